Background: an optimization exercise with open tools, aiming at small area. Do not read the settings as production practice. The RTL was checked by simulation tests, not by an equivalence proof against the original design. Order is by start time. A run may have started before the one above it ended, and the first run may already hold edits. Some runs may be left out. An edit can pass the tests and still lose a function that they never use. Power is estimated from default activity; no workload was simulated.

[flow/run.sh]
#!/bin/bash
# synth_recipe.tcl (not shown) runs the flow's synth.tcl, then flattens the netlist and writes it again
# the make line also repeats each setting of config.mk as NAME=value (left out here)
make -C /OpenROAD-flow-scripts/flow DESIGN_CONFIG=/design/flow/config.mk WORK_HOME=/design/flow/orfs CLKGATE_MAP_FILE= SYNTH_SCRIPT=/design/flow/synth_recipe.tcl finish
[flow/config.mk]
export PLATFORM = sky130hd
export DESIGN_NAME = Gelu_Top
export DESIGN_NICKNAME = Gelu_Top
export VERILOG_FILES = /design/flow/design.v
export SDC_FILE = /design/flow/constraint.sdc
export NUM_CORES = 8
export LEC_CHECK = 0
export ABC_AREA = 1
export CAP_MARGIN = 20
export CORE_MARGIN = 2
export CORE_UTILIZATION = 40
export SLEW_MARGIN = 20
[flow/constraint.sdc]
create_clock -name core_clock -period 6.0 [get_ports {clk}]
set_input_delay 1.2000 -clock core_clock [delete_from_list [all_inputs] [get_ports {clk}]]
set_output_delay 1.2000 -clock core_clock [all_outputs]
set_load 0.01 [all_outputs]
[flow/design.v]
module gelu_corr (x00, x01, x02, x03, x04, x05, x06, x07, x08, x09, x10, z0, z1, z2, z3, z4);
  input  x00, x01, x02, x03, x04, x05, x06, x07, x08, x09, x10;
  output z0, z1, z2, z3, z4;
  wire new_n17, new_n18, new_n19, new_n20, new_n21, new_n22, new_n23,
    new_n24, new_n25, new_n27, new_n28, new_n29, new_n30, new_n31, new_n32,
    new_n33, new_n34, new_n35, new_n36, new_n37, new_n38, new_n39, new_n40,
    new_n41, new_n42, new_n43, new_n44, new_n45, new_n46, new_n47, new_n48,
    new_n49, new_n50, new_n51, new_n52, new_n53, new_n54, new_n55, new_n56,
    new_n57, new_n58, new_n59, new_n60, new_n61, new_n62, new_n63, new_n64,
    new_n65, new_n66, new_n67, new_n68, new_n69, new_n70, new_n71, new_n72,
    new_n73, new_n74, new_n75, new_n76, new_n77, new_n78, new_n79, new_n80,
    new_n82, new_n83, new_n84, new_n85, new_n86, new_n87, new_n88, new_n89,
    new_n90, new_n91, new_n92, new_n93, new_n94, new_n95, new_n96, new_n97,
    new_n98, new_n99, new_n100, new_n101, new_n102, new_n103, new_n104,
    new_n105, new_n106, new_n107, new_n108, new_n109, new_n110, new_n111,
    new_n112, new_n113, new_n114, new_n115, new_n116, new_n117, new_n118,
    new_n119, new_n120, new_n121, new_n122, new_n123, new_n124, new_n125,
    new_n126, new_n127, new_n128, new_n129, new_n130, new_n131, new_n132,
    new_n133, new_n134, new_n135, new_n136, new_n137, new_n138, new_n139,
    new_n140, new_n141, new_n142, new_n143, new_n144, new_n145, new_n146,
    new_n147, new_n149, new_n150, new_n151, new_n152, new_n153, new_n154,
    new_n155, new_n156, new_n157, new_n158, new_n159, new_n160, new_n161,
    new_n162, new_n163, new_n164, new_n165, new_n166, new_n167, new_n168,
    new_n169, new_n170, new_n171, new_n172, new_n173, new_n174, new_n175,
    new_n176, new_n177, new_n178, new_n179, new_n180, new_n181, new_n182,
    new_n183, new_n184, new_n185, new_n186, new_n187, new_n188, new_n189,
    new_n190, new_n191, new_n192, new_n193, new_n194, new_n195, new_n196,
    new_n197, new_n198, new_n199, new_n200, new_n201, new_n202, new_n203,
    new_n204, new_n205, new_n206, new_n207, new_n208, new_n209, new_n210,
    new_n211, new_n212, new_n213, new_n214, new_n216, new_n217, new_n218,
    new_n219, new_n220, new_n221, new_n222, new_n223, new_n224, new_n225,
    new_n226, new_n227, new_n228, new_n229, new_n230, new_n231, new_n232,
    new_n233, new_n234, new_n235, new_n236, new_n237, new_n238, new_n239,
    new_n240, new_n241, new_n242, new_n243, new_n244, new_n245, new_n246,
    new_n247, new_n248, new_n249, new_n250, new_n251, new_n252, new_n253,
    new_n254, new_n255, new_n256, new_n257, new_n258, new_n259, new_n260,
    new_n261, new_n262, new_n263, new_n264, new_n265, new_n266, new_n267,
    new_n268, new_n269, new_n270, new_n271, new_n272, new_n273, new_n274,
    new_n275, new_n276, new_n277, new_n278, new_n279, new_n280, new_n281,
    new_n282, new_n283, new_n284, new_n285, new_n286, new_n287, new_n288,
    new_n289, new_n290, new_n291, new_n292, new_n293, new_n294, new_n295,
    new_n296, new_n297, new_n298, new_n299, new_n300, new_n301, new_n302,
    new_n303, new_n304, new_n305, new_n306, new_n307, new_n308, new_n309,
    new_n310, new_n311, new_n312, new_n313, new_n314, new_n315, new_n316,
    new_n317, new_n318, new_n319, new_n320, new_n321, new_n322, new_n323,
    new_n324, new_n325, new_n326, new_n327, new_n328, new_n329, new_n330,
    new_n331, new_n332, new_n333, new_n334, new_n335, new_n336, new_n337,
    new_n338, new_n339, new_n340, new_n341, new_n342, new_n343, new_n344,
    new_n345, new_n346, new_n347, new_n348, new_n349, new_n350, new_n351,
    new_n352, new_n353, new_n354, new_n355, new_n356, new_n357, new_n358,
    new_n359, new_n360, new_n361, new_n362, new_n363, new_n364, new_n365,
    new_n366, new_n367, new_n368, new_n369, new_n370, new_n371, new_n372,
    new_n373, new_n374, new_n375, new_n376, new_n377, new_n378, new_n379,
    new_n380, new_n381, new_n382;
  assign new_n17 = ~x07 & ~x09;
  assign new_n18 = ~x08 & ~x10;
  assign new_n19 = new_n17 & new_n18;
  assign new_n20 = x06 & ~new_n19;
  assign new_n21 = ~x04 & ~new_n20;
  assign new_n22 = x01 & x02;
  assign new_n23 = ~x04 & ~x05;
  assign new_n24 = x00 & ~new_n23;
  assign new_n25 = new_n22 & new_n24;
  assign z0 = ~new_n21 & new_n25;
  assign new_n27 = ~x10 & new_n17;
  assign new_n28 = x02 & x05;
  assign new_n29 = ~new_n27 & ~new_n28;
  assign new_n30 = ~x09 & x10;
  assign new_n31 = x09 & ~x10;
  assign new_n32 = x07 & ~new_n31;
  assign new_n33 = ~new_n30 & new_n32;
  assign new_n34 = ~x03 & ~new_n33;
  assign new_n35 = x08 & ~new_n34;
  assign new_n36 = ~new_n29 & new_n35;
  assign new_n37 = x02 & new_n18;
  assign new_n38 = ~x02 & ~x05;
  assign new_n39 = x09 & x10;
  assign new_n40 = ~x08 & ~new_n39;
  assign new_n41 = new_n38 & ~new_n40;
  assign new_n42 = ~new_n37 & ~new_n41;
  assign new_n43 = x03 & ~x07;
  assign new_n44 = ~new_n42 & new_n43;
  assign new_n45 = x08 & x10;
  assign new_n46 = x09 & new_n45;
  assign new_n47 = ~x02 & ~x08;
  assign new_n48 = x05 & ~new_n47;
  assign new_n49 = ~new_n46 & ~new_n48;
  assign new_n50 = ~x02 & ~x07;
  assign new_n51 = ~x03 & new_n50;
  assign new_n52 = ~new_n49 & new_n51;
  assign new_n53 = ~new_n44 & ~new_n52;
  assign new_n54 = ~new_n36 & new_n53;
  assign new_n55 = x07 & new_n38;
  assign new_n56 = x03 & x05;
  assign new_n57 = x07 & new_n56;
  assign new_n58 = ~x08 & new_n57;
  assign new_n59 = ~new_n55 & ~new_n58;
  assign new_n60 = new_n54 & new_n59;
  assign new_n61 = x04 & ~new_n60;
  assign new_n62 = x03 & x10;
  assign new_n63 = ~x09 & ~new_n62;
  assign new_n64 = x08 & ~new_n63;
  assign new_n65 = ~x04 & ~x07;
  assign new_n66 = ~new_n64 & new_n65;
  assign new_n67 = ~new_n61 & ~new_n66;
  assign new_n68 = x06 & new_n38;
  assign new_n69 = ~new_n67 & new_n68;
  assign new_n70 = ~x08 & ~x09;
  assign new_n71 = ~x07 & new_n70;
  assign new_n72 = x02 & ~x05;
  assign new_n73 = new_n71 & new_n72;
  assign new_n74 = ~x06 & new_n23;
  assign new_n75 = x00 & x01;
  assign new_n76 = x04 & x05;
  assign new_n77 = new_n75 & ~new_n76;
  assign new_n78 = ~new_n74 & new_n77;
  assign new_n79 = ~new_n73 & new_n78;
  assign new_n80 = ~z0 & new_n79;
  assign z1 = ~new_n69 & new_n80;
  assign new_n82 = ~x07 & ~new_n46;
  assign new_n83 = ~x03 & ~x07;
  assign new_n84 = ~x05 & ~new_n83;
  assign new_n85 = ~new_n82 & new_n84;
  assign new_n86 = ~new_n28 & ~new_n85;
  assign new_n87 = new_n21 & ~new_n86;
  assign new_n88 = ~x08 & new_n83;
  assign new_n89 = x06 & ~new_n88;
  assign new_n90 = ~x02 & x05;
  assign new_n91 = x04 & new_n90;
  assign new_n92 = ~new_n89 & new_n91;
  assign new_n93 = ~new_n87 & ~new_n92;
  assign new_n94 = ~new_n69 & new_n93;
  assign new_n95 = x01 & ~new_n94;
  assign new_n96 = ~x03 & ~x09;
  assign new_n97 = x07 & new_n28;
  assign new_n98 = new_n35 & new_n97;
  assign new_n99 = ~new_n96 & new_n98;
  assign new_n100 = x06 & new_n28;
  assign new_n101 = ~new_n99 & ~new_n100;
  assign new_n102 = ~x10 & new_n96;
  assign new_n103 = ~x08 & new_n102;
  assign new_n104 = ~x06 & ~new_n103;
  assign new_n105 = ~new_n46 & ~new_n104;
  assign new_n106 = x07 & ~new_n105;
  assign new_n107 = x01 & ~new_n71;
  assign new_n108 = x06 & ~new_n107;
  assign new_n109 = ~x05 & ~new_n108;
  assign new_n110 = ~new_n106 & new_n109;
  assign new_n111 = x02 & ~x04;
  assign new_n112 = ~new_n110 & new_n111;
  assign new_n113 = new_n101 & new_n112;
  assign new_n114 = x03 & x07;
  assign new_n115 = ~new_n83 & ~new_n114;
  assign new_n116 = ~x05 & ~new_n115;
  assign new_n117 = ~new_n30 & ~new_n116;
  assign new_n118 = x08 & new_n72;
  assign new_n119 = ~x07 & ~new_n56;
  assign new_n120 = x04 & ~x05;
  assign new_n121 = ~x08 & new_n120;
  assign new_n122 = ~new_n90 & ~new_n121;
  assign new_n123 = new_n119 & ~new_n122;
  assign new_n124 = ~new_n118 & ~new_n123;
  assign new_n125 = ~new_n98 & new_n124;
  assign new_n126 = ~new_n117 & ~new_n125;
  assign new_n127 = ~new_n51 & ~new_n72;
  assign new_n128 = ~x03 & x09;
  assign new_n129 = x08 & new_n128;
  assign new_n130 = x04 & ~new_n129;
  assign new_n131 = ~new_n127 & new_n130;
  assign new_n132 = ~x08 & new_n30;
  assign new_n133 = x03 & new_n72;
  assign new_n134 = new_n132 & new_n133;
  assign new_n135 = x06 & ~new_n134;
  assign new_n136 = ~new_n131 & ~new_n135;
  assign new_n137 = ~new_n126 & new_n136;
  assign new_n138 = new_n46 & new_n97;
  assign new_n139 = new_n90 & new_n115;
  assign new_n140 = ~new_n138 & ~new_n139;
  assign new_n141 = new_n135 & new_n140;
  assign new_n142 = ~new_n61 & new_n141;
  assign new_n143 = ~new_n137 & ~new_n142;
  assign new_n144 = x04 & new_n22;
  assign new_n145 = ~new_n143 & new_n144;
  assign new_n146 = ~new_n113 & ~new_n145;
  assign new_n147 = ~new_n95 & new_n146;
  assign z2 = x00 & ~new_n147;
  assign new_n149 = x03 & x09;
  assign new_n150 = x10 & new_n149;
  assign new_n151 = ~x08 & ~new_n150;
  assign new_n152 = ~x07 & ~new_n151;
  assign new_n153 = x07 & ~x08;
  assign new_n154 = new_n63 & new_n153;
  assign new_n155 = ~new_n152 & ~new_n154;
  assign new_n156 = new_n22 & new_n74;
  assign new_n157 = ~new_n155 & new_n156;
  assign new_n158 = ~x00 & ~new_n157;
  assign new_n159 = new_n40 & ~new_n149;
  assign new_n160 = new_n74 & ~new_n159;
  assign new_n161 = new_n147 & new_n160;
  assign new_n162 = x07 & new_n103;
  assign new_n163 = ~new_n46 & ~new_n162;
  assign new_n164 = x02 & x07;
  assign new_n165 = new_n163 & new_n164;
  assign new_n166 = new_n107 & ~new_n165;
  assign new_n167 = ~x01 & ~new_n50;
  assign new_n168 = x06 & ~new_n167;
  assign new_n169 = ~new_n166 & new_n168;
  assign new_n170 = ~x02 & x07;
  assign new_n171 = ~x01 & ~new_n63;
  assign new_n172 = ~x06 & ~new_n171;
  assign new_n173 = ~new_n50 & ~new_n172;
  assign new_n174 = x01 & new_n63;
  assign new_n175 = x08 & ~new_n174;
  assign new_n176 = ~new_n173 & new_n175;
  assign new_n177 = new_n170 & new_n176;
  assign new_n178 = ~x01 & x07;
  assign new_n179 = ~x02 & new_n178;
  assign new_n180 = new_n159 & new_n179;
  assign new_n181 = ~new_n177 & ~new_n180;
  assign new_n182 = ~new_n169 & new_n181;
  assign new_n183 = ~new_n69 & new_n182;
  assign new_n184 = new_n23 & ~new_n183;
  assign new_n185 = x07 & new_n39;
  assign new_n186 = new_n75 & ~new_n185;
  assign new_n187 = ~x08 & ~new_n149;
  assign new_n188 = x06 & x07;
  assign new_n189 = ~new_n102 & new_n188;
  assign new_n190 = ~new_n187 & new_n189;
  assign new_n191 = ~x04 & ~new_n190;
  assign new_n192 = ~new_n101 & new_n191;
  assign new_n193 = new_n74 & new_n162;
  assign new_n194 = x00 & ~new_n193;
  assign new_n195 = ~new_n192 & new_n194;
  assign new_n196 = ~new_n186 & ~new_n195;
  assign new_n197 = x07 & x08;
  assign new_n198 = x09 & new_n197;
  assign new_n199 = x05 & ~new_n82;
  assign new_n200 = ~new_n198 & ~new_n199;
  assign new_n201 = ~x06 & ~new_n200;
  assign new_n202 = ~x03 & x05;
  assign new_n203 = new_n197 & new_n202;
  assign new_n204 = ~new_n19 & ~new_n90;
  assign new_n205 = ~x06 & new_n70;
  assign new_n206 = ~new_n204 & ~new_n205;
  assign new_n207 = ~new_n203 & ~new_n206;
  assign new_n208 = ~new_n201 & new_n207;
  assign new_n209 = ~x04 & ~new_n208;
  assign new_n210 = ~new_n143 & ~new_n209;
  assign new_n211 = x01 & ~new_n210;
  assign new_n212 = ~new_n196 & ~new_n211;
  assign new_n213 = ~new_n184 & new_n212;
  assign new_n214 = ~new_n161 & new_n213;
  assign z3 = ~new_n158 & ~new_n214;
  assign new_n216 = new_n47 & ~new_n114;
  assign new_n217 = ~new_n119 & new_n216;
  assign new_n218 = ~new_n128 & new_n217;
  assign new_n219 = new_n56 & new_n197;
  assign new_n220 = new_n18 & new_n55;
  assign new_n221 = ~new_n219 & ~new_n220;
  assign new_n222 = new_n135 & new_n221;
  assign new_n223 = ~new_n218 & new_n222;
  assign new_n224 = new_n54 & new_n223;
  assign new_n225 = x03 & new_n118;
  assign new_n226 = ~x03 & x10;
  assign new_n227 = new_n38 & new_n226;
  assign new_n228 = ~new_n50 & ~new_n227;
  assign new_n229 = ~new_n225 & new_n228;
  assign new_n230 = ~x03 & ~new_n129;
  assign new_n231 = x02 & new_n27;
  assign new_n232 = ~new_n132 & ~new_n231;
  assign new_n233 = ~new_n230 & new_n232;
  assign new_n234 = ~new_n229 & new_n233;
  assign new_n235 = ~x06 & ~new_n217;
  assign new_n236 = ~new_n234 & new_n235;
  assign new_n237 = x04 & ~new_n236;
  assign new_n238 = ~new_n224 & new_n237;
  assign new_n239 = x07 & ~x09;
  assign new_n240 = x06 & ~x08;
  assign new_n241 = ~new_n239 & ~new_n240;
  assign new_n242 = new_n41 & new_n115;
  assign new_n243 = ~x06 & ~new_n45;
  assign new_n244 = x02 & new_n57;
  assign new_n245 = ~new_n243 & new_n244;
  assign new_n246 = ~new_n242 & ~new_n245;
  assign new_n247 = ~new_n241 & ~new_n246;
  assign new_n248 = ~x04 & ~x09;
  assign new_n249 = ~x06 & new_n43;
  assign new_n250 = new_n248 & new_n249;
  assign new_n251 = ~new_n48 & new_n250;
  assign new_n252 = ~new_n247 & ~new_n251;
  assign new_n253 = ~new_n238 & new_n252;
  assign new_n254 = x01 & ~new_n253;
  assign new_n255 = x02 & new_n103;
  assign new_n256 = ~x01 & ~x07;
  assign new_n257 = new_n70 & ~new_n256;
  assign new_n258 = ~new_n255 & new_n257;
  assign new_n259 = new_n50 & ~new_n62;
  assign new_n260 = x03 & new_n178;
  assign new_n261 = x09 & ~new_n260;
  assign new_n262 = ~new_n259 & new_n261;
  assign new_n263 = x06 & ~new_n262;
  assign new_n264 = ~new_n258 & new_n263;
  assign new_n265 = ~new_n40 & new_n170;
  assign new_n266 = ~x07 & new_n45;
  assign new_n267 = ~new_n64 & ~new_n266;
  assign new_n268 = ~new_n265 & new_n267;
  assign new_n269 = ~new_n264 & new_n268;
  assign new_n270 = x02 & new_n39;
  assign new_n271 = ~new_n231 & ~new_n270;
  assign new_n272 = ~new_n176 & new_n271;
  assign new_n273 = ~new_n269 & new_n272;
  assign new_n274 = new_n62 & new_n71;
  assign new_n275 = ~x01 & ~new_n163;
  assign new_n276 = ~new_n17 & ~new_n128;
  assign new_n277 = ~new_n114 & new_n276;
  assign new_n278 = x08 & ~x10;
  assign new_n279 = ~new_n178 & new_n278;
  assign new_n280 = new_n277 & new_n279;
  assign new_n281 = ~new_n179 & ~new_n280;
  assign new_n282 = ~new_n275 & new_n281;
  assign new_n283 = ~x06 & ~new_n282;
  assign new_n284 = ~new_n274 & ~new_n283;
  assign new_n285 = ~new_n273 & new_n284;
  assign new_n286 = new_n23 & ~new_n285;
  assign new_n287 = x01 & ~new_n31;
  assign new_n288 = ~x02 & ~new_n287;
  assign new_n289 = x01 & new_n28;
  assign new_n290 = new_n30 & new_n289;
  assign new_n291 = ~new_n118 & ~new_n290;
  assign new_n292 = x01 & x09;
  assign new_n293 = x07 & new_n292;
  assign new_n294 = ~x03 & ~new_n248;
  assign new_n295 = ~new_n293 & new_n294;
  assign new_n296 = ~new_n291 & new_n295;
  assign new_n297 = ~new_n128 & ~new_n256;
  assign new_n298 = x02 & ~new_n297;
  assign new_n299 = x07 & ~new_n260;
  assign new_n300 = ~new_n298 & ~new_n299;
  assign new_n301 = new_n121 & ~new_n152;
  assign new_n302 = ~new_n300 & new_n301;
  assign new_n303 = ~new_n296 & ~new_n302;
  assign new_n304 = ~new_n288 & ~new_n303;
  assign new_n305 = new_n27 & new_n47;
  assign new_n306 = ~new_n270 & ~new_n305;
  assign new_n307 = x05 & ~x07;
  assign new_n308 = ~x08 & new_n307;
  assign new_n309 = x01 & x07;
  assign new_n310 = ~new_n197 & ~new_n309;
  assign new_n311 = ~new_n308 & new_n310;
  assign new_n312 = ~new_n306 & new_n311;
  assign new_n313 = new_n202 & new_n256;
  assign new_n314 = new_n306 & ~new_n313;
  assign new_n315 = ~x04 & ~new_n314;
  assign new_n316 = ~new_n312 & new_n315;
  assign new_n317 = ~new_n304 & ~new_n316;
  assign new_n318 = ~x06 & ~new_n317;
  assign new_n319 = ~new_n190 & ~new_n308;
  assign new_n320 = x01 & x05;
  assign new_n321 = new_n40 & new_n320;
  assign new_n322 = new_n319 & new_n321;
  assign new_n323 = ~new_n96 & ~new_n292;
  assign new_n324 = new_n266 & ~new_n323;
  assign new_n325 = new_n150 & new_n153;
  assign new_n326 = ~new_n19 & ~new_n325;
  assign new_n327 = ~new_n324 & new_n326;
  assign new_n328 = ~new_n322 & new_n327;
  assign new_n329 = x06 & ~new_n328;
  assign new_n330 = ~x06 & ~x09;
  assign new_n331 = new_n56 & new_n330;
  assign new_n332 = new_n119 & new_n292;
  assign new_n333 = ~x06 & new_n320;
  assign new_n334 = ~new_n57 & ~new_n333;
  assign new_n335 = ~new_n332 & new_n334;
  assign new_n336 = ~new_n39 & ~new_n335;
  assign new_n337 = ~new_n331 & ~new_n336;
  assign new_n338 = x08 & ~new_n337;
  assign new_n339 = ~x07 & new_n96;
  assign new_n340 = x05 & ~new_n339;
  assign new_n341 = x06 & ~new_n340;
  assign new_n342 = new_n319 & ~new_n341;
  assign new_n343 = ~x01 & ~new_n342;
  assign new_n344 = ~new_n338 & ~new_n343;
  assign new_n345 = ~new_n329 & new_n344;
  assign new_n346 = new_n111 & ~new_n345;
  assign new_n347 = ~new_n318 & ~new_n346;
  assign new_n348 = ~new_n286 & new_n347;
  assign new_n349 = ~new_n254 & new_n348;
  assign new_n350 = x00 & ~new_n349;
  assign new_n351 = x02 & ~new_n63;
  assign new_n352 = ~x02 & new_n96;
  assign new_n353 = ~new_n149 & ~new_n352;
  assign new_n354 = ~new_n351 & new_n353;
  assign new_n355 = x01 & ~new_n354;
  assign new_n356 = x07 & ~new_n355;
  assign new_n357 = ~x02 & ~new_n159;
  assign new_n358 = ~x00 & ~new_n357;
  assign new_n359 = x00 & ~new_n277;
  assign new_n360 = ~new_n358 & ~new_n359;
  assign new_n361 = ~x03 & new_n19;
  assign new_n362 = new_n74 & ~new_n361;
  assign new_n363 = ~x00 & ~x01;
  assign new_n364 = ~new_n40 & ~new_n363;
  assign new_n365 = x08 & ~new_n102;
  assign new_n366 = ~new_n364 & ~new_n365;
  assign new_n367 = new_n362 & new_n366;
  assign new_n368 = ~new_n360 & new_n367;
  assign new_n369 = ~new_n356 & new_n368;
  assign new_n370 = new_n22 & new_n23;
  assign new_n371 = x00 & x09;
  assign new_n372 = ~new_n330 & ~new_n371;
  assign new_n373 = new_n370 & new_n372;
  assign new_n374 = new_n88 & new_n373;
  assign new_n375 = x00 & ~new_n129;
  assign new_n376 = new_n50 & ~new_n375;
  assign new_n377 = ~x00 & new_n164;
  assign new_n378 = ~new_n376 & ~new_n377;
  assign new_n379 = x01 & new_n160;
  assign new_n380 = ~new_n378 & new_n379;
  assign new_n381 = ~new_n374 & ~new_n380;
  assign new_n382 = ~new_n369 & new_n381;
  assign z4 = new_n350 | ~new_n382;
endmodule
module Gelu (
    input  [2:0] in_scale,
    input        g,
    input  [7:0] x,
    output [7:0] y
);
wire       sign = x[7];
wire [6:0] m    = x[6:0] ^ {7{sign}};
wire [4:0] c;
gelu_corr u_c (
    .x00(in_scale[2]), .x01(in_scale[1]), .x02(in_scale[0]), .x03(sign),
    .x04(m[6]), .x05(m[5]), .x06(m[4]), .x07(m[3]), .x08(m[2]), .x09(m[1]), .x10(m[0]),
    .z0(c[4]), .z1(c[3]), .z2(c[2]), .z3(c[1]), .z4(c[0])
);
wire [7:0] xp = x & {8{~sign & g}};
wire [4:0] cg = c & {5{g}};
assign y = xp - {3'b000, cg};
endmodule
module Gelu_Top
(
    input clk,
    input rst_n,
    input gelu,
    input [2:0]    in_scale,
    input [8 *32-1:0]    dat_in,
    output[8 *32-1:0]    dat_out,
    input  in_vld,
    output out_vld
);
wire [8 *32-1:0] y;
genvar i;
generate
    for (i = 0; i < 32; i = i + 1) begin : act
        Gelu u_Gelu (
            .in_scale (in_scale),
            .g        (gelu),
            .x        (dat_in[i*8 +: 8]),
            .y        (y[i*8 +: 8])
        );
    end
endgenerate
reg [8 *32-1:0] y_reg;
reg vld_reg;
always @(posedge clk) y_reg <= y;
always @(posedge clk or negedge rst_n)
    if (!rst_n) vld_reg <= 1'b0;
    else        vld_reg <= in_vld;
assign dat_out = y_reg;
assign out_vld = vld_reg;
endmodule
==> results.sh, run 1 <==
export IMPL_drt_total_wl_um=296000
export IMPL_ant_nets=0
export IMPL_clockBufferDepth=3
export IMPL_gp_congestion=1.04
export IMPL_grt_pass1_wl_um=451000
export IMPL_max_stage_delay_ps=610
export IMPL_synth_nets=12100
export IMPL_synth_xor_area_share_pct=2.60
export IMPL_initial_utilization_pct=40.4
export IMPL_syn_inst=11300
export IMPL_crit_required_ps=6570
export IMPL_h_tree_depth=2
export IMPL_final_layout_size_suffix_gt1_share_pct=4.24
export IMPL_cp_end_kind="flip-flop"
export IMPL_yosys_area_top_type_share_pct=21.6
export IMPL_grt_total_usage_pct=36.6
export IMPL_synthesis_area_mm2=0.0599
export IMPL_cts_hold_buffers=0
export IMPL_nFillCells=16100
export IMPL_cap_violations=0
export IMPL_grt_overflow=0
export IMPL_fp_dieW_um=391
export IMPL_slew_headroom_pct=47.0
export IMPL_synth_simple_gate_area_share_pct=42.1
export IMPL_synthTopCellsByCount="3442 x nand2_1, 1408 x nor2_1, 1223 x inv_1, 819 x o21ai_0, 716 x nand3_1"
export IMPL_syn_to_final_growth_pct=15.0
export IMPL_postCtsSetupBuffers=0
export IMPL_synth_cell_types=56
export IMPL_power_w=0.0126
export IMPL_fmax_mhz=197
export IMPL_critPathLaunch="dat_in[247]"
export IMPL_synth_yosys_seq_area_share_pct=8.60
export IMPL_critPathMaxFanout=10
export IMPL_dp_cells=13500
export IMPL_setup_viol=0
export IMPL_syn_avg_cell_area_um2=5.30
export IMPL_core_area_mm2=0.148
export IMPL_cts_root_buf="clkbuf_16"
export IMPL_crit_arrival_ps=5640
export IMPL_p_leak_nw=34.3
export IMPL_yosys_top_cells_area="nand2_1 22%, ha_1 10%, nor2_1 8.8%, dfxtp_1 8.6%, inv_1 7.7%"
export IMPL_worst_pin_slew_ps=795
export IMPL_synth_edf_count=0
export IMPL_die_area_mm2=0.153
export IMPL_die_h_um=391
export IMPL_yosys_mux_area_fraction_pct=0
export IMPL_dpl_hpwl_um=218000
export IMPL_io_pins=520
export IMPL_via_per_inst=6.17
export IMPL_cts_clk_slew_worst_paths_ps=60
export IMPL_row_count=141
export IMPL_clkSinkCount=257
export IMPL_yosysWarningCount=1
export IMPL_synth_flop_cell="dfxtp_1"
export IMPL_drtIter0Drc=13300
export IMPL_cpMostUsedCell="nand2_1"
export IMPL_synth_most_common_cell="nand2_1"
export IMPL_synth_top_family_by_area="simple AND/OR/NAND/NOR gates"
export IMPL_rsz0062_at_grt="no"
export IMPL_crit_slowest_cell="clkdlybuf4s50_1"
export IMPL_fin_ws_ps=933
export IMPL_min_path_type="input port to asynchronous set/reset pin"
export IMPL_drc_errors=0
export IMPL_hold_viol=0
export IMPL_drt_pass1_iter_count=19
export IMPL_wl_per_cell_um=21.7
export IMPL_final_cells=13600
export IMPL_pwr_density_cell_mw_per_mm2=183
export IMPL_slew_viol_final=0
export IMPL_synth_compound_area_share_pct=23.0
export IMPL_portBuffers=519
export IMPL_nets=12400
export IMPL_vias=83900
export IMPL_pre_cts_ws_ps=441
export IMPL_ir_drop_mv=0.216
export IMPL_path_class="input port to flip-flop"
export IMPL_largest_reg_flops=256
export IMPL_min_period_ps=5070
export IMPL_tns_ps=0
export IMPL_finalCritPeriodShare_pct=84.5
export IMPL_ys_ff_latch=257
export IMPL_grt_max_degree=108
export IMPL_ctsResizeCount=0
export IMPL_ys_async_sr_fraction_pct=0.389
export IMPL_regArea_mm2=0.00515
export IMPL_grt_pass1_vias=78000
export IMPL_multiInputGateArea_mm2=0.0472
export IMPL_antenna_found_initial=29
export IMPL_cp_start_kind="input port"
export IMPL_synth_fa_ha_area_share_pct=11.1
export IMPL_synth_top_area_cell="nand2_1"
export IMPL_postLayoutCoreUtil_pct=46.5
export IMPL_cts_buffers=39
export IMPL_status="complete, no violations"
export IMPL_cts_tree="done"
==> power breakdown <==
| part | total [W] | internal, W | switching [W] |
|---|---|---|---|
| registers | 0.00234 | 0.00212 | 0.000222 |
| clock network | 0.00251 | 0.00143 | 0.00108 |
| logic | 0.00778 | 0.00275 | 0.00503 |
| total | 0.0126 | 0.00630 | 0.00633 |
==> stage by stage <==
| step | area (µm²) | hold slack [ps] |
|---|---|---|
| 2_1_floorplan | 59900 | 904 |
| 3_3_place_gp | 67500 | 1350 |
| 3_5_place_dp | 67500 | 1350 |
| 4_1_cts | 68800 | 682 |
| 5_1_grt | 68900 | 700 |
| 6_report | 68900 | 720 |
==> metal layers <==
| layer | vias up | track usage, % | share of wire [%] |
|---|---|---|---|
| met5 | - | 0 | 0.039 |
| met4 | 18 | 19.1 | 6.1 |
| met3 | 1401 | 9.00 | 13 |
| met2 | 6724 | 55.6 | 42 |
| met1 | 37600 | 47.6 | 39 |
| li1 | 38200 | - | - |
==> worst max-delay path by stage <==
stage	end	slack, ps	cells past startpoint
global placement	y_reg[246]	410	22
detailed placement	y_reg[71]	440	26
floorplan	y_reg[117]	1570	29
CTS	y_reg[71]	1100	26
finish	y_reg[247]	930	25
global route	y_reg[71]	510	28
==> critical path, delay by kind of cell <==
family	cells	cell delay, ps
fa+ha+maj	2	920
compound gates	3	700
simple gates	17	1750
buf+inv	3	1040
==> cells by family (layout without fill, tap and decap cells) <==
family | after synthesis | count (layout)
and+or+nand+nor | 6156 | 6156
adders and majority gates | 512 | 512
buffers and inverters | 1866 | 2210
DFF | 257 | 257
other | 0 | 16
AOI/OAI and AO/OA | 2342 | 2342
xor gates and xnor gates | 172 | 172
==> layout by cell type (no fill, tap or decap), drive strengths merged, types with 52 or more instances in the layout <==
master         netlist  routed
nand2             3467    3467
nor2              1419    1419
inv               1262    1266
o21ai              847     847
nand3              716     716
a21oi              701     701
clkdlybuf4s50        0     515
ha                 480     480
buf                371     322
nor3               265     265
dfxtp              256     256
nand4              189     189
o211ai             152     152
xor2               114     114
o22ai              113     113
a211oi             101     101
o31ai               76      76
o2111ai             73      73
xnor2               58      58
a22oi               52      52
==> cell type report <==
class / count / share of cell area [%]
repair buffers: 837 / 11.4
inverters: 1303 / 7.14
flip-flops and latches: 257 / 7.48
well taps: 1930 / 3.51
clock inverters: 20 / 0.323
diodes: 16 / 0.0581
multi-input cells: 9182 / 68.5
clock buffers: 50 / 1.60
==> run 2, diff against run 1 <==
==> flow/design.v (replaced) <==
module gelu_corr (x00, x01, x02, x03, x04, x05, x06, x07, x08, x09, x10, x11, z0, z1, z2, z3, z4);
  input  x00, x01, x02, x03, x04, x05, x06, x07, x08, x09, x10, x11;
  output z0, z1, z2, z3, z4;
  wire new_n18, new_n19, new_n20, new_n21, new_n22, new_n23, new_n24,
    new_n25, new_n26, new_n27, new_n28, new_n29, new_n30, new_n31, new_n32,
    new_n33, new_n34, new_n35, new_n37, new_n38, new_n39, new_n40, new_n41,
    new_n42, new_n43, new_n44, new_n45, new_n46, new_n47, new_n48, new_n49,
    new_n50, new_n51, new_n52, new_n53, new_n54, new_n55, new_n56, new_n57,
    new_n58, new_n59, new_n60, new_n61, new_n62, new_n63, new_n64, new_n66,
    new_n67, new_n68, new_n69, new_n70, new_n71, new_n72, new_n73, new_n74,
    new_n75, new_n76, new_n77, new_n78, new_n79, new_n80, new_n81, new_n82,
    new_n83, new_n84, new_n85, new_n86, new_n87, new_n88, new_n89, new_n90,
    new_n91, new_n92, new_n93, new_n94, new_n95, new_n96, new_n97, new_n98,
    new_n99, new_n100, new_n101, new_n102, new_n103, new_n104, new_n105,
    new_n106, new_n107, new_n108, new_n109, new_n110, new_n111, new_n112,
    new_n113, new_n114, new_n115, new_n116, new_n117, new_n118, new_n119,
    new_n120, new_n121, new_n122, new_n123, new_n124, new_n125, new_n126,
    new_n127, new_n128, new_n129, new_n130, new_n131, new_n132, new_n133,
    new_n134, new_n135, new_n136, new_n137, new_n138, new_n139, new_n140,
    new_n141, new_n142, new_n143, new_n144, new_n145, new_n146, new_n147,
    new_n148, new_n149, new_n150, new_n151, new_n152, new_n153, new_n154,
    new_n155, new_n156, new_n157, new_n158, new_n159, new_n160, new_n161,
    new_n162, new_n163, new_n164, new_n165, new_n166, new_n167, new_n168,
    new_n169, new_n170, new_n171, new_n172, new_n173, new_n174, new_n175,
    new_n176, new_n177, new_n178, new_n179, new_n180, new_n181, new_n182,
    new_n183, new_n184, new_n185, new_n186, new_n187, new_n188, new_n189,
    new_n190, new_n191, new_n192, new_n194, new_n195, new_n196, new_n197,
    new_n198, new_n199, new_n200, new_n201, new_n202, new_n203, new_n204,
    new_n206, new_n207, new_n208, new_n209, new_n210, new_n211, new_n212,
    new_n213, new_n214, new_n215, new_n216, new_n217, new_n218, new_n219,
    new_n220, new_n221, new_n222, new_n223, new_n224, new_n225, new_n226,
    new_n227, new_n228, new_n229, new_n230, new_n231, new_n232, new_n233,
    new_n234, new_n235, new_n236, new_n237, new_n238, new_n239, new_n240,
    new_n241, new_n242, new_n243, new_n244, new_n245, new_n246, new_n247,
    new_n248, new_n249, new_n250, new_n251, new_n252, new_n253, new_n254,
    new_n255, new_n256, new_n257, new_n258, new_n259, new_n260, new_n261,
    new_n262, new_n263, new_n264, new_n265, new_n266, new_n267, new_n268,
    new_n269, new_n270, new_n271, new_n272, new_n273, new_n274, new_n275,
    new_n276, new_n277, new_n278, new_n279, new_n280, new_n281, new_n282,
    new_n283, new_n284, new_n285, new_n286, new_n287, new_n288, new_n289,
    new_n290, new_n291, new_n292, new_n293, new_n294, new_n295, new_n296,
    new_n297, new_n298, new_n299, new_n300, new_n301, new_n302, new_n303,
    new_n304, new_n305, new_n306, new_n307, new_n308, new_n309, new_n310,
    new_n311, new_n312, new_n313;
  assign new_n18 = ~x03 & ~x06;
  assign new_n19 = x05 & ~new_n18;
  assign new_n20 = ~x09 & ~x10;
  assign new_n21 = x09 & x10;
  assign new_n22 = ~x08 & ~new_n21;
  assign new_n23 = ~x11 & new_n22;
  assign new_n24 = ~x06 & ~x09;
  assign new_n25 = ~x10 & x11;
  assign new_n26 = new_n24 & new_n25;
  assign new_n27 = ~new_n23 & ~new_n26;
  assign new_n28 = new_n20 & ~new_n27;
  assign new_n29 = x03 & ~new_n28;
  assign new_n30 = x06 & x07;
  assign new_n31 = new_n29 & new_n30;
  assign new_n32 = ~new_n19 & ~new_n31;
  assign new_n33 = x00 & x01;
  assign new_n34 = x02 & new_n33;
  assign new_n35 = x03 & new_n34;
  assign z0 = ~new_n32 & new_n35;
  assign new_n37 = ~x03 & x05;
  assign new_n38 = x06 & ~x07;
  assign new_n39 = new_n37 & new_n38;
  assign new_n40 = ~x05 & ~x08;
  assign new_n41 = x04 & x11;
  assign new_n42 = ~x10 & ~new_n41;
  assign new_n43 = x09 & ~new_n42;
  assign new_n44 = new_n40 & ~new_n43;
  assign new_n45 = ~x04 & ~new_n21;
  assign new_n46 = ~x04 & ~x11;
  assign new_n47 = x09 & ~new_n46;
  assign new_n48 = ~new_n45 & new_n47;
  assign new_n49 = x10 & x11;
  assign new_n50 = x04 & new_n49;
  assign new_n51 = ~x08 & ~new_n50;
  assign new_n52 = ~new_n48 & new_n51;
  assign new_n53 = x05 & ~new_n52;
  assign new_n54 = ~new_n44 & ~new_n53;
  assign new_n55 = x07 & new_n18;
  assign new_n56 = ~new_n54 & new_n55;
  assign new_n57 = ~new_n39 & ~new_n56;
  assign new_n58 = ~x08 & new_n20;
  assign new_n59 = x07 & ~new_n58;
  assign new_n60 = x00 & ~x06;
  assign new_n61 = ~x05 & new_n60;
  assign new_n62 = ~new_n59 & new_n61;
  assign new_n63 = new_n34 & ~new_n62;
  assign new_n64 = new_n32 & new_n63;
  assign z1 = new_n57 & new_n64;
  assign new_n66 = x08 & new_n30;
  assign new_n67 = ~x10 & new_n46;
  assign new_n68 = x10 & ~new_n46;
  assign new_n69 = ~new_n67 & ~new_n68;
  assign new_n70 = x09 & ~new_n69;
  assign new_n71 = ~x04 & ~new_n70;
  assign new_n72 = new_n66 & ~new_n71;
  assign new_n73 = x06 & x09;
  assign new_n74 = x07 & ~new_n73;
  assign new_n75 = new_n27 & new_n74;
  assign new_n76 = ~x04 & x08;
  assign new_n77 = new_n21 & new_n76;
  assign new_n78 = ~x04 & x07;
  assign new_n79 = ~new_n38 & ~new_n78;
  assign new_n80 = ~new_n77 & new_n79;
  assign new_n81 = ~new_n75 & new_n80;
  assign new_n82 = ~new_n72 & ~new_n81;
  assign new_n83 = ~x07 & ~new_n41;
  assign new_n84 = new_n47 & new_n83;
  assign new_n85 = ~x05 & ~new_n84;
  assign new_n86 = ~new_n82 & ~new_n85;
  assign new_n87 = ~x07 & ~x10;
  assign new_n88 = x08 & ~new_n42;
  assign new_n89 = x09 & new_n88;
  assign new_n90 = new_n87 & new_n89;
  assign new_n91 = ~new_n86 & ~new_n90;
  assign new_n92 = x03 & ~new_n91;
  assign new_n93 = ~x03 & x06;
  assign new_n94 = x11 & new_n93;
  assign new_n95 = ~new_n37 & ~new_n94;
  assign new_n96 = ~x07 & ~x08;
  assign new_n97 = ~new_n26 & ~new_n45;
  assign new_n98 = new_n96 & ~new_n97;
  assign new_n99 = ~x04 & ~x08;
  assign new_n100 = ~x09 & new_n99;
  assign new_n101 = x04 & x08;
  assign new_n102 = x09 & new_n101;
  assign new_n103 = new_n30 & ~new_n102;
  assign new_n104 = ~new_n100 & new_n103;
  assign new_n105 = ~new_n98 & ~new_n104;
  assign new_n106 = ~new_n95 & ~new_n105;
  assign new_n107 = ~new_n92 & ~new_n106;
  assign new_n108 = new_n19 & ~new_n72;
  assign new_n109 = new_n107 & new_n108;
  assign new_n110 = new_n57 & ~new_n109;
  assign new_n111 = new_n34 & ~new_n110;
  assign new_n112 = ~x02 & ~new_n48;
  assign new_n113 = x03 & ~new_n112;
  assign new_n114 = x06 & x08;
  assign new_n115 = new_n113 & new_n114;
  assign new_n116 = x03 & x07;
  assign new_n117 = ~x06 & ~new_n21;
  assign new_n118 = ~new_n20 & ~new_n117;
  assign new_n119 = ~x07 & new_n118;
  assign new_n120 = ~new_n116 & ~new_n119;
  assign new_n121 = ~x11 & new_n20;
  assign new_n122 = new_n76 & new_n121;
  assign new_n123 = x02 & ~new_n122;
  assign new_n124 = ~new_n120 & new_n123;
  assign new_n125 = ~new_n115 & ~new_n124;
  assign new_n126 = x08 & ~new_n30;
  assign new_n127 = x09 & new_n49;
  assign new_n128 = ~new_n30 & new_n127;
  assign new_n129 = ~new_n126 & ~new_n128;
  assign new_n130 = new_n29 & new_n129;
  assign new_n131 = ~x06 & new_n96;
  assign new_n132 = x07 & new_n127;
  assign new_n133 = ~new_n131 & ~new_n132;
  assign new_n134 = ~new_n130 & new_n133;
  assign new_n135 = ~new_n125 & new_n134;
  assign new_n136 = ~x02 & x06;
  assign new_n137 = ~x10 & ~new_n47;
  assign new_n138 = ~x04 & ~x09;
  assign new_n139 = x08 & ~new_n138;
  assign new_n140 = ~new_n137 & new_n139;
  assign new_n141 = new_n136 & ~new_n140;
  assign new_n142 = new_n116 & new_n141;
  assign new_n143 = x06 & ~new_n127;
  assign new_n144 = ~x08 & ~new_n143;
  assign new_n145 = new_n73 & ~new_n78;
  assign new_n146 = ~new_n49 & ~new_n145;
  assign new_n147 = ~new_n132 & ~new_n146;
  assign new_n148 = ~new_n144 & new_n147;
  assign new_n149 = new_n113 & new_n148;
  assign new_n150 = ~x08 & x09;
  assign new_n151 = ~x03 & new_n150;
  assign new_n152 = x07 & ~new_n101;
  assign new_n153 = ~new_n151 & new_n152;
  assign new_n154 = new_n149 & ~new_n153;
  assign new_n155 = ~x10 & ~x11;
  assign new_n156 = ~x08 & new_n155;
  assign new_n157 = ~new_n114 & ~new_n156;
  assign new_n158 = ~x09 & ~new_n157;
  assign new_n159 = new_n150 & ~new_n155;
  assign new_n160 = x02 & ~new_n159;
  assign new_n161 = ~new_n158 & new_n160;
  assign new_n162 = new_n116 & ~new_n161;
  assign new_n163 = ~new_n149 & new_n162;
  assign new_n164 = ~new_n154 & ~new_n163;
  assign new_n165 = x04 & new_n127;
  assign new_n166 = new_n131 & ~new_n165;
  assign new_n167 = ~new_n66 & ~new_n93;
  assign new_n168 = ~new_n166 & new_n167;
  assign new_n169 = x02 & ~new_n89;
  assign new_n170 = x03 & new_n69;
  assign new_n171 = ~new_n169 & ~new_n170;
  assign new_n172 = new_n168 & ~new_n171;
  assign new_n173 = ~x09 & ~new_n68;
  assign new_n174 = ~x03 & ~x07;
  assign new_n175 = new_n126 & ~new_n174;
  assign new_n176 = ~new_n173 & new_n175;
  assign new_n177 = new_n96 & new_n173;
  assign new_n178 = ~new_n136 & ~new_n177;
  assign new_n179 = ~new_n176 & new_n178;
  assign new_n180 = ~new_n172 & new_n179;
  assign new_n181 = new_n164 & new_n180;
  assign new_n182 = ~new_n142 & ~new_n181;
  assign new_n183 = ~new_n135 & new_n182;
  assign new_n184 = ~x08 & ~new_n183;
  assign new_n185 = x07 & ~new_n184;
  assign new_n186 = x02 & ~new_n185;
  assign new_n187 = x03 & ~new_n169;
  assign new_n188 = new_n183 & new_n187;
  assign new_n189 = ~new_n186 & ~new_n188;
  assign new_n190 = ~x05 & new_n33;
  assign new_n191 = new_n168 & new_n190;
  assign new_n192 = ~new_n189 & new_n191;
  assign z2 = new_n111 | new_n192;
  assign new_n194 = ~new_n56 & new_n107;
  assign new_n195 = new_n34 & ~new_n194;
  assign new_n196 = ~new_n183 & new_n190;
  assign new_n197 = ~x09 & ~new_n51;
  assign new_n198 = ~new_n150 & ~new_n197;
  assign new_n199 = ~new_n88 & ~new_n198;
  assign new_n200 = ~x01 & x02;
  assign new_n201 = x03 & new_n200;
  assign new_n202 = new_n62 & new_n201;
  assign new_n203 = new_n199 & new_n202;
  assign new_n204 = ~new_n196 & ~new_n203;
  assign z3 = new_n195 | ~new_n204;
  assign new_n206 = ~x03 & x04;
  assign new_n207 = x10 & ~x11;
  assign new_n208 = new_n206 & ~new_n207;
  assign new_n209 = x05 & ~new_n208;
  assign new_n210 = x03 & x11;
  assign new_n211 = ~x05 & ~x10;
  assign new_n212 = ~new_n210 & new_n211;
  assign new_n213 = x04 & new_n212;
  assign new_n214 = x09 & ~new_n212;
  assign new_n215 = ~new_n96 & ~new_n214;
  assign new_n216 = ~new_n213 & new_n215;
  assign new_n217 = ~x02 & ~x03;
  assign new_n218 = ~x01 & ~new_n20;
  assign new_n219 = ~new_n217 & new_n218;
  assign new_n220 = ~new_n216 & ~new_n219;
  assign new_n221 = ~new_n209 & ~new_n220;
  assign new_n222 = new_n40 & new_n69;
  assign new_n223 = ~new_n221 & ~new_n222;
  assign new_n224 = ~x01 & new_n199;
  assign new_n225 = ~x03 & ~new_n224;
  assign new_n226 = x03 & new_n199;
  assign new_n227 = ~new_n206 & ~new_n226;
  assign new_n228 = ~new_n225 & new_n227;
  assign new_n229 = new_n40 & ~new_n201;
  assign new_n230 = x01 & x02;
  assign new_n231 = x04 & new_n230;
  assign new_n232 = ~new_n229 & ~new_n231;
  assign new_n233 = ~new_n228 & new_n232;
  assign new_n234 = ~new_n223 & ~new_n233;
  assign new_n235 = ~z2 & ~new_n234;
  assign new_n236 = ~new_n47 & ~new_n54;
  assign new_n237 = ~x02 & ~new_n236;
  assign new_n238 = ~new_n235 & new_n237;
  assign new_n239 = ~x04 & x05;
  assign new_n240 = ~new_n54 & ~new_n239;
  assign new_n241 = ~x02 & ~new_n240;
  assign new_n242 = ~new_n20 & new_n239;
  assign new_n243 = new_n54 & new_n242;
  assign new_n244 = ~new_n241 & ~new_n243;
  assign new_n245 = x01 & ~new_n37;
  assign new_n246 = ~new_n244 & new_n245;
  assign new_n247 = ~new_n234 & ~new_n246;
  assign new_n248 = new_n99 & new_n201;
  assign new_n249 = x07 & ~new_n248;
  assign new_n250 = new_n60 & ~new_n249;
  assign new_n251 = ~new_n247 & new_n250;
  assign new_n252 = ~new_n238 & new_n251;
  assign new_n253 = x08 & new_n118;
  assign new_n254 = ~new_n194 & ~new_n253;
  assign new_n255 = x07 & ~x11;
  assign new_n256 = new_n24 & new_n255;
  assign new_n257 = ~new_n153 & ~new_n256;
  assign new_n258 = new_n254 & ~new_n257;
  assign new_n259 = x09 & new_n93;
  assign new_n260 = ~x07 & ~new_n101;
  assign new_n261 = ~new_n259 & new_n260;
  assign new_n262 = ~new_n254 & new_n261;
  assign new_n263 = ~new_n258 & ~new_n262;
  assign new_n264 = ~x11 & new_n21;
  assign new_n265 = new_n87 & new_n206;
  assign new_n266 = new_n25 & new_n239;
  assign new_n267 = ~new_n37 & ~new_n266;
  assign new_n268 = ~new_n265 & new_n267;
  assign new_n269 = ~new_n264 & ~new_n268;
  assign new_n270 = ~new_n263 & new_n269;
  assign new_n271 = ~new_n91 & ~new_n155;
  assign new_n272 = ~new_n37 & ~new_n271;
  assign new_n273 = new_n104 & new_n271;
  assign new_n274 = new_n48 & ~new_n126;
  assign new_n275 = ~new_n87 & new_n150;
  assign new_n276 = ~new_n74 & new_n275;
  assign new_n277 = ~new_n274 & ~new_n276;
  assign new_n278 = ~new_n273 & ~new_n277;
  assign new_n279 = ~new_n272 & new_n278;
  assign new_n280 = x05 & ~new_n96;
  assign new_n281 = new_n92 & new_n280;
  assign new_n282 = ~new_n279 & ~new_n281;
  assign new_n283 = ~new_n270 & new_n282;
  assign new_n284 = new_n34 & ~new_n283;
  assign new_n285 = x02 & new_n207;
  assign new_n286 = new_n18 & ~new_n20;
  assign new_n287 = ~new_n285 & new_n286;
  assign new_n288 = ~new_n43 & new_n287;
  assign new_n289 = new_n183 & new_n288;
  assign new_n290 = ~new_n22 & new_n141;
  assign new_n291 = ~new_n164 & ~new_n290;
  assign new_n292 = ~new_n43 & ~new_n122;
  assign new_n293 = x02 & ~new_n255;
  assign new_n294 = x03 & ~new_n293;
  assign new_n295 = ~new_n292 & new_n294;
  assign new_n296 = x02 & ~x03;
  assign new_n297 = new_n42 & new_n296;
  assign new_n298 = x03 & x10;
  assign new_n299 = x07 & ~new_n298;
  assign new_n300 = ~new_n297 & new_n299;
  assign new_n301 = new_n198 & new_n300;
  assign new_n302 = ~new_n295 & ~new_n301;
  assign new_n303 = ~x06 & ~new_n302;
  assign new_n304 = ~x02 & ~new_n206;
  assign new_n305 = ~new_n121 & ~new_n304;
  assign new_n306 = x06 & new_n96;
  assign new_n307 = ~new_n305 & new_n306;
  assign new_n308 = ~new_n113 & new_n307;
  assign new_n309 = ~new_n303 & ~new_n308;
  assign new_n310 = ~new_n291 & new_n309;
  assign new_n311 = ~new_n289 & new_n310;
  assign new_n312 = new_n190 & ~new_n311;
  assign new_n313 = ~new_n284 & ~new_n312;
  assign z4 = new_n252 | ~new_n313;
endmodule
module Gelu (
    input  [2:0] in_scale,
    input        g,
    input  [7:0] x,
    output [7:0] y
);
wire       sign = x[7];
wire [6:0] m    = x[6:0] ^ {7{sign}};
wire [4:0] c;
gelu_corr u_c (
    .x00(g), .x01(in_scale[2]), .x02(in_scale[1]), .x03(in_scale[0]), .x04(sign),
    .x05(m[6]), .x06(m[5]), .x07(m[4]), .x08(m[3]), .x09(m[2]), .x10(m[1]), .x11(m[0]),
    .z0(c[4]), .z1(c[3]), .z2(c[2]), .z3(c[1]), .z4(c[0])
);
wire [6:0] a = x[6:0] & {7{~sign & g}};
wire [6:0] cc = {2'b00, c};
wire [7:0] b;                        
assign b[0] = 1'b0;
genvar i;
generate
    for (i = 0; i < 7; i = i + 1) begin : sub
        wire p = a[i] ^ cc[i];
        assign y[i]   = p ^ b[i];
        assign b[i+1] = (~a[i] & cc[i]) | (~p & b[i]);
    end
endgenerate
assign y[7] = b[7];
endmodule
module Gelu_Top
(
    input clk,
    input rst_n,
    input gelu,
    input [2:0]    in_scale,
    input [8 *32-1:0]    dat_in,
    output[8 *32-1:0]    dat_out,
    input  in_vld,
    output out_vld
);
wire [8 *32-1:0] y;
genvar i;
generate
    for (i = 0; i < 32; i = i + 1) begin : act
        Gelu u_Gelu (
            .in_scale (in_scale),
            .g        (gelu),
            .x        (dat_in[i*8 +: 8]),
            .y        (y[i*8 +: 8])
        );
    end
endgenerate
reg [8 *32-1:0] y_reg;
reg vld_reg;
always @(posedge clk) y_reg <= y;
always @(posedge clk or negedge rst_n)
    if (!rst_n) vld_reg <= 1'b0;
    else        vld_reg <= in_vld;
assign dat_out = y_reg;
assign out_vld = vld_reg;
endmodule
==> flow/flow/run.sh (new file) <==
#!/bin/bash
# Own layout flow: the standard ORFS flow (standard.sh) with three changes:
#  - synthesis maps the logic with an area-only ABC script (flow/abc_area.script:
#    no buffering/upsizing inside ABC; OpenROAD repairs timing later) and without
#    Yosys's full/half-adder extraction;
#  - ports are buffered with sky130_fd_sc_hd__buf_1;
#  - CTS does not add dummy loads.
# Each tool's output goes to a log file in this folder.
set -euo pipefail
W=$(pwd)
rm -rf "$W/scripts"
cp -r "$FLOW_HOME/scripts" "$W/scripts"
cp "$W/flow/abc_area.script" "$W/scripts/abc_area.script"
export SCRIPTS_DIR="$W/scripts"
bash standard.sh ADDER_MAP_FILE= \
  "BUFFER_PORTS_ARGS=-buffer_cell sky130_fd_sc_hd__buf_1" \
  "CTS_ARGS=-sink_clustering_enable -repair_clock_nets -dont_use_dummy_load" \
  finish > "$W/flow_make.log" 2>&1
==> flow/flow/abc_area.script (new file) <==
strash
dch
map -a
topo
stime -c
==> flow/standard.sh (new file) <==
#!/bin/bash
# synth_recipe.tcl (not shown) runs the flow's synth.tcl, then flattens the netlist and writes it again
# the make line also repeats each setting of config.mk as NAME=value (left out here)
make -C /OpenROAD-flow-scripts/flow DESIGN_CONFIG=/design/flow/config.mk WORK_HOME=/design/flow/orfs CLKGATE_MAP_FILE= SYNTH_SCRIPT=/design/flow/synth_recipe.tcl "${@:-finish}"
--- a/flow/config.mk
+++ b/flow/config.mk
@@ -10,3 +10,3 @@
 export CORE_MARGIN = 2
-export CORE_UTILIZATION = 40
+export CORE_UTILIZATION = 30
 export SLEW_MARGIN = 20
removed: flow/run.sh
==> results.sh, run 2 <==
export IMPL_synth_cell_types=39
export IMPL_via_per_inst=5.96
export IMPL_final_common_cell="nand2_1"
export IMPL_grt_max_degree=117
export IMPL_final_layout_size_suffix_gt1_share_pct=12.1
export IMPL_hold_viol=0
export IMPL_critPathMaxFanout=10
export IMPL_drt_total_wl_um=246000
export IMPL_regArea_mm2=0.00515
export IMPL_synthTopCellsByCount="1587 x nand2_1, 1564 x nor2_1, 1086 x clkinv_1, 707 x a21oi_1, 603 x o21ai_0"
export IMPL_min_period_ps=5340
export IMPL_ant_nets=0
export IMPL_crit_required_ps=6470
export IMPL_io_pins=520
export IMPL_rsz0062_at_grt="no"
export IMPL_cp_end_kind="flip-flop"
export IMPL_cts_hold_buffers=0
export IMPL_fmax_mhz=187
export IMPL_status="complete, no violations"
export IMPL_synth_most_common_cell="nand2_1"
export IMPL_busiest_layer="met2"
export IMPL_crit_arrival_ps=5800
export IMPL_dpl_hpwl_um=186000
export IMPL_largest_reg_flops=256
export IMPL_wl_per_cell_um=21.5
export IMPL_setup_viol=0
export IMPL_synth_yosys_seq_area_share_pct=11.9
export IMPL_pwr_density_cell_mw_per_mm2=185
export IMPL_syn_inst=7991
export IMPL_cts_root_buf="clkbuf_16"
export IMPL_cap_violations=0
export IMPL_synth_edf_count=0
export IMPL_worst_pin_slew_ps=1050
export IMPL_path_class="input port to flip-flop"
export IMPL_use_met2_pct=48.9
export IMPL_drt_pass1_iter_count=10
export IMPL_met3_usage_pct=7.64
export IMPL_grt_met1_usage_pct=39.6
export IMPL_core_area_mm2=0.143
export IMPL_row_count=139
export IMPL_syn_avg_cell_area_um2=5.40
export IMPL_grt_overflow=0
export IMPL_cts_clk_slew_worst_paths_ps=50
export IMPL_vias=68200
export IMPL_ir_drop_mv=0.197
export IMPL_nFillCells=15900
export IMPL_p_leak_nw=22.1
export IMPL_whs_ps=339
export IMPL_grt_total_usage_pct=31.6
export IMPL_portBuffers=519
export IMPL_finalCritPeriodShare_pct=88.9
export IMPL_die_area_mm2=0.147
export IMPL_initial_utilization_pct=30.2
export IMPL_grt_pass1_vias=63900
export IMPL_cts_tree="done"
export IMPL_grt_pass1_wl_um=370000
export IMPL_synth_nets=8254
export IMPL_cts_buffers=37
export IMPL_gp_congestion=1.03
export IMPL_slew_headroom_pct=29.7
export IMPL_cp_start_kind="input port"
export IMPL_min_path_type="input port to asynchronous set/reset pin"
export IMPL_fp_dieW_um=383
export IMPL_synthesis_area_mm2=0.0432
export IMPL_nets=9788
export IMPL_yosysWarningCount=1
export IMPL_synth_flop_cell="dfxtp_1"
export IMPL_yosys_area_top_type_share_pct=13.8
export IMPL_yosys_top_cells_area="nand2_1 14%, nor2_1 14%, dfxtp_1 12%, clkinv_1 9.4%, a21oi_1 8.2%"
export IMPL_synth_top_area_cell="nand2_1"
export IMPL_antenna_found_initial=39
export IMPL_layout_common_cells="1587 x nand2_1, 1558 x nor2_1, 1078 x clkinv_1"
export IMPL_tns_ps=0
export IMPL_drc_errors=0
export IMPL_clockBufferDepth=3
export IMPL_slew_viol_final=0
export IMPL_ys_ff_latch=257
export IMPL_h_tree_depth=2
export IMPL_ys_async_sr_fraction_pct=0.389
export IMPL_clkSinkCount=257
export IMPL_multiInputGateArea_mm2=0.0340
export IMPL_power_w=0.0104
export IMPL_syn_to_final_growth_pct=30.0
export IMPL_die_h_um=383
export IMPL_drtIter0Drc=9426
export IMPL_ctsResizeCount=0
export IMPL_postCtsSetupBuffers=0
==> run 2: cell types whose count changed in the layout (fill, tap and decap cells not counted), moves of 145 or more <==
cell / change
nor2_1: +153
nand2_1: -1853
nand3_1: -489
clkinv_1: +1038
inv_1: -1218
clkdlybuf4s50_1: -515
a31oi_1: +145
o21ai_0: -216
buf_1: +516
ha_1: -480
buf_4: +659
==> run 2: area by class of cell <==
| class | instances | share of cell area [%] |
|---|---|---|
| Antenna cell | 16 | 0.0714 |
| Clock buffer | 37 | 1.65 |
| Inverter | 1086 | 7.33 |
| Multi-Input combinational cell | 6648 | 60.6 |
| Sequential cell | 257 | 9.18 |
| Tap cell | 1903 | 4.24 |
| Timing Repair Buffer | 1495 | 16.9 |
==> run 2: worst max-delay path, stage by stage <==
cell	delay (ps)
buf_1	180
clkinv_1	180
buf_4	170
nor2_1	40
nor2_1	770
nor2_1	140
a2111oi_0	520
buf_4	200
nor4_1	40
a21oi_1	240
o2111ai_1	140
nand3_1	140
o32ai_1	90
nand3b_1	190
a31oi_1	100
o221ai_1	280
nand2_1	120
nor2_1	100
a21oi_1	50
o21ai_0	230
a21boi_0	160
o21bai_1	230
nand2_1	120
xor2_1	150
==> run 2: cells by family after synthesis <==
family,share of synthesized area (%)
compound gates,36.1
xor+xnor,5.84
buf+inv,9.45
flops,11.9
mux,0.0232
simple gates,36.7
==> run 2: per-layer routing <==
metal | share of wire, % | wire length [µm] | vias to the layer above
met5 | 0.095 | 234 | -
met4 | 6.5 | 16100 | 40
met3 | 12 | 29700 | 1188
met2 | 43 | 105000 | 5024
met1 | 39 | 95200 | 30700
li1 | - | - | 31300
==> run 2: stage by stage <==
stage | instance area [µm²] | instances | worst slack (ps) | utilization [%]
2_1_floorplan | 43200 | 7991 | 300 | -
6_report | 56100 | 11400 | 665 | 39.2
3_3_place_gp | 55100 | 11400 | 95.1 | 38.5
4_1_cts | 56100 | 11400 | 817 | 39.2
5_1_grt | 56100 | 11400 | 118 | 39.2
3_5_place_dp | 55100 | 11400 | 222 | 38.5
==> run 2: final timing paths <==
check / cells past startpoint / to / start / slack [ps]
setup / recovery: 24 / y_reg[142] / dat_in[143] / 660
max in group asynchronous: 1 / vld_reg / rst_n / 5560
min in group core_clock: 1 / vld_reg / in_vld / 690
hold / removal: 1 / vld_reg / rst_n / 340
==> run 2: where the power goes <==
part,switching [W],total (W),internal [W],leakage [nW]
Clock,0.000851,0.00192,0.00107,0.456
Combinational,0.00398,0.00616,0.00218,19.5
Sequential,0.000193,0.00229,0.00210,2.15
==> run 3, diff against run 2 <==
==> flow/design.v (replaced) <==
module gelu_corr (x00, x01, x02, x03, x04, x05, x06, x07, x08, x09, x10, z0, z1, z2, z3, z4);
  input  x00, x01, x02, x03, x04, x05, x06, x07, x08, x09, x10;
  output z0, z1, z2, z3, z4;
  wire new_n17, new_n18, new_n19, new_n20, new_n21, new_n22, new_n23,
    new_n24, new_n25, new_n26, new_n28, new_n29, new_n30, new_n31, new_n32,
    new_n33, new_n34, new_n35, new_n36, new_n37, new_n38, new_n39, new_n40,
    new_n41, new_n42, new_n43, new_n44, new_n45, new_n46, new_n47, new_n48,
    new_n49, new_n50, new_n51, new_n52, new_n53, new_n54, new_n55, new_n56,
    new_n57, new_n58, new_n59, new_n60, new_n61, new_n62, new_n63, new_n64,
    new_n65, new_n66, new_n67, new_n68, new_n69, new_n70, new_n71, new_n72,
    new_n73, new_n74, new_n75, new_n76, new_n77, new_n79, new_n80, new_n81,
    new_n82, new_n83, new_n84, new_n85, new_n86, new_n87, new_n88, new_n89,
    new_n90, new_n91, new_n92, new_n93, new_n94, new_n95, new_n96, new_n97,
    new_n98, new_n99, new_n100, new_n101, new_n102, new_n103, new_n104,
    new_n105, new_n106, new_n107, new_n108, new_n109, new_n110, new_n111,
    new_n112, new_n113, new_n114, new_n115, new_n116, new_n117, new_n118,
    new_n119, new_n120, new_n121, new_n122, new_n123, new_n124, new_n125,
    new_n126, new_n127, new_n128, new_n129, new_n130, new_n131, new_n132,
    new_n133, new_n134, new_n135, new_n136, new_n137, new_n138, new_n139,
    new_n140, new_n141, new_n142, new_n143, new_n144, new_n145, new_n146,
    new_n147, new_n148, new_n149, new_n150, new_n151, new_n152, new_n153,
    new_n154, new_n155, new_n156, new_n157, new_n158, new_n159, new_n160,
    new_n161, new_n162, new_n163, new_n164, new_n165, new_n166, new_n167,
    new_n168, new_n169, new_n170, new_n171, new_n172, new_n173, new_n174,
    new_n175, new_n176, new_n177, new_n178, new_n179, new_n180, new_n181,
    new_n182, new_n183, new_n184, new_n185, new_n186, new_n187, new_n188,
    new_n189, new_n190, new_n191, new_n192, new_n193, new_n194, new_n195,
    new_n197, new_n198, new_n199, new_n200, new_n201, new_n202, new_n203,
    new_n204, new_n205, new_n206, new_n207, new_n208, new_n209, new_n210,
    new_n211, new_n212, new_n213, new_n214, new_n215, new_n216, new_n217,
    new_n218, new_n219, new_n220, new_n221, new_n222, new_n223, new_n224,
    new_n225, new_n226, new_n227, new_n228, new_n229, new_n231, new_n232,
    new_n233, new_n234, new_n235, new_n236, new_n237, new_n238, new_n239,
    new_n240, new_n241, new_n242, new_n243, new_n244, new_n245, new_n246,
    new_n247, new_n248, new_n249, new_n250, new_n251, new_n252, new_n253,
    new_n254, new_n255, new_n256, new_n257, new_n258, new_n259, new_n260,
    new_n261, new_n262, new_n263, new_n264, new_n265, new_n266, new_n267,
    new_n268, new_n269, new_n270, new_n271, new_n272;
  assign new_n17 = x00 & ~x04;
  assign new_n18 = ~x07 & ~x08;
  assign new_n19 = ~x09 & ~x10;
  assign new_n20 = new_n18 & new_n19;
  assign new_n21 = x02 & ~x05;
  assign new_n22 = x06 & ~new_n21;
  assign new_n23 = ~new_n20 & new_n22;
  assign new_n24 = new_n17 & ~new_n23;
  assign new_n25 = x02 & ~new_n24;
  assign new_n26 = x00 & x01;
  assign z0 = new_n25 & new_n26;
  assign new_n28 = ~x03 & x04;
  assign new_n29 = x09 & x10;
  assign new_n30 = x08 & new_n29;
  assign new_n31 = x03 & x05;
  assign new_n32 = x08 & new_n31;
  assign new_n33 = ~new_n30 & ~new_n32;
  assign new_n34 = ~x02 & ~x07;
  assign new_n35 = x02 & x07;
  assign new_n36 = ~new_n34 & ~new_n35;
  assign new_n37 = ~new_n33 & ~new_n36;
  assign new_n38 = ~x02 & x07;
  assign new_n39 = ~x08 & ~x09;
  assign new_n40 = ~x03 & ~x10;
  assign new_n41 = new_n39 & new_n40;
  assign new_n42 = ~new_n38 & ~new_n41;
  assign new_n43 = ~x05 & ~new_n42;
  assign new_n44 = ~new_n37 & ~new_n43;
  assign new_n45 = ~x02 & ~new_n44;
  assign new_n46 = new_n28 & ~new_n45;
  assign new_n47 = x10 & new_n39;
  assign new_n48 = new_n21 & ~new_n47;
  assign new_n49 = x04 & ~new_n48;
  assign new_n50 = ~x03 & ~x09;
  assign new_n51 = ~new_n19 & ~new_n50;
  assign new_n52 = x08 & new_n51;
  assign new_n53 = ~x07 & ~new_n52;
  assign new_n54 = ~new_n49 & ~new_n53;
  assign new_n55 = ~x04 & ~new_n39;
  assign new_n56 = ~x05 & ~x09;
  assign new_n57 = x10 & new_n18;
  assign new_n58 = ~new_n56 & new_n57;
  assign new_n59 = ~new_n55 & ~new_n58;
  assign new_n60 = x02 & ~new_n59;
  assign new_n61 = x03 & x09;
  assign new_n62 = x10 & new_n61;
  assign new_n63 = new_n18 & ~new_n62;
  assign new_n64 = ~x02 & ~x05;
  assign new_n65 = x04 & new_n64;
  assign new_n66 = new_n63 & new_n65;
  assign new_n67 = ~new_n60 & ~new_n66;
  assign new_n68 = ~new_n54 & new_n67;
  assign new_n69 = ~new_n46 & new_n68;
  assign new_n70 = ~x05 & x06;
  assign new_n71 = new_n69 & new_n70;
  assign new_n72 = x04 & ~new_n64;
  assign new_n73 = ~new_n71 & ~new_n72;
  assign new_n74 = ~x04 & ~x05;
  assign new_n75 = ~x06 & new_n74;
  assign new_n76 = new_n26 & ~new_n75;
  assign new_n77 = ~new_n25 & new_n76;
  assign z1 = new_n73 & new_n77;
  assign new_n79 = new_n26 & ~new_n73;
  assign new_n80 = x07 & ~new_n44;
  assign new_n81 = ~x05 & new_n52;
  assign new_n82 = ~new_n80 & ~new_n81;
  assign new_n83 = ~x02 & ~new_n61;
  assign new_n84 = new_n44 & new_n83;
  assign new_n85 = ~x01 & ~new_n84;
  assign new_n86 = ~new_n82 & new_n85;
  assign new_n87 = ~x01 & ~x07;
  assign new_n88 = ~x05 & x07;
  assign new_n89 = ~new_n87 & ~new_n88;
  assign new_n90 = x03 & new_n34;
  assign new_n91 = x08 & new_n61;
  assign new_n92 = ~new_n90 & ~new_n91;
  assign new_n93 = ~new_n89 & new_n92;
  assign new_n94 = x01 & x02;
  assign new_n95 = new_n20 & ~new_n94;
  assign new_n96 = ~x08 & ~new_n29;
  assign new_n97 = new_n94 & ~new_n96;
  assign new_n98 = ~new_n95 & ~new_n97;
  assign new_n99 = ~new_n93 & new_n98;
  assign new_n100 = x02 & new_n30;
  assign new_n101 = ~new_n74 & ~new_n100;
  assign new_n102 = ~new_n99 & new_n101;
  assign new_n103 = ~x09 & new_n40;
  assign new_n104 = x01 & ~x05;
  assign new_n105 = ~new_n62 & new_n104;
  assign new_n106 = ~new_n103 & new_n105;
  assign new_n107 = ~x08 & ~new_n40;
  assign new_n108 = ~x07 & ~new_n107;
  assign new_n109 = new_n106 & new_n108;
  assign new_n110 = ~new_n102 & ~new_n109;
  assign new_n111 = ~new_n86 & new_n110;
  assign new_n112 = ~x06 & ~new_n111;
  assign new_n113 = new_n32 & ~new_n111;
  assign new_n114 = ~new_n22 & ~new_n37;
  assign new_n115 = x01 & ~new_n19;
  assign new_n116 = new_n18 & ~new_n115;
  assign new_n117 = x08 & new_n115;
  assign new_n118 = ~x09 & new_n87;
  assign new_n119 = ~new_n117 & ~new_n118;
  assign new_n120 = ~new_n116 & new_n119;
  assign new_n121 = x02 & ~new_n120;
  assign new_n122 = ~new_n114 & new_n121;
  assign new_n123 = ~new_n113 & new_n122;
  assign new_n124 = ~new_n112 & ~new_n123;
  assign new_n125 = x08 & ~new_n103;
  assign new_n126 = ~new_n70 & ~new_n125;
  assign new_n127 = x07 & x08;
  assign new_n128 = new_n126 & new_n127;
  assign new_n129 = ~x02 & x05;
  assign new_n130 = x06 & ~new_n129;
  assign new_n131 = x06 & new_n18;
  assign new_n132 = ~new_n130 & ~new_n131;
  assign new_n133 = ~new_n128 & ~new_n132;
  assign new_n134 = x05 & x07;
  assign new_n135 = new_n30 & new_n134;
  assign new_n136 = new_n133 & ~new_n135;
  assign new_n137 = ~new_n69 & new_n136;
  assign new_n138 = x01 & new_n137;
  assign new_n139 = new_n124 & new_n138;
  assign new_n140 = ~new_n86 & ~new_n130;
  assign new_n141 = ~x03 & ~new_n96;
  assign new_n142 = ~new_n52 & new_n141;
  assign new_n143 = x09 & new_n134;
  assign new_n144 = new_n142 & new_n143;
  assign new_n145 = ~new_n61 & new_n96;
  assign new_n146 = x07 & ~new_n145;
  assign new_n147 = ~x01 & ~new_n21;
  assign new_n148 = ~new_n146 & new_n147;
  assign new_n149 = ~new_n144 & ~new_n148;
  assign new_n150 = new_n133 & new_n149;
  assign new_n151 = x08 & new_n21;
  assign new_n152 = ~new_n150 & ~new_n151;
  assign new_n153 = ~new_n140 & new_n152;
  assign new_n154 = new_n62 & new_n117;
  assign new_n155 = ~x05 & ~x07;
  assign new_n156 = ~x06 & new_n155;
  assign new_n157 = ~new_n154 & new_n156;
  assign new_n158 = new_n24 & ~new_n129;
  assign new_n159 = ~new_n157 & new_n158;
  assign new_n160 = ~new_n153 & new_n159;
  assign new_n161 = ~new_n139 & new_n160;
  assign new_n162 = ~new_n79 & ~new_n161;
  assign new_n163 = x02 & ~x09;
  assign new_n164 = x10 & new_n163;
  assign new_n165 = ~new_n142 & ~new_n164;
  assign new_n166 = ~new_n44 & ~new_n165;
  assign new_n167 = ~x08 & ~new_n51;
  assign new_n168 = x07 & ~new_n167;
  assign new_n169 = ~new_n63 & ~new_n168;
  assign new_n170 = ~x03 & new_n169;
  assign new_n171 = ~new_n42 & ~new_n170;
  assign new_n172 = ~x05 & ~x08;
  assign new_n173 = ~x10 & new_n172;
  assign new_n174 = ~new_n32 & ~new_n173;
  assign new_n175 = new_n171 & new_n174;
  assign new_n176 = x02 & new_n88;
  assign new_n177 = ~x06 & ~new_n176;
  assign new_n178 = x06 & ~new_n34;
  assign new_n179 = new_n52 & ~new_n178;
  assign new_n180 = ~new_n177 & ~new_n179;
  assign new_n181 = x02 & ~x03;
  assign new_n182 = ~new_n31 & ~new_n181;
  assign new_n183 = new_n52 & new_n182;
  assign new_n184 = ~new_n180 & ~new_n183;
  assign new_n185 = x04 & ~new_n184;
  assign new_n186 = ~new_n175 & new_n185;
  assign new_n187 = ~new_n137 & new_n186;
  assign new_n188 = ~new_n166 & ~new_n187;
  assign new_n189 = ~new_n155 & new_n188;
  assign new_n190 = ~x02 & ~new_n47;
  assign new_n191 = x04 & ~new_n190;
  assign new_n192 = ~new_n189 & new_n191;
  assign new_n193 = ~x06 & ~new_n192;
  assign new_n194 = new_n72 & ~new_n137;
  assign new_n195 = ~new_n193 & new_n194;
  assign z2 = ~new_n162 & ~new_n195;
  assign new_n197 = ~new_n145 & new_n157;
  assign new_n198 = x01 & x07;
  assign new_n199 = ~new_n126 & new_n198;
  assign new_n200 = new_n44 & new_n199;
  assign new_n201 = ~new_n197 & ~new_n200;
  assign new_n202 = ~new_n153 & new_n201;
  assign new_n203 = new_n17 & ~new_n202;
  assign new_n204 = ~new_n55 & new_n90;
  assign new_n205 = ~x08 & new_n38;
  assign new_n206 = ~new_n164 & ~new_n205;
  assign new_n207 = new_n28 & ~new_n206;
  assign new_n208 = ~new_n204 & ~new_n207;
  assign new_n209 = new_n193 & ~new_n208;
  assign new_n210 = new_n188 & ~new_n209;
  assign new_n211 = ~new_n59 & new_n129;
  assign new_n212 = x04 & new_n34;
  assign new_n213 = ~new_n211 & ~new_n212;
  assign new_n214 = new_n210 & ~new_n213;
  assign new_n215 = ~new_n52 & ~new_n134;
  assign new_n216 = ~x07 & ~new_n29;
  assign new_n217 = ~x04 & ~new_n155;
  assign new_n218 = ~new_n216 & new_n217;
  assign new_n219 = ~new_n215 & new_n218;
  assign new_n220 = x00 & ~new_n219;
  assign new_n221 = new_n193 & new_n220;
  assign new_n222 = ~new_n214 & new_n221;
  assign new_n223 = new_n32 & new_n38;
  assign new_n224 = new_n26 & ~new_n223;
  assign new_n225 = new_n74 & new_n94;
  assign new_n226 = new_n169 & new_n225;
  assign new_n227 = ~new_n224 & ~new_n226;
  assign new_n228 = ~new_n137 & ~new_n227;
  assign new_n229 = ~new_n222 & new_n228;
  assign z3 = new_n203 | new_n229;
  assign new_n231 = x00 & ~new_n145;
  assign new_n232 = new_n171 & ~new_n231;
  assign new_n233 = x00 & new_n169;
  assign new_n234 = ~x02 & ~new_n145;
  assign new_n235 = ~x07 & ~new_n125;
  assign new_n236 = ~new_n234 & new_n235;
  assign new_n237 = ~x01 & ~new_n236;
  assign new_n238 = new_n75 & ~new_n237;
  assign new_n239 = ~new_n233 & new_n238;
  assign new_n240 = ~new_n232 & new_n239;
  assign new_n241 = ~z3 & new_n240;
  assign new_n242 = z1 & ~new_n121;
  assign new_n243 = ~x05 & ~new_n242;
  assign new_n244 = ~x07 & ~new_n243;
  assign new_n245 = ~x08 & new_n106;
  assign new_n246 = new_n150 & ~new_n245;
  assign new_n247 = x06 & new_n63;
  assign new_n248 = ~new_n246 & ~new_n247;
  assign new_n249 = ~x04 & ~new_n248;
  assign new_n250 = ~new_n244 & new_n249;
  assign new_n251 = x01 & ~x02;
  assign new_n252 = new_n167 & new_n251;
  assign new_n253 = new_n250 & ~new_n252;
  assign new_n254 = new_n124 & ~new_n253;
  assign new_n255 = x03 & ~new_n63;
  assign new_n256 = x00 & new_n21;
  assign new_n257 = ~new_n198 & new_n256;
  assign new_n258 = ~new_n255 & new_n257;
  assign new_n259 = ~new_n29 & ~new_n39;
  assign new_n260 = new_n26 & new_n38;
  assign new_n261 = ~new_n259 & new_n260;
  assign new_n262 = ~new_n17 & ~new_n261;
  assign new_n263 = ~new_n258 & new_n262;
  assign new_n264 = ~new_n124 & new_n253;
  assign new_n265 = ~new_n263 & ~new_n264;
  assign new_n266 = ~new_n254 & new_n265;
  assign new_n267 = new_n26 & ~new_n210;
  assign new_n268 = x01 & new_n18;
  assign new_n269 = new_n181 & new_n268;
  assign new_n270 = new_n250 & new_n269;
  assign new_n271 = ~new_n267 & ~new_n270;
  assign new_n272 = ~new_n266 & new_n271;
  assign z4 = new_n241 | ~new_n272;
endmodule
module Gelu (
    input  [2:0] in_scale,
    input        g,
    input  [7:0] x,
    output [7:0] y
);
wire       sign = x[7];
wire [6:0] m    = x[6:0] ^ {7{sign}};
wire [4:0] ct;
gelu_corr u_c (
    .x00(in_scale[2]), .x01(in_scale[1]), .x02(in_scale[0]), .x03(sign),
    .x04(m[6]), .x05(m[5]), .x06(m[4]), .x07(m[3]), .x08(m[2]), .x09(m[1]), .x10(m[0]),
    .z0(ct[4]), .z1(ct[3]), .z2(ct[2]), .z3(ct[1]), .z4(ct[0])
);
wire [6:0] a = x[6:0] & {7{~sign & g}};
wire [6:0] c = {2'b00, ct & {5{g}}};
wire [7:0] b;                        
assign b[0] = 1'b0;
genvar i;
generate
    for (i = 0; i < 7; i = i + 1) begin : sub
        wire p = a[i] ^ c[i];
        assign y[i]   = p ^ b[i];
        assign b[i+1] = (~a[i] & c[i]) | (~p & b[i]);
    end
endgenerate
assign y[7] = b[7];
endmodule
module Gelu_Top
(
    input clk,
    input rst_n,
    input gelu,
    input [2:0]    in_scale,
    input [8 *32-1:0]    dat_in,
    output[8 *32-1:0]    dat_out,
    input  in_vld,
    output out_vld
);
wire [8 *32-1:0] y;
genvar i;
generate
    for (i = 0; i < 32; i = i + 1) begin : act
        Gelu u_Gelu (
            .in_scale (in_scale),
            .g        (gelu),
            .x        (dat_in[i*8 +: 8]),
            .y        (y[i*8 +: 8])
        );
    end
endgenerate
reg [8 *32-1:0] y_reg;
reg vld_reg;
always @(posedge clk) y_reg <= y;
always @(posedge clk or negedge rst_n)
    if (!rst_n) vld_reg <= 1'b0;
    else        vld_reg <= in_vld;
assign dat_out = y_reg;
assign out_vld = vld_reg;
endmodule
--- a/flow/flow/run.sh
+++ b/flow/flow/run.sh
@@ -1,3 +1,3 @@
 #!/bin/bash
-# Own layout flow: the standard ORFS flow (standard.sh) with three changes:
+# Own layout flow: the standard ORFS flow (standard.sh) with these changes:
 #  - synthesis maps the logic with an area-only ABC script (flow/abc_area.script:
@@ -6,4 +6,4 @@
 #  - ports are buffered with sky130_fd_sc_hd__buf_1;
-#  - CTS does not add dummy loads.
-# Each tool's output goes to a log file in this folder.
+#  - CTS adds no dummy loads.
+# make's output goes to flow_make.log here; ORFS keeps each step's log under orfs/logs.
 set -euo pipefail
--- a/flow/config.mk
+++ b/flow/config.mk
@@ -11,2 +11,4 @@
 export CORE_UTILIZATION = 30
+export GPL_TIMING_DRIVEN = 0
+export SETUP_SLACK_MARGIN = 0.2
 export SLEW_MARGIN = 20
==> results.sh, run 3 <==
export IMPL_grt_pass1_vias=55900
export IMPL_cts_buffers=37
export IMPL_syn_avg_cell_area_um2=5.36
export IMPL_core_area_mm2=0.133
export IMPL_cp_start_kind="input port"
export IMPL_cts_tree="done"
export IMPL_p_leak_nw=18.2
export IMPL_yosys_area_top_type_share_pct=16.5
export IMPL_critPathMaxFanout=34
export IMPL_ant_nets=0
export IMPL_pre_cts_ws_ps=-1850
export IMPL_yosys_top_cells_area="nor2_1 17%, dfxtp_1 13%, nand2_1 11%, clkinv_1 9.7%, o21ai_0 8.0%"
export IMPL_synth_yosys_seq_area_share_pct=12.8
export IMPL_synth_nets=7746
export IMPL_slew_viol_final=0
export IMPL_vias=62300
export IMPL_cts_clk_slew_worst_paths_ps=50
export IMPL_portBuffers=519
export IMPL_synth_edf_count=0
export IMPL_wl_per_cell_um=21.7
export IMPL_grt_max_degree=129
export IMPL_ys_ff_latch=257
export IMPL_ys_async_sr_fraction_pct=0.389
export IMPL_status="complete, no violations"
export IMPL_cpMostUsedCell="nand2_1"
export IMPL_syn_to_final_growth_pct=24.0
export IMPL_path_class="input port to flip-flop"
export IMPL_grt_pass1_wl_um=312000
export IMPL_fin_ws_ps=406
export IMPL_setup_viol=0
export IMPL_cts_hold_buffers=0
export IMPL_min_path_type="input port to asynchronous set/reset pin"
export IMPL_via_per_inst=6.22
export IMPL_io_pins=520
export IMPL_final_common_cell="nor2_1"
export IMPL_synthesis_area_mm2=0.0401
export IMPL_min_period_ps=5590
export IMPL_finalCritPeriodShare_pct=93.2
export IMPL_synth_flop_cell="dfxtp_1"
export IMPL_clockBufferDepth=3
export IMPL_drt_total_wl_um=217000
export IMPL_synth_most_common_cell="nor2_1"
export IMPL_drc_errors=0
export IMPL_drt_pass1_iter_count=9
export IMPL_yosysWarningCount=1
export IMPL_gp_congestion=1.03
export IMPL_initial_utilization_pct=30.2
export IMPL_cts_root_buf="clkbuf_16"
export IMPL_crit_required_ps=6470
export IMPL_ir_drop_mv=0.196
export IMPL_cap_violations=0
export IMPL_synthTopCellsByCount="1768 x nor2_1, 1174 x nand2_1, 1037 x clkinv_1, 638 x o21ai_0, 534 x a21oi_1"
export IMPL_max_stage_delay_ps=270
export IMPL_largest_reg_flops=256
export IMPL_drtIter0Drc=9243
export IMPL_fmax_mhz=179
export IMPL_crit_slowest_cell="o21ai_2"
export IMPL_grt_overflow=0
export IMPL_postLayoutCoreUtil_pct=37.4
export IMPL_die_area_mm2=0.137
export IMPL_final_layout_size_suffix_gt1_share_pct=11.4
export IMPL_dpl_hpwl_um=142000
export IMPL_pwr_density_cell_mw_per_mm2=192
export IMPL_hold_viol=0
export IMPL_crit_arrival_ps=6060
export IMPL_nets=8496
export IMPL_syn_inst=7483
export IMPL_clkSinkCount=257
export IMPL_cp_end_kind="flip-flop"
export IMPL_slew_headroom_pct=33.2
export IMPL_grt_total_usage_pct=28.0
export IMPL_power_w=0.00955
export IMPL_antenna_found_initial=29
export IMPL_h_tree_depth=2
export IMPL_worst_pin_slew_ps=995
export IMPL_fp_dieW_um=370
export IMPL_row_count=134
export IMPL_synth_cell_types=38
export IMPL_rsz0062_at_grt="yes"
export IMPL_synth_top_area_cell="nor2_1"
export IMPL_layout_common_cells="1498 x nor2_1, 1158 x nand2_1, 890 x clkinv_1"
export IMPL_die_h_um=370
[run 3: path summary, 6_finish.rpt]
check                       startpoint   endpoint  slack (ps)  depth (start not counted)
min                              rst_n    vld_reg         360                          1
min in group core_clock         in_vld    vld_reg         700                          1
max in group asynchronous        rst_n    vld_reg        5550                          1
max                        in_scale[0]  y_reg[38]         410                         30
[run 3: power by group]
| part | switching [W] | internal [W] |
|---|---|---|
| clock network | 0.000874 | 0.00107 |
| registers | 0.000140 | 0.00207 |
| logic | 0.00377 | 0.00162 |
| total | 0.00478 | 0.00477 |
[run 3: per-layer routing]
layer  GRT usage [%]  routed length (µm)  up-vias
li1                -                   -    28000
met3            8.35               31200     1386
met2            41.9               88000     5276
met5               0                 283        -
met1            36.0               81800    27600
met4            15.2               15700       38
[run 3: critical path, delay by kind of cell]
kind                      cells  cell delay [ps]
xor gates and xnor gates      1              210
buffers and inverters         7             1230
and+or+nand+nor               9             1020
AOI/OAI and AO/OA            13             2240
[run 3: repair_timing]
item                       CTS  global route
setup endpoints to repair  223           149
cloned                       8            11
hold endpoints to repair     0             0
setup buffers                7           127
resized for setup          297           563
pin swaps                    3            46
[run 3: stage by stage]
stage	cell area [µm²]	hold slack, ps	instances	setup TNS, ps
after CTS	47100	327	9861	0
final	49800	357	10000	0
after floorplan	40200	904	7483	0
after global routing	49800	336	10000	0
after global placement	44400	962	9770	-8088360
after detailed placement	45300	964	9809	-258470
[run 3: layout make-up]
class	count	area, µm²
multi-input cells	6190	32800
repair inverters	14	238
well taps	1768	2210
fillers	14700	83300
repair buffers	696	4120
diodes	7	17.5
flip-flops and latches	257	5150
clock buffers	37	926
inverters	1037	4290
[run 3: cells by family after synthesis]
| family | after synthesis | synth area share, % |
|---|---|---|
| AND/OR/NAND/NOR | 3828 | 39.1 |
| buffers and inverters | 1037 | 9.70 |
| AO/OA/AOI/OAI | 2163 | 34.0 |
| flip-flops | 257 | 12.8 |
| XOR/XNOR | 198 | 4.32 |
==> run 4, diff against run 3 <==
==> flow/run.sh (new file) <==
#!/bin/bash
# synth_recipe.tcl (not shown) runs the flow's synth.tcl, then flattens the netlist and writes it again
# the make line also repeats each setting of config.mk as NAME=value (left out here)
make -C /OpenROAD-flow-scripts/flow DESIGN_CONFIG=/design/flow/config.mk WORK_HOME=/design/flow/orfs CLKGATE_MAP_FILE= SYNTH_SCRIPT=/design/flow/synth_recipe.tcl finish
removed: flow/flow/run.sh
removed: flow/flow/abc_area.script
removed: flow/standard.sh
==> results.sh, run 4 <==
export IMPL_status="complete, no violations"
export IMPL_critPathMaxFanout=10
export IMPL_crit_arrival_ps=6300
export IMPL_p_leak_nw=31.1
export IMPL_path_class="input port to flip-flop"
export IMPL_cts_clk_slew_worst_paths_ps=50
export IMPL_synth_cell_types=55
export IMPL_cp_start_kind="input port"
export IMPL_hold_viol=0
export IMPL_portBuffers=517
export IMPL_antenna_found_initial=39
export IMPL_clockPowerShare_pct=17.9
export IMPL_synth_simple_gate_area_share_pct=47.1
export IMPL_grt_pass1_wl_um=443000
export IMPL_drtIter0Drc=9699
export IMPL_cts_buffers=35
export IMPL_clockBufferDepth=3
export IMPL_stdcell_area_mm2=0.0622
export IMPL_synth_flop_cell="dfxtp_1"
export IMPL_synth_compound_area_share_pct=15.5
export IMPL_die_h_um=407
export IMPL_synth_top_family_by_area="simple AND/OR/NAND/NOR gates"
export IMPL_die_area_mm2=0.166
export IMPL_row_count=148
export IMPL_power_w=0.0119
export IMPL_gp_congestion=1.08
export IMPL_cp_end_kind="flip-flop"
export IMPL_synth_edf_count=0
export IMPL_clkSinkCount=257
export IMPL_drt_total_wl_um=320000
export IMPL_nets=10200
export IMPL_cap_violations=0
export IMPL_synthTopCellsByCount="2962 x nand2_1, 1132 x inv_1, 805 x nor2_1, 746 x nand3_1, 334 x o21ai_0"
export IMPL_finalCritPeriodShare_pct=96.3
export IMPL_whs_ps=705
export IMPL_grt_max_degree=13
export IMPL_drt_pass1_iter_count=10
export IMPL_power_share_combinational_pct=63.5
export IMPL_ant_nets=0
export IMPL_cts_tree="done"
export IMPL_synth_xor_area_share_pct=0
export IMPL_synth_top_area_cell="nand2_1"
export IMPL_ys_async_sr_fraction_pct=0.389
export IMPL_layout_common_cells="2820 x nand2_1, 1103 x inv_1, 764 x nor2_1"
export IMPL_synthesis_area_mm2=0.0488
export IMPL_core_area_mm2=0.162
export IMPL_grt_pass1_vias=62500
export IMPL_synth_fa_ha_area_share_pct=12.6
export IMPL_initial_utilization_pct=30.1
export IMPL_min_period_ps=5780
export IMPL_syn_inst=8804
export IMPL_dpl_hpwl_um=237000
export IMPL_h_tree_depth=2
export IMPL_worst_pin_slew_ps=1350
export IMPL_p_sw_share_pct=49.2
export IMPL_ir_drop_mv=0.184
export IMPL_p_switching_w=0.00588
export IMPL_yosys_area_top_type_share_pct=22.8
export IMPL_yosys_mux_area_fraction_pct=0
export IMPL_final_layout_size_suffix_gt1_share_pct=16.2
export IMPL_min_path_type="input port to asynchronous set/reset pin"
export IMPL_internal_power_w=0.00606
export IMPL_synth_most_common_cell="nand2_1"
export IMPL_nFillCells=18100
export IMPL_grt_overflow=0
export IMPL_cts_root_buf="clkbuf_16"
export IMPL_yosysWarningCount=1
export IMPL_fp_dieW_um=407
export IMPL_syn_avg_cell_area_um2=5.54
export IMPL_fmax_mhz=173
export IMPL_slew_viol_final=0
export IMPL_io_pins=520
export IMPL_rsz0062_at_grt="yes"
export IMPL_vias=68500
export IMPL_largest_reg_flops=256
export IMPL_multiInputGateArea_mm2=0.0382
export IMPL_crit_required_ps=6530
export IMPL_placed_cell_area_mm2=0.0576
export IMPL_syn_to_final_growth_pct=27.4
export IMPL_grt_total_usage_pct=36.4
export IMPL_seq_power_share_pct=18.5
export IMPL_synth_yosys_seq_area_share_pct=10.5
export IMPL_via_per_inst=5.83
export IMPL_ys_ff_latch=257
export IMPL_wl_per_cell_um=27.2
export IMPL_synth_nets=9483
export IMPL_drc_errors=0
export IMPL_regArea_mm2=0.00515
export IMPL_yosys_top_cells_area="nand2_1 23%, dfxtp_1 10%, inv_1 8.7%, nand3_1 7.6%, ha_1 7.4%"
export IMPL_slew_headroom_pct=10.0
export IMPL_pwr_density_cell_mw_per_mm2=192
export IMPL_setup_viol=0
export IMPL_final_common_cell="nand2_1"
## run 4: per-stage QoR
step	TNS, ps	std cells	setup WS (ps)	utilization, %
2_1_floorplan	0	8804	237	-
3_3_place_gp	-397710	11500	-2560	35.0
3_5_place_dp	-219330	11500	-1840	35.5
4_1_cts	0	11600	163	36.8
5_1_grt	0	11700	131	38.3
6_report	0	11800	223	38.3
## run 4: per-layer routing
| metal | track usage (%) | wire length, µm | up-vias |
|---|---|---|---|
| met5 | 0.259 | 264 | - |
| met4 | 28.9 | 31600 | 28 |
| met3 | 12.0 | 42100 | 1437 |
| met2 | 52.8 | 128000 | 5328 |
| met1 | 43.9 | 118000 | 31500 |
| li1 | - | - | 30200 |
## run 4: kinds of logic (layout without fill, tap and decap cells)
kind of cell,after synthesis,after routing
and+or+nand+nor,5315,5315
buffers and inverters,1599,2365
AOI/OAI and AO/OA,1217,1217
adders and majority gates,416,416
DFF,257,257
other,0,18
## run 4: final cells by class
cell class,instances,area share [%]
diodes,18,0.0724
plain buffers,339,4.30
clock buffers,48,1.62
clock inverters,13,0.217
inverters,1260,7.92
multi-input cells,6948,61.5
flip-flops and latches,257,8.28
well taps,2175,4.38
repair buffers,705,11.7
## run 4: power by group through the flow
| stage | registers (W) | clock network [W] | logic (W) |
|---|---|---|---|
| detailed placement | 0.00225 | 0 | 0.00687 |
| floorplan | 0.00245 | 0 | 0.00368 |
| global placement | 0.00225 | 0 | 0.00687 |
| global route | 0.00225 | 0.00227 | 0.00805 |
| CTS | 0.00222 | 0.00223 | 0.00701 |
| finish | 0.00221 | 0.00214 | 0.00758 |
## run 4: worst paths after layout
path                        startpoint         to  depth (start not counted)
max in group asynchronous        rst_n    vld_reg                          1
worst min-delay path             rst_n    vld_reg                          1
worst max-delay path       in_scale[0]  y_reg[30]                         20
min in group core_clock         in_vld    vld_reg                          1
## run 4: repair_timing
action,in CTS,in global routing
setup endpoints to repair,168,111
pin swaps,18,92
hold buffers,0,0
resized for setup,223,578
gates cloned,6,1
buffers inserted,35,113
## run 4: worst max-delay path: stages
cell and delay (ps):
buf_12 130, inv_8 80, buf_2 460, buf_2 860, nor3_1 170, o21ai_0 350
a21boi_1 260, nand3_1 100, nand2_1 80, nand2_1 110, nand3_1 100, a21oi_1 120
ha_1 220, fa_1 390, fa_1 390, fa_1 390, fa_2 370, ha_1 200
ha_1 280, inv_1 40
==> run 5, diff against run 4 <==
==> flow/flow/run.sh (new file) <==
#!/bin/bash
# Own layout flow: the standard ORFS flow (standard.sh) with these changes:
#  - synthesis maps the logic with an area-only ABC script (flow/abc_area.script:
#    no buffering/upsizing inside ABC; OpenROAD repairs timing later) and without
#    Yosys's full/half-adder extraction;
#  - ports are buffered with sky130_fd_sc_hd__buf_1;
#  - CTS adds no dummy loads.
# make's output goes to flow_make.log here; ORFS keeps each step's log under orfs/logs.
set -euo pipefail
W=$(pwd)
rm -rf "$W/scripts"
cp -r "$FLOW_HOME/scripts" "$W/scripts"
cp "$W/flow/abc_area.script" "$W/scripts/abc_area.script"
export SCRIPTS_DIR="$W/scripts"
bash standard.sh ADDER_MAP_FILE= \
  "BUFFER_PORTS_ARGS=-buffer_cell sky130_fd_sc_hd__buf_1" \
  "CTS_ARGS=-sink_clustering_enable -repair_clock_nets -dont_use_dummy_load" \
  finish > "$W/flow_make.log" 2>&1
==> flow/flow/abc_area.script (new file) <==
strash
dch
map -a
topo
stime -c
==> flow/standard.sh (new file) <==
#!/bin/bash
# synth_recipe.tcl (not shown) runs the flow's synth.tcl, then flattens the netlist and writes it again
# the make line also repeats each setting of config.mk as NAME=value (left out here)
make -C /OpenROAD-flow-scripts/flow DESIGN_CONFIG=/design/flow/config.mk WORK_HOME=/design/flow/orfs CLKGATE_MAP_FILE= SYNTH_SCRIPT=/design/flow/synth_recipe.tcl "${@:-finish}"
--- a/flow/config.mk
+++ b/flow/config.mk
@@ -10,5 +10,5 @@
 export CORE_MARGIN = 2
-export CORE_UTILIZATION = 30
+export CORE_UTILIZATION = 40
 export GPL_TIMING_DRIVEN = 0
-export SETUP_SLACK_MARGIN = 0.2
+export SETUP_SLACK_MARGIN = 0.1
 export SLEW_MARGIN = 20
removed: flow/run.sh
==> results.sh, run 5 <==
export IMPL_setup_viol=0
export IMPL_synth_most_common_cell="nor2_1"
export IMPL_gp_congestion=1.01
export IMPL_cts_clk_slew_worst_paths_ps=50
export IMPL_via_per_inst=6.43
export IMPL_synth_nets=7746
export IMPL_min_period_ps=5730
export IMPL_stdcell_area_mm2=0.0484
export IMPL_synth_edf_count=0
export IMPL_path_class="input port to flip-flop"
export IMPL_hold_viol=0
export IMPL_p_switching_w=0.00473
export IMPL_crit_arrival_ps=6180
export IMPL_grt_overflow=0
export IMPL_ir_drop_mv=0.195
export IMPL_fmax_mhz=174
export IMPL_wl_per_cell_um=21.8
export IMPL_syn_to_final_growth_pct=20.5
export IMPL_cts_tree="done"
export IMPL_grt_max_degree=197
export IMPL_status="complete, no violations"
export IMPL_seq_power_share_pct=23.5
export IMPL_layout_common_cells="1523 x nor2_1, 1161 x nand2_1, 890 x clkinv_1"
export IMPL_yosysWarningCount=1
export IMPL_cp_end_kind="flip-flop"
export IMPL_ys_ff_latch=257
export IMPL_synth_top_area_cell="nor2_1"
export IMPL_final_common_cell="nor2_1"
export IMPL_cp_start_kind="input port"
export IMPL_clockPowerShare_pct=20.5
export IMPL_io_pins=520
export IMPL_synthTopCellsByCount="1768 x nor2_1, 1174 x nand2_1, 1037 x clkinv_1, 638 x o21ai_0, 534 x a21oi_1"
export IMPL_drt_pass1_iter_count=10
export IMPL_regArea_mm2=0.00515
export IMPL_final_cells=9495
export IMPL_antenna_found_initial=18
export IMPL_yosys_top_cells_area="nor2_1 17%, dfxtp_1 13%, nand2_1 11%, clkinv_1 9.7%, o21ai_0 8.0%"
export IMPL_p_leak_nw=17.8
export IMPL_internal_power_w=0.00472
export IMPL_power_share_combinational_pct=56.0
export IMPL_synth_cell_types=38
export IMPL_drtIter0Drc=8382
export IMPL_row_count=116
export IMPL_drc_errors=0
export IMPL_placed_cell_area_mm2=0.0447
export IMPL_initial_utilization_pct=40.3
export IMPL_finalCritPeriodShare_pct=95.5
export IMPL_slew_viol_final=0
export IMPL_largest_reg_flops=256
export IMPL_max_stage_delay_ps=410
export IMPL_syn_avg_cell_area_um2=5.36
export IMPL_critPathMaxFanout=128
export IMPL_ant_nets=0
export IMPL_min_path_type="input port to asynchronous set/reset pin"
export IMPL_drt_total_wl_um=207000
export IMPL_synthesis_area_mm2=0.0401
export IMPL_fp_dieW_um=321
export IMPL_cts_root_buf="clkbuf_16"
export IMPL_nets=8450
export IMPL_grt_pass1_wl_um=307000
export IMPL_synth_yosys_seq_area_share_pct=12.8
export IMPL_die_area_mm2=0.103
export IMPL_rsz0062_at_grt="yes"
export IMPL_worst_pin_slew_ps=1040
export IMPL_dp_cells=9339
export IMPL_cts_buffers=37
export IMPL_yosys_area_top_type_share_pct=16.5
export IMPL_slew_headroom_pct=30.5
export IMPL_syn_inst=7483
export IMPL_dpl_hpwl_um=145000
export IMPL_portBuffers=519
export IMPL_ys_async_sr_fraction_pct=0.389
export IMPL_final_layout_size_suffix_gt1_share_pct=10.2
export IMPL_h_tree_depth=2
export IMPL_nFillCells=10800
export IMPL_crit_slowest_cell="clkinv_16"
export IMPL_core_area_mm2=0.0997
export IMPL_grt_pass1_vias=55100
export IMPL_die_h_um=321
export IMPL_synth_flop_cell="dfxtp_1"
export IMPL_clockBufferDepth=3
export IMPL_vias=61000
export IMPL_clkSinkCount=257
export IMPL_pwr_density_cell_mw_per_mm2=195
export IMPL_multiInputGateArea_mm2=0.0325
export IMPL_cap_violations=0
export IMPL_crit_required_ps=6450
export IMPL_grt_total_usage_pct=36.7
export IMPL_cpMostUsedCell="nand2_1"
export IMPL_p_sw_share_pct=50.0
-- run 5: power by group through the flow --
| stage | sequential [W] | combinational (W) | clock, W |
|---|---|---|---|
| 2_1_floorplan | 0.00239 | 0.00290 | 0 |
| 3_3_place_gp | 0.00225 | 0.00481 | 0 |
| 3_5_place_dp | 0.00225 | 0.00473 | 0 |
| 4_1_cts | 0.00222 | 0.00482 | 0.00198 |
| 5_1_grt | 0.00224 | 0.00568 | 0.00204 |
| 6_report | 0.00222 | 0.00529 | 0.00194 |
-- run 5: what timing repair did --
| action | CTS | global route |
|---|---|---|
| gates resized for setup | 244 | 519 |
| hold buffers | 0 | 0 |
| gates cloned | 1 | 4 |
| pin swaps | 2 | 24 |
| setup buffers | 4 | 98 |
| endpoints found under the setup margin | 232 | 153 |
-- run 5: area by class of cell --
class	instances	share of cell area, %
tap	1298	3.36
timing repair inverter	3	0.0802
timing repair buffer	661	7.81
clock buffer	37	1.91
antenna	12	0.0621
multi-input combinational	6190	67.3
inverter	1037	8.84
sequential	257	10.6
-- run 5: routing by layer --
layer	global-route usage [%]	routed length (µm)	up-vias
met3	8.99	27200	1170
li1	-	-	27800
met5	0	129	-
met2	57.6	89100	4866
met4	19.3	13000	12
met1	46.4	77400	27100
-- run 5: worst paths after layout --
| kind | cells past startpoint | from | endpoint |
|---|---|---|---|
| min in group core_clock | 1 | in_vld | vld_reg |
| worst max-delay path | 30 | in_scale[0] | y_reg[6] |
| worst min-delay path | 1 | rst_n | vld_reg |
| max in group asynchronous | 1 | rst_n | vld_reg |
-- run 5: logic make-up after synthesis --
kind of cell           Yosys count  share of synthesized area, %
AO/OA/AOI/OAI                 2163                          34.0
XOR/XNOR                       198                          4.32
flip-flops                     257                          12.8
AND/OR/NAND/NOR               3828                          39.1
buffers and inverters         1037                          9.70
-- run 5: worst max-delay path, delay by kind of cell --
kind            cells  cell delay, ps
xor+xnor            1             180
simple gates       14            1690
compound gates     10            1790
buf+inv             5            1170
-- run 5: stage by stage --
stage / power [W] / hold WS (ps) / worst slack, ps / setup TNS, ps / utilization, %
detailed placement: 0.00698 / 965 / -2090 / -299780 / 44.9
floorplan: 0.00529 / 904 / 119 / 0 / -
finish: 0.00945 / 325 / 269 / 0 / 48.5
global placement: 0.00705 / 963 / -32930 / -8056040 / 43.9
CTS: 0.00901 / 300 / 31.2 / 0 / 46.3
global route: 0.00995 / 308 / 3.43 / 0 / 48.5
==> run 6, diff against run 5 <==
--- a/flow/config.mk
+++ b/flow/config.mk
@@ -10,3 +10,3 @@
 export CORE_MARGIN = 2
-export CORE_UTILIZATION = 40
+export CORE_UTILIZATION = 35
 export GPL_TIMING_DRIVEN = 0
==> results.sh, run 6 <==
export IMPL_status="complete, no violations"
export IMPL_synth_top_area_cell="nor2_1"
export IMPL_clockBufferDepth=3
export IMPL_crit_arrival_ps=6210
export IMPL_path_class="input port to flip-flop"
export IMPL_stdcell_area_mm2=0.0488
export IMPL_drtIter0Drc=9934
export IMPL_finalCritPeriodShare_pct=95.8
export IMPL_grt_total_usage_pct=32.0
export IMPL_yosys_top_cells_area="nor2_1 17%, dfxtp_1 13%, nand2_1 11%, clkinv_1 9.7%, o21ai_0 8.0%"
export IMPL_cpMostUsedCell="nand2_1"
export IMPL_min_period_ps=5750
export IMPL_fp_dieW_um=343
export IMPL_ant_nets=0
export IMPL_grt_pass1_wl_um=306000
export IMPL_cts_clk_slew_worst_paths_ps=50
export IMPL_yosys_area_top_type_share_pct=16.5
export IMPL_critPathMaxFanout=12
export IMPL_drc_errors=0
export IMPL_vias=61300
export IMPL_grt_max_degree=99
export IMPL_core_area_mm2=0.114
export IMPL_layout_common_cells="1525 x nor2_1, 1166 x nand2_1, 896 x clkinv_1"
export IMPL_synthesis_area_mm2=0.0401
export IMPL_seq_power_share_pct=23.4
export IMPL_drt_pass1_iter_count=9
export IMPL_pre_cts_ws_ps=-2150
export IMPL_power_share_combinational_pct=55.8
export IMPL_crit_slowest_cell="o2111ai_1"
export IMPL_dpl_hpwl_um=142000
export IMPL_syn_to_final_growth_pct=21.6
export IMPL_syn_inst=7483
export IMPL_slew_headroom_pct=29.4
export IMPL_final_layout_size_suffix_gt1_share_pct=10.2
export IMPL_cts_root_buf="clkbuf_16"
export IMPL_cp_start_kind="input port"
export IMPL_ys_async_sr_fraction_pct=0.389
export IMPL_synth_edf_count=0
export IMPL_worst_pin_slew_ps=1050
export IMPL_p_switching_w=0.00467
export IMPL_power_w=0.00943
export IMPL_cap_violations=0
export IMPL_placed_cell_area_mm2=0.0450
export IMPL_wl_per_cell_um=21.2
export IMPL_crit_required_ps=6460
export IMPL_synth_most_common_cell="nor2_1"
export IMPL_synth_yosys_seq_area_share_pct=12.8
export IMPL_row_count=124
export IMPL_gp_congestion=1.02
export IMPL_synth_cell_types=38
export IMPL_nets=8463
export IMPL_synth_flop_cell="dfxtp_1"
export IMPL_final_common_cell="nor2_1"
export IMPL_hold_viol=0
export IMPL_min_path_type="input port to asynchronous set/reset pin"
export IMPL_h_tree_depth=2
export IMPL_grt_pass1_vias=55100
export IMPL_p_sw_share_pct=49.5
export IMPL_synth_nets=7746
export IMPL_cp_end_kind="flip-flop"
export IMPL_internal_power_w=0.00476
export IMPL_antenna_found_initial=27
export IMPL_portBuffers=519
export IMPL_ir_drop_mv=0.225
export IMPL_drt_total_wl_um=207000
export IMPL_postLayoutCoreUtil_pct=42.8
export IMPL_rsz0062_at_grt="yes"
export IMPL_tns_ps=0
export IMPL_cts_tree="done"
export IMPL_synthTopCellsByCount="1768 x nor2_1, 1174 x nand2_1, 1037 x clkinv_1, 638 x o21ai_0, 534 x a21oi_1"
export IMPL_io_pins=520
export IMPL_die_area_mm2=0.117
export IMPL_max_stage_delay_ps=280
export IMPL_pwr_density_cell_mw_per_mm2=193
export IMPL_clkSinkCount=257
export IMPL_via_per_inst=6.30
export IMPL_cts_buffers=38
export IMPL_initial_utilization_pct=35.2
export IMPL_syn_avg_cell_area_um2=5.36
export IMPL_largest_reg_flops=256
export IMPL_setup_viol=0
export IMPL_slew_viol_final=0
export IMPL_die_h_um=343
export IMPL_clockPowerShare_pct=20.8
export IMPL_fin_ws_ps=253
export IMPL_grt_overflow=0
export IMPL_ys_ff_latch=257
export IMPL_yosysWarningCount=1
export IMPL_fmax_mhz=174
export IMPL_p_leak_nw=17.9
-- run 6: critical path, delay by kind of cell --
family,cells,cell delay [ps]
AOI/OAI and AO/OA,13,2250
xor gates and xnor gates,1,120
buffers and inverters,6,870
and+or+nand+nor,13,1760
-- run 6: final cells by class --
class	count	area, µm²
fill	12500	65200
multi-input combinational	6189	32500
sequential	257	5150
inverter	1037	4260
timing repair buffer	671	3940
tap	1512	1890
clock buffer	38	951
timing repair inverter	6	76.3
antenna	17	42.5
-- run 6: cell families (layout without fill, tap and decap cells) --
family,count (synthesis),in the layout,share of synthesized area (%)
compound gates,2163,2163,34.0
xor+xnor,198,198,4.32
buf+inv,1037,1752,9.70
flops,257,257,12.8
other cells,0,17,0
simple gates,3828,3828,39.1
-- run 6: path summary, 6_finish.rpt --
kind                             from  cells after the start        end
worst max-delay path       dat_in[55]                     33  y_reg[54]
worst min-delay path            rst_n                      1    vld_reg
max in group asynchronous       rst_n                      1    vld_reg
min in group core_clock        in_vld                      1    vld_reg
-- run 6: power groups by stage --
stage / Combinational (W) / Clock [W] / Sequential [W]
2_1_floorplan: 0.00290 / 0 / 0.00239
3_3_place_gp: 0.00477 / 0 / 0.00224
3_5_place_dp: 0.00469 / 0 / 0.00224
4_1_cts: 0.00479 / 0.00203 / 0.00221
5_1_grt: 0.00568 / 0.00208 / 0.00223
6_report: 0.00527 / 0.00196 / 0.00221
-- run 6: metrics by stage --
step           instances  hold WS [ps]
6_report            9727           347
5_1_grt             9722           322
4_1_cts             9599           316
3_5_place_dp        9555           966
3_3_place_gp        9514           966
2_1_floorplan       7483           904
-- run 6: layer usage --
metal | routed length (µm) | up-vias | track usage, %
li1 | - | 27800 | -
met4 | 14400 | 22 | 18.3
met2 | 87200 | 5008 | 49.2
met3 | 27500 | 1297 | 8.55
met1 | 77500 | 27100 | 40.3
met5 | 143 | - | 0
-- run 6: timing repair --
action,in CTS,in global routing
gates resized for setup,241,505
setup endpoints to repair,225,149
pin swaps,2,25
cloned,5,7
hold buffers,0,0
buffers inserted,2,104
==> run 7, diff against run 6 <==
--- a/flow/flow/run.sh
+++ b/flow/flow/run.sh
@@ -2,4 +2,5 @@
 # Own layout flow: the standard ORFS flow (standard.sh) with these changes:
-#  - synthesis maps the logic with an area-only ABC script (flow/abc_area.script:
-#    no buffering/upsizing inside ABC; OpenROAD repairs timing later) and without
+#  - synthesis maps the logic with its own ABC script (flow/abc_area.script: a
+#    balanced AIG mapped for area under a 2.5 ns delay target, with no buffering or
+#    upsizing inside ABC, as OpenROAD repairs timing later) and without
 #    Yosys's full/half-adder extraction;
==> flow/flow/abc_area.script (replaced) <==
strash
&get -n
&b
&put
dch
map -D 2500
topo
--- a/flow/config.mk
+++ b/flow/config.mk
@@ -10,3 +10,3 @@
 export CORE_MARGIN = 2
-export CORE_UTILIZATION = 35
+export CORE_UTILIZATION = 40
 export GPL_TIMING_DRIVEN = 0
==> results.sh, run 7 <==
export IMPL_fp_dieW_um=323
export IMPL_drc_errors=0
export IMPL_rsz0062_at_grt="yes"
export IMPL_synthTopCellsByCount="1864 x nand2_1, 1240 x nor2_1, 870 x clkinv_1, 669 x o21ai_0, 582 x a21oi_1"
export IMPL_final_common_cell="nand2_1"
export IMPL_slew_viol_final=0
export IMPL_grt_overflow=0
export IMPL_cts_root_buf="clkbuf_16"
export IMPL_finalCritPeriodShare_pct=96.1
export IMPL_synth_most_common_cell="nand2_1"
export IMPL_layout_common_cells="1860 x nand2_1, 1160 x nor2_1, 831 x clkinv_1"
export IMPL_cp_start_kind="input port"
export IMPL_synth_edf_count=0
export IMPL_worst_pin_slew_ps=1140
export IMPL_ys_ff_latch=257
export IMPL_syn_inst=7543
export IMPL_synth_cell_types=41
export IMPL_cts_clk_slew_worst_paths_ps=50
export IMPL_min_period_ps=5770
export IMPL_hold_viol=0
export IMPL_gp_congestion=1.04
export IMPL_cts_hold_buffers=0
export IMPL_synth_top_area_cell="nand2_1"
export IMPL_final_layout_size_suffix_gt1_share_pct=5.43
export IMPL_yosysWarningCount=1
export IMPL_slew_headroom_pct=24.0
export IMPL_initial_utilization_pct=40.5
export IMPL_antenna_found_initial=38
export IMPL_nets=8426
export IMPL_crit_slowest_cell="or2_2"
export IMPL_vias=61100
export IMPL_crit_arrival_ps=6330
export IMPL_p_leak_nw=17.8
export IMPL_largest_reg_flops=256
export IMPL_min_path_type="input port to asynchronous set/reset pin"
export IMPL_yosys_top_cells_area="nand2_1 17%, dfxtp_1 13%, nor2_1 11%, o21ai_0 8.2%, clkinv_1 8.0%"
export IMPL_postLayoutCoreUtil_pct=46.9
export IMPL_die_h_um=323
export IMPL_path_class="input port to flip-flop"
export IMPL_grt_pass1_vias=54800
export IMPL_clockBufferDepth=3
export IMPL_io_pins=520
export IMPL_stdcell_area_mm2=0.0470
export IMPL_syn_to_final_growth_pct=15.9
export IMPL_ant_nets=0
export IMPL_yosys_area_top_type_share_pct=17.2
export IMPL_drtIter0Drc=8467
export IMPL_pwr_density_cell_mw_per_mm2=197
export IMPL_core_area_mm2=0.100
export IMPL_syn_avg_cell_area_um2=5.38
export IMPL_dpl_hpwl_um=143000
export IMPL_crit_required_ps=6570
export IMPL_cts_buffers=36
export IMPL_grt_max_degree=206
export IMPL_setup_viol=0
export IMPL_placed_cell_area_mm2=0.0451
export IMPL_h_tree_depth=2
export IMPL_cts_tree="done"
export IMPL_nFillCells=11000
export IMPL_cap_violations=0
export IMPL_cp_end_kind="flip-flop"
export IMPL_synth_flop_cell="dfxtp_1"
export IMPL_ir_drop_mv=0.200
export IMPL_tns_ps=0
export IMPL_synthesis_area_mm2=0.0406
export IMPL_portBuffers=519
export IMPL_grt_pass1_wl_um=306000
export IMPL_max_stage_delay_ps=300
export IMPL_wl_per_cell_um=21.3
export IMPL_grt_total_usage_pct=36.3
export IMPL_cp_cell_sequence="buf_8 -> buf_12 -> buf_12 -> buf_16 -> inv_8 -> nor2_4 -> a21boi_0 -> o22ai_1 -> nand3_1 -> a21oi_1 -> nor2_2 -> o21ai_0 -> or2_2 -> a21oi_1 -> o311ai_0 -> nand2_1 -> nand2_1 -> o221ai_1 -> a31oi_1 -> o21ai_0 -> a21oi_1 -> o21ai_1 -> o211ai_1 -> nand2_1"
export IMPL_drt_total_wl_um=203000
export IMPL_clkSinkCount=257
export IMPL_row_count=116
export IMPL_via_per_inst=6.41
export IMPL_drt_pass1_iter_count=10
export IMPL_status="complete, no violations"
export IMPL_ys_async_sr_fraction_pct=0.389
export IMPL_critPathMaxFanout=30
export IMPL_synth_nets=7806
export IMPL_die_area_mm2=0.104
export IMPL_fmax_mhz=173
export IMPL_synth_yosys_seq_area_share_pct=12.7
[run 7: report_power, final]
group          total, W  internal [W]  switching [W]
registers       0.00221       0.00207       0.000140
clock network   0.00189       0.00105       0.000844
logic           0.00515       0.00151        0.00365
total           0.00925       0.00462        0.00463
[run 7: area by class of cell]
cell class | count | area [µm²] | area share (%)
inverter | 870 | 3420 | 7.26
timing repair buffer | 577 | 2890 | 6.14
tap | 1357 | 1700 | 3.61
antenna | 21 | 52.6 | 0.112
clock buffer | 36 | 901 | 1.91
sequential | 257 | 5150 | 10.9
multi-input combinational | 6416 | 32800 | 69.8
timing repair inverter | 5 | 88.8 | 0.189
[run 7: per-layer routing]
layer | GRT usage [%] | part of all wire (%) | up-vias
met5 | 0 | 0.082 | -
met4 | 20.4 | 6.8 | 28
met3 | 10.1 | 14 | 1186
met2 | 55.6 | 42 | 5118
met1 | 45.8 | 37 | 26900
li1 | - | - | 27900
[run 7: kinds of logic (layout without fill, tap and decap cells)]
group / Yosys count / in the layout / share of synthesized area, %
flops: 257 / 257 / 12.7
buf+inv: 870 / 1488 / 8.04
simple gates: 3920 / 3920 / 39.4
xor+xnor: 228 / 228 / 4.92
other cells: 0 / 21 / 0
compound gates: 2268 / 2268 / 34.9
[run 7: stage by stage]
step / power, W / hold WS (ps) / setup WS [ps] / instances
6_report: 0.00925 / 325 / 231 / 9539
5_1_grt: 0.00980 / 305 / 9.79 / 9537
4_1_cts: 0.00901 / 296 / 13.1 / 9501
3_5_place_dp: 0.00702 / 969 / -2030 / 9456
3_3_place_gp: 0.00711 / 973 / -25610 / 9419
2_1_floorplan: 0.00534 / 904 / 176 / 7543
[run 7: what timing repair did]
action,CTS,global route
cloned,3,3
buffers inserted,6,14
endpoints found under the hold margin,0,0
pin swaps,4,4
setup endpoints to repair,253,120
resized for setup,106,204
[run 7: critical path: cells and delay by family]
kind,cells,cell delay (ps)
AO/OA/AOI/OAI,12,2550
buffers and inverters,5,1210
AND/OR/NAND/NOR,7,1280
[run 7: worst max path at each step]
| stage | slack [ps] | cells past startpoint | endpoint | from |
|---|---|---|---|---|
| floorplan | 180 | 11 | y_reg[103] | in_scale[1] |
| global placement | -25610 | 12 | y_reg[95] | in_scale[0] |
| detailed placement | -2030 | 23 | y_reg[254] | in_scale[0] |
| CTS | 10 | 21 | y_reg[254] | dat_in[255] |
| global route | 10 | 25 | y_reg[110] | in_scale[0] |
| finish | 230 | 24 | y_reg[126] | in_scale[0] |
==> run 8, diff against run 7 <==
--- a/flow/flow/run.sh
+++ b/flow/flow/run.sh
@@ -7,3 +7,3 @@
 #  - ports are buffered with sky130_fd_sc_hd__buf_1;
-#  - CTS adds no dummy loads.
+#  - CTS clusters up to 20 sinks within 80 um per leaf buffer and adds no dummy loads.
 # make's output goes to flow_make.log here; ORFS keeps each step's log under orfs/logs.
@@ -17,3 +17,3 @@
   "BUFFER_PORTS_ARGS=-buffer_cell sky130_fd_sc_hd__buf_1" \
-  "CTS_ARGS=-sink_clustering_enable -repair_clock_nets -dont_use_dummy_load" \
+  "CTS_ARGS=-sink_clustering_enable -repair_clock_nets -dont_use_dummy_load -sink_clustering_size 20 -sink_clustering_max_diameter 80" \
   finish > "$W/flow_make.log" 2>&1
--- a/flow/config.mk
+++ b/flow/config.mk
@@ -12,3 +12,3 @@
 export GPL_TIMING_DRIVEN = 0
-export SETUP_SLACK_MARGIN = 0.1
+export SETUP_SLACK_MARGIN = 0.15
 export SLEW_MARGIN = 20
==> results.sh, run 8 <==
export IMPL_status="complete, no violations"
export IMPL_ys_async_sr_fraction_pct=0.389
export IMPL_synth_flop_cell="dfxtp_1"
export IMPL_grt_max_degree=206
export IMPL_grt_overflow=0
export IMPL_final_layout_size_suffix_gt1_share_pct=5.31
export IMPL_tns_ps=0
export IMPL_drt_pass1_iter_count=12
export IMPL_grt_pass1_vias=54800
export IMPL_yosys_top_cells_area="nand2_1 17%, dfxtp_1 13%, nor2_1 11%, o21ai_0 8.2%, clkinv_1 8.0%"
export IMPL_slew_headroom_pct=24.1
export IMPL_grt_total_usage_pct=36.1
export IMPL_layout_common_cells="1859 x nand2_1, 1162 x nor2_1, 830 x clkinv_1"
export IMPL_setup_viol=0
export IMPL_crit_required_ps=6570
export IMPL_p_leak_nw=17.7
export IMPL_hold_viol=0
export IMPL_synth_yosys_seq_area_share_pct=12.7
export IMPL_initial_utilization_pct=40.5
export IMPL_largest_reg_flops=256
export IMPL_wl_per_cell_um=21.1
export IMPL_rsz0062_at_grt="yes"
export IMPL_clockBufferDepth=3
export IMPL_ant_nets=0
export IMPL_yosysWarningCount=1
export IMPL_antenna_found_initial=37
export IMPL_drt_total_wl_um=201000
export IMPL_synth_edf_count=0
export IMPL_critPathLaunch="in_scale[0]"
export IMPL_nFillCells=11000
export IMPL_synth_top_area_cell="nand2_1"
export IMPL_final_common_cell="nand2_1"
export IMPL_h_tree_depth=1
export IMPL_portBuffers=519
export IMPL_dpl_hpwl_um=143000
export IMPL_grt_pass1_wl_um=305000
export IMPL_multiInputGateArea_mm2=0.0328
export IMPL_min_path_type="input port to asynchronous set/reset pin"
export IMPL_drc_errors=0
export IMPL_syn_to_final_growth_pct=15.4
export IMPL_vias=61100
export IMPL_syn_avg_cell_area_um2=5.38
export IMPL_cap_violations=0
export IMPL_synth_cell_types=41
export IMPL_ir_drop_mv=0.258
export IMPL_crit_arrival_ps=6300
export IMPL_synth_most_common_cell="nand2_1"
export IMPL_fp_dieW_um=323
export IMPL_synthTopCellsByCount="1864 x nand2_1, 1240 x nor2_1, 870 x clkinv_1, 669 x o21ai_0, 582 x a21oi_1"
export IMPL_cp_start_kind="input port"
export IMPL_fmax_mhz=175
export IMPL_io_pins=520
export IMPL_pwr_density_cell_mw_per_mm2=191
export IMPL_cts_clk_slew_worst_paths_ps=60
export IMPL_core_area_mm2=0.100
export IMPL_die_area_mm2=0.104
export IMPL_via_per_inst=6.41
export IMPL_slew_viol_final=0
export IMPL_synthesis_area_mm2=0.0406
export IMPL_critPathMaxFanout=30
export IMPL_worst_pin_slew_ps=1140
export IMPL_cts_tree="done"
export IMPL_cts_root_buf="clkbuf_16"
export IMPL_cp_end_kind="flip-flop"
export IMPL_min_period_ps=5730
export IMPL_row_count=116
export IMPL_ys_ff_latch=257
export IMPL_syn_inst=7543
export IMPL_cts_buffers=29
export IMPL_path_class="input port to flip-flop"
export IMPL_regArea_mm2=0.00515
export IMPL_fin_ws_ps=272
export IMPL_synth_nets=7806
export IMPL_gp_congestion=1.04
export IMPL_drtIter0Drc=8601
export IMPL_pre_cts_ws_ps=-2030
export IMPL_yosys_area_top_type_share_pct=17.2
export IMPL_die_h_um=323
export IMPL_finalCritPeriodShare_pct=95.5
export IMPL_nets=8417
export IMPL_clkSinkCount=257
run 8: cell counts after synthesis:
No cell type changed its count.
run 8: cell type report:
| type | instances | share of cell area (%) |
|---|---|---|
| Antenna cell | 28 | 0.150 |
| Inverter | 870 | 7.31 |
| Timing Repair Buffer | 576 | 6.14 |
| Multi-Input combinational cell | 6416 | 70.1 |
| Timing Repair inverter | 4 | 0.166 |
| Sequential cell | 257 | 11.0 |
| Tap cell | 1357 | 3.62 |
| Clock buffer | 29 | 1.55 |
run 8: logic make-up (layout without fill, tap and decap cells):
kind of cell	count (synthesis)	count (layout)	synth area share [%]
compound gates	2268	2268	34.9
buf+inv	870	1479	8.04
xor+xnor	228	228	4.92
flops	257	257	12.7
simple gates	3920	3920	39.4
other cells	0	28	0
run 8: report_power, final:
| part | internal [W] | total, W | switching, W |
|---|---|---|---|
| Combinational | 0.00150 | 0.00514 | 0.00364 |
| Clock | 0.000831 | 0.00158 | 0.000752 |
| Sequential | 0.00207 | 0.00221 | 0.000140 |
| Total | 0.00440 | 0.00893 | 0.00453 |
run 8: critical path: stages:
cell and delay [ps]:
buf_6 280, buf_12 250, buf_12 260, buf_16 250
inv_8 190, nor2_2 300, a21boi_0 230, o22ai_1 90
nand3_1 150, a21oi_1 70, nor2_1 330, o21ai_0 230
or2_2 310, a21oi_1 220, o311ai_0 180, nand2_1 130
nand2_1 100, o221ai_1 350, a31oi_1 190, o21ai_1 250
a21oi_1 140, o21ai_1 250, o211ai_1 160, nand2_1 100
run 8: final timing paths:
| kind | end | slack (ps) | cells after the start |
|---|---|---|---|
| hold / removal | vld_reg | 290 | 1 |
| min in group core_clock | vld_reg | 640 | 1 |
| max in group asynchronous | vld_reg | 5610 | 1 |
| setup / recovery | y_reg[62] | 270 | 24 |
run 8: metal layers:
layer	global-route usage [%]	vias up	wire length [µm]
li1	-	27900	-
met2	55.3	5019	85500
met5	0	-	148
met1	45.5	27000	76300
met4	20.1	24	12400
met3	9.95	1136	26900
run 8: metrics by stage:
| step | utilization, % | total power [W] | area (µm²) | std cells | hold WS (ps) |
|---|---|---|---|---|---|
| floorplan | - | 0.00534 | 40700 | 7543 | 904 |
| global placement | 44.2 | 0.00711 | 44300 | 9419 | 973 |
| detailed placement | 44.9 | 0.00702 | 45100 | 9456 | 969 |
| finish | 46.7 | 0.00893 | 46900 | 9537 | 289 |
| CTS | 46.0 | 0.00869 | 46100 | 9494 | 267 |
| global route | 46.7 | 0.00949 | 46800 | 9526 | 260 |
run 8: timing repair:
item | CTS | global route
setup buffers | 6 | 13
setup endpoints to repair | 252 | 116
cloned | 3 | 2
pin swaps | 4 | 3
hold buffers | 0 | 0
resized for setup | 97 | 209
==> run 9, diff against run 8 <==
==> flow/design.v (replaced) <==
module gelu_corr (x00, x01, x02, x03, x04, x05, x06, x07, x08, x09, x10, z0, z1, z2, z3, z4);
  input  x00, x01, x02, x03, x04, x05, x06, x07, x08, x09, x10;
  output z0, z1, z2, z3, z4;
  wire new_n17, new_n18, new_n19, new_n20, new_n21, new_n22, new_n23,
    new_n24, new_n25, new_n26, new_n28, new_n29, new_n30, new_n31, new_n32,
    new_n33, new_n34, new_n35, new_n36, new_n37, new_n38, new_n39, new_n40,
    new_n41, new_n42, new_n43, new_n44, new_n45, new_n46, new_n47, new_n48,
    new_n49, new_n50, new_n51, new_n52, new_n53, new_n54, new_n55, new_n56,
    new_n57, new_n58, new_n59, new_n60, new_n61, new_n62, new_n63, new_n64,
    new_n65, new_n66, new_n67, new_n68, new_n69, new_n70, new_n71, new_n72,
    new_n73, new_n74, new_n75, new_n76, new_n77, new_n78, new_n79, new_n80,
    new_n81, new_n82, new_n83, new_n84, new_n85, new_n86, new_n87, new_n88,
    new_n89, new_n90, new_n91, new_n92, new_n93, new_n94, new_n95, new_n96,
    new_n97, new_n99, new_n100, new_n101, new_n102, new_n103, new_n104,
    new_n105, new_n106, new_n107, new_n108, new_n109, new_n110, new_n111,
    new_n112, new_n113, new_n114, new_n115, new_n116, new_n117, new_n118,
    new_n119, new_n121, new_n122, new_n123, new_n124, new_n125, new_n126,
    new_n127, new_n128, new_n129, new_n130, new_n131, new_n132, new_n133,
    new_n134, new_n135, new_n136, new_n137, new_n138, new_n139, new_n140,
    new_n141, new_n142, new_n143, new_n144, new_n145, new_n146, new_n147,
    new_n148, new_n149, new_n150, new_n151, new_n152, new_n153, new_n154,
    new_n155, new_n156, new_n157, new_n158, new_n159, new_n160, new_n161,
    new_n162, new_n163, new_n164, new_n165, new_n166, new_n167, new_n168,
    new_n169, new_n170, new_n171, new_n172, new_n173, new_n174, new_n175,
    new_n176, new_n177, new_n178, new_n179, new_n180, new_n181, new_n182,
    new_n183, new_n184, new_n185, new_n186, new_n187, new_n188, new_n189,
    new_n190, new_n192, new_n193, new_n194, new_n195, new_n196, new_n197,
    new_n198, new_n199, new_n200, new_n201, new_n202, new_n203, new_n204,
    new_n205, new_n206, new_n207, new_n208, new_n209, new_n210, new_n211,
    new_n212, new_n213, new_n214, new_n215, new_n216, new_n217, new_n218,
    new_n219, new_n220, new_n221, new_n222, new_n223, new_n224, new_n225,
    new_n226, new_n227, new_n228, new_n229, new_n230, new_n231, new_n232,
    new_n233, new_n234, new_n235, new_n236, new_n237, new_n238, new_n239,
    new_n240, new_n241, new_n242, new_n243, new_n244, new_n245, new_n246,
    new_n247, new_n248, new_n249, new_n250, new_n251, new_n252, new_n253,
    new_n254, new_n255, new_n256, new_n257, new_n258, new_n259, new_n260,
    new_n261, new_n262, new_n263, new_n264, new_n265, new_n266, new_n267,
    new_n268, new_n269;
  assign new_n17 = ~x08 & ~x09;
  assign new_n18 = ~x10 & new_n17;
  assign new_n19 = x06 & ~x07;
  assign new_n20 = new_n18 & new_n19;
  assign new_n21 = x05 & x06;
  assign new_n22 = ~new_n20 & new_n21;
  assign new_n23 = x02 & ~x04;
  assign new_n24 = ~new_n22 & new_n23;
  assign new_n25 = x02 & ~new_n24;
  assign new_n26 = x00 & x01;
  assign z0 = new_n25 & new_n26;
  assign new_n28 = ~x04 & ~x05;
  assign new_n29 = x02 & x06;
  assign new_n30 = ~x09 & ~x10;
  assign new_n31 = ~x03 & new_n30;
  assign new_n32 = ~x08 & new_n31;
  assign new_n33 = x02 & ~new_n32;
  assign new_n34 = x07 & new_n33;
  assign new_n35 = ~new_n29 & ~new_n34;
  assign new_n36 = ~x05 & ~new_n35;
  assign new_n37 = x08 & ~new_n30;
  assign new_n38 = ~x09 & x10;
  assign new_n39 = ~x07 & ~x10;
  assign new_n40 = ~new_n38 & ~new_n39;
  assign new_n41 = ~new_n37 & ~new_n40;
  assign new_n42 = x06 & ~new_n41;
  assign new_n43 = x03 & ~new_n42;
  assign new_n44 = x08 & x09;
  assign new_n45 = ~x03 & ~new_n44;
  assign new_n46 = new_n37 & ~new_n45;
  assign new_n47 = ~x06 & ~new_n46;
  assign new_n48 = x09 & x10;
  assign new_n49 = x03 & x09;
  assign new_n50 = ~new_n48 & ~new_n49;
  assign new_n51 = ~x02 & x08;
  assign new_n52 = new_n50 & new_n51;
  assign new_n53 = ~new_n47 & ~new_n52;
  assign new_n54 = ~new_n43 & new_n53;
  assign new_n55 = new_n36 & new_n54;
  assign new_n56 = ~new_n28 & ~new_n55;
  assign new_n57 = x03 & x08;
  assign new_n58 = ~x07 & ~new_n48;
  assign new_n59 = ~new_n57 & new_n58;
  assign new_n60 = ~x03 & ~x08;
  assign new_n61 = ~x07 & new_n60;
  assign new_n62 = ~x02 & ~new_n61;
  assign new_n63 = x06 & new_n62;
  assign new_n64 = ~new_n59 & new_n63;
  assign new_n65 = x08 & new_n48;
  assign new_n66 = ~new_n57 & ~new_n65;
  assign new_n67 = new_n34 & ~new_n66;
  assign new_n68 = new_n38 & new_n67;
  assign new_n69 = ~new_n30 & ~new_n48;
  assign new_n70 = ~x03 & new_n69;
  assign new_n71 = x07 & ~new_n60;
  assign new_n72 = ~x08 & x10;
  assign new_n73 = x03 & ~new_n72;
  assign new_n74 = ~new_n71 & ~new_n73;
  assign new_n75 = new_n29 & ~new_n74;
  assign new_n76 = ~new_n70 & new_n75;
  assign new_n77 = x04 & x05;
  assign new_n78 = ~new_n76 & new_n77;
  assign new_n79 = ~new_n68 & new_n78;
  assign new_n80 = ~new_n64 & ~new_n79;
  assign new_n81 = new_n56 & new_n80;
  assign new_n82 = x06 & x07;
  assign new_n83 = ~x06 & ~x07;
  assign new_n84 = x03 & new_n83;
  assign new_n85 = ~new_n82 & ~new_n84;
  assign new_n86 = new_n48 & ~new_n85;
  assign new_n87 = ~x02 & ~new_n83;
  assign new_n88 = ~new_n86 & ~new_n87;
  assign new_n89 = new_n46 & ~new_n88;
  assign new_n90 = ~x05 & ~new_n89;
  assign new_n91 = x02 & ~new_n17;
  assign new_n92 = ~x07 & ~new_n91;
  assign new_n93 = new_n90 & new_n92;
  assign new_n94 = ~x04 & x06;
  assign new_n95 = ~new_n93 & new_n94;
  assign new_n96 = ~new_n81 & ~new_n95;
  assign new_n97 = ~new_n25 & new_n26;
  assign z1 = ~new_n96 & new_n97;
  assign new_n99 = x01 & new_n90;
  assign new_n100 = new_n24 & ~new_n99;
  assign new_n101 = x01 & new_n96;
  assign new_n102 = ~new_n100 & ~new_n101;
  assign new_n103 = x05 & ~new_n67;
  assign new_n104 = ~new_n29 & new_n103;
  assign new_n105 = ~x08 & ~new_n48;
  assign new_n106 = ~new_n49 & new_n105;
  assign new_n107 = x02 & ~new_n57;
  assign new_n108 = ~new_n37 & new_n107;
  assign new_n109 = ~new_n106 & ~new_n108;
  assign new_n110 = ~new_n49 & ~new_n109;
  assign new_n111 = new_n82 & ~new_n110;
  assign new_n112 = ~x01 & ~new_n111;
  assign new_n113 = ~new_n36 & new_n112;
  assign new_n114 = ~new_n104 & new_n113;
  assign new_n115 = new_n83 & new_n90;
  assign new_n116 = new_n21 & new_n62;
  assign new_n117 = x00 & ~new_n116;
  assign new_n118 = ~new_n115 & new_n117;
  assign new_n119 = ~new_n114 & new_n118;
  assign z2 = ~new_n102 & new_n119;
  assign new_n121 = new_n45 & new_n83;
  assign new_n122 = x07 & new_n57;
  assign new_n123 = x06 & ~new_n61;
  assign new_n124 = ~new_n122 & new_n123;
  assign new_n125 = ~new_n121 & ~new_n124;
  assign new_n126 = ~x02 & ~new_n125;
  assign new_n127 = new_n79 & ~new_n126;
  assign new_n128 = x00 & ~new_n127;
  assign new_n129 = ~x06 & ~x09;
  assign new_n130 = x02 & ~x06;
  assign new_n131 = x02 & ~x07;
  assign new_n132 = ~new_n130 & ~new_n131;
  assign new_n133 = ~new_n129 & new_n132;
  assign new_n134 = ~new_n60 & ~new_n130;
  assign new_n135 = x01 & ~new_n134;
  assign new_n136 = ~new_n133 & new_n135;
  assign new_n137 = ~new_n83 & ~new_n136;
  assign new_n138 = new_n28 & ~new_n137;
  assign new_n139 = ~new_n128 & ~new_n138;
  assign new_n140 = x08 & new_n131;
  assign new_n141 = x03 & ~new_n18;
  assign new_n142 = new_n17 & ~new_n141;
  assign new_n143 = x07 & ~new_n142;
  assign new_n144 = ~new_n59 & ~new_n61;
  assign new_n145 = ~new_n143 & new_n144;
  assign new_n146 = ~new_n140 & ~new_n145;
  assign new_n147 = ~x00 & ~new_n146;
  assign new_n148 = new_n50 & new_n83;
  assign new_n149 = ~x08 & new_n148;
  assign new_n150 = ~new_n70 & new_n149;
  assign new_n151 = x03 & ~new_n65;
  assign new_n152 = new_n82 & ~new_n105;
  assign new_n153 = ~new_n151 & new_n152;
  assign new_n154 = new_n65 & new_n83;
  assign new_n155 = x02 & ~new_n154;
  assign new_n156 = ~new_n153 & new_n155;
  assign new_n157 = ~new_n150 & ~new_n156;
  assign new_n158 = ~x04 & ~new_n20;
  assign new_n159 = ~new_n157 & new_n158;
  assign new_n160 = new_n56 & ~new_n159;
  assign new_n161 = ~new_n147 & ~new_n160;
  assign new_n162 = x08 & new_n121;
  assign new_n163 = ~new_n57 & ~new_n60;
  assign new_n164 = x06 & ~new_n17;
  assign new_n165 = ~new_n163 & new_n164;
  assign new_n166 = new_n62 & ~new_n71;
  assign new_n167 = ~new_n165 & new_n166;
  assign new_n168 = ~new_n162 & new_n167;
  assign new_n169 = ~new_n38 & new_n168;
  assign new_n170 = ~x07 & new_n47;
  assign new_n171 = ~new_n169 & new_n170;
  assign new_n172 = ~new_n64 & ~new_n103;
  assign new_n173 = ~x02 & new_n172;
  assign new_n174 = ~new_n171 & new_n173;
  assign new_n175 = x01 & ~new_n174;
  assign new_n176 = ~new_n161 & new_n175;
  assign new_n177 = ~new_n139 & new_n176;
  assign new_n178 = ~x06 & x07;
  assign new_n179 = ~new_n90 & ~new_n178;
  assign new_n180 = ~new_n19 & new_n33;
  assign new_n181 = ~new_n92 & ~new_n180;
  assign new_n182 = ~new_n109 & new_n178;
  assign new_n183 = ~new_n181 & ~new_n182;
  assign new_n184 = new_n90 & ~new_n183;
  assign new_n185 = x01 & ~new_n184;
  assign new_n186 = ~new_n179 & new_n185;
  assign new_n187 = ~new_n114 & ~new_n186;
  assign new_n188 = x00 & ~x04;
  assign new_n189 = ~new_n149 & new_n188;
  assign new_n190 = ~new_n187 & new_n189;
  assign z3 = new_n177 | new_n190;
  assign new_n192 = ~x08 & new_n82;
  assign new_n193 = ~x10 & new_n192;
  assign new_n194 = ~x06 & x10;
  assign new_n195 = ~new_n57 & new_n194;
  assign new_n196 = new_n87 & ~new_n195;
  assign new_n197 = ~new_n193 & new_n196;
  assign new_n198 = ~new_n145 & new_n197;
  assign new_n199 = ~new_n171 & ~new_n198;
  assign new_n200 = new_n45 & ~new_n92;
  assign new_n201 = ~x05 & ~new_n200;
  assign new_n202 = ~new_n199 & new_n201;
  assign new_n203 = new_n105 & new_n130;
  assign new_n204 = new_n37 & ~new_n151;
  assign new_n205 = ~new_n18 & new_n19;
  assign new_n206 = ~new_n204 & new_n205;
  assign new_n207 = ~new_n203 & ~new_n206;
  assign new_n208 = ~new_n157 & new_n207;
  assign new_n209 = ~x04 & ~new_n208;
  assign new_n210 = new_n56 & ~new_n209;
  assign new_n211 = ~new_n202 & new_n210;
  assign new_n212 = ~x02 & ~x06;
  assign new_n213 = ~new_n183 & ~new_n212;
  assign new_n214 = ~new_n17 & new_n134;
  assign new_n215 = ~x06 & new_n48;
  assign new_n216 = x07 & ~new_n215;
  assign new_n217 = ~new_n214 & new_n216;
  assign new_n218 = ~new_n89 & ~new_n217;
  assign new_n219 = ~new_n213 & ~new_n218;
  assign new_n220 = ~new_n31 & new_n148;
  assign new_n221 = ~new_n29 & new_n142;
  assign new_n222 = ~new_n83 & ~new_n131;
  assign new_n223 = ~new_n17 & ~new_n37;
  assign new_n224 = ~new_n222 & new_n223;
  assign new_n225 = ~new_n221 & ~new_n224;
  assign new_n226 = ~new_n220 & ~new_n225;
  assign new_n227 = new_n69 & new_n192;
  assign new_n228 = new_n28 & ~new_n227;
  assign new_n229 = ~new_n226 & new_n228;
  assign new_n230 = ~new_n219 & new_n229;
  assign new_n231 = ~new_n211 & ~new_n230;
  assign new_n232 = x06 & new_n57;
  assign new_n233 = ~new_n219 & new_n232;
  assign new_n234 = ~x03 & new_n38;
  assign new_n235 = new_n130 & new_n234;
  assign new_n236 = ~new_n168 & ~new_n235;
  assign new_n237 = new_n79 & new_n236;
  assign new_n238 = ~new_n233 & new_n237;
  assign new_n239 = new_n26 & ~new_n238;
  assign new_n240 = ~new_n231 & new_n239;
  assign new_n241 = new_n44 & ~new_n148;
  assign new_n242 = new_n131 & ~new_n232;
  assign new_n243 = ~new_n241 & new_n242;
  assign new_n244 = ~new_n141 & new_n212;
  assign new_n245 = ~new_n243 & ~new_n244;
  assign new_n246 = ~new_n111 & new_n245;
  assign new_n247 = ~new_n172 & new_n246;
  assign new_n248 = x07 & ~new_n33;
  assign new_n249 = ~new_n31 & new_n149;
  assign new_n250 = ~new_n248 & ~new_n249;
  assign new_n251 = ~x05 & ~new_n250;
  assign new_n252 = ~x05 & ~new_n53;
  assign new_n253 = ~new_n248 & ~new_n252;
  assign new_n254 = ~new_n251 & ~new_n253;
  assign new_n255 = ~new_n247 & ~new_n254;
  assign new_n256 = ~x00 & ~new_n18;
  assign new_n257 = x03 & ~new_n39;
  assign new_n258 = x04 & ~new_n257;
  assign new_n259 = ~new_n256 & ~new_n258;
  assign new_n260 = ~new_n255 & new_n259;
  assign new_n261 = ~x00 & ~x01;
  assign new_n262 = new_n109 & new_n261;
  assign new_n263 = ~new_n57 & new_n130;
  assign new_n264 = x04 & ~new_n263;
  assign new_n265 = ~new_n26 & ~new_n264;
  assign new_n266 = ~new_n262 & new_n265;
  assign new_n267 = ~new_n139 & new_n266;
  assign new_n268 = ~new_n260 & new_n267;
  assign new_n269 = ~new_n176 & new_n268;
  assign z4 = new_n240 | new_n269;
endmodule
module Gelu (
    input  [2:0] in_scale,
    input        g,
    input  [7:0] x,
    output [7:0] y
);
wire       sign = x[7];
wire [6:0] m    = x[6:0] ^ {7{sign}};
wire [4:0] ct;
gelu_corr u_c (
    .x00(in_scale[2]), .x01(in_scale[1]), .x02(in_scale[0]), .x03(sign),
    .x04(m[6]), .x05(m[5]), .x06(m[4]), .x07(m[3]), .x08(m[2]), .x09(m[1]), .x10(m[0]),
    .z0(ct[4]), .z1(ct[3]), .z2(ct[2]), .z3(ct[1]), .z4(ct[0])
);
wire [6:0] a = x[6:0] & {7{~sign & g}};
wire [6:0] c = {2'b00, ct & {5{g}}};
wire [7:0] b;                        
assign b[0] = 1'b0;
genvar i;
generate
    for (i = 0; i < 7; i = i + 1) begin : sub
        wire p = a[i] ^ c[i];
        assign y[i]   = p ^ b[i];
        assign b[i+1] = (~a[i] & c[i]) | (~p & b[i]);
    end
endgenerate
assign y[7] = b[7];
endmodule
module Gelu_Top
(
    input clk,
    input rst_n,
    input gelu,
    input [2:0]    in_scale,
    input [8 *32-1:0]    dat_in,
    output[8 *32-1:0]    dat_out,
    input  in_vld,
    output out_vld
);
wire [8 *32-1:0] y;
genvar i;
generate
    for (i = 0; i < 32; i = i + 1) begin : act
        Gelu u_Gelu (
            .in_scale (in_scale),
            .g        (gelu),
            .x        (dat_in[i*8 +: 8]),
            .y        (y[i*8 +: 8])
        );
    end
endgenerate
reg [8 *32-1:0] y_reg;
reg vld_reg;
always @(posedge clk) y_reg <= y;
always @(posedge clk or negedge rst_n)
    if (!rst_n) vld_reg <= 1'b0;
    else        vld_reg <= in_vld;
assign dat_out = y_reg;
assign out_vld = vld_reg;
endmodule
==> results.sh, run 9 <==
export IMPL_final_layout_size_suffix_gt1_share_pct=3.41
export IMPL_synth_nets=7700
export IMPL_cts_buffers=36
export IMPL_row_count=116
export IMPL_stdcell_area_mm2=0.0461
export IMPL_crit_required_ps=6520
export IMPL_final_common_cell="nand2_1"
export IMPL_layout_common_cells="1549 x nand2_1, 1357 x nor2_1, 899 x clkinv_1"
export IMPL_critPathLaunch="in_scale[0]"
export IMPL_cp_cell_sequence="clkbuf_4 -> clkinv_16 -> buf_16 -> buf_16 -> o21ai_0 -> a2111oi_0 -> nand2_1 -> nand3_1 -> a21oi_1 -> o32ai_1 -> a32o_1 -> nand3_1 -> nor2_1 -> a21oi_1 -> o21ai_0 -> a21boi_0 -> o22ai_1 -> nand2_1 -> xor2_1"
export IMPL_dp_cells=9284
export IMPL_hold_viol=0
export IMPL_yosys_top_cells_area="nand2_1 14%, nor2_1 13%, dfxtp_1 13%, clkinv_1 8.6%, a21oi_1 8.3%"
export IMPL_ys_ff_latch=257
export IMPL_cp_top_family="compound AO/OA/AOI/OAI gates"
export IMPL_core_area_mm2=0.100
export IMPL_crit_arrival_ps=6150
export IMPL_synth_yosys_seq_area_share_pct=12.7
export IMPL_synth_edf_count=0
export IMPL_p_leak_nw=16.7
export IMPL_die_area_mm2=0.104
export IMPL_synth_most_common_cell="nand2_1"
export IMPL_cts_tree="done"
export IMPL_crit_path_end="y_reg[102]"
export IMPL_die_h_um=322
export IMPL_cap_violations=0
export IMPL_yosys_area_top_type_share_pct=14.4
export IMPL_grt_max_degree=209
export IMPL_grt_total_usage_pct=35.6
export IMPL_path_class="input port to flip-flop"
export IMPL_worst_pin_slew_ps=1060
export IMPL_yosysWarningCount=1
export IMPL_cp_start_kind="input port"
export IMPL_wl_per_cell_um=21.0
export IMPL_cts_hold_buffers=0
export IMPL_syn_inst=7437
export IMPL_setup_viol=0
export IMPL_min_path_type="input port to asynchronous set/reset pin"
export IMPL_clkSinkCount=257
export IMPL_synth_flop_cell="dfxtp_1"
export IMPL_fp_dieW_um=322
export IMPL_synth_top_area_cell="nand2_1"
export IMPL_placed_cell_area_mm2=0.0448
export IMPL_cp_depth=19
export IMPL_grt_pass1_vias=54500
export IMPL_antenna_found_initial=23
export IMPL_final_cells=9352
export IMPL_drt_total_wl_um=197000
export IMPL_synthTopCellsByCount="1549 x nand2_1, 1378 x nor2_1, 931 x clkinv_1, 668 x a21oi_1, 533 x o21ai_0"
export IMPL_via_per_inst=6.47
export IMPL_tns_ps=0
export IMPL_fmax_mhz=178
export IMPL_rsz0062_at_grt="yes"
export IMPL_grt_pass1_wl_um=300000
export IMPL_ir_drop_mv=0.196
export IMPL_finalCritPeriodShare_pct=93.8
export IMPL_pre_cts_ws_ps=-2090
export IMPL_syn_to_final_growth_pct=14.0
export IMPL_cp_end_kind="flip-flop"
export IMPL_drtIter0Drc=11000
export IMPL_whs_ps=360
export IMPL_synthesis_area_mm2=0.0404
export IMPL_critPathMaxFanout=159
export IMPL_io_pins=520
export IMPL_ant_nets=0
export IMPL_h_tree_depth=2
export IMPL_slew_headroom_pct=29.1
export IMPL_syn_avg_cell_area_um2=5.44
export IMPL_vias=60500
export IMPL_largest_reg_flops=256
export IMPL_clockBufferDepth=3
export IMPL_crit_slowest_cell="a2111oi_0"
export IMPL_nets=8301
export IMPL_slew_viol_final=0
export IMPL_synth_cell_types=48
export IMPL_min_period_ps=5630
export IMPL_ys_async_sr_fraction_pct=0.389
export IMPL_grt_overflow=0
export IMPL_max_stage_delay_ps=710
export IMPL_portBuffers=519
export IMPL_cts_root_buf="clkbuf_16"
export IMPL_fin_ws_ps=374
export IMPL_drc_errors=0
export IMPL_initial_utilization_pct=40.4
export IMPL_pwr_density_cell_mw_per_mm2=195
export IMPL_cts_clk_slew_worst_paths_ps=80
export IMPL_drt_pass1_iter_count=10
export IMPL_crit_buf_inv=4
export IMPL_status="complete, no violations"
export IMPL_dpl_hpwl_um=144000
export IMPL_gp_congestion=1.05
[run 9: cell types whose count changed after synthesis, sizes merged, moves of 58 or more]
| cell | delta |
|---|---|
| a21oi | +86 |
| nor3 | +75 |
| xnor2 | +68 |
| o21ai | -136 |
| o211ai | +71 |
| xor2 | -58 |
| o2111ai | -66 |
| nand2 | -315 |
| nor2 | +138 |
| clkinv | +61 |
| nand3 | -71 |
| a31oi | -66 |
[run 9: cells by family after synthesis]
| logic type | Yosys count | synth area share, % |
|---|---|---|
| fa+ha+maj | 3 | 0.0743 |
| xor+xnor | 238 | 5.15 |
| buf+inv | 931 | 8.64 |
| compound gates | 2280 | 35.7 |
| simple gates | 3728 | 37.7 |
| flops | 257 | 12.7 |
[run 9: report_power, final]
part	switching, W	leakage, nW	internal, W	total (W)
clock network	0.000837	0.444	0.00104	0.00188
logic	0.00345	14.1	0.00148	0.00492
registers	0.000137	2.14	0.00204	0.00218
total	0.00442	16.7	0.00456	0.00898
[run 9: metal layers]
layer	GRT usage [%]	share of wire [%]
met1	44.6	37
met2	55.6	43
met3	9.65	14
met4	18.4	6.3
met5	0	0.047
[run 9: cell type report]
type                       count  area (µm²)
tap                         1298        1620
multi-input combinational   6249       31900
antenna                       18        45.0
fill                       10800       54100
sequential                   257        5150
timing repair buffer         563        2800
inverter                     931        3670
clock buffer                  36         901
[run 9: worst min-delay path by stage]
stage	end	slack, ps	cells past startpoint
6_report	vld_reg	360	1
5_1_grt	vld_reg	330	1
4_1_cts	vld_reg	330	1
3_5_place_dp	vld_reg	960	1
3_3_place_gp	vld_reg	960	1
2_1_floorplan	vld_reg	900	0
[run 9: timing repair]
| action | 4_1_cts | 5_1_grt |
|---|---|---|
| pin swaps | 2 | 0 |
| endpoints found under the setup margin | 157 | 91 |
| resized for setup | 8 | 87 |
| cloned | 0 | 1 |
| hold endpoints to repair | 0 | 0 |
| buffers inserted | 2 | 11 |
[run 9: per-stage QoR]
step           total power (W)  util [%]
3_3_place_gp           0.00699      44.0
4_1_cts                0.00882      45.7
5_1_grt                0.00952      46.0
6_report               0.00898      46.0
3_5_place_dp           0.00688      44.7
2_1_floorplan          0.00528         -
==> run 10, diff against run 9 <==
--- a/flow/config.mk
+++ b/flow/config.mk
@@ -12,2 +12,3 @@
 export GPL_TIMING_DRIVEN = 0
+export PLACE_DENSITY = 0.7
 export SETUP_SLACK_MARGIN = 0.15
==> results.sh, run 10 <==
export IMPL_synth_simple_gate_area_share_pct=37.7
export IMPL_slew_headroom_pct=29.5
export IMPL_grt_overflow=0
export IMPL_synth_cell_types=48
export IMPL_status="complete, no violations"
export IMPL_fp_dieW_um=322
export IMPL_cts_root_buf="clkbuf_16"
export IMPL_synth_yosys_seq_area_share_pct=12.7
export IMPL_synth_top_family_by_area="simple AND/OR/NAND/NOR gates"
export IMPL_regArea_mm2=0.00515
export IMPL_yosys_mux_area_fraction_pct=0
export IMPL_syn_avg_cell_area_um2=5.44
export IMPL_critPathMaxFanout=84
export IMPL_h_tree_depth=1
export IMPL_slew_viol_final=0
export IMPL_grt_pass1_vias=54700
export IMPL_setup_viol=0
export IMPL_syn_inst=7437
export IMPL_syn_to_final_growth_pct=13.4
export IMPL_final_common_cell="nand2_1"
export IMPL_path_class="input port to flip-flop"
export IMPL_pwr_density_cell_mw_per_mm2=190
export IMPL_yosysWarningCount=1
export IMPL_largest_reg_flops=256
export IMPL_ys_async_sr_fraction_pct=0.389
export IMPL_fmax_mhz=174
export IMPL_core_area_mm2=0.100
export IMPL_ir_drop_mv=0.250
export IMPL_drt_pass1_iter_count=8
export IMPL_clkSinkCount=257
export IMPL_wl_per_cell_um=21.6
export IMPL_fin_ws_ps=265
export IMPL_finalCritPeriodShare_pct=95.6
export IMPL_nets=8292
export IMPL_pre_cts_ws_ps=-2530
export IMPL_crit_required_ps=6460
export IMPL_synth_top_area_cell="nand2_1"
export IMPL_die_h_um=322
export IMPL_worst_pin_slew_ps=1050
export IMPL_yosys_area_top_type_share_pct=14.4
export IMPL_multiInputGateArea_mm2=0.0319
export IMPL_portBuffers=519
export IMPL_cpMostUsedCell="o21ai_0"
export IMPL_nFillCells=10700
export IMPL_cts_buffers=28
export IMPL_synth_most_common_cell="nand2_1"
export IMPL_cap_violations=0
export IMPL_grt_total_usage_pct=36.3
export IMPL_drtIter0Drc=10700
export IMPL_dpl_hpwl_um=147000
export IMPL_gp_congestion=1.04
export IMPL_synth_flop_cell="dfxtp_1"
export IMPL_antenna_found_initial=14
export IMPL_final_cells=9333
export IMPL_min_path_type="input port to asynchronous set/reset pin"
export IMPL_crit_buf_inv=6
export IMPL_synthTopCellsByCount="1549 x nand2_1, 1378 x nor2_1, 931 x clkinv_1, 668 x a21oi_1, 533 x o21ai_0"
export IMPL_row_count=116
export IMPL_cp_start_kind="input port"
export IMPL_cp_cell_sequence="buf_2 -> buf_16 -> buf_12 -> clkinv_16 -> buf_16 -> nor2_1 -> clkinv_1 -> a21oi_1 -> a31oi_1 -> nand2_1 -> o21ai_0 -> o311ai_0 -> o32ai_2 -> xor2_1 -> a21boi_0 -> o21ai_0 -> maj3_1 -> o2bb2ai_1 -> o21ai_0 -> nand2_1"
export IMPL_ys_ff_latch=257
export IMPL_io_pins=520
export IMPL_ant_nets=0
export IMPL_critPathLaunch="in_scale[0]"
export IMPL_synthesis_area_mm2=0.0404
export IMPL_synth_compound_area_share_pct=35.7
export IMPL_p_leak_nw=16.6
export IMPL_synth_edf_count=0
export IMPL_crit_slowest_cell="a21boi_0"
export IMPL_min_period_ps=5740
export IMPL_clockBufferDepth=3
export IMPL_drt_total_wl_um=201000
export IMPL_initial_utilization_pct=40.4
export IMPL_max_stage_delay_ps=460
export IMPL_crit_arrival_ps=6190
export IMPL_grt_pass1_wl_um=305000
export IMPL_grt_max_degree=107
export IMPL_final_layout_size_suffix_gt1_share_pct=3.34
export IMPL_hold_viol=0
export IMPL_cts_clk_slew_worst_paths_ps=80
export IMPL_synth_fa_ha_area_share_pct=0.0743
export IMPL_die_area_mm2=0.104
export IMPL_cp_end_kind="flip-flop"
export IMPL_via_per_inst=6.49
export IMPL_synth_nets=7700
export IMPL_drc_errors=0
export IMPL_rsz0062_at_grt="no"
export IMPL_vias=60600
export IMPL_synth_xor_area_share_pct=5.15
export IMPL_dp_cells=9282
export IMPL_cts_tree="done"
export IMPL_cp_top_family="compound AO/OA/AOI/OAI gates"
export IMPL_yosys_top_cells_area="nand2_1 14%, nor2_1 13%, dfxtp_1 13%, clkinv_1 8.6%, a21oi_1 8.3%"
export IMPL_layout_common_cells="1549 x nand2_1, 1357 x nor2_1, 899 x clkinv_1"
-- run 10: cell types whose count changed in the layout (fill, tap and decap cells not counted), moves of 2 or more --
cell,change
o311ai_0,-4
clkinvlp_4,-5
clkinv_2,+4
diode_2,-10
clkinv_8,+2
clkbuf_16,-9
buf_12,-4
o311ai_1,+4
-- run 10: how the worst max path moves through the flow --
| stage | depth (start not counted) | to | slack, ps |
|---|---|---|---|
| 2_1_floorplan | 12 | y_reg[166] | 330 |
| 3_3_place_gp | 14 | y_reg[205] | -15020 |
| 3_5_place_dp | 19 | y_reg[118] | -2530 |
| 4_1_cts | 22 | y_reg[30] | 180 |
| 5_1_grt | 26 | y_reg[126] | 150 |
| 6_report | 20 | y_reg[205] | 260 |
-- run 10: report_power, final --
| part | internal (W) | total, W | switching (W) |
|---|---|---|---|
| sequential | 0.00204 | 0.00216 | 0.000117 |
| clock | 0.000804 | 0.00154 | 0.000739 |
| combinational | 0.00148 | 0.00499 | 0.00352 |
| total | 0.00432 | 0.00869 | 0.00437 |
-- run 10: what timing repair did --
item,in CTS,in global routing
resized for setup,15,84
cloned,2,1
hold buffers,0,0
setup endpoints to repair,161,90
pin swaps,3,0
buffers inserted,3,9
-- run 10: logic make-up after synthesis --
logic type | count (synthesis)
AND/OR/NAND/NOR | 3728
AO/OA/AOI/OAI | 2280
buffers and inverters | 931
flip-flops | 257
XOR/XNOR | 238
adder cells (fa/ha/maj) | 3
-- run 10: cell type report --
type	instances	area share [%]
Antenna cell	8	0.0436
Tap cell	1298	3.54
Timing Repair Buffer	560	6.02
Clock buffer	28	1.53
Sequential cell	257	11.2
Inverter	931	8.00
Timing Repair inverter	2	0.0600
Multi-Input combinational cell	6249	69.6
-- run 10: routing by layer --
| layer | wire (µm) | track usage, % | share of wire, % | vias to the layer above |
|---|---|---|---|---|
| met4 | 13600 | 19.8 | 6.7 | 10 |
| met1 | 74600 | 45.1 | 37 | 26700 |
| met5 | 69 | 0 | 0.034 | - |
| met3 | 26600 | 8.51 | 13 | 1322 |
| met2 | 86500 | 57.7 | 43 | 5064 |
| li1 | - | - | - | 27500 |
-- run 10: through the flow --
stage / hold slack [ps] / TNS (ps) / instance area, µm² / util (%) / power, W
after CTS: 321 / 0 / 45600 / 45.5 / 0.00849
after detailed placement: 964 / -304780 / 44800 / 44.7 / 0.00690
after global placement: 963 / -3607470 / 44000 / 44.0 / 0.00701
after floorplan: 904 / 0 / 40500 / - / 0.00528
final: 359 / 0 / 45900 / 45.8 / 0.00869
after global routing: 335 / 0 / 45900 / 45.8 / 0.00920
==> run 11, diff against run 10 <==
==> flow/design.v (replaced) <==
module gelu_corr (x03, x04, x05, x06, x00, x01, x02, x07, x08, x09, x10, z0, z1, z2, z3, z4);
  input  x03, x04, x05, x06, x00, x01, x02, x07, x08, x09, x10;
  output z0, z1, z2, z3, z4;
  wire new_n17, new_n18, new_n19, new_n20, new_n21, new_n22, new_n23,
    new_n24, new_n25, new_n27, new_n28, new_n29, new_n30, new_n31, new_n32,
    new_n33, new_n34, new_n35, new_n36, new_n37, new_n38, new_n39, new_n40,
    new_n41, new_n42, new_n43, new_n44, new_n45, new_n46, new_n47, new_n48,
    new_n49, new_n51, new_n52, new_n53, new_n54, new_n55, new_n56, new_n57,
    new_n58, new_n59, new_n60, new_n61, new_n62, new_n63, new_n64, new_n65,
    new_n66, new_n67, new_n68, new_n69, new_n70, new_n71, new_n72, new_n73,
    new_n74, new_n75, new_n76, new_n77, new_n78, new_n79, new_n80, new_n81,
    new_n82, new_n83, new_n84, new_n85, new_n86, new_n87, new_n88, new_n89,
    new_n90, new_n91, new_n92, new_n93, new_n94, new_n95, new_n96, new_n97,
    new_n98, new_n99, new_n100, new_n101, new_n102, new_n103, new_n104,
    new_n105, new_n106, new_n107, new_n108, new_n109, new_n110, new_n111,
    new_n112, new_n113, new_n114, new_n115, new_n116, new_n117, new_n118,
    new_n119, new_n120, new_n121, new_n122, new_n123, new_n124, new_n125,
    new_n126, new_n127, new_n128, new_n129, new_n130, new_n131, new_n132,
    new_n133, new_n134, new_n135, new_n137, new_n138, new_n139, new_n140,
    new_n141, new_n142, new_n143, new_n144, new_n145, new_n146, new_n147,
    new_n148, new_n149, new_n150, new_n151, new_n152, new_n153, new_n154,
    new_n155, new_n156, new_n157, new_n158, new_n159, new_n160, new_n161,
    new_n162, new_n163, new_n164, new_n165, new_n166, new_n167, new_n168,
    new_n169, new_n170, new_n171, new_n172, new_n173, new_n174, new_n175,
    new_n176, new_n177, new_n178, new_n179, new_n180, new_n181, new_n182,
    new_n183, new_n184, new_n185, new_n187, new_n188, new_n189, new_n190,
    new_n191, new_n192, new_n193, new_n194, new_n195, new_n196, new_n197,
    new_n198, new_n199, new_n200, new_n201, new_n202, new_n203, new_n204,
    new_n205, new_n206, new_n207, new_n208, new_n209, new_n210, new_n211,
    new_n212, new_n213, new_n214, new_n215, new_n216, new_n217, new_n218,
    new_n219, new_n220, new_n221, new_n222, new_n223, new_n224, new_n225,
    new_n226, new_n227, new_n228, new_n229, new_n230, new_n231, new_n232,
    new_n233, new_n234, new_n235, new_n236, new_n237, new_n238, new_n239,
    new_n240, new_n241, new_n242, new_n243, new_n244, new_n245, new_n246,
    new_n247, new_n248, new_n249, new_n250, new_n251, new_n252, new_n253,
    new_n254, new_n255;
  assign new_n17 = ~x09 & ~x10;
  assign new_n18 = ~x07 & ~x08;
  assign new_n19 = new_n17 & new_n18;
  assign new_n20 = x05 & x06;
  assign new_n21 = ~new_n19 & new_n20;
  assign new_n22 = x02 & new_n21;
  assign new_n23 = ~x04 & ~new_n22;
  assign new_n24 = x00 & x01;
  assign new_n25 = x02 & new_n24;
  assign z0 = ~new_n23 & new_n25;
  assign new_n27 = x06 & x07;
  assign new_n28 = ~x05 & ~new_n27;
  assign new_n29 = x06 & ~x07;
  assign new_n30 = ~x08 & ~x09;
  assign new_n31 = x02 & ~new_n30;
  assign new_n32 = ~x03 & ~x09;
  assign new_n33 = x08 & ~new_n17;
  assign new_n34 = ~new_n32 & new_n33;
  assign new_n35 = ~new_n31 & ~new_n34;
  assign new_n36 = new_n29 & ~new_n35;
  assign new_n37 = new_n28 & ~new_n36;
  assign new_n38 = new_n23 & ~new_n37;
  assign new_n39 = x09 & x10;
  assign new_n40 = x03 & x08;
  assign new_n41 = ~x05 & ~new_n40;
  assign new_n42 = ~new_n39 & new_n41;
  assign new_n43 = ~x03 & ~x08;
  assign new_n44 = new_n29 & ~new_n43;
  assign new_n45 = ~new_n42 & new_n44;
  assign new_n46 = ~x02 & ~new_n45;
  assign new_n47 = x04 & new_n28;
  assign new_n48 = new_n46 & new_n47;
  assign new_n49 = ~new_n38 & ~new_n48;
  assign z1 = new_n24 & ~new_n49;
  assign new_n51 = x08 & new_n39;
  assign new_n52 = ~x06 & ~new_n40;
  assign new_n53 = ~new_n51 & new_n52;
  assign new_n54 = ~x06 & ~x07;
  assign new_n55 = x02 & ~new_n54;
  assign new_n56 = ~new_n53 & new_n55;
  assign new_n57 = x05 & ~new_n56;
  assign new_n58 = new_n17 & new_n43;
  assign new_n59 = ~x05 & x02;
  assign new_n60 = x07 & new_n59;
  assign new_n61 = ~new_n58 & new_n60;
  assign new_n62 = ~new_n57 & ~new_n61;
  assign new_n63 = x06 & new_n59;
  assign new_n64 = new_n62 & ~new_n63;
  assign new_n65 = x00 & ~x01;
  assign new_n66 = ~x04 & new_n65;
  assign new_n67 = ~new_n64 & new_n66;
  assign new_n68 = ~new_n27 & ~new_n54;
  assign new_n69 = ~x06 & ~new_n39;
  assign new_n70 = x09 & new_n69;
  assign new_n71 = ~x05 & ~new_n70;
  assign new_n72 = ~new_n43 & ~new_n71;
  assign new_n73 = x07 & ~new_n72;
  assign new_n74 = ~x03 & x02;
  assign new_n75 = ~x06 & x02;
  assign new_n76 = ~new_n74 & ~new_n75;
  assign new_n77 = ~x08 & ~new_n39;
  assign new_n78 = new_n76 & new_n77;
  assign new_n79 = new_n73 & new_n78;
  assign new_n80 = x03 & ~new_n39;
  assign new_n81 = ~x03 & ~new_n17;
  assign new_n82 = ~new_n80 & ~new_n81;
  assign new_n83 = x03 & x09;
  assign new_n84 = ~new_n39 & ~new_n83;
  assign new_n85 = ~x08 & ~new_n84;
  assign new_n86 = ~new_n82 & ~new_n85;
  assign new_n87 = new_n54 & ~new_n86;
  assign new_n88 = ~new_n33 & new_n36;
  assign new_n89 = ~new_n87 & ~new_n88;
  assign new_n90 = ~new_n17 & new_n43;
  assign new_n91 = ~new_n51 & ~new_n90;
  assign new_n92 = x02 & new_n27;
  assign new_n93 = ~new_n91 & new_n92;
  assign new_n94 = ~x04 & ~x05;
  assign new_n95 = ~new_n93 & new_n94;
  assign new_n96 = new_n89 & new_n95;
  assign new_n97 = ~new_n79 & new_n96;
  assign new_n98 = ~new_n33 & ~new_n40;
  assign new_n99 = ~new_n35 & ~new_n98;
  assign new_n100 = new_n94 & ~new_n99;
  assign new_n101 = ~new_n97 & ~new_n100;
  assign new_n102 = ~new_n68 & ~new_n101;
  assign new_n103 = new_n24 & ~new_n102;
  assign new_n104 = ~new_n21 & ~new_n36;
  assign new_n105 = ~x04 & ~new_n104;
  assign new_n106 = new_n103 & ~new_n105;
  assign new_n107 = ~new_n67 & ~new_n106;
  assign new_n108 = x10 & new_n30;
  assign new_n109 = new_n59 & ~new_n108;
  assign new_n110 = new_n89 & new_n109;
  assign new_n111 = ~x06 & ~x09;
  assign new_n112 = x10 & new_n111;
  assign new_n113 = new_n62 & new_n112;
  assign new_n114 = x02 & x10;
  assign new_n115 = new_n18 & new_n114;
  assign new_n116 = new_n76 & ~new_n115;
  assign new_n117 = ~new_n17 & ~new_n39;
  assign new_n118 = x08 & new_n27;
  assign new_n119 = ~new_n117 & new_n118;
  assign new_n120 = ~new_n116 & ~new_n119;
  assign new_n121 = ~new_n113 & new_n120;
  assign new_n122 = ~new_n110 & ~new_n121;
  assign new_n123 = ~x06 & ~new_n34;
  assign new_n124 = ~x03 & ~new_n54;
  assign new_n125 = ~new_n123 & new_n124;
  assign new_n126 = new_n37 & ~new_n125;
  assign new_n127 = ~new_n122 & ~new_n126;
  assign new_n128 = x04 & ~new_n127;
  assign new_n129 = ~new_n27 & ~new_n45;
  assign new_n130 = ~x02 & ~new_n129;
  assign new_n131 = new_n128 & ~new_n130;
  assign new_n132 = x05 & ~x02;
  assign new_n133 = new_n131 & new_n132;
  assign new_n134 = ~new_n131 & ~new_n132;
  assign new_n135 = ~new_n133 & ~new_n134;
  assign z2 = ~new_n107 & ~new_n135;
  assign new_n137 = new_n29 & z2;
  assign new_n138 = ~x05 & ~new_n99;
  assign new_n139 = ~x06 & ~new_n138;
  assign new_n140 = new_n24 & ~new_n139;
  assign new_n141 = ~new_n54 & ~new_n140;
  assign new_n142 = ~x07 & x08;
  assign new_n143 = new_n64 & ~new_n142;
  assign new_n144 = new_n89 & new_n143;
  assign new_n145 = ~new_n58 & ~new_n144;
  assign new_n146 = ~new_n103 & new_n145;
  assign new_n147 = ~new_n141 & ~new_n146;
  assign new_n148 = new_n30 & new_n54;
  assign new_n149 = new_n91 & new_n148;
  assign new_n150 = ~x08 & new_n84;
  assign new_n151 = new_n27 & ~new_n150;
  assign new_n152 = ~x03 & new_n151;
  assign new_n153 = new_n51 & ~new_n68;
  assign new_n154 = x02 & ~new_n153;
  assign new_n155 = ~new_n152 & new_n154;
  assign new_n156 = ~new_n149 & ~new_n155;
  assign new_n157 = x05 & new_n156;
  assign new_n158 = new_n147 & ~new_n157;
  assign new_n159 = ~new_n137 & new_n158;
  assign new_n160 = ~new_n33 & new_n74;
  assign new_n161 = new_n151 & ~new_n160;
  assign new_n162 = new_n64 & ~new_n161;
  assign new_n163 = ~x01 & ~new_n162;
  assign new_n164 = x03 & x10;
  assign new_n165 = ~x08 & ~new_n164;
  assign new_n166 = ~x07 & ~new_n165;
  assign new_n167 = new_n30 & ~new_n164;
  assign new_n168 = ~new_n166 & ~new_n167;
  assign new_n169 = ~x06 & new_n59;
  assign new_n170 = x01 & new_n169;
  assign new_n171 = ~new_n168 & new_n170;
  assign new_n172 = ~x00 & ~new_n171;
  assign new_n173 = ~x04 & ~new_n172;
  assign new_n174 = ~new_n163 & new_n173;
  assign new_n175 = ~new_n159 & new_n174;
  assign new_n176 = new_n20 & new_n40;
  assign new_n177 = ~new_n32 & ~new_n43;
  assign new_n178 = new_n54 & new_n177;
  assign new_n179 = ~new_n176 & ~new_n178;
  assign new_n180 = ~x05 & new_n108;
  assign new_n181 = ~new_n179 & ~new_n180;
  assign new_n182 = ~new_n68 & ~new_n181;
  assign new_n183 = new_n46 & ~new_n182;
  assign new_n184 = new_n24 & ~new_n183;
  assign new_n185 = new_n128 & new_n184;
  assign z3 = new_n175 | new_n185;
  assign new_n187 = new_n65 & new_n169;
  assign new_n188 = new_n54 & new_n100;
  assign new_n189 = ~new_n187 & ~new_n188;
  assign new_n190 = x01 & new_n95;
  assign new_n191 = new_n189 & ~new_n190;
  assign new_n192 = x02 & ~x07;
  assign new_n193 = ~new_n111 & ~new_n192;
  assign new_n194 = new_n43 & ~new_n193;
  assign new_n195 = x01 & new_n54;
  assign new_n196 = ~new_n75 & ~new_n195;
  assign new_n197 = ~new_n194 & new_n196;
  assign new_n198 = new_n172 & ~new_n197;
  assign new_n199 = ~new_n191 & new_n198;
  assign new_n200 = ~new_n147 & new_n199;
  assign new_n201 = ~x03 & new_n112;
  assign new_n202 = new_n127 & ~new_n201;
  assign new_n203 = ~new_n99 & ~new_n167;
  assign new_n204 = x02 & ~new_n69;
  assign new_n205 = new_n68 & ~new_n204;
  assign new_n206 = ~new_n203 & new_n205;
  assign new_n207 = ~new_n33 & new_n59;
  assign new_n208 = ~new_n206 & ~new_n207;
  assign new_n209 = ~new_n179 & ~new_n208;
  assign new_n210 = x04 & ~new_n209;
  assign new_n211 = new_n59 & new_n148;
  assign new_n212 = ~x05 & new_n165;
  assign new_n213 = ~new_n32 & ~new_n52;
  assign new_n214 = ~new_n212 & new_n213;
  assign new_n215 = new_n73 & ~new_n214;
  assign new_n216 = new_n46 & ~new_n181;
  assign new_n217 = ~new_n215 & new_n216;
  assign new_n218 = ~new_n211 & ~new_n217;
  assign new_n219 = new_n210 & new_n218;
  assign new_n220 = ~new_n202 & new_n219;
  assign new_n221 = new_n97 & ~new_n206;
  assign new_n222 = ~new_n19 & new_n192;
  assign new_n223 = ~new_n75 & ~new_n222;
  assign new_n224 = ~x06 & ~new_n77;
  assign new_n225 = new_n33 & ~new_n80;
  assign new_n226 = ~new_n224 & ~new_n225;
  assign new_n227 = ~new_n223 & new_n226;
  assign new_n228 = x05 & ~new_n227;
  assign new_n229 = ~new_n156 & new_n228;
  assign new_n230 = ~new_n210 & new_n229;
  assign new_n231 = ~new_n221 & ~new_n230;
  assign new_n232 = ~new_n220 & new_n231;
  assign new_n233 = new_n24 & ~new_n232;
  assign new_n234 = ~new_n129 & new_n162;
  assign new_n235 = ~x04 & ~new_n57;
  assign new_n236 = ~new_n234 & new_n235;
  assign new_n237 = x08 & ~new_n32;
  assign new_n238 = ~new_n111 & new_n237;
  assign new_n239 = new_n192 & ~new_n238;
  assign new_n240 = new_n54 & ~new_n114;
  assign new_n241 = ~new_n59 & ~new_n240;
  assign new_n242 = x03 & ~new_n19;
  assign new_n243 = ~new_n241 & ~new_n242;
  assign new_n244 = ~new_n239 & ~new_n243;
  assign new_n245 = ~new_n236 & new_n244;
  assign new_n246 = ~x02 & new_n84;
  assign new_n247 = ~new_n123 & ~new_n246;
  assign new_n248 = ~new_n144 & ~new_n247;
  assign new_n249 = new_n236 & new_n248;
  assign new_n250 = x03 & ~new_n77;
  assign new_n251 = ~new_n189 & ~new_n250;
  assign new_n252 = ~new_n66 & ~new_n251;
  assign new_n253 = ~new_n249 & ~new_n252;
  assign new_n254 = ~new_n245 & new_n253;
  assign new_n255 = ~new_n233 & ~new_n254;
  assign z4 = new_n200 | ~new_n255;
endmodule
module Gelu (
    input  [2:0] in_scale,
    input        g,
    input  [7:0] x,
    output [7:0] y
);
wire       sign = x[7];
wire [6:0] m    = x[6:0] ^ {7{sign}};
wire [4:0] ct;
gelu_corr u_c (
    .x00(in_scale[2]), .x01(in_scale[1]), .x02(in_scale[0]), .x03(sign),
    .x04(m[6]), .x05(m[5]), .x06(m[4]), .x07(m[3]), .x08(m[2]), .x09(m[1]), .x10(m[0]),
    .z0(ct[4]), .z1(ct[3]), .z2(ct[2]), .z3(ct[1]), .z4(ct[0])
);
wire [6:0] a = x[6:0] & {7{~sign & g}};
wire [6:0] c = {2'b00, ct & {5{g}}};
wire [7:0] b;                        
assign b[0] = 1'b0;
genvar i;
generate
    for (i = 0; i < 7; i = i + 1) begin : sub
        wire p = a[i] ^ c[i];
        assign y[i]   = p ^ b[i];
        assign b[i+1] = (~a[i] & c[i]) | (~p & b[i]);
    end
endgenerate
assign y[7] = b[7];
endmodule
module Gelu_Top
(
    input clk,
    input rst_n,
    input gelu,
    input [2:0]    in_scale,
    input [8 *32-1:0]    dat_in,
    output[8 *32-1:0]    dat_out,
    input  in_vld,
    output out_vld
);
wire [8 *32-1:0] y;
genvar i;
generate
    for (i = 0; i < 32; i = i + 1) begin : act
        Gelu u_Gelu (
            .in_scale (in_scale),
            .g        (gelu),
            .x        (dat_in[i*8 +: 8]),
            .y        (y[i*8 +: 8])
        );
    end
endgenerate
reg [8 *32-1:0] y_reg;
reg vld_reg;
always @(posedge clk) y_reg <= y;
always @(posedge clk or negedge rst_n)
    if (!rst_n) vld_reg <= 1'b0;
    else        vld_reg <= in_vld;
assign dat_out = y_reg;
assign out_vld = vld_reg;
endmodule
==> results.sh, run 11 <==
export IMPL_die_area_mm2=0.102
export IMPL_min_period_ps=5540
export IMPL_synth_flop_cell="dfxtp_1"
export IMPL_multiInputGateArea_mm2=0.0310
export IMPL_io_pins=520
export IMPL_p_leak_nw=17.8
export IMPL_synth_cell_types=43
export IMPL_ys_ff_latch=257
export IMPL_worst_pin_slew_ps=1050
export IMPL_critPathMaxFanout=14
export IMPL_synthesis_area_mm2=0.0398
export IMPL_synth_xor_area_share_pct=3.55
export IMPL_gp_congestion=1.05
export IMPL_regArea_mm2=0.00515
export IMPL_clockBufferDepth=3
export IMPL_cts_hold_buffers=0
export IMPL_yosys_area_top_type_share_pct=15.3
export IMPL_die_h_um=319
export IMPL_drc_errors=0
export IMPL_pwr_density_cell_mw_per_mm2=188
export IMPL_drt_total_wl_um=188000
export IMPL_initial_utilization_pct=40.4
export IMPL_fmax_mhz=181
export IMPL_min_path_type="input port to asynchronous set/reset pin"
export IMPL_grt_overflow=0
export IMPL_rsz0062_at_grt="no"
export IMPL_core_area_mm2=0.0984
export IMPL_slew_viol_final=0
export IMPL_h_tree_depth=1
export IMPL_drt_pass1_iter_count=10
export IMPL_setup_viol=0
export IMPL_cap_violations=0
export IMPL_wl_met2_um=81200
export IMPL_grt_pass1_wl_um=288000
export IMPL_crit_required_ps=6620
export IMPL_cp_start_kind="input port"
export IMPL_whs_ps=323
export IMPL_synth_simple_gate_area_share_pct=39.2
export IMPL_vias=59700
export IMPL_pre_cts_ws_ps=-2100
export IMPL_synth_compound_area_share_pct=34.6
export IMPL_final_common_cell="nand2_1"
export IMPL_synth_most_common_cell="nor2_1"
export IMPL_dpl_hpwl_um=140000
export IMPL_cp_end_kind="flip-flop"
export IMPL_ir_drop_mv=0.239
export IMPL_nets=8436
export IMPL_drt_met1_wl_um=70600
export IMPL_max_stage_delay_ps=430
export IMPL_synth_edf_count=0
export IMPL_syn_avg_cell_area_um2=5.24
export IMPL_synth_top_area_cell="nor2_1"
export IMPL_cts_tree="done"
export IMPL_grt_max_degree=199
export IMPL_top_layer="met5"
export IMPL_largest_reg_flops=256
export IMPL_nFillCells=10600
export IMPL_synth_yosys_seq_area_share_pct=13.0
export IMPL_grt_pass1_vias=53600
export IMPL_cts_clk_slew_worst_paths_ps=80
export IMPL_ys_async_sr_fraction_pct=0.389
export IMPL_path_class="input port to flip-flop"
export IMPL_crit_buf_inv=4
export IMPL_slew_headroom_pct=30.1
export IMPL_yosysWarningCount=1
export IMPL_cp_top_family="compound AO/OA/AOI/OAI gates"
export IMPL_syn_to_final_growth_pct=14.1
export IMPL_row_count=115
export IMPL_crit_arrival_ps=6150
export IMPL_cpMostUsedCell="o21ai_0"
export IMPL_fin_ws_ps=463
export IMPL_antenna_found_initial=27
export IMPL_hold_viol=0
export IMPL_cts_buffers=30
export IMPL_via_per_inst=6.30
export IMPL_grt_total_usage_pct=34.2
export IMPL_ant_nets=0
export IMPL_synth_nets=7849
export IMPL_wl_met3_um=23400
export IMPL_finalCritPeriodShare_pct=92.3
export IMPL_postLayoutCoreUtil_pct=46.1
export IMPL_clkSinkCount=257
export IMPL_crit_slowest_cell="nor2_2"
export IMPL_yosys_mux_area_fraction_pct=0
export IMPL_drtIter0Drc=10000
export IMPL_layout_common_cells="1576 x nand2_1, 1559 x nor2_1, 980 x clkinv_1"
export IMPL_synth_fa_ha_area_share_pct=0
export IMPL_syn_inst=7586
export IMPL_wl_per_cell_um=19.8
export IMPL_fp_dieW_um=319
export IMPL_synthTopCellsByCount="1624 x nor2_1, 1576 x nand2_1, 1028 x clkinv_1, 738 x o21ai_0, 618 x a21oi_1"
export IMPL_final_layout_size_suffix_gt1_share_pct=3.11
export IMPL_status="complete, no violations"
export IMPL_synth_top_family_by_area="simple AND/OR/NAND/NOR gates"
export IMPL_portBuffers=519
export IMPL_cts_root_buf="clkbuf_16"
export IMPL_yosys_top_cells_area="nor2_1 15%, nand2_1 15%, dfxtp_1 13%, clkinv_1 9.7%, o21ai_0 9.3%"
==> run 11: cell count changes after synthesis, moves of 50 or more <==
cell | before | now
o211ai_1 | 131 | 257
nor3_1 | 291 | 176
a32oi_1 | 87 | 22
clkinv_1 | 931 | 1028
nor2_1 | 1378 | 1624
nand4_1 | 18 | 89
a31oi_1 | 126 | 76
o221ai_1 | 61 | 9
xnor2_1 | 169 | 77
o21ai_0 | 533 | 738
a21oi_1 | 668 | 618
a211oi_1 | 108 | 19
==> run 11: final cells by class <==
| type | count | area share, % |
|---|---|---|
| Sequential cell | 257 | 11.4 |
| Inverter | 1028 | 8.88 |
| Antenna cell | 22 | 0.121 |
| Clock buffer | 30 | 1.65 |
| Timing Repair Buffer | 555 | 6.13 |
| Multi-Input combinational cell | 6301 | 68.3 |
| Tap cell | 1287 | 3.55 |
==> run 11: per-layer routing <==
metal | up-vias | global-route usage, %
li1 | 27500 | -
met5 | - | 0
met1 | 26200 | 43.0
met4 | 12 | 18.9
met3 | 1182 | 6.79
met2 | 4845 | 54.5
==> run 11: per-stage QoR <==
stage	cells	cell area (µm²)	setup TNS [ps]	power, W
floorplan	7586	39800	0	0.00513
global placement	9392	43300	-4798150	0.00679
detailed placement	9424	44100	-234090	0.00669
CTS	9455	45000	0	0.00836
global route	9475	45400	0	0.00908
finish	9480	45400	0	0.00853
==> run 11: where the power goes <==
part / internal, W / switching, W / leakage (nW)
Sequential: 0.00204 / 0.000150 / 2.14
Clock: 0.000859 / 0.000759 / 0.370
Combinational: 0.00136 / 0.00336 / 15.3
==> run 11: final timing paths <==
path                             start    endpoint  slack [ps]  cells past startpoint
setup / recovery           dat_in[159]  y_reg[158]         460                     26
hold / removal                   rst_n     vld_reg         320                      1
max in group asynchronous        rst_n     vld_reg        5580                      1
min in group core_clock         in_vld     vld_reg         740                      1
==> run 11: cell families after synthesis <==
family          Yosys count
compound gates         2261
simple gates           3879
xor+xnor                161
buf+inv                1028
flops                   257
==> run 11: what timing repair did <==
| action | CTS | global route |
|---|---|---|
| endpoints found under the setup margin | 154 | 116 |
| cloned | 0 | 1 |
| setup buffers | 1 | 2 |
| pin swaps | 1 | 0 |
| gates resized for setup | 58 | 101 |
==> run 12, diff against run 11 <==
==> flow/design.v (replaced) <==
module gelu_corr (x03, x04, x05, x06, x07, x00, x01, x02, x08, x09, x10, z0, z1, z2, z3, z4);
  input  x03, x04, x05, x06, x07, x00, x01, x02, x08, x09, x10;
  output z0, z1, z2, z3, z4;
  wire new_n17, new_n18, new_n19, new_n20, new_n21, new_n22, new_n23,
    new_n24, new_n25, new_n27, new_n28, new_n29, new_n30, new_n31, new_n32,
    new_n33, new_n34, new_n35, new_n36, new_n37, new_n38, new_n39, new_n40,
    new_n41, new_n42, new_n43, new_n44, new_n45, new_n46, new_n47, new_n48,
    new_n49, new_n50, new_n51, new_n52, new_n53, new_n54, new_n55, new_n56,
    new_n57, new_n58, new_n59, new_n60, new_n61, new_n63, new_n64, new_n65,
    new_n66, new_n67, new_n68, new_n69, new_n70, new_n71, new_n72, new_n73,
    new_n74, new_n75, new_n76, new_n77, new_n78, new_n79, new_n80, new_n81,
    new_n82, new_n83, new_n84, new_n85, new_n86, new_n87, new_n88, new_n89,
    new_n90, new_n91, new_n92, new_n93, new_n94, new_n95, new_n96, new_n97,
    new_n98, new_n99, new_n100, new_n101, new_n102, new_n103, new_n104,
    new_n105, new_n106, new_n107, new_n108, new_n109, new_n110, new_n111,
    new_n112, new_n113, new_n114, new_n115, new_n116, new_n117, new_n118,
    new_n119, new_n120, new_n121, new_n122, new_n123, new_n124, new_n125,
    new_n126, new_n127, new_n128, new_n129, new_n130, new_n132, new_n133,
    new_n134, new_n135, new_n136, new_n137, new_n138, new_n139, new_n140,
    new_n141, new_n142, new_n143, new_n144, new_n145, new_n146, new_n147,
    new_n148, new_n149, new_n150, new_n151, new_n152, new_n153, new_n154,
    new_n155, new_n156, new_n157, new_n158, new_n159, new_n160, new_n161,
    new_n162, new_n163, new_n164, new_n165, new_n166, new_n167, new_n168,
    new_n169, new_n170, new_n171, new_n172, new_n173, new_n174, new_n175,
    new_n176, new_n177, new_n178, new_n179, new_n180, new_n181, new_n182,
    new_n183, new_n184, new_n185, new_n186, new_n187, new_n188, new_n190,
    new_n191, new_n192, new_n193, new_n194, new_n195, new_n196, new_n197,
    new_n198, new_n199, new_n200, new_n201, new_n202, new_n203, new_n204,
    new_n205, new_n206, new_n207, new_n208, new_n209, new_n210, new_n211,
    new_n212, new_n213, new_n214, new_n215, new_n216, new_n217, new_n218,
    new_n219, new_n220, new_n221, new_n222, new_n223, new_n224, new_n225,
    new_n226, new_n227, new_n228, new_n229, new_n230, new_n231, new_n232,
    new_n233, new_n234, new_n235, new_n236, new_n237, new_n238, new_n239,
    new_n240, new_n241, new_n242, new_n243, new_n244, new_n245, new_n246,
    new_n247, new_n248, new_n249, new_n250, new_n251, new_n252, new_n253,
    new_n254, new_n255;
  assign new_n17 = x00 & x01;
  assign new_n18 = ~x04 & ~x07;
  assign new_n19 = ~x08 & ~x09;
  assign new_n20 = ~x10 & new_n19;
  assign new_n21 = new_n18 & new_n20;
  assign new_n22 = x05 & x06;
  assign new_n23 = ~x04 & ~new_n22;
  assign new_n24 = x02 & ~new_n23;
  assign new_n25 = ~new_n21 & new_n24;
  assign z0 = new_n17 & new_n25;
  assign new_n27 = ~x06 & ~x07;
  assign new_n28 = x08 & x09;
  assign new_n29 = ~x03 & ~new_n28;
  assign new_n30 = new_n27 & ~new_n29;
  assign new_n31 = x03 & new_n22;
  assign new_n32 = x07 & x08;
  assign new_n33 = new_n31 & new_n32;
  assign new_n34 = ~new_n30 & ~new_n33;
  assign new_n35 = ~x05 & ~x08;
  assign new_n36 = ~x09 & x10;
  assign new_n37 = new_n35 & new_n36;
  assign new_n38 = ~new_n34 & ~new_n37;
  assign new_n39 = x03 & x08;
  assign new_n40 = x09 & x10;
  assign new_n41 = ~new_n22 & ~new_n40;
  assign new_n42 = ~x03 & ~x08;
  assign new_n43 = ~new_n41 & ~new_n42;
  assign new_n44 = ~new_n39 & ~new_n43;
  assign new_n45 = x06 & ~x07;
  assign new_n46 = new_n44 & new_n45;
  assign new_n47 = ~new_n38 & ~new_n46;
  assign new_n48 = x06 & new_n47;
  assign new_n49 = ~x05 & ~new_n48;
  assign new_n50 = x04 & ~new_n49;
  assign new_n51 = ~x04 & ~x05;
  assign new_n52 = ~x09 & ~x10;
  assign new_n53 = x08 & ~new_n52;
  assign new_n54 = ~new_n29 & new_n53;
  assign new_n55 = ~x02 & ~new_n54;
  assign new_n56 = ~new_n19 & ~new_n55;
  assign new_n57 = ~x07 & ~new_n56;
  assign new_n58 = x06 & ~new_n57;
  assign new_n59 = new_n51 & ~new_n58;
  assign new_n60 = new_n17 & ~new_n25;
  assign new_n61 = ~new_n59 & new_n60;
  assign z1 = ~new_n50 & new_n61;
  assign new_n63 = x03 & ~new_n53;
  assign new_n64 = ~new_n40 & new_n63;
  assign new_n65 = x06 & ~new_n64;
  assign new_n66 = x06 & ~x10;
  assign new_n67 = ~x03 & new_n28;
  assign new_n68 = ~new_n66 & ~new_n67;
  assign new_n69 = x07 & ~new_n68;
  assign new_n70 = ~x05 & ~new_n69;
  assign new_n71 = ~new_n65 & new_n70;
  assign new_n72 = ~x03 & new_n19;
  assign new_n73 = ~x10 & new_n72;
  assign new_n74 = ~new_n27 & ~new_n73;
  assign new_n75 = new_n71 & ~new_n74;
  assign new_n76 = ~x03 & x10;
  assign new_n77 = ~x08 & ~new_n40;
  assign new_n78 = ~x03 & ~new_n77;
  assign new_n79 = x08 & new_n40;
  assign new_n80 = x06 & ~new_n79;
  assign new_n81 = ~new_n78 & new_n80;
  assign new_n82 = x07 & ~new_n81;
  assign new_n83 = ~x06 & new_n79;
  assign new_n84 = ~new_n82 & ~new_n83;
  assign new_n85 = ~new_n76 & ~new_n84;
  assign new_n86 = new_n75 & ~new_n85;
  assign new_n87 = x01 & ~new_n86;
  assign new_n88 = ~x05 & ~new_n39;
  assign new_n89 = ~new_n42 & ~new_n88;
  assign new_n90 = x06 & x10;
  assign new_n91 = ~new_n29 & new_n90;
  assign new_n92 = ~new_n89 & ~new_n91;
  assign new_n93 = x07 & ~new_n92;
  assign new_n94 = new_n31 & new_n53;
  assign new_n95 = ~x08 & ~new_n22;
  assign new_n96 = x09 & ~new_n95;
  assign new_n97 = x07 & ~new_n96;
  assign new_n98 = new_n44 & ~new_n97;
  assign new_n99 = ~new_n94 & ~new_n98;
  assign new_n100 = ~new_n93 & new_n99;
  assign new_n101 = ~new_n66 & new_n100;
  assign new_n102 = ~new_n40 & ~new_n52;
  assign new_n103 = new_n32 & ~new_n102;
  assign new_n104 = ~x03 & ~new_n103;
  assign new_n105 = x05 & ~new_n104;
  assign new_n106 = ~new_n101 & new_n105;
  assign new_n107 = ~new_n39 & ~new_n53;
  assign new_n108 = new_n106 & ~new_n107;
  assign new_n109 = x02 & ~new_n75;
  assign new_n110 = ~new_n108 & new_n109;
  assign new_n111 = new_n23 & new_n110;
  assign new_n112 = ~new_n87 & ~new_n111;
  assign new_n113 = ~x07 & new_n42;
  assign new_n114 = new_n22 & ~new_n113;
  assign new_n115 = ~new_n110 & new_n114;
  assign new_n116 = ~new_n112 & ~new_n115;
  assign new_n117 = x08 & new_n36;
  assign new_n118 = ~x06 & ~new_n117;
  assign new_n119 = new_n106 & ~new_n118;
  assign new_n120 = ~new_n71 & ~new_n119;
  assign new_n121 = x02 & ~new_n120;
  assign new_n122 = x04 & ~new_n121;
  assign new_n123 = new_n25 & ~new_n122;
  assign new_n124 = x07 & new_n40;
  assign new_n125 = ~x05 & ~new_n124;
  assign new_n126 = x02 & ~new_n125;
  assign new_n127 = ~new_n35 & new_n126;
  assign new_n128 = z1 & ~new_n127;
  assign new_n129 = x00 & ~new_n128;
  assign new_n130 = ~new_n123 & new_n129;
  assign z2 = new_n116 & new_n130;
  assign new_n132 = x05 & ~x02;
  assign new_n133 = ~x04 & ~new_n132;
  assign new_n134 = x05 & ~new_n84;
  assign new_n135 = new_n107 & new_n134;
  assign new_n136 = x03 & x09;
  assign new_n137 = new_n77 & ~new_n136;
  assign new_n138 = x06 & x07;
  assign new_n139 = ~new_n137 & new_n138;
  assign new_n140 = ~new_n135 & new_n139;
  assign new_n141 = new_n133 & ~new_n140;
  assign new_n142 = ~new_n116 & new_n141;
  assign new_n143 = ~x02 & ~new_n72;
  assign new_n144 = x01 & ~new_n143;
  assign new_n145 = ~new_n27 & ~new_n144;
  assign new_n146 = ~x01 & ~new_n107;
  assign new_n147 = new_n51 & ~new_n146;
  assign new_n148 = ~new_n145 & new_n147;
  assign new_n149 = ~new_n17 & ~new_n148;
  assign new_n150 = ~new_n142 & new_n149;
  assign new_n151 = ~x06 & x07;
  assign new_n152 = ~x02 & ~new_n151;
  assign new_n153 = new_n47 & new_n152;
  assign new_n154 = new_n122 & ~new_n153;
  assign new_n155 = x05 & x10;
  assign new_n156 = new_n57 & ~new_n155;
  assign new_n157 = new_n87 & ~new_n156;
  assign new_n158 = new_n27 & new_n137;
  assign new_n159 = ~new_n157 & ~new_n158;
  assign new_n160 = ~new_n107 & new_n151;
  assign new_n161 = ~new_n55 & new_n160;
  assign new_n162 = ~new_n134 & ~new_n161;
  assign new_n163 = new_n22 & new_n40;
  assign new_n164 = x08 & ~new_n41;
  assign new_n165 = ~new_n163 & new_n164;
  assign new_n166 = ~new_n73 & ~new_n165;
  assign new_n167 = ~x05 & x02;
  assign new_n168 = new_n138 & new_n167;
  assign new_n169 = new_n166 & new_n168;
  assign new_n170 = new_n162 & ~new_n169;
  assign new_n171 = ~new_n159 & new_n170;
  assign new_n172 = x00 & ~new_n171;
  assign new_n173 = ~x04 & ~x06;
  assign new_n174 = new_n19 & new_n173;
  assign new_n175 = ~new_n76 & new_n174;
  assign new_n176 = ~new_n133 & ~new_n175;
  assign new_n177 = ~new_n20 & ~new_n72;
  assign new_n178 = new_n151 & new_n177;
  assign new_n179 = new_n27 & new_n77;
  assign new_n180 = ~x00 & x01;
  assign new_n181 = x02 & new_n180;
  assign new_n182 = ~new_n113 & new_n181;
  assign new_n183 = ~new_n179 & new_n182;
  assign new_n184 = ~new_n178 & new_n183;
  assign new_n185 = ~x06 & new_n184;
  assign new_n186 = ~new_n176 & ~new_n185;
  assign new_n187 = ~new_n172 & new_n186;
  assign new_n188 = ~new_n154 & ~new_n187;
  assign z3 = ~new_n150 & new_n188;
  assign new_n190 = new_n84 & new_n110;
  assign new_n191 = x08 & ~new_n136;
  assign new_n192 = ~new_n47 & ~new_n191;
  assign new_n193 = new_n84 & ~new_n192;
  assign new_n194 = ~new_n110 & ~new_n193;
  assign new_n195 = new_n54 & new_n167;
  assign new_n196 = new_n141 & ~new_n195;
  assign new_n197 = ~new_n194 & new_n196;
  assign new_n198 = ~new_n190 & new_n197;
  assign new_n199 = ~new_n166 & new_n198;
  assign new_n200 = ~new_n77 & ~new_n138;
  assign new_n201 = ~new_n81 & ~new_n200;
  assign new_n202 = new_n136 & new_n201;
  assign new_n203 = ~new_n67 & ~new_n102;
  assign new_n204 = ~new_n64 & new_n203;
  assign new_n205 = ~new_n202 & ~new_n204;
  assign new_n206 = new_n75 & ~new_n205;
  assign new_n207 = new_n162 & ~new_n206;
  assign new_n208 = ~new_n126 & ~new_n207;
  assign new_n209 = new_n35 & new_n205;
  assign new_n210 = ~new_n45 & ~new_n209;
  assign new_n211 = x02 & new_n177;
  assign new_n212 = x06 & ~new_n53;
  assign new_n213 = new_n211 & ~new_n212;
  assign new_n214 = ~new_n156 & ~new_n213;
  assign new_n215 = ~new_n210 & new_n214;
  assign new_n216 = ~new_n208 & ~new_n215;
  assign new_n217 = ~x01 & new_n55;
  assign new_n218 = ~x00 & ~new_n217;
  assign new_n219 = ~new_n216 & ~new_n218;
  assign new_n220 = ~x02 & ~new_n177;
  assign new_n221 = ~new_n201 & new_n220;
  assign new_n222 = new_n126 & new_n201;
  assign new_n223 = ~new_n176 & ~new_n222;
  assign new_n224 = ~new_n221 & new_n223;
  assign new_n225 = ~new_n219 & new_n224;
  assign new_n226 = ~new_n199 & new_n225;
  assign new_n227 = new_n27 & new_n63;
  assign new_n228 = ~new_n120 & ~new_n227;
  assign new_n229 = ~x03 & ~x06;
  assign new_n230 = new_n36 & new_n229;
  assign new_n231 = x02 & ~new_n230;
  assign new_n232 = ~new_n228 & new_n231;
  assign new_n233 = ~new_n100 & ~new_n211;
  assign new_n234 = ~new_n202 & ~new_n233;
  assign new_n235 = ~new_n38 & ~new_n234;
  assign new_n236 = ~new_n110 & new_n235;
  assign new_n237 = x04 & ~new_n236;
  assign new_n238 = ~new_n232 & new_n237;
  assign new_n239 = ~new_n226 & ~new_n238;
  assign new_n240 = ~new_n149 & ~new_n184;
  assign new_n241 = ~new_n239 & new_n240;
  assign new_n242 = x07 & ~new_n136;
  assign new_n243 = ~new_n28 & ~new_n242;
  assign new_n244 = x05 & ~new_n32;
  assign new_n245 = ~new_n243 & new_n244;
  assign new_n246 = new_n133 & ~new_n245;
  assign new_n247 = ~new_n21 & ~new_n167;
  assign new_n248 = new_n179 & ~new_n247;
  assign new_n249 = ~new_n18 & ~new_n167;
  assign new_n250 = new_n229 & ~new_n249;
  assign new_n251 = ~new_n248 & ~new_n250;
  assign new_n252 = ~new_n246 & new_n251;
  assign new_n253 = x00 & new_n149;
  assign new_n254 = ~new_n252 & new_n253;
  assign new_n255 = ~new_n198 & new_n254;
  assign z4 = new_n241 | new_n255;
endmodule
module Gelu (
    input  [2:0] in_scale,
    input        g,
    input  [7:0] x,
    output [7:0] y
);
wire       sign = x[7];
wire [6:0] m    = x[6:0] ^ {7{sign}};
wire [4:0] ct;
gelu_corr u_c (
    .x00(in_scale[2]), .x01(in_scale[1]), .x02(in_scale[0]), .x03(sign),
    .x04(m[6]), .x05(m[5]), .x06(m[4]), .x07(m[3]), .x08(m[2]), .x09(m[1]), .x10(m[0]),
    .z0(ct[4]), .z1(ct[3]), .z2(ct[2]), .z3(ct[1]), .z4(ct[0])
);
wire [6:0] a = x[6:0] & {7{~sign & g}};
wire [6:0] c = {2'b00, ct & {5{g}}};
wire [7:0] b;                        
assign b[0] = 1'b0;
genvar i;
generate
    for (i = 0; i < 7; i = i + 1) begin : sub
        wire p = a[i] ^ c[i];
        assign y[i]   = p ^ b[i];
        assign b[i+1] = (~a[i] & c[i]) | (~p & b[i]);
    end
endgenerate
assign y[7] = b[7];
endmodule
module Gelu_Top
(
    input clk,
    input rst_n,
    input gelu,
    input [2:0]    in_scale,
    input [8 *32-1:0]    dat_in,
    output[8 *32-1:0]    dat_out,
    input  in_vld,
    output out_vld
);
wire [8 *32-1:0] y;
genvar i;
generate
    for (i = 0; i < 32; i = i + 1) begin : act
        Gelu u_Gelu (
            .in_scale (in_scale),
            .g        (gelu),
            .x        (dat_in[i*8 +: 8]),
            .y        (y[i*8 +: 8])
        );
    end
endgenerate
reg [8 *32-1:0] y_reg;
reg vld_reg;
always @(posedge clk) y_reg <= y;
always @(posedge clk or negedge rst_n)
    if (!rst_n) vld_reg <= 1'b0;
    else        vld_reg <= in_vld;
assign dat_out = y_reg;
assign out_vld = vld_reg;
endmodule
==> results.sh, run 12 <==
export IMPL_status="complete, no violations"
export IMPL_critPathMaxFanout=17
export IMPL_final_layout_size_suffix_gt1_share_pct=3.28
export IMPL_syn_avg_cell_area_um2=5.37
export IMPL_worst_pin_slew_ps=909
export IMPL_yosys_top_cells_area="nand2_1 15%, nor2_1 13%, dfxtp_1 13%, clkinv_1 9.5%, o21ai_0 8.9%"
export IMPL_grt_max_degree=172
export IMPL_cts_clk_slew_worst_paths_ps=70
export IMPL_multiInputGateArea_mm2=0.0308
export IMPL_cts_root_buf="clkbuf_16"
export IMPL_largest_reg_flops=256
export IMPL_fin_ws_ps=428
export IMPL_ant_nets=0
export IMPL_synthesis_area_mm2=0.0395
export IMPL_setup_viol=0
export IMPL_pre_cts_ws_ps=-1930
export IMPL_synth_cell_types=49
export IMPL_drt_total_wl_um=185000
export IMPL_grt_total_usage_pct=34.1
export IMPL_initial_utilization_pct=40.2
export IMPL_h_tree_depth=1
export IMPL_synth_nets=7610
export IMPL_core_area_mm2=0.0981
export IMPL_p_sw_share_pct=49.4
export IMPL_dpl_hpwl_um=139000
export IMPL_vias=58100
export IMPL_drt_pass1_iter_count=9
export IMPL_clkSinkCount=257
export IMPL_cap_violations=0
export IMPL_layout_common_cells="1528 x nand2_1, 1393 x nor2_1, 979 x clkinv_1"
export IMPL_slew_headroom_pct=39.4
export IMPL_fmax_mhz=179
export IMPL_synth_edf_count=0
export IMPL_rsz0062_at_grt="yes"
export IMPL_gp_congestion=1.05
export IMPL_clockBufferDepth=3
export IMPL_slew_viol_final=0
export IMPL_synthTopCellsByCount="1528 x nand2_1, 1404 x nor2_1, 1001 x clkinv_1, 698 x o21ai_0, 644 x a21oi_1"
export IMPL_grt_pass1_vias=52200
export IMPL_die_area_mm2=0.101
export IMPL_cts_buffers=31
export IMPL_nFillCells=10400
export IMPL_hold_viol=0
export IMPL_seq_power_share_pct=25.6
export IMPL_final_common_cell="nand2_1"
export IMPL_synth_top_area_cell="nand2_1"
export IMPL_stdcell_area_mm2=0.0449
export IMPL_tns_ps=0
export IMPL_p_leak_nw=17.1
export IMPL_portBuffers=519
export IMPL_grt_pass1_wl_um=284000
export IMPL_via_per_inst=6.29
export IMPL_die_h_um=318
export IMPL_postLayoutCoreUtil_pct=45.7
export IMPL_yosysWarningCount=1
export IMPL_wl_per_cell_um=20.0
export IMPL_min_path_type="input port to asynchronous set/reset pin"
export IMPL_clockPowerShare_pct=18.5
export IMPL_fp_dieW_um=318
export IMPL_crit_arrival_ps=6100
export IMPL_internal_power_w=0.00444
export IMPL_regArea_mm2=0.00515
export IMPL_ys_ff_latch=257
export IMPL_ys_async_sr_fraction_pct=0.389
export IMPL_finalCritPeriodShare_pct=92.9
export IMPL_drc_errors=0
export IMPL_p_switching_w=0.00434
export IMPL_placed_cell_area_mm2=0.0437
export IMPL_synth_yosys_seq_area_share_pct=13.0
export IMPL_antenna_found_initial=33
export IMPL_io_pins=520
export IMPL_synth_most_common_cell="nand2_1"
export IMPL_cts_tree="done"
export IMPL_min_period_ps=5570
export IMPL_path_class="input port to flip-flop"
export IMPL_yosys_area_top_type_share_pct=14.5
export IMPL_power_share_combinational_pct=55.9
export IMPL_nets=8189
export IMPL_syn_to_final_growth_pct=13.7
export IMPL_syn_inst=7347
export IMPL_pwr_density_cell_mw_per_mm2=196
export IMPL_cp_end_kind="flip-flop"
export IMPL_grt_overflow=0
export IMPL_drtIter0Drc=9486
export IMPL_row_count=115
export IMPL_ir_drop_mv=0.261
export IMPL_crit_required_ps=6530
export IMPL_cp_start_kind="input port"
export IMPL_synth_flop_cell="dfxtp_1"
==> run 12: cell types whose count changed after synthesis, moves of 43 or more <==
| cell | delta |
|---|---|
| o2111ai_1 | +64 |
| o211ai_1 | -130 |
| a31oi_1 | +87 |
| o22ai_1 | -89 |
| nor2_1 | -220 |
| a311oi_1 | -54 |
| xnor2_1 | +90 |
| o221ai_1 | +55 |
| nand2_1 | -48 |
| nand4_1 | -85 |
| nand3_1 | -43 |
==> run 12: cell type report <==
class / count / share of cell area [%]
inverters: 1001 / 8.63
well taps: 1287 / 3.59
repair buffers: 546 / 5.88
clock buffers: 31 / 1.73
diodes: 26 / 0.145
multi-input cells: 6089 / 68.6
flip-flops and latches: 257 / 11.5
==> run 12: routing by layer <==
| layer | part of all wire [%] | GRT usage (%) | routed length [µm] |
|---|---|---|---|
| met4 | 6.5 | 19.8 | 12100 |
| met3 | 13 | 9.58 | 24300 |
| met5 | 0.056 | 0 | 104 |
| met1 | 38 | 42.1 | 69800 |
| met2 | 43 | 52.9 | 78900 |
==> run 12: power groups by stage <==
stage	clock network [W]	logic [W]	registers (W)
3_3_place_gp	0	0.00473	0.00228
6_report	0.00163	0.00491	0.00225
2_1_floorplan	0	0.00291	0.00242
4_1_cts	0.00168	0.00468	0.00224
3_5_place_dp	0	0.00466	0.00228
5_1_grt	0.00174	0.00531	0.00227
==> run 12: critical path: stages <==
cell	delay, ps
buf_2	320
clkinvlp_4	340
nor2_2	280
nor2_1	110
nor2_1	350
nor2_1	110
o21ai_0	360
a21oi_1	70
nor3_1	340
a211oi_1	200
a21boi_1	380
nand2_1	110
o211ai_1	140
o21a_1	140
a31oi_1	50
o32ai_2	330
a31oi_1	180
o21ai_0	490
a21o_2	240
a21boi_0	110
o21ai_0	160
nand2_1	60
==> run 12: final timing paths <==
| check | from | to | slack (ps) |
|---|---|---|---|
| max | dat_in[39] | y_reg[38] | 430 |
| min | rst_n | vld_reg | 300 |
| max in group asynchronous | rst_n | vld_reg | 5600 |
| min in group core_clock | in_vld | vld_reg | 650 |
==> run 12: repair_timing <==
action                     4_1_cts  5_1_grt
gates resized for setup         22       86
buffers inserted                 2        0
setup endpoints to repair      129      114
hold buffers                     0        0
pin swaps                        1        0
==> run 12: logic make-up (layout without fill, tap and decap cells) <==
family          after synthesis  after routing  share of synthesized area (%)
compound gates             2331           2331                           36.7
buf+inv                    1001           1578                           9.52
flops                       257            257                           13.0
simple gates               3547           3547                           36.0
other cells                   0             26                              0
xor+xnor                    211            211                           4.68
==> run 12: through the flow <==
step,total power (W),hold slack [ps],instances
final,0.00878,299,9237
after global routing,0.00932,265,9232
after CTS,0.00861,266,9211
after global placement,0.00701,964,9153
after floorplan,0.00532,904,7347
after detailed placement,0.00693,965,9178
==> run 13, diff against run 12 <==
--- a/flow/flow/run.sh
+++ b/flow/flow/run.sh
@@ -3,3 +3,3 @@
 #  - synthesis maps the logic with its own ABC script (flow/abc_area.script: a
-#    balanced AIG mapped for area under a 2.5 ns delay target, with no buffering or
+#    balanced AIG mapped for area under a 2.8 ns delay target, with no buffering or
 #    upsizing inside ABC, as OpenROAD repairs timing later) and without
==> flow/flow/abc_area.script (replaced) <==
strash
&get -n
&b
&put
dch
map -D 2800
topo
==> results.sh, run 13 <==
export IMPL_status="complete, no violations"
export IMPL_syn_to_final_growth_pct=14.2
export IMPL_yosys_top_cells_area="nor2_1 14%, dfxtp_1 13%, nand2_1 12%, o21ai_0 11%, clkinv_1 9.9%"
export IMPL_drtIter0Drc=8319
export IMPL_yosys_area_top_type_share_pct=13.6
export IMPL_cap_violations=0
export IMPL_grt_total_usage_pct=34.0
export IMPL_hold_viol=0
export IMPL_grt_overflow=0
export IMPL_cts_buffers=25
export IMPL_synth_yosys_seq_area_share_pct=13.3
export IMPL_vias=56600
export IMPL_synth_flop_cell="dfxtp_1"
export IMPL_nets=7926
export IMPL_cts_hold_buffers=0
export IMPL_drt_total_wl_um=182000
export IMPL_clockPowerShare_pct=16.7
export IMPL_p_sw_share_pct=49.6
export IMPL_path_class="input port to flip-flop"
export IMPL_wl_per_cell_um=20.4
export IMPL_p_leak_nw=16.1
export IMPL_synth_edf_count=0
export IMPL_power_share_combinational_pct=56.9
export IMPL_layout_common_cells="1366 x nor2_1, 1206 x nand2_1, 974 x clkinv_1"
export IMPL_via_per_inst=6.32
export IMPL_synthesis_area_mm2=0.0387
export IMPL_final_layout_size_suffix_gt1_share_pct=4.67
export IMPL_critPathMaxFanout=60
export IMPL_core_area_mm2=0.0963
export IMPL_row_count=114
export IMPL_ys_ff_latch=257
export IMPL_crit_arrival_ps=6090
export IMPL_synthTopCellsByCount="1398 x nor2_1, 1208 x nand2_1, 1016 x clkinv_1, 828 x o21ai_0, 520 x a21oi_1"
export IMPL_synth_top_area_cell="nor2_1"
export IMPL_dp_cells=8900
export IMPL_ys_async_sr_fraction_pct=0.389
export IMPL_p_switching_w=0.00419
export IMPL_initial_utilization_pct=40.2
export IMPL_grt_max_degree=128
export IMPL_seq_power_share_pct=26.4
export IMPL_slew_viol_final=0
export IMPL_slew_headroom_pct=46.3
export IMPL_final_common_cell="nor2_1"
export IMPL_drt_pass1_iter_count=14
export IMPL_synth_most_common_cell="nor2_1"
export IMPL_setup_viol=0
export IMPL_fmax_mhz=177
export IMPL_postLayoutCoreUtil_pct=45.9
export IMPL_h_tree_depth=1
export IMPL_yosysWarningCount=1
export IMPL_internal_power_w=0.00427
export IMPL_gp_congestion=1.03
export IMPL_synth_cell_types=44
export IMPL_crit_slowest_cell="buf_16"
export IMPL_dpl_hpwl_um=136000
export IMPL_fp_dieW_um=315
export IMPL_grt_pass1_wl_um=276000
export IMPL_die_h_um=315
export IMPL_portBuffers=519
export IMPL_rsz0062_at_grt="yes"
export IMPL_crit_required_ps=6450
export IMPL_placed_cell_area_mm2=0.0428
export IMPL_max_stage_delay_ps=320
export IMPL_antenna_found_initial=24
export IMPL_syn_inst=7081
export IMPL_ir_drop_mv=0.219
export IMPL_min_period_ps=5640
export IMPL_power_w=0.00846
export IMPL_cp_cell_sequence="buf_4 -> buf_12 -> buf_12 -> clkinv_8 -> buf_16 -> nor2_1 -> nand2_4 -> inv_4 -> buf_12 -> o2111ai_1 -> o21ai_0 -> nand2_1 -> o21ai_0 -> o211ai_1 -> xor2_1 -> nor2_1 -> nor2_1 -> o21ai_0 -> a21o_2 -> a21boi_2 -> a211oi_1 -> or2b_2"
export IMPL_cp_start_kind="input port"
export IMPL_cts_clk_slew_worst_paths_ps=60
export IMPL_finalCritPeriodShare_pct=94.0
export IMPL_cts_root_buf="clkbuf_16"
export IMPL_synth_nets=7344
export IMPL_final_cells=8957
export IMPL_stdcell_area_mm2=0.0442
export IMPL_die_area_mm2=0.0992
export IMPL_clockBufferDepth=3
export IMPL_io_pins=520
export IMPL_nFillCells=10400
export IMPL_drc_errors=0
export IMPL_min_path_type="input port to asynchronous set/reset pin"
export IMPL_cts_tree="done"
export IMPL_worst_pin_slew_ps=805
export IMPL_tns_ps=0
export IMPL_cp_end_kind="flip-flop"
export IMPL_largest_reg_flops=256
export IMPL_pwr_density_cell_mw_per_mm2=192
export IMPL_grt_pass1_vias=50900
export IMPL_syn_avg_cell_area_um2=5.46
export IMPL_ant_nets=0
export IMPL_clkSinkCount=257
-- run 13: how the worst max path moves through the flow --
stage | start | end | slack, ps | depth (start not counted)
2_1_floorplan | gelu | y_reg[246] | 300 | 10
3_3_place_gp | in_scale[0] | y_reg[102] | -17880 | 18
3_5_place_dp | dat_in[215] | y_reg[214] | -1070 | 23
4_1_cts | dat_in[215] | y_reg[214] | 80 | 24
5_1_grt | dat_in[87] | y_reg[86] | 120 | 22
6_report | in_scale[0] | y_reg[102] | 360 | 22
-- run 13: power by group through the flow --
| stage | logic, W | registers (W) | clock network, W |
|---|---|---|---|
| after floorplan | 0.00280 | 0.00242 | 0 |
| after global placement | 0.00460 | 0.00227 | 0 |
| after detailed placement | 0.00452 | 0.00227 | 0 |
| after CTS | 0.00455 | 0.00223 | 0.00145 |
| after global routing | 0.00521 | 0.00226 | 0.00150 |
| final | 0.00481 | 0.00223 | 0.00141 |
-- run 13: worst max-delay path, delay by kind of cell --
| kind | cells | cell delay (ps) |
|---|---|---|
| AOI/OAI and AO/OA | 8 | 1440 |
| xor gates and xnor gates | 1 | 250 |
| buffers and inverters | 7 | 1960 |
| and+or+nand+nor | 6 | 1090 |
-- run 13: per-stage QoR --
step	setup slack, ps	hold WS [ps]
final	359	392
after global routing	121	389
after CTS	75.1	367
after detailed placement	-1070	968
after global placement	-17880	965
after floorplan	302	904
-- run 13: final cells by class --
type	count	area (µm²)	area share [%]
well taps	1276	1600	3.62
multi-input cells	5808	30100	68.1
repair buffers	555	2690	6.09
flip-flops and latches	257	5150	11.7
diodes	20	50.0	0.113
clock buffers	25	626	1.42
inverters	1016	3960	8.96
-- run 13: repair_timing --
action                                  in CTS  in global routing
hold endpoints to repair                     0                  0
pin swaps                                    1                  1
gates resized for setup                     47                150
gates cloned                                 0                  2
endpoints found under the setup margin      59                122
setup buffers                                1                  9
-- run 13: kinds of logic after synthesis --
logic type	after synthesis	synth area share [%]
AND/OR/NAND/NOR	3206	33.5
AO/OA/AOI/OAI	2370	38.0
buffers and inverters	1016	9.86
flip-flops	257	13.3
XOR/XNOR	232	5.26
-- run 13: routing by layer --
metal	GRT usage [%]	up-vias	part of all wire, %
met1	42.6	25200	38
li1	-	26000	-
met3	6.35	1013	11
met2	55.0	4348	44
met4	18.7	14	6.1
met5	0	-	0.042

## separate check: timing with driven ports
No port has a modelled driver above. Below, the same layouts with a new extraction and two added sets of constraints.
Step 1: set_driving_cell puts a clkbuf_16 on clk and a buf_2 on each other input, an assumption about the parent block.
Step 2 moves the port delays by t, midway between the first and last clock arrival at a register: inputs arrive t later, outputs are due t later. That takes back most of the time a late clock gives input paths.
Slacks: ideal / step 1 / step 2; pairs: ideal / step 1.
run	shift t [ns]	setup slack, ns	worst setup path after step 2	worst data-port slew with drivers (ns)	cell pins on the clock port's net
run 1	0.715	0.933 / 0.963 / 0.248	input to register	0.16	1
run 2	0.664	0.665 / 0.698 / 0.034	input to register	0.22	1
run 3	0.671	0.406 / 0.439 / -0.232	input to register	0.18	1
run 4	0.716	0.223 / 0.124 / -0.592	input to register	0.22	1
run 5	0.679	0.269 / 0.308 / -0.371	input to register	0.16	1
run 6	0.671	0.253 / 0.302 / -0.369	input to register	0.14	1
run 7	0.679	0.231 / 0.262 / -0.418	input to register	0.16	1
run 8	0.724	0.272 / 0.313 / -0.411	input to register	0.16	1
run 9	0.680	0.374 / 0.423 / -0.257	input to register	0.15	1
run 10	0.701	0.265 / 0.306 / -0.395	input to register	0.13	1
run 11	0.707	0.463 / 0.488 / -0.219	input to register	0.16	1
run 12	0.705	0.428 / 0.329 / -0.375	input to register	0.18	1
run 13	0.666	0.359 / 0.406 / -0.261	input to register	0.16	1
Met with ideal ports but missed after step 2: setup timing in 11 of these runs. For run 4, which loses most, drivers alone change the setup slack by -0.099 ns; drivers and shift together by -0.815 ns.
